Source: an optimization exercise on an open RTL-to-GDS flow (aim: small area and a short achievable clock period). Production flows keep margins and buffers that such runs may drop.
RTL that was checked went through simulation tests only; none was proved equivalent to the original.
Runs are listed by start time; runs that overlapped did not see each other's results, and the first one shown may already differ from the original design.
Not every run is shown, and edits may drop behaviour that the tests do not exercise.
Function not checked in runs 2 to 6, 8 to 13, 17, 19, 21 and 23: the RTL went through the layout flow alone.

$ cat flow/config.mk
export PLATFORM = sky130hd
export DESIGN_NAME = processor_top
export DESIGN_NICKNAME = processor_top
export VERILOG_FILES = /design/flow/design.v
export SDC_FILE = /design/flow/constraint.sdc
export NUM_CORES = 4
export LEC_CHECK = 0
export CAP_MARGIN = 20
export CORE_MARGIN = 2
export CORE_UTILIZATION = 40
export SLEW_MARGIN = 20
$ cat flow/constraint.sdc
create_clock -name core_clock -period 15.0 [get_ports {clk}]
set_input_delay 3.0000 -clock core_clock [delete_from_list [all_inputs] [get_ports {clk}]]
set_output_delay 3.0000 -clock core_clock [all_outputs]
set_load 0.01 [all_outputs]
$ cat flow/design.v
`timescale 1ns / 1ps
module full_adder (
    input wire A,
    input wire B,
    input wire Cin,
    output wire Sum,
    output wire Cout
);
    assign Sum = A ^ B ^ Cin;
    assign Cout = (A & B) | (B & Cin) | (A & Cin);
endmodule
`timescale 1ns / 1ps
module mux4_to_1 (
    input wire I0,
    input wire I1,
    input wire I2,
    input wire I3,
    input wire [1:0] sel,
    output reg Out
);
    always @(*) begin
        case (sel)
            2'b00: Out = I0;
            2'b01: Out = I1;
            2'b10: Out = I2;
            2'b11: Out = I3;
				default: Out = I0;
        endcase
    end
endmodule
`timescale 1ns / 1ps
module alu (
    input wire [15:0] A,  
    input wire [15:0] B,  
    input wire [3:0] sel,  
    input wire clk,
    input wire resetn,
	 input wire is_compare,
    output wire [15:0] S,  
    output reg NEGATIVE_reg,  
    output reg ZERO_reg,  
    output reg CARRY_reg,  
    output reg OVERFLOW_reg,  
	 output reg LOW_reg  
);
    wire [15:0] B_muxed;
    wire [15:0] Cin_sig;
    wire [15:0] C_out;
	 wire [15:0] S_out;
    reg NEGATIVE;
    reg ZERO;
    reg CARRY;
    reg OVERFLOW;
	 reg LOW;
    assign B_muxed = sel[0] ? ~B : B;
    generate
        genvar i;
        for (i = 0; i < 16; i = i + 1) begin
            if (i == 0) begin
                mux4_to_1 m4_to_1 (
                    .I0(1'b0),
                    .I1(1'b1),
                    .I2(sel[0]),
                    .I3(B[i]),
                    .sel(sel[2:1]),
                    .Out(Cin_sig[i])
                );
                full_adder fa (
                    .A(A[i]),
                    .B(B_muxed[i]),
                    .Cin(Cin_sig[i]),
                    .Sum(S_out[i]),
                    .Cout(C_out[i])
                );
            end else begin
                mux4_to_1 m4_to_1 (
                    .I0(1'b0),
                    .I1(1'b1),
                    .I2(C_out[i-1]),
                    .I3(B[i]),
                    .sel(sel[2:1]),
                    .Out(Cin_sig[i])
                );
                full_adder fa (
                    .A(A[i]),
                    .B(B_muxed[i]),
                    .Cin(Cin_sig[i]),
                    .Sum(S_out[i]),
                    .Cout(C_out[i])
                );
            end
        end
    endgenerate
	 assign S[15:0] = sel[3] ? C_out[15:0] : S_out[15:0];
	always @(*) begin
		case(sel)
			4'b0100 : begin  
							CARRY = C_out[15];
							OVERFLOW = Cin_sig[15] ^ C_out[15];
							NEGATIVE = 0;
							ZERO = 0;
							LOW = 0;
						 end
			4'b0101 : begin 
							if (is_compare == 0) begin  
								CARRY = ~C_out[15];
								OVERFLOW = Cin_sig[15] ^ C_out[15];
								LOW = 0;
								NEGATIVE = S_out[15] ^ C_out[15] ^ Cin_sig[15];
							end else begin  
								LOW = ~C_out[15];
								NEGATIVE = S_out[15] ^ C_out[15] ^ Cin_sig[15];
								CARRY = 0;
								OVERFLOW = 0;
							end
							if (S == 0) begin  
								ZERO = 1;
							end else begin
								ZERO = 0;
							end
						 end
			default: begin
							if (S == 0) begin
								ZERO = 1;
							end else begin
								ZERO = 0;
							end
							CARRY = 0;
							OVERFLOW = 0;
							LOW = 0;
							NEGATIVE = 0;
						end
		endcase
	end
    always @(posedge clk or negedge resetn) begin
        if (!resetn) begin
            NEGATIVE_reg <= 0;
            ZERO_reg <= 0;
            CARRY_reg <= 0;
            OVERFLOW_reg <= 0;
				LOW_reg <= 0;
        end else begin
            NEGATIVE_reg <= NEGATIVE;
            ZERO_reg <= ZERO;
            CARRY_reg <= CARRY;
            OVERFLOW_reg <= OVERFLOW;
				LOW_reg <= LOW;
        end
    end
endmodule
`timescale 1ns / 1ps
`timescale 1ns / 1ps
module condition_logic (
    input wire [3:0] condition_code,  
    input wire negative_flag,
    input wire zero_flag,
    input wire carry_flag,
    input wire overflow_flag,
    output reg condition_met  
);
    always @(*) begin
        case (condition_code)
            4'b0000: condition_met = zero_flag;  
            4'b0001: condition_met = ~zero_flag;  
            4'b0010: condition_met = carry_flag;  
            4'b0011: condition_met = ~carry_flag;  
            4'b0100: condition_met = negative_flag;  
            4'b0101: condition_met = ~negative_flag;  
            4'b0110: condition_met = overflow_flag;  
            4'b0111: condition_met = ~overflow_flag;  
            4'b1000: condition_met = carry_flag & ~zero_flag;  
            4'b1001: condition_met = ~carry_flag | zero_flag;  
            4'b1010: condition_met = negative_flag == overflow_flag;  
            4'b1011: condition_met = negative_flag != overflow_flag;  
            4'b1100: condition_met = ~zero_flag & (negative_flag == overflow_flag);  
            4'b1101: condition_met = zero_flag | (negative_flag != overflow_flag);  
            4'b1110: condition_met = 1'b1;  
            default: condition_met = 1'b0;  
        endcase
    end
endmodule
`timescale 1ns / 1ps
module control_unit (
    input wire clk,
    input wire resetn,
    output reg load_enable,
    output reg pc_enable,
	 output reg wen_rf_wb_state
);
    localparam FETCH = 2'b00;
    localparam EXECUTE = 2'b01;
    localparam WRITE_BACK = 2'b10;
    reg [1:0] current_state, next_state;
    always @(posedge clk or negedge resetn) begin
        if (!resetn)
            current_state <= FETCH;
        else
            current_state <= next_state;
    end
    always @(*) begin
        case (current_state)
            FETCH: next_state = EXECUTE;
            EXECUTE: next_state = WRITE_BACK;
            WRITE_BACK: next_state = FETCH;
            default: next_state = FETCH;
        endcase
    end
    always @(*) begin        
        case (current_state)
            FETCH: begin
                   load_enable = 1;
                   pc_enable = 0;
						 wen_rf_wb_state = 0;
            end
            EXECUTE: begin
                     load_enable = 0;
                     pc_enable = 0;
                     wen_rf_wb_state = 0;
            end
            WRITE_BACK: begin
                        load_enable = 0;
                        pc_enable = 1;
								wen_rf_wb_state = 1;
            end
				default: begin
							load_enable = 0;
							pc_enable = 0;
							wen_rf_wb_state = 0;
				end				
        endcase
    end
endmodule
`timescale 1ns / 1ps
module spblockram (
    input wire clk,
    input wire mem_write,
    input wire [4:0] address,  
    input wire [15:0] write_data,  
    output [15:0] read_data  
);
    reg [15:0] RAM [0:31];
	 reg [4:0] read_addr;
    always @(posedge clk) begin
        if (mem_write) begin
            RAM[address] <= write_data;
        end
		  read_addr <= address;
    end
	 assign read_data = RAM[read_addr];
endmodule
module instruction_decoder (
    input wire [15:0] instruction,  
    output reg [3:0] opcode,        
    output reg [3:0] rdest,         
    output reg [3:0] rsrc,          
    output reg [3:0] imm_high,      
    output reg [3:0] imm_low,       
    output reg [3:0] alu_sel,       
    output reg is_branch,           
    output reg is_jump,             
    output reg is_imm,              
	 output reg is_imm_signext,      
	 output reg is_imm_zeroext,      
	 output reg is_imm_8bit_ls_ext,  
    output reg is_cmp,              
	 output reg wen_rf,              
	 output reg [3:0] cond,          
	 output reg is_shifter,          
	 output reg [4:0] shift_imm,     
	 output reg [2:0] wdata_sel_rf,  
	 output reg wen_mem,
	 output reg [7:0] displacement,
	 output reg is_jal
);
    always @(*) begin
        opcode = instruction[15:12];
        rdest = instruction[11:8];
        rsrc = instruction[3:0];
        imm_high = instruction[7:4];
        imm_low = instruction[3:0];
        alu_sel = 4'b1010;
        is_branch = 0;
        is_jump = 0;
        is_imm = 0; 
        is_cmp = 0; 
		  wen_rf = 0;
		  is_imm_signext = 0;
		  is_imm_zeroext = 0;
		  is_imm_8bit_ls_ext = 0;
		  cond = 0;
		  is_shifter = 0;
		  wdata_sel_rf = 3'b000;
		  wen_mem = 0;
		  displacement = 0;
		  is_jal = 0;
		  shift_imm = instruction[4:0];
        case (opcode)
            4'b0000: begin  
				    rsrc = instruction[3:0];
					 rdest = instruction[11:8];
                case (instruction[7:4])
                    4'b0101: begin alu_sel = 4'b0100;  
						                 wen_rf = 1;
											  wdata_sel_rf = 3'b000;
						           end
                    4'b1001: begin alu_sel = 4'b0101;  
						                 wen_rf = 1;
											  wdata_sel_rf = 3'b000;
						           end
                    4'b1011: begin
                                   alu_sel = 4'b0101;  
                                   is_cmp = 1;
								           wen_rf = 0;
                             end
                    4'b0001: begin alu_sel = 4'b1000;  
						                 wen_rf = 1;
											  wdata_sel_rf = 3'b000;
						           end
                    4'b0010: begin alu_sel = 4'b1010;  
						                 wen_rf = 1;
											  wdata_sel_rf = 3'b000;
						           end
                    4'b0011: begin alu_sel = 4'b0000;  
						                 wen_rf = 1;
											  wdata_sel_rf = 3'b000;
						           end
						  4'b1101: begin                     
									        wen_rf = 1;
											  wdata_sel_rf = 3'b001;
						           end
                    default: begin alu_sel = 4'b1010;  
						                 wen_rf = 1;
											  wdata_sel_rf = 3'b000;
						           end
                endcase
            end
            4'b0101: begin  
                is_imm = 1;  
                imm_high = instruction[7:4];  
                imm_low = instruction[3:0];  
                is_imm_signext = 1;
					 alu_sel = 4'b0100;  
					 wen_rf = 1;
					 wdata_sel_rf = 3'b000;
            end
				4'b0001: begin  
                is_imm = 1;  
                imm_high = instruction[7:4];  
                imm_low = instruction[3:0];  
                is_imm_zeroext = 1;
					 alu_sel = 4'b1000;  
					 wen_rf = 1;
					 wdata_sel_rf = 3'b000;
            end
				4'b1001: begin  
                is_imm = 1;  
                imm_high = instruction[7:4];  
                imm_low = instruction[3:0];  
                is_imm_signext = 1;
					 alu_sel = 4'b0101;  
					 wen_rf = 1;
					 wdata_sel_rf = 3'b000;
            end
				4'b1101: begin  
                is_imm = 1;  
                imm_high = instruction[7:4];  
                imm_low = instruction[3:0];  
                is_imm_zeroext = 1;
					 wen_rf = 1;
					 wdata_sel_rf = 3'b001;
            end
				4'b0010: begin  
                is_imm = 1;  
                imm_high = instruction[7:4];  
                imm_low = instruction[3:0];  
                is_imm_zeroext = 1;
					 alu_sel = 4'b1010;  
					 wen_rf = 1;
					 wdata_sel_rf = 3'b000;
            end
				4'b0011: begin  
                is_imm = 1;  
                imm_high = instruction[7:4];  
                imm_low = instruction[3:0];  
                is_imm_zeroext = 1;
					 alu_sel = 4'b0000;  
					 wen_rf = 1;
					 wdata_sel_rf = 3'b000;
            end
				4'b1011: begin  
                is_imm = 1;  
                imm_high = instruction[7:4];  
                imm_low = instruction[3:0];  
                is_imm_signext = 1;
					 alu_sel = 4'b0101;  
					 is_cmp = 1;
            end
            4'b1111: begin  
                is_imm = 1;  
                imm_high = instruction[7:4];
                imm_low = instruction[3:0];
					 is_imm_8bit_ls_ext = 1;
					 wen_rf = 1;
					 wdata_sel_rf = 3'b010;
            end
            4'b1000: begin  
					 is_shifter = 1;
					 wen_rf = 1;
					 wdata_sel_rf = 3'b011;
                if (instruction[7:4] == 4'b0100) begin  
                    rsrc = instruction[3:0];
						  rdest = instruction[11:8];
                end else if (instruction[7:4] == 4'b0000 || instruction[7:4] == 4'b0001) begin  
                    is_imm = 1;
						  shift_imm = instruction[4:0];
                end
            end
            4'b0100: begin  
                if (instruction[7:4] == 4'b0000) begin  
                    wdata_sel_rf = 3'b101;
						  wen_rf = 1;
                end else if (instruction[7:4] == 4'b0100) begin  
                    rsrc = instruction[3:0];
						  rdest = instruction[11:8];
						  wen_mem = 1;
                end else if (instruction[7:4] == 4'b1000) begin  
						wdata_sel_rf = 3'b100;
						is_jal = 1;
					 end else if (instruction[7:4] == 4'b1100) begin  
						cond = instruction[11:8];
						is_jump = 1;
					 end
            end
            4'b1100: begin  
                is_branch = 1;
					 cond = instruction[11:8];
					 displacement = instruction[7:0];
            end
        endcase
    end
endmodule
`timescale 1ns / 1ps
module instruction_register (
    input wire clk,                 
    input wire resetn,              
    input wire [15:0] instruction_in,  
    input wire load_enable,         
    output reg [15:0] instruction_out  
);
    always @(posedge clk or negedge resetn) begin
        if (!resetn) begin
            instruction_out <= 16'b0;
        end else if (load_enable) begin
            instruction_out <= instruction_in;
        end
    end
endmodule
`timescale 1ns / 1ps
module program_counter(
    input wire clk,
    input wire resetn,
    input wire [3:0] cond,
    input wire is_branch,
    input wire is_jump,
    input wire is_jal,
    input wire [7:0] disp,
    input wire [15:0] jump_target,
    input wire PC_enb,
	 input wire negative_flag,
	 input wire zero_flag,
	 input wire carry_flag,
	 input wire overflow_flag,
    output wire [15:0] PC
    );
	wire condition_met;
	wire jump;
	wire branch;
	wire signed [15:0] disp_ext;
	reg [15:0] PC_reg;
	wire [15:0] next_PC;
	wire [15:0] adder_out;
	wire adder_in;
	condition_logic inst_cl (
		 .condition_code(cond), 
		 .negative_flag(negative_flag), 
		 .zero_flag(zero_flag), 
		 .carry_flag(carry_flag), 
		 .overflow_flag(overflow_flag), 
		 .condition_met(condition_met)
    );
	assign jump = (is_jal) ? 1 :
	              (is_jump) ? condition_met : 0;
	assign branch = (is_branch) ? condition_met : 0;
	assign disp_ext = {{8{disp[7]}}, disp};  
	assign adder_in = (branch) ? disp_ext : 1;
	assign adder_out = adder_in + PC_reg;
	assign next_PC = (jump) ? jump_target : adder_out;
	always@(posedge clk,negedge resetn) begin
		if (~resetn) begin
			PC_reg <= 0;
		end else if(PC_enb == 1) begin
			PC_reg <= next_PC;
		end	
	end
	assign PC = PC_reg;
endmodule
`timescale 1ns / 1ps
module register_file (
    input wire clk,                 
    input wire resetn,              
    input wire [3:0] read_addr1,    
    input wire [3:0] read_addr2,    
    input wire [3:0] write_addr,    
    input wire [15:0] write_data,   
    input wire write_enable,        
    output reg [15:0] read_data1,   
    output reg [15:0] read_data2    
);
    reg [15:0] general_purpose_registers [15:0];
    always @(*) begin
        read_data1 = general_purpose_registers[read_addr1];
        read_data2 = general_purpose_registers[read_addr2];
    end
	 integer i;
    always @(posedge clk or negedge resetn) begin
        if (!resetn) begin
            for (i = 0; i < 16; i = i + 1) begin
                general_purpose_registers[i] <= 16'b0;
            end
        end else if (write_enable) begin
            general_purpose_registers[write_addr] <= write_data;
        end
    end
endmodule
`timescale 1ns / 1ps
module shifter(
    input wire [15:0] data_in,         
    input wire [4:0] shift,            
    output reg [15:0] data_out         
);
    wire [15:0] left_shifted;          
    wire [15:0] right_shifted;         
    wire signed [4:0] signed_shift = shift;  
    assign left_shifted = data_in << signed_shift;
    assign right_shifted = data_in >> -signed_shift;
    always @(*) begin
        if (signed_shift >= 0) begin
            data_out = left_shifted;
        end else begin
            data_out = right_shifted;
        end
    end
endmodule
`timescale 1ns / 1ps
module processor_top (
    input wire clk,
    input wire resetn,
	 input wire [15:0] instruction_input,
	 input wire mem_write,
	 output wire [15:0] PC_out
);
	wire pc_enable;
	wire load_enable;
	wire wen_rf_wb_state;
	wire wen_rf_sync;
	wire wen_rf;
	wire [15:0] instruction;
	wire [15:0] instruction_in;
	wire [3:0] opcode;
	wire [3:0] rdest;
	wire [3:0] rsrc;
	wire [3:0] imm_high;
	wire [3:0] imm_low;
	wire [3:0] alu_sel;
	wire is_branch;
	wire is_jump;
	wire is_jal;
	wire [7:0] disp;
	wire [15:0] read_data1;
	wire [15:0] read_data2;
	wire negative_flag;
	wire zero_flag;
	wire carry_flag;
	wire overflow_flag;
	wire low_flag;
	wire [15:0] PC;
	wire is_imm;
	wire [7:0] imm;
	reg [15:0] imm_ext;
	wire is_cmp;
	wire [3:0] cond;
	wire [4:0] shift_imm;
	wire [4:0] shift;
	wire [15:0] shifter_out;
	wire [2:0] wdata_sel_rf;
	wire [15:0] mem_data;
	wire [15:0] B_operand;
	wire [15:0] alu_result;
	reg [15:0] write_data;
	wire is_imm_signext;
	wire is_imm_zeroext;
	wire is_imm_8bit_ls_ext;
	wire wen_mem;
	assign imm = {imm_high,imm_low};
	assign wen_rf_sync = wen_rf_wb_state && wen_rf;
		control_unit controller (
			 .clk(clk), 
			 .resetn(resetn), 
			 .load_enable(load_enable), 
			 .pc_enable(pc_enable), 
			 .wen_rf_wb_state(wen_rf_wb_state)
			 );
		program_counter pc_inst (
			 .clk(clk), 
			 .resetn(resetn), 
			 .cond(cond), 
			 .is_branch(is_branch), 
			 .is_jump(is_jump), 
			 .is_jal(is_jal), 
			 .disp(disp), 
			 .jump_target(read_data2), 
			 .PC_enb(pc_enable), 
			 .negative_flag(negative_flag), 
			 .zero_flag(zero_flag), 
			 .carry_flag(carry_flag), 
			 .overflow_flag(overflow_flag), 
			 .PC(PC)
			 );
	assign PC_out = PC;
    instruction_register IR_inst (
			.clk(clk), 
			.resetn(resetn), 
			.instruction_in(instruction_in), 
			.load_enable(load_enable), 
			.instruction_out(instruction)
    );
		instruction_decoder instr_decoder (
			 .instruction(instruction), 
			 .opcode(opcode), 
			 .rdest(rdest), 
			 .rsrc(rsrc), 
			 .imm_high(imm_high), 
			 .imm_low(imm_low), 
			 .alu_sel(alu_sel), 
			 .is_branch(is_branch), 
			 .is_jump(is_jump), 
			 .is_imm(is_imm), 
			 .is_imm_signext(is_imm_signext), 
			 .is_imm_zeroext(is_imm_zeroext), 
			 .is_imm_8bit_ls_ext(is_imm_8bit_ls_ext), 
			 .is_cmp(is_cmp), 
			 .wen_rf(wen_rf), 
			 .cond(cond), 
			 .is_shifter(), 
			 .shift_imm(shift_imm), 
			 .wdata_sel_rf(wdata_sel_rf), 
			 .wen_mem(wen_mem), 
			 .displacement(disp), 
			 .is_jal(is_jal)
			 );
	always@(*) begin
		if (is_imm_signext == 1) begin
			imm_ext = {{8{imm[7]}}, imm};
		end else if (is_imm_8bit_ls_ext == 1) begin
			imm_ext = {imm,{8{1'b0}}};
		end else begin
			imm_ext = {{8{1'b0}},imm};
		end
	end
	assign shift = (is_imm) ? shift_imm : read_data2[4:0];
		register_file RF_inst (
			 .clk(clk), 
			 .resetn(resetn), 
			 .read_addr1(rdest), 
			 .read_addr2(rsrc), 
			 .write_addr(rdest), 
			 .write_data(write_data), 
			 .write_enable(wen_rf_sync), 
			 .read_data1(read_data1), 
			 .read_data2(read_data2)
			 );
	always@(*) begin
		case(wdata_sel_rf)
			3'b000: write_data = alu_result;
			3'b001: write_data = B_operand;
			3'b010: write_data = imm_ext;
			3'b011: write_data = shifter_out;
			3'b100: write_data = PC + 1;
			3'b101: write_data = mem_data;
			default: write_data = alu_result;
		endcase
	end
		alu ALU_inst (
			 .A(read_data1), 
			 .B(B_operand), 
			 .sel(alu_sel), 
			 .clk(clk), 
			 .resetn(resetn), 
			 .is_compare(is_cmp), 
			 .S(alu_result), 
			 .NEGATIVE_reg(negative_flag), 
			 .ZERO_reg(zero_flag), 
			 .CARRY_reg(carry_flag), 
			 .OVERFLOW_reg(overflow_flag), 
			 .LOW_reg(low_flag)
			 );
	assign B_operand = (is_imm) ? imm_ext : read_data2;
			shifter brl_shifter (
			 .data_in(read_data1), 
			 .shift(shift), 
			 .data_out(shifter_out)
			 );
		spblockram instr_mem (
			 .clk(clk), 
			 .mem_write(mem_write), 
			 .address(PC[4:0]), 
			 .write_data(instruction_input), 
			 .read_data(instruction_in)
			 );
		spblockram data_mem (
			 .clk(clk), 
			 .mem_write(wen_mem), 
			 .address(read_data2[4:0]), 
			 .write_data(read_data1), 
			 .read_data(mem_data)
			 );
endmodule
$ cat flow/run.sh
#!/bin/bash
# synth_recipe.tcl (not shown) runs the flow's synth.tcl, then flattens the netlist and writes it again
# the make line also repeats each setting of config.mk as NAME=value (left out here)
make -C /OpenROAD-flow-scripts/flow DESIGN_CONFIG=/design/flow/config.mk WORK_HOME=/design/flow/orfs CLKGATE_MAP_FILE= SYNTH_SCRIPT=/design/flow/synth_recipe.tcl finish
==> metrics.cfg, run 1 <==
[outcome]
outcome = finished clean

[final_layout]
nNetsFinal = 4078
drive_gt1_share_pct = 22.75
syn2layout_area_growth_pct = 13.46

[drt]
postRouteAntennaNets = 0
num_vias = 37450
drt_pre_antenna_iters = 6
routed_via_density = 6.156
drt_iter0_drc = 4436
post_drt_wl_per_cell_um = 32.01
drc = 0
drt_wl_total_um = 194700

[grt]
grt_overflow = 0
antenna_found_initial = 12
grt_pass1_vias = 36720
grt_max_degree = 105
grt_pass1_wl_um = 277900
grtUsageTotal_pct = 25.50

[worst_setup_path]
r2r_cells = 43
cp.buffers_inverters = 1
cp.depth = 43
cp.required_ps = 15670
slowest_delay_ps = 580
cp_data_arrival_time_ps = 15080
critPathKind = reg -> reg
crit_top_cell = fa_1
crit_family = adder cells
cp-end-kind = register
start_kind = register
cp_slowest_cell = dfrtp_2
path_max_fanout = 17

[yosys]
yosysTopAreaCell = edfxtp_1
synth_edf_count = 1024
netlist.area_leader.share_pct = 51.52
synthTopCellsByArea = edfxtp_1 (52%), mux4_2 (13%), dfrtp_1 (12%)
ys_seq_area_share_pct = 64.18
syn_nets = 3995
syn-cell-area_mm2 = 0.05968
ys_types = 111
synthArstFlopShare_pct = 22.14
postSynthRegisterBits = 1328
synth_area_per_cell_um2 = 15.10
syn_inst = 3952
synth_top_flop_cell = edfxtp_1
synth.yosys.warnings = 12

[placed_design]
dp_slack_ps = 759.8
place.gp.congestion = 0.9837
port_buffers = 34
dp_hpwl_um = 127800

[clock_network]
cts_buffers = 141
clock-root-buffer = clkbuf_16
clk_path_buf_depth = 3
postCtsSetupRepairBufs = 0
numClockSinks = 1328
cts_htree_levels = 4
clk_pin_slew_ps = 60
clkLatencyLatePin_ps = 820
cts_hold_buf = 0
cts_resized = 0
cts_tree = yes

[die]
num_io_pins = 35
die_x_um = 390.3
start_util_pct = 40.32
core_mm2 = 0.1480
dieHeight_um = 390.3
rows = 141
dieArea_mm2 = 0.1523

[hold_path]
min_path_cells = 1
hp-class = reg -> reg

[sta]
rsz0062_at_grt = false
fmax_mhz = 69.42
post-route-period-util_pct = 96.03
hold_violations = 0
setup_viol = 0
fin_skew_ps = 55.81
relSlewSlack_pct = 22.37
period_needed_ps = 14400
setup_ws_ps = 595.3
slew_viol_final = 0
worstMarginPinSlew_ps = 1164
setup-tns-final_ps = 0

[run]
cap_viol_max_count = 0

## Yosys cell counts (21+ instances only)
cell / count
clkbuf_1: 133
xnor2_1: 21
nand3_1: 92
inv_1: 36
a21oi_1: 141
nor2_1: 255
mux2_2: 43
nor3_1: 46
a22o_1: 21
o21ai_1: 44
nand2_1: 317
mux2i_1: 121
mux4_2: 335
buf_4: 21
nand2b_1: 31
dfrtp_1: 294
buf_1: 34
edfxtp_1: 1024
and3_1: 22
a221oi_1: 35
nor2b_1: 28
a22oi_1: 41
buf_2: 76
o21ai_0: 214
o22ai_1: 28
a31oi_1: 63
## metal layers
metal,wire [um],track usage [%],vias up
met2,91620,40.24,1547
met1,81630,35.27,19670
met4,7586,9.435,16
met5,98,0,-
met3,13780,4.815,387
li1,-,-,15830
## layout make-up
cell class / instances / area [um2]
Tap cell: 1930 / 2415
Timing Repair Buffer: 224 / 1738
Multi-Input combinational cell: 2302 / 20290
Sequential cell: 1328 / 38340
Antenna cell: 4 / 10.01
Clock buffer: 186 / 3829
Inverter: 38 / 147.6
Clock inverter: 72 / 950.9
Fill cell: 12760 / 80300
## placed cells by master (no fill, tap or decap), types with 52 or more instances in the layout
master | synthesis | routed
edfxtp_1 | 1024 | 1024
mux4_2 | 335 | 335
nand2_1 | 317 | 317
dfrtp_1 | 294 | 286
o21ai_0 | 214 | 214
nor2_1 | 255 | 200
buf_4 | 21 | 186
clkbuf_16 | 0 | 142
a21oi_1 | 141 | 138
mux2i_1 | 121 | 121
nand3_1 | 92 | 88
a31oi_1 | 63 | 57
nor2_2 | 1 | 52
## final timing paths
check | from | end | slack (ps)
max in group asynchronous | resetn | RF_inst.general_purpose_registers[5][3]$_DFFE_PN0P_ | 10530
min in group asynchronous | resetn | RF_inst.general_purpose_registers[13][11]$_DFFE_PN0P_ | 2200
hold / removal | controller.current_state[1]$_DFF_PN0_ | controller.current_state[1]$_DFF_PN0_ | 480
hold reg to reg | controller.current_state[1]$_DFF_PN0_ | controller.current_state[1]$_DFF_PN0_ | 480
setup / recovery | IR_inst.instruction_out[0]$_DFFE_PN0N_ | RF_inst.general_purpose_registers[11][15]$_DFFE_PN0P_ | 600
setup reg to reg | IR_inst.instruction_out[0]$_DFFE_PN0N_ | RF_inst.general_purpose_registers[11][15]$_DFFE_PN0P_ | 600
## cells by family (layout without fill, tap and decap cells)
family,Yosys count,after routing,share of synthesized area [%]
compound gates,824,824,9.285
xor+xnor,37,37,0.5430
fa+ha+maj,24,24,0.7170
buf+inv,322,520,2.545
flops,1328,1328,64.18
mux,500,500,15.51
other cells,0,4,0
simple gates,917,917,7.218
## stage by stage
step	area (um2)	utilization, %	std cells	hold slack, ps
2_1_floorplan	59680	-	3952	426.7
3_3_place_gp	62960	42.53	5821	452.1
3_5_place_dp	62980	42.55	5821	461.6
4_1_cts	67760	45.78	6079	467.9
5_1_grt	67700	45.74	6080	501.8
6_report	67710	45.75	6084	476.3
Power of run 1 is not shown: the default activity estimate is doubtful for this run.
==> run 2, diff against run 1 <==
==> flow/design.v (replaced) <==
`timescale 1ns / 1ps
module processor_top (
    input wire clk,
    input wire resetn,
    input wire [15:0] instruction_input,
    input wire mem_write,
    output wire [15:0] PC_out
);
    reg st_e, st_w;                  
    wire st_f = ~st_e & ~st_w;
    always @(posedge clk or negedge resetn) begin
        if (!resetn) begin
            st_e <= 1'b0;
            st_w <= 1'b0;
        end else begin
            st_e <= st_f;
            st_w <= st_e;
        end
    end
    reg  [15:0] pc;
    wire [15:0] pc_next;
    always @(posedge clk or negedge resetn) begin
        if (!resetn)
            pc <= 16'd0;
        else if (st_w)
            pc <= pc_next;
    end
    assign PC_out = pc;
    reg [15:0] imem [0:31];
    reg [4:0]  ra;
    always @(posedge clk) begin
        if (mem_write)
            imem[pc[4:0]] <= instruction_input;
        ra <= pc[4:0];
    end
    reg [15:0] ir;
    always @(posedge clk) begin
        if (st_f)
            ir <= imem[ra];
    end
    wire [3:0] op = ir[15:12];
    wire [3:0] fn = ir[7:4];
    wire [3:0] rd = ir[11:8];
    wire [3:0] rs = ir[3:0];
    reg [15:0] rf [0:15];
    reg [15:0] rv;
    wire       rf_we;
    wire [15:0] wd;
    always @(posedge clk) begin
        if (rf_we)
            rf[rd] <= wd;
    end
    always @(posedge clk or negedge resetn) begin
        if (!resetn)
            rv <= 16'd0;
        else if (rf_we)
            rv[rd] <= 1'b1;
    end
    reg [15:0] A, B;
    always @(posedge clk) begin
        A <= rv[rd] ? rf[rd] : 16'd0;
        B <= rv[rs] ? rf[rs] : 16'd0;
    end
    reg [15:0] dmem [0:31];
    reg        sp;                   
    always @(posedge clk) begin
        sp <= st_e & (op == 4'b0100) & (fn == 4'b0100);
        if (sp)
            dmem[B[4:0]] <= A;
    end
    wire [15:0] mdata = dmem[B[4:0]];
    wire z = ~|(A | B);
    reg  taken;
    always @(*) begin
        case (rd)
            4'd0, 4'd13: taken = z;
            4'd1, 4'd12: taken = ~z;
            4'd3, 4'd5, 4'd7, 4'd9, 4'd10, 4'd14: taken = 1'b1;
            default: taken = 1'b0;
        endcase
    end
    wire is_jal = (op == 4'b0100) & (fn == 4'b1000);
    wire is_jc  = (op == 4'b0100) & (fn == 4'b1100);
    wire is_bc  = (op == 4'b1100);
    wire jump   = is_jal | (is_jc & taken);
    wire inc    = (is_bc & taken) ? ir[0] : 1'b1;
    assign pc_next = jump ? B : pc + {15'd0, inc};
    wire is_imm  = (op != 4'b0000);
    wire sext    = (op == 4'b0101) | (op == 4'b1001);
    wire [15:0] Y = is_imm ? {{8{sext & ir[7]}}, ir[7:0]} : B;
    wire sub     = (op == 4'b1001) | (op == 4'b0000 & fn == 4'b1001);
    wire [15:0] sum = A + (sub ? ~Y : Y) + {15'd0, sub};
    wire [4:0]  sh = (fn[3:1] == 3'b000) ? ir[4:0] : B[4:0];
    wire [4:0]  nsh = -sh;
    wire [15:0] shl = A << sh[3:0];
    wire [15:0] shr = A >> nsh;
    wire [15:0] shout = sh[4] ? shr : shl;
    reg [15:0] res;
    reg        wen;
    always @(*) begin
        res = A | Y;
        wen = 1'b0;
        case (op)
            4'b0000: begin
                wen = (fn != 4'b1011);
                case (fn)
                    4'b0101, 4'b1001: res = sum;
                    4'b0001: res = A & Y;
                    4'b0011: res = A ^ Y;
                    4'b1101: res = Y;
                    default: res = A | Y;
                endcase
            end
            4'b0101, 4'b1001: begin wen = 1'b1; res = sum;   end
            4'b0001:          begin wen = 1'b1; res = A & Y; end
            4'b0010:          begin wen = 1'b1; res = A | Y; end
            4'b0011:          begin wen = 1'b1; res = A ^ Y; end
            4'b1101:          begin wen = 1'b1; res = Y;     end
            4'b1111:          begin wen = 1'b1; res = {ir[7:0], 8'h00}; end
            4'b1000:          begin wen = 1'b1; res = shout; end
            4'b0100:          begin wen = (fn == 4'b0000); res = mdata; end
            default:          begin wen = 1'b0; end
        endcase
    end
    assign wd    = res;
    assign rf_we = st_w & wen;
endmodule
==> run 2 against run 1 <==
Net effect:
- count of clock-buffer cells in the layout decreased by 3
- critical path depth fell by 31
- via count down 14%
- largest cell class unchanged
- cell count decreased by 13%
- area after synthesis down 0.68%
- worst setup slack gained 9100 ps
- register-to-register slack improved by 9100 ps
- still clean on timing, DRC and antenna
- critical endpoint is now rf[9][10]$_DFFE_PP_
- fmax rose to 2.7 times the previous value
==> metrics.cfg, run 2 <==
[outcome]
outcome = finished clean

[placed_design]
dp_cells = 5043
dp_slack_ps = 9503
dp_hpwl_um = 97820
port_buffers = 34
place.gp.congestion = 0.9504

[yosys]
synth.most_common_cell = edfxtp_1
synth_area_per_cell_um2 = 18.84
syn_nets = 3222
ys_types = 94
synthArstFlopShare_pct = 2.485
ys_seq_area_share_pct = 68.37
netlist.area_leader.share_pct = 65.65
synth_common_cells = edfxtp_1 (1296), mux4_2 (461), nor2_1 (143)
synth_edf_count = 1296
syn_inst = 3147
postSynthRegisterBits = 1368
synthTopCellsByArea = edfxtp_1 (66%), mux4_2 (18%), dfrtp_1 (1.4%)
synth.yosys.warnings = 1
syn-cell-area_mm2 = 0.05928
yosysTopAreaCell = edfxtp_1
synth_top_flop_cell = edfxtp_1

[worst_setup_path]
r2r_end = rf[9][10]$_DFFE_PP_
cp.required_ps = 15510
cp_data_arrival_time_ps = 5850
r2r_slack_ps = 9660
critPathKind = reg -> reg
r2r-start = ir[5]$_DFFE_PP_
r2r_cells = 12
path_max_fanout = 47
cp-end-kind = register
start_kind = register

[sta]
rsz0062_at_grt = false
fin_skew_ps = 40.15
hold_violations = 0
period_needed_ps = 5341
setup_viol = 0
setup-tns-final_ps = 0
setup_ws_ps = 9659
fmax_mhz = 187.2
post-route-period-util_pct = 35.61
slew_viol_final = 0
worstMarginPinSlew_ps = 1058
relSlewSlack_pct = 28.85

[drt]
num_vias = 32040
drt_iter0_drc = 3715
postRouteAntennaNets = 0
drc = 0
drt_pre_antenna_iters = 9
routed_via_density = 6.055
post_drt_wl_per_cell_um = 30.04
drt_wl_total_um = 159000

[hold_path]
holdPathEnd = st_w$_DFF_PN0_
hp-class = reg -> reg
min_path_cells = 0
hp-start = st_e$_DFF_PN0_

[grt]
grt_max_degree = 97
grtUsageTotal_pct = 20.92
antenna_found_initial = 3
grt_overflow = 0
grt_pass1_vias = 31830
grt_pass1_wl_um = 228800

[clock_network]
numClockSinks = 1368
cts_htree_levels = 4
cts_hold_buf = 0
clk_pin_slew_ps = 60
clk_path_buf_depth = 3
clkLatencyLatePin_ps = 780
cts_buffers = 142
postCtsSetupRepairBufs = 0
cts_tree = yes
clock-root-buffer = clkbuf_16
cts_resized = 0

[die]
dieHeight_um = 389.0
num_io_pins = 35
die_x_um = 389.0
core_mm2 = 0.1475
start_util_pct = 40.19
dieArea_mm2 = 0.1513
rows = 141

[final_layout]
stdcell_count = 5292
fill_cells = 12480
nNetsFinal = 3332
final_cell_mix = edfxtp_1 (1296), mux4_2 (461), clkbuf_16 (143)
syn2layout_area_growth_pct = 13.00
mostFrequentLayoutCell = edfxtp_1
drive_gt1_share_pct = 27.66
antennaDiodeCount = 0

[run]
cap_viol_max_count = 0

run 2: cell count changes in the layout (fill, tap and decap cells not counted), sizes merged, moves of 28 or more:
cell and change:
ha +48, mux2i -47, a31oi -41, dfxtp +28, o21ai -203, nand3 -45
a21oi -70, mux4 +126, dfrtp -260, nor2 -114, buf -65, nand2 -240
edfxtp +272
run 2: per-stage QoR:
step | area [um2] | util [%] | hold WS [ps]
floorplan | 59280 | - | 375.1
global placement | 62390 | 42.31 | 425.9
detailed placement | 62400 | 42.31 | 435.6
CTS | 66980 | 45.41 | 461.2
global route | 66990 | 45.42 | 485.5
finish | 66990 | 45.42 | 467.9
run 2: cell type report:
cell class | count | area (um2) | share of cell area (%)
sequential | 1368 | 40560 | 60.55
multi-input combinational | 1523 | 17870 | 26.68
clock buffer | 183 | 3789 | 5.656
tap | 1930 | 2415 | 3.605
timing repair buffer | 172 | 1371 | 2.047
clock inverter | 66 | 789.5 | 1.179
inverter | 50 | 190.2 | 0.2839
run 2: how the worst max path moves through the flow:
stage                          from                      to  slack [ps]  depth (start not counted)
floorplan                 mem_write   imem[12][0]$_DFFE_PP_       10280                          3
global placement          mem_write   imem[18][3]$_DFFE_PP_        9530                          3
detailed placement        mem_write  imem[22][14]$_DFFE_PP_        9500                          3
CTS                 ir[5]$_DFFE_PP_    rf[11][10]$_DFFE_PP_        9750                         12
global route        ir[5]$_DFFE_PP_     rf[4][13]$_DFFE_PP_        9290                         11
finish              ir[5]$_DFFE_PP_     rf[9][10]$_DFFE_PP_        9660                         12
run 2: worst max-delay path, stage by stage (launching register included):
cell,delay (ps)
edfxtp_1,360
buf_4,300
or4b_1,670
nand2_2,510
inv_2,330
ha_1,770
inv_2,250
mux4_2,470
mux2i_1,210
nor3_1,70
o41ai_1,620
a32oi_1,240
buf_4,240
run 2: per-layer routing:
| layer | wire (um) | track usage (%) | vias up |
|---|---|---|---|
| met4 | 3877 | 5.765 | 2 |
| met1 | 68620 | 30.34 | 17050 |
| met5 | 8 | 0 | - |
| met3 | 12770 | 4.462 | 233 |
| li1 | - | - | 13360 |
| met2 | 73680 | 32.10 | 1394 |
run 2: kinds of logic after synthesis:
kind of cell | Yosys count | share of synthesized area, %
mux | 562 | 19.30
fa+ha+maj | 56 | 1.195
compound gates | 399 | 4.794
flops | 1368 | 68.37
xor+xnor | 32 | 0.5298
simple gates | 474 | 4.093
buf+inv | 256 | 1.720
Power of run 2 is not shown: the default activity estimate is doubtful for this run.
==> run 3, diff against run 2 <==
==> flow/design.v (replaced) <==
`timescale 1ns / 1ps
module processor_top (
    input wire clk,
    input wire resetn,
    input wire [15:0] instruction_input,
    input wire mem_write,
    output wire [15:0] PC_out
);
    integer i;
    reg st_e, st_w;                  
    wire st_f = ~st_e & ~st_w;
    always @(posedge clk or negedge resetn) begin
        if (!resetn) begin
            st_e <= 1'b0;
            st_w <= 1'b0;
        end else begin
            st_e <= st_f;
            st_w <= st_e;
        end
    end
    reg  [15:0] pc;
    wire [15:0] pc_next;
    always @(posedge clk or negedge resetn) begin
        if (!resetn)
            pc <= 16'd0;
        else if (st_w)
            pc <= pc_next;
    end
    assign PC_out = pc;
    reg [15:0] imem [0:31];
    reg [4:0]  ra;
    always @(posedge clk) begin
        for (i = 0; i < 32; i = i + 1)
            if (mem_write && pc[4:0] == i)
                imem[i] <= instruction_input;
    end
    always @(posedge clk or negedge resetn) begin
        if (!resetn)
            ra <= 5'd0;
        else
            ra <= pc[4:0];
    end
    reg [15:0] imem_q;
    always @(*) begin
        imem_q = 16'd0;
        for (i = 0; i < 32; i = i + 1)
            imem_q = imem_q | ({16{ra == i}} & imem[i]);
    end
    reg [15:0] ir;
    always @(posedge clk) begin
        if (st_f)
            ir <= imem_q;
    end
    wire [3:0] op = ir[15:12];
    wire [3:0] fn = ir[7:4];
    wire [3:0] rd = ir[11:8];
    wire [3:0] rs = ir[3:0];
    wire op_rr   = (op == 4'b0000);
    wire op_mem  = (op == 4'b0100);
    wire is_sub  = (op == 4'b1001) | (op == 4'b1011) | (op_rr & (fn == 4'b1001 | fn == 4'b1011));
    wire is_sext = (op == 4'b0101) | (op == 4'b1001) | (op == 4'b1011);
    wire is_zext = (op == 4'b0001) | (op == 4'b0010) | (op == 4'b0011) | (op == 4'b1101);
    wire is_lui  = (op == 4'b1111);
    wire is_lshi = (op == 4'b1000) & (fn[3:1] == 3'b000);
    wire c_sum   = (op == 4'b0101) | (op == 4'b1001) | (op_rr & (fn == 4'b0101 | fn == 4'b1001));
    wire c_and   = (op == 4'b0001) | (op_rr & fn == 4'b0001);
    wire c_xor   = (op == 4'b0011) | (op_rr & fn == 4'b0011);
    wire c_pass  = (op == 4'b1101) | is_lui | (op_rr & fn == 4'b1101);
    wire c_sh    = (op == 4'b1000);
    wire c_ld    = op_mem & (fn == 4'b0000);
    wire c_or    = (op == 4'b0010) | (op_rr & ~(fn == 4'b0101 | fn == 4'b1001 | fn == 4'b1011 |
                                                fn == 4'b0001 | fn == 4'b0011 | fn == 4'b1101));
    wire wen     = c_sum | c_and | c_xor | c_pass | c_sh | c_ld | c_or;
    reg [15:0] rf [0:15];
    reg [15:0] rv;
    wire [15:0] wd;
    wire        rf_we = st_w & wen;
    always @(posedge clk) begin
        for (i = 0; i < 16; i = i + 1)
            if (rf_we && rd == i)
                rf[i] <= wd;
    end
    always @(posedge clk or negedge resetn) begin
        if (!resetn)
            rv <= 16'd0;
        else
            for (i = 0; i < 16; i = i + 1)
                if (rf_we && rd == i)
                    rv[i] <= 1'b1;
    end
    reg [15:0] rdat_d, rdat_s;
    always @(*) begin
        rdat_d = 16'd0;
        rdat_s = 16'd0;
        for (i = 0; i < 16; i = i + 1) begin
            rdat_d = rdat_d | ({16{rd == i && rv[i]}} & rf[i]);
            rdat_s = rdat_s | ({16{rs == i && rv[i]}} & rf[i]);
        end
    end
    reg [15:0] A, B;
    wire [15:0] yimm = is_lui  ? {ir[7:0], 8'h00} :
                       is_lshi ? {11'd0, ir[4:0]} :
                                 {{8{is_sext & ir[7]}}, ir[7:0]};
    wire        use_imm = is_sext | is_zext | is_lui | is_lshi;
    wire [15:0] y = use_imm ? yimm : rdat_s;
    always @(posedge clk) begin
        A <= rdat_d;
        B <= is_sub ? ~y : y;
    end
    reg [15:0] dmem [0:31];
    reg        sp;                   
    always @(posedge clk) begin
        sp <= st_e & op_mem & (fn == 4'b0100);
        for (i = 0; i < 32; i = i + 1)
            if (sp && B[4:0] == i)
                dmem[i] <= A;
    end
    reg [15:0] mdata;
    always @(*) begin
        mdata = 16'd0;
        for (i = 0; i < 32; i = i + 1)
            mdata = mdata | ({16{B[4:0] == i}} & dmem[i]);
    end
    wire z = ~|(A | B);
    reg  taken;
    always @(*) begin
        case (rd)
            4'd0, 4'd13: taken = z;
            4'd1, 4'd12: taken = ~z;
            4'd3, 4'd5, 4'd7, 4'd9, 4'd10, 4'd14: taken = 1'b1;
            default: taken = 1'b0;
        endcase
    end
    wire is_jal = op_mem & (fn == 4'b1000);
    wire is_jc  = op_mem & (fn == 4'b1100);
    wire is_bc  = (op == 4'b1100);
    wire jump   = is_jal | (is_jc & taken);
    wire inc    = ~(is_bc & taken) | ir[0];
    assign pc_next = jump ? B : pc + {15'd0, inc};
    wire [15:0] sum = A + B + {15'd0, is_sub};
    wire [31:0] shx = {16'd0, A} << {~B[4], B[3:0]};
    assign wd = ({16{c_sum}}  & sum)      |
                ({16{c_and}}  & (A & B))  |
                ({16{c_or}}   & (A | B))  |
                ({16{c_xor}}  & (A ^ B))  |
                ({16{c_pass}} & B)        |
                ({16{c_sh}}   & shx[31:16]) |
                ({16{c_ld}}   & mdata);
endmodule
--- a/flow/config.mk
+++ b/flow/config.mk
@@ -8,4 +8,6 @@
 export CAP_MARGIN = 20
 export CORE_MARGIN = 2
 export CORE_UTILIZATION = 40
+export CTS_BUF_LIST = sky130_fd_sc_hd__clkbuf_4 sky130_fd_sc_hd__clkbuf_8
+export CTS_CLUSTER_SIZE = 30
 export SLEW_MARGIN = 20
==> run 3 against run 2 <==
Net effect:
- still clean
- via count rose by 13%
- count of clock-buffer cells in the layout rose by 116
- critical path depth fell by 11
- fmax fell by 1.4%
- routed wire length rose by 20%
- design area fell by 7.7%
- non-clock buffer count rose by 33
- register-to-register slack improved by 330 ps
- area after synthesis fell by 8.9%
- synthesized cell count rose by 8.9%
- sequential share of layout area rose by 5.1 points
==> metrics.cfg, run 3 <==
[drt]
postRouteAntennaNets = 0
drt_wl_total_um = 190800
num_vias = 36210
post_drt_wl_per_cell_um = 34.00
drt_iter0_drc = 6118
drc = 0
drt_pre_antenna_iters = 7
routed_via_density = 6.455

[outcome]
outcome = finished clean

[sta]
rsz0062_at_grt = false
hold_violations = 0
hold_ws_ps = 448.4
worstMarginPinSlew_ps = 1288
setup-tns-final_ps = 0
post-route-period-util_pct = 36.13
slew_viol_final = 0
fin_skew_ps = 95.42
setup_ws_ps = 9581
relSlewSlack_pct = 14.14
setup_viol = 0
fmax_mhz = 184.5
period_needed_ps = 5419

[worst_setup_path]
cp.buffers_inverters = 1
path_max_fanout = 13
cp-end-kind = output port
cp_slowest_cell = dfrtp_1
slowest_delay_ps = 780
crit_chain = clkdlybuf4s50_1
cp.required_ps = 12000
cp_data_arrival_time_ps = 2420
critPathKind = reg -> out
crit_family = flip-flops
start_kind = register

[yosys]
syn_nets = 3482
synth_edf_count = 1296
ys_types = 84
synthTopCellsByArea = edfxtp_1 (72%), a22oi_1 (7.2%), a221oi_1 (2.2%)
synth.most_common_cell = edfxtp_1
yosysTopAreaCell = edfxtp_1
syn_inst = 3426
synth_area_per_cell_um2 = 15.76
syn-cell-area_mm2 = 0.05400
synth.yosys.warnings = 4
synth_common_cells = edfxtp_1 (1296), a22oi_1 (519), nand2_1 (198)
synthArstFlopShare_pct = 2.851
ys_seq_area_share_pct = 75.10
synth_top_flop_cell = edfxtp_1
postSynthRegisterBits = 1368
netlist.area_leader.share_pct = 72.07

[placed_design]
dp_hpwl_um = 115200
port_buffers = 34
dp_cells = 5199
dp_slack_ps = 9429
place.gp.congestion = 0.9421

[final_layout]
regArea_mm2 = 0.04056
mostFrequentLayoutCell = edfxtp_1
syn2layout_area_growth_pct = 14.44
fill_cells = 11580
stdcell_count = 5610
drive_gt1_share_pct = 17.48
final_cell_mix = edfxtp_1 (1296), a22oi_1 (519), clkbuf_8 (228)
multi_input_area_mm2 = 0.01278
nNetsFinal = 3708

[clock_network]
postCtsSetupRepairBufs = 0
cts_tree = yes
numClockSinks = 1368
cts_htree_levels = 4
clk_pin_slew_ps = 60
cts_resized = 0
clkLatencyLatePin_ps = 970
clk_path_buf_depth = 3
cts_hold_buf = 0
clock-root-buffer = clkbuf_8
cts_buffers = 216

[hold_path]
hp-class = reg -> reg

[die]
num_io_pins = 35
rows = 134
dieArea_mm2 = 0.1380
start_util_pct = 40.36
die_x_um = 371.4
dieHeight_um = 371.4
core_mm2 = 0.1338

[grt]
antenna_found_initial = 10
grt_max_degree = 40
grt_overflow = 0
grt_pass1_vias = 34230
grt_pass1_wl_um = 263600
grtUsageTotal_pct = 27.30

[run]
cap_viol_max_count = 0

## run 3: changes by cell type after synthesis, moves of 34 or more
| cell | delta |
|---|---|
| a221oi_1 | +122 |
| a22o_1 | +125 |
| nand4_1 | +83 |
| a21oi_1 | -34 |
| mux2i_1 | -40 |
| nand2_1 | +120 |
| mux4_2 | -454 |
| a22oi_1 | +479 |
## run 3: through the flow
stage / cell area (um2) / utilization (%)
after floorplan: 54000 / -
after global placement: 57230 / 42.77
after detailed placement: 57250 / 42.79
after CTS: 61720 / 46.13
after global routing: 61800 / 46.19
final: 61800 / 46.19
## run 3: worst paths after layout
check                             startpoint              endpoint  slack, ps  cells past startpoint
setup / recovery           pc[2]$_DFFE_PN0P_             PC_out[2]       9580                      1
hold reg to reg               st_e$_DFF_PN0_        st_w$_DFF_PN0_        450                      0
hold / removal                st_e$_DFF_PN0_        st_w$_DFF_PN0_        450                      0
min in group asynchronous             resetn     pc[7]$_DFFE_PN0P_       2180                      1
setup reg to reg            ir[13]$_DFFE_PP_  rf[13][14]$_DFFE_PP_       9990                     13
max in group asynchronous             resetn     rv[4]$_DFFE_PN0P_      12190                      1
## run 3: layer usage
layer	routed length (um)	global-route usage, %
met5	47	0
met4	9994	13.45
met3	23680	7.706
met2	85190	41.09
met1	71850	36.36
## run 3: layout make-up
type / instances / share of cell area (%)
antenna: 4 / 0.01620
tap: 1768 / 3.579
sequential: 1368 / 65.62
inverter: 49 / 0.2976
clock buffer: 299 / 5.940
timing repair buffer: 205 / 2.571
clock inverter: 105 / 1.302
multi-input combinational: 1812 / 20.67
## run 3: logic make-up after synthesis
kind of cell               after synthesis  share of synthesized area [%]
DFF                                   1368                          75.10
AOI/OAI and AO/OA                      979                          14.08
and+or+nand+nor                        726                          6.703
buffers and inverters                  246                          1.830
muxes                                   43                         0.9662
adders and majority gates               37                         0.8851
xor gates and xnor gates                27                         0.4379
Power of run 3 is not shown: the default activity estimate is doubtful for this run.
==> run 4, diff against run 3 <==
--- a/flow/config.mk
+++ b/flow/config.mk
@@ -8,6 +8,4 @@
 export CAP_MARGIN = 20
 export CORE_MARGIN = 2
 export CORE_UTILIZATION = 40
-export CTS_BUF_LIST = sky130_fd_sc_hd__clkbuf_4 sky130_fd_sc_hd__clkbuf_8
-export CTS_CLUSTER_SIZE = 30
 export SLEW_MARGIN = 20
==> run 4 against run 3 <==
Net effect:
- still clean on timing, DRC and antenna
- routed wire length is 0.57% lower
- area after synthesis stayed put
- synthesized cell count stayed put
- sequential share of layout area is 0.13 points lower
- via count is 1.2% lower
- first-iteration DRC count is 2.2% higher
- die area stayed put
- count of clock-buffer cells in the layout is 119 lower
- non-clock buffer count is 1 lower
- critical endpoint unchanged
==> metrics.cfg, run 4 <==
[yosys]
synthXorXnorAreaFrac_pct = 0.4379
synthTopCellsByArea = edfxtp_1 (72%), a22oi_1 (7.2%), a221oi_1 (2.2%)
synth_top_flop_cell = edfxtp_1
synth-simple-area-share_pct = 6.703
synth.yosys.warnings = 4
synthArstFlopShare_pct = 2.851
syn_inst = 3426
synth_edf_count = 1296
synth_top_family_by_area = compound AO/OA/AOI/OAI gates
synth_adder_area_share_pct = 0.8851
ys_seq_area_share_pct = 75.10
syn-cell-area_mm2 = 0.05400
synth_area_per_cell_um2 = 15.76
synth-compound-area-share_pct = 14.08
synth_common_cells = edfxtp_1 (1296), a22oi_1 (519), nand2_1 (198)
netlist.area_leader.share_pct = 72.07
postSynthRegisterBits = 1368
syn_nets = 3482
synth.most_common_cell = edfxtp_1
synth_mux_area_share_pct = 0.9662
ys_types = 84
yosysTopAreaCell = edfxtp_1

[run]
cap_viol_max_count = 0

[worst_setup_path]
cp.buffers_inverters = 1
r2r_slack_ps = 10040
cp_data_arrival_time_ps = 2230
cp-end-kind = output port
crit_family = flip-flops
slowest_delay_ps = 770
critPathKind = reg -> out
start_kind = register
path_max_fanout = 13
cp.required_ps = 12000
cp_slowest_cell = dfrtp_1
crit_chain = clkdlybuf4s50_1

[sta]
setup_viol = 0
fmax_mhz = 191.3
fin_skew_ps = 26.00
rsz0062_at_grt = false
relSlewSlack_pct = 17.11
setup_ws_ps = 9772
worstMarginPinSlew_ps = 1232
slew_viol_final = 0
setup-tns-final_ps = 0
hold_violations = 0
period_needed_ps = 5228
post-route-period-util_pct = 34.85

[drt]
drt_pre_antenna_iters = 7
post_drt_wl_per_cell_um = 34.71
postRouteAntennaNets = 0
routed_via_density = 6.551
drt_wl_total_um = 189700
num_vias = 35790
drt_iter0_drc = 6250
drc = 0

[die]
num_io_pins = 35
dieArea_mm2 = 0.1380
rows = 134
die_x_um = 371.4
dieHeight_um = 371.4
core_mm2 = 0.1338
start_util_pct = 40.36

[clock_network]
postCtsSetupRepairBufs = 0
cts_buffers = 144
cts_htree_levels = 4
clock-root-buffer = clkbuf_16
clkLatencyLatePin_ps = 790
clk_path_buf_depth = 3
clk_pin_slew_ps = 60
cts_resized = 0
cts_hold_buf = 0
cts_tree = yes
numClockSinks = 1368

[final_layout]
postLayoutCoreUtil_pct = 46.29
nNetsFinal = 3635
syn2layout_area_growth_pct = 14.68
finalInstanceArea_mm2 = 0.06193
mostFrequentLayoutCell = edfxtp_1
fill_cells = 11510
drive_gt1_share_pct = 13.89
final_cell_mix = edfxtp_1 (1296), a22oi_1 (519), nand2_1 (198)

[grt]
grt_pass1_wl_um = 262100
antenna_found_initial = 7
grtUsageTotal_pct = 27.16
grt_overflow = 0
grt_max_degree = 40
grt_pass1_vias = 33530

[placed_design]
port_buffers = 34
dp_slack_ps = 9429
place.gp.congestion = 0.9421
place_area_mm2 = 0.05725
dp_hpwl_um = 115200

[outcome]
outcome = finished clean

[hold_path]
hp-class = reg -> reg

run 4: cell types whose count changed in the layout (fill, tap and decap cells not counted), sizes merged:
cell,previous run,this run
bufinv,5,11
inv,57,53
clkinvlp,4,1
clkbuf,299,180
buf,181,180
clkinv,88,63
run 4: per-layer routing:
metal | share of wire [%] | GRT usage (%) | up-vias | wire, um
met5 | 0.012 | 0.03497 | - | 23
met4 | 5.0 | 12.15 | 4 | 9465
met3 | 13 | 7.107 | 502 | 24540
met2 | 45 | 41.35 | 2904 | 84720
met1 | 37 | 36.64 | 17990 | 70920
li1 | - | - | 14390 | -
run 4: final cells by class:
class | count | area (um2) | share of cell area, %
antenna | 4 | 10.01 | 0.01616
clock buffer | 180 | 3759 | 6.069
clock inverter | 79 | 839.6 | 1.356
inverter | 49 | 183.9 | 0.2970
multi-input combinational | 1812 | 12790 | 20.65
sequential | 1368 | 40550 | 65.49
tap | 1768 | 2212 | 3.572
timing repair buffer | 204 | 1582 | 2.554
run 4: worst paths after layout:
path | start | endpoint | cells after the start
worst max-delay path | pc[2]$_DFFE_PN0P_ | PC_out[2] | 1
worst min-delay path | st_e$_DFF_PN0_ | st_w$_DFF_PN0_ | 0
worst max register to register | ir[13]$_DFFE_PP_ | rf[5][14]$_DFFE_PP_ | 13
worst min register to register | st_e$_DFF_PN0_ | st_w$_DFF_PN0_ | 0
max in group asynchronous | resetn | rv[5]$_DFFE_PN0P_ | 1
min in group asynchronous | resetn | pc[10]$_DFFE_PN0P_ | 1
run 4: cell families (layout without fill, tap and decap cells):
family / count (synthesis) / count (layout)
flip-flops: 1368 / 1368
AO/OA/AOI/OAI: 979 / 979
AND/OR/NAND/NOR: 726 / 726
buffers and inverters: 246 / 512
multiplexers: 43 / 43
adder cells (fa/ha/maj): 37 / 37
XOR/XNOR: 27 / 27
other: 0 / 4
run 4: through the flow:
step                      instances  hold slack (ps)
after CTS                      5458            445.3
after global placement         5199            433.3
after floorplan                3426            367.9
after global routing           5461            459.9
after detailed placement       5199            425.1
final                          5464            447.3
Power of run 4 is not shown: the default activity estimate is doubtful for this run.
==> run 5, diff against run 4 <==
==> flow/flow/run.sh (new file) <==
#!/bin/bash
# The standard layout (standard.sh: ORFS synthesis through finish), with timing repair
# asked to keep more setup slack than the clock period needs, so that it also shortens the paths
# that already meet the clock. The clock, constraints and everything else are the standard flow's.
set -euo pipefail
bash standard.sh SETUP_SLACK_MARGIN=10.8 finish > make_finish.log 2>&1
==> flow/standard.sh (new file) <==
#!/bin/bash
# synth_recipe.tcl (not shown) runs the flow's synth.tcl, then flattens the netlist and writes it again
# the make line also repeats each setting of config.mk as NAME=value (left out here)
make -C /OpenROAD-flow-scripts/flow DESIGN_CONFIG=/design/flow/config.mk WORK_HOME=/design/flow/orfs CLKGATE_MAP_FILE= SYNTH_SCRIPT=/design/flow/synth_recipe.tcl "${@:-finish}"
removed: flow/run.sh
==> run 5 against run 4 <==
Net effect:
- worst hold slack got worse by 10 ps
- area after synthesis unchanged
- first-iteration DRC count fell by 2.1%
- synthesized cell count unchanged
- sequential share of layout area down 1.0 points
- still clean
- global-route usage is essentially flat
- via count up 0.99%
- fmax grew 17%
- non-clock buffer count increased by 58
==> metrics.cfg, run 5 <==
[outcome]
outcome = finished clean

[yosys]
synth_common_cells = edfxtp_1 (1296), a22oi_1 (519), nand2_1 (198)
syn-cell-area_mm2 = 0.05400
ys_seq_area_share_pct = 75.10
ys_types = 84
synthTopCellsByArea = edfxtp_1 (72%), a22oi_1 (7.2%), a221oi_1 (2.2%)
synthArstFlopShare_pct = 2.851
postSynthRegisterBits = 1368
syn_inst = 3426
netlist.area_leader.share_pct = 72.07
synth_area_per_cell_um2 = 15.76
synth_edf_count = 1296
synth.most_common_cell = edfxtp_1
synth_top_flop_cell = edfxtp_1
syn_nets = 3482
synth.yosys.warnings = 4
yosysTopAreaCell = edfxtp_1

[die]
rows = 134
start_util_pct = 40.36
dieHeight_um = 371.4
dieArea_mm2 = 0.1380
die_x_um = 371.4
num_io_pins = 35
core_mm2 = 0.1338

[placed_design]
dp_hpwl_um = 115400
dp_slack_ps = 9466
dp_cells = 5197
port_buffers = 34
place.gp.congestion = 0.9092

[run]
cap_viol_max_count = 0

[sta]
relSlewSlack_pct = 16.88
setup_ws_ps = 10540
fmax_mhz = 224.1
worstMarginPinSlew_ps = 1247
setup-tns-final_ps = 0
slew_viol_final = 0
rsz0062_at_grt = true
period_needed_ps = 4462
fin_skew_ps = 58.04
hold_ws_ps = 436.9
post-route-period-util_pct = 29.75
setup_viol = 0
hold_violations = 0

[drt]
drt_iter0_drc = 6118
num_vias = 36150
postRouteAntennaNets = 0
drt_pre_antenna_iters = 6
post_drt_wl_per_cell_um = 34.42
routed_via_density = 6.550
drt_wl_total_um = 190000
drc = 0

[hold_path]
hp-start = st_e$_DFF_PN0_
hp-class = reg -> reg

[grt]
grt_pass1_wl_um = 262400
grt_pass1_vias = 34030
grtUsageTotal_pct = 27.14
antenna_found_initial = 7
grt_overflow = 0
grt_max_degree = 40

[clock_network]
cts_tree = yes
clkLatencyLatePin_ps = 810
clk_pin_slew_ps = 60
cts_hold_buf = 0
clock-root-buffer = clkbuf_16
cts_htree_levels = 4
numClockSinks = 1368
clk_path_buf_depth = 3
cts_buffers = 144

[worst_setup_path]
cp_data_arrival_time_ps = 1460
r2r-start = ir[12]$_DFFE_PP_
cp-end-kind = output port
crit_start = pc[1]$_DFFE_PN0P_
cp.buffers_inverters = 1
critPathKind = reg -> out
cp_slowest_cell = dfrtp_2
start_kind = register
path_max_fanout = 2
cp.required_ps = 12000
crit_chain = buf_6
slowest_delay_ps = 500
crit_family = flip-flops

[final_layout]
fill_cells = 11460
final_cell_mix = edfxtp_1 (1296), a22oi_1 (519), buf_4 (201)
syn2layout_area_growth_pct = 16.60
mostFrequentLayoutCell = edfxtp_1
nNetsFinal = 3694
stdcell_count = 5519
drive_gt1_share_pct = 16.60

-- run 5: changes by cell type in the layout (fill, tap and decap cells not counted), sizes merged --
cell	change
diode	+1
inv	+2
clkdlybuf4s50	-21
buf	+79
clkinvlp	+4
or4	+1
clkinv	-6
clkbuf	-5
-- run 5: cell type report --
cell class | instances | area, um2 | share of cell area (%)
clock inverter | 79 | 922.1 | 1.465
antenna | 5 | 12.51 | 0.01987
clock buffer | 175 | 3740 | 5.940
sequential | 1368 | 40580 | 64.44
tap | 1768 | 2212 | 3.513
inverter | 49 | 202.7 | 0.3219
multi-input combinational | 1813 | 12990 | 20.64
timing repair buffer | 262 | 2306 | 3.662
-- run 5: layer usage --
metal	share of wire [%]	GRT usage, %	up-vias
met5	0.0068	0	-
met4	4.6	11.34	2
met3	13	7.032	520
met2	45	41.64	2791
met1	38	36.72	18310
li1	-	-	14530
-- run 5: logic make-up after synthesis --
family	share of synthesized area (%)
xor gates and xnor gates	0.4379
DFF	75.10
and+or+nand+nor	6.703
AOI/OAI and AO/OA	14.08
muxes	0.9662
adders and majority gates	0.8851
buffers and inverters	1.830
-- run 5: what timing repair did --
action / 4_1_cts / 5_1_grt
gates resized for setup: 130 / 19
gates cloned: 0 / 1
pin swaps: 19 / 6
setup buffers: 55 / 7
setup endpoints to repair: 502 / 146
-- run 5: stage by stage --
step                      utilization [%]  instance area (um2)
after floorplan                         -                54110
after global placement              42.76                57200
after detailed placement            42.82                57290
after CTS                           46.90                62750
after global routing                47.05                62950
final                               47.06                62960
-- run 5: path summary, 6_finish.rpt --
path | to | slack, ps | cells after the start
hold reg to reg | st_w$_DFF_PN0_ | 440 | 0
setup reg to reg | rf[10][14]$_DFFE_PP_ | 10930 | 13
setup / recovery | PC_out[1] | 10540 | 1
min in group asynchronous | pc[0]$_DFFE_PN0P_ | 2340 | 1
max in group asynchronous | pc[2]$_DFFE_PN0P_ | 11980 | 1
hold / removal | st_w$_DFF_PN0_ | 440 | 0
Power of run 5 is not shown: the default activity estimate is doubtful for this run.
==> run 6, diff against run 5 <==
--- a/flow/design.v
+++ b/flow/design.v
@@ -98,6 +98,7 @@
         end
     end
     reg [15:0] A, B;
+    reg        sub_q;                
     wire [15:0] yimm = is_lui  ? {ir[7:0], 8'h00} :
                        is_lshi ? {11'd0, ir[4:0]} :
                                  {{8{is_sext & ir[7]}}, ir[7:0]};
@@ -106,6 +107,7 @@
     always @(posedge clk) begin
         A <= rdat_d;
         B <= is_sub ? ~y : y;
+        sub_q <= is_sub;
     end
     reg [15:0] dmem [0:31];
     reg        sp;                   
@@ -136,8 +138,10 @@
     wire is_bc  = (op == 4'b1100);
     wire jump   = is_jal | (is_jc & taken);
     wire inc    = ~(is_bc & taken) | ir[0];
-    assign pc_next = jump ? B : pc + {15'd0, inc};
-    wire [15:0] sum = A + B + {15'd0, is_sub};
+    wire [15:0] pc_inc = pc + 16'd1;
+    assign pc_next = jump ? B : (inc ? pc_inc : pc);
+    wire [16:0] sum1 = {A, 1'b1} + {B, sub_q};
+    wire [15:0] sum  = sum1[16:1];
     wire [31:0] shx = {16'd0, A} << {~B[4], B[3:0]};
     assign wd = ({16{c_sum}}  & sum)      |
                 ({16{c_and}}  & (A & B))  |
==> flow/flow/run.sh (replaced) <==
#!/bin/bash
# The standard layout (standard.sh: ORFS synthesis through finish), with timing repair
# asked to keep more setup slack than the clock period needs, so that it also shortens the paths
# that already meet the clock, and clock tree synthesis without dummy loads. The clock,
# constraints and everything else are the standard flow's.
set -euo pipefail
bash standard.sh SETUP_SLACK_MARGIN=11 \
  "CTS_ARGS=-sink_clustering_enable -repair_clock_nets -dont_use_dummy_load -sink_clustering_size 30 -sink_clustering_max_diameter 60" \
  finish > make_finish.log 2>&1
--- a/flow/config.mk
+++ b/flow/config.mk
@@ -7,5 +7,5 @@
 export LEC_CHECK = 0
 export CAP_MARGIN = 20
 export CORE_MARGIN = 2
-export CORE_UTILIZATION = 40
+export CORE_UTILIZATION = 55
 export SLEW_MARGIN = 20
==> run 6 against run 5 <==
Net effect:
- still clean
- worst hold slack better by 11 ps
- core utilization up 14 points
- area after synthesis up 0.12%
- routed wire length up 0.62%
- worst setup slack better by 95 ps
- sequential share of layout area up 3.3 points
- global-route usage up 10 points
- synthesized cell count about the same
- first-iteration DRC count up 1.3%
- critical path depth unchanged
- via count down 1.5%
- cell count down 12%
- highest routed layer unchanged
==> metrics.cfg, run 6 <==
[hold_path]
holdPathEnd = st_w$_DFF_PN0_
min_path_cells = 0
hp-start = st_e$_DFF_PN0_
hp-class = reg -> reg

[placed_design]
dp_hpwl_um = 119100
port_buffers = 34
place.gp.congestion = 0.9570

[sta]
fin_skew_ps = 78.21
setup_viol = 0
setup-tns-final_ps = 0
hold_violations = 0
worstMarginPinSlew_ps = 1267
fmax_mhz = 229.0
relSlewSlack_pct = 15.56
post-route-period-util_pct = 29.12
period_needed_ps = 4368
slew_viol_final = 0
rsz0062_at_grt = true

[drt]
routed_via_density = 7.318
post_drt_wl_per_cell_um = 39.30
postRouteAntennaNets = 0
drc = 0
drt_wl_total_um = 191100
drt_iter0_drc = 6200
num_vias = 35600
drt_pre_antenna_iters = 6

[clock_network]
clk_path_buf_depth = 3
cts_hold_buf = 0
numClockSinks = 1369
cts_htree_levels = 3
clkLatencyLatePin_ps = 720
cts_buffers = 95
clk_pin_slew_ps = 70
clock-root-buffer = clkbuf_16
cts_tree = yes

[yosys]
syn_inst = 3424
synthTopCellsByArea = edfxtp_1 (72%), a22oi_1 (7.1%), a22o_1 (2.2%)
synth_area_per_cell_um2 = 15.79
synth_top_flop_cell = edfxtp_1
synth.most_common_cell = edfxtp_1
ys_seq_area_share_pct = 75.04
synth.yosys.warnings = 4
ys_types = 81
synthArstFlopShare_pct = 2.849
synth_edf_count = 1296
postSynthRegisterBits = 1369
syn_nets = 3483
netlist.area_leader.share_pct = 71.98
synth_common_cells = edfxtp_1 (1296), a22oi_1 (508), clkbuf_1 (175)
syn-cell-area_mm2 = 0.05407
yosysTopAreaCell = edfxtp_1

[worst_setup_path]
cp_data_arrival_time_ps = 1370
cp-end-kind = output port
start_kind = register
critPathKind = reg -> out
crit_family = flip-flops
path_max_fanout = 2
r2r_cells = 8
r2r-start = B[3]$_DFF_P_
cp.required_ps = 12000
cp.buffers_inverters = 1
crit_chain = buf_6
r2r_slack_ps = 11120
r2r_end = rf[4][12]$_DFFE_PP_
cp_slowest_cell = dfrtp_4
slowest_delay_ps = 550

[grt]
antenna_found_initial = 8
grtUsageTotal_pct = 37.58
grt_overflow = 0
grt_pass1_wl_um = 264000
grt_max_degree = 40
grt_pass1_vias = 34000

[die]
rows = 115
die_x_um = 317.5
num_io_pins = 35
dieArea_mm2 = 0.1008
core_mm2 = 0.09784
start_util_pct = 55.26
dieHeight_um = 317.5

[final_layout]
postLayoutCoreUtil_pct = 61.27
multi_input_area_mm2 = 0.01305
mostFrequentLayoutCell = edfxtp_1
syn2layout_area_growth_pct = 10.89
regArea_mm2 = 0.04059
drive_gt1_share_pct = 13.49
fill_cells = 7180
nNetsFinal = 3634
final_cell_mix = edfxtp_1 (1296), a22oi_1 (508), buf_4 (194)

[outcome]
outcome = finished clean

[run]
cap_viol_max_count = 0

run 6: cell count changes after synthesis, sizes merged, moves of 21 or more:
| cell | delta |
|---|---|
| and3 | +46 |
| buf | -24 |
| clkbuf | +22 |
| nand2 | -37 |
| nand3 | +23 |
| nor2 | -31 |
| o21bai | -21 |
run 6: layout make-up:
class / instances / area share (%)
Antenna cell: 4 / 0.01670
Multi-Input combinational cell: 1808 / 21.77
Clock buffer: 95 / 3.965
Tap cell: 1287 / 2.686
Inverter: 52 / 0.3256
Timing Repair Buffer: 249 / 3.539
Sequential cell: 1369 / 67.70
run 6: stage by stage:
stage          hold WS, ps  std cells  worst slack, ps  cell area (um2)
2_1_floorplan        367.9       3424            10850            54250
3_3_place_gp         410.0       4704             9469            56720
3_5_place_dp         413.2       4707             9497            56780
4_1_cts              439.8       4846            10620            59700
5_1_grt              460.9       4860            10640            59940
6_report             448.4       4864            10630            59950
run 6: how the worst max path moves through the flow:
stage / slack (ps) / end / depth (start not counted) / start
finish: 10630 / PC_out[4] / 1 / pc[4]$_DFFE_PN0P_
global route: 10640 / PC_out[4] / 1 / pc[4]$_DFFE_PN0P_
CTS: 10620 / PC_out[4] / 1 / pc[4]$_DFFE_PN0P_
detailed placement: 9500 / imem[23][1]$_DFFE_PP_ / 3 / mem_write
global placement: 9470 / imem[14][0]$_DFFE_PP_ / 3 / mem_write
floorplan: 10850 / imem[28][0]$_DFFE_PP_ / 2 / mem_write
run 6: repair_timing:
item,CTS,global route
resized for setup,116,10
pin swaps,20,8
endpoints found under the setup margin,752,203
buffers inserted,44,12
run 6: kinds of logic after synthesis:
| logic type | Yosys count | synth area share (%) |
|---|---|---|
| AO/OA/AOI/OAI | 959 | 13.74 |
| adder cells (fa/ha/maj) | 40 | 0.9395 |
| multiplexers | 53 | 1.064 |
| flip-flops | 1369 | 75.04 |
| AND/OR/NAND/NOR | 729 | 7.007 |
| buffers and inverters | 247 | 1.766 |
| XOR/XNOR | 27 | 0.4374 |
run 6: routing by layer:
layer	vias to the layer above	routed length (um)	global-route usage (%)
li1	14300	-	-
met1	17950	70210	51.18
met2	2817	86400	58.14
met3	528	24880	8.884
met4	4	9618	16.95
met5	-	27	0
Power of run 6 is not shown: the default activity estimate is doubtful for this run.
==> run 7, diff against run 6 <==
--- a/flow/design.v
+++ b/flow/design.v
@@ -29,10 +29,16 @@
     assign PC_out = pc;
     reg [15:0] imem [0:31];
     reg [4:0]  ra;
+    reg        pw;
+    reg [4:0]  pa;
+    reg [15:0] pd;
     always @(posedge clk) begin
+        pw <= mem_write;
+        pa <= pc[4:0];
+        pd <= instruction_input;
         for (i = 0; i < 32; i = i + 1)
-            if (mem_write && pc[4:0] == i)
-                imem[i] <= instruction_input;
+            if (pw && pa == i)
+                imem[i] <= pd;
     end
     always @(posedge clk or negedge resetn) begin
         if (!resetn)
@@ -49,7 +55,7 @@
     reg [15:0] ir;
     always @(posedge clk) begin
         if (st_f)
-            ir <= imem_q;
+            ir <= (pw && pa == ra) ? pd : imem_q;
     end
     wire [3:0] op = ir[15:12];
     wire [3:0] fn = ir[7:4];
==> run 7 against run 6 <==
Net effect:
- synthesized cell count up 3.0%
- worst hold slack improved by 38 ps
- clock skew fell by 2.5 ps
- sequential cell count grew 22
- fmax grew 2.5%
- cell count is 1.8% higher
- area after synthesis is 1.4% higher
- die area up 1.3%
- count of clock-buffer cells in the layout increased by 11
- critical path depth is the same
- first-iteration DRC count is 23% higher
- largest cell class unchanged
==> metrics.cfg, run 7 <==
[clock_network]
clk_path_buf_depth = 3
cts_buffers = 106
clk_pin_slew_ps = 80
clock-root-buffer = clkbuf_16
cts_hold_buf = 0
clkLatencyLatePin_ps = 730
numClockSinks = 1391
cts_htree_levels = 3
cts_tree = yes

[worst_setup_path]
cp-end-kind = output port
slowest_delay_ps = 430
cp_data_arrival_time_ps = 1260
path_max_fanout = 2
cp.required_ps = 12000
critPathKind = reg -> out
r2r_slack_ps = 11050
crit_chain = buf_6
cp.buffers_inverters = 1
cp_slowest_cell = dfrtp_2
crit_family = flip-flops
start_kind = register

[die]
dieArea_mm2 = 0.1022
rows = 115
core_mm2 = 0.09856
start_util_pct = 55.60
num_io_pins = 35
dieHeight_um = 319.7
die_x_um = 319.7

[sta]
period_needed_ps = 4260
worstMarginPinSlew_ps = 1203
setup_viol = 0
slew_viol_final = 0
relSlewSlack_pct = 19.34
hold_violations = 0
post-route-period-util_pct = 28.40
setup-tns-final_ps = 0
fmax_mhz = 234.8
setup_ws_ps = 10740
rsz0062_at_grt = true
fin_skew_ps = 75.76

[hold_path]
hp-class = reg -> reg

[yosys]
postSynthRegisterBits = 1391
synth.yosys.warnings = 4
syn-cell-area_mm2 = 0.05480
syn_inst = 3528
netlist.area_leader.share_pct = 71.02
synth.most_common_cell = edfxtp_1
yosysTopAreaCell = edfxtp_1
synth_common_cells = edfxtp_1 (1296), a22oi_1 (609), nand2_1 (232)
synth_top_flop_cell = edfxtp_1
ys_seq_area_share_pct = 74.84
synthTopCellsByArea = edfxtp_1 (71%), a22oi_1 (8.3%), dfxtp_1 (2.0%)
ys_types = 78
synth_area_per_cell_um2 = 15.53
synth_edf_count = 1296
synthArstFlopShare_pct = 2.804
syn_nets = 3582

[run]
cap_viol_max_count = 0

[drt]
drt_pre_antenna_iters = 9
routed_via_density = 7.413
drc = 0
num_vias = 36720
drt_iter0_drc = 7642
post_drt_wl_per_cell_um = 39.48
drt_wl_total_um = 195600
postRouteAntennaNets = 0

[placed_design]
dp_hpwl_um = 115800
dp_slack_ps = 10370
port_buffers = 34
place.gp.congestion = 0.9389

[grt]
grtUsageTotal_pct = 38.08
grt_pass1_vias = 35080
antenna_found_initial = 4
grt_max_degree = 40
grt_overflow = 0
grt_pass1_wl_um = 270200

[final_layout]
drive_gt1_share_pct = 13.07
mostFrequentLayoutCell = edfxtp_1
multi_input_area_mm2 = 0.01335
fill_cells = 7121
antennaDiodeCount = 0
postLayoutCoreUtil_pct = 61.62
nNetsFinal = 3722
regArea_mm2 = 0.04102
syn2layout_area_growth_pct = 10.83
final_cell_mix = edfxtp_1 (1296), a22oi_1 (609), nand2_1 (231)

[outcome]
outcome = finished clean

==> run 7: changes by cell type after synthesis, moves of 28 or more <==
cell	delta
a221oi_1	-45
a22o_1	-50
a22oi_1	+101
and3_1	-34
nand2_1	+70
nor2_1	+28
==> run 7: layout make-up <==
type / instances / area share, %
Multi-Input combinational cell: 1896 / 21.99
Tap cell: 1287 / 2.651
Inverter: 45 / 0.2905
Timing Repair Buffer: 228 / 3.160
Clock buffer: 106 / 4.367
Sequential cell: 1391 / 67.54
==> run 7: kinds of logic after synthesis <==
kind of cell / count (synthesis) / share of synthesized area, %
AOI/OAI and AO/OA: 981 / 13.62
xor gates and xnor gates: 31 / 0.5091
adders and majority gates: 35 / 0.8128
buffers and inverters: 241 / 1.703
DFF: 1391 / 74.84
muxes: 68 / 1.482
and+or+nand+nor: 781 / 7.030
==> run 7: what timing repair did <==
item                       4_1_cts  5_1_grt
buffers inserted                27        5
gates resized for setup         92       13
hold endpoints to repair         0        0
setup endpoints to repair      449      162
pin swaps                        8        2
==> run 7: final timing paths <==
kind,start,endpoint,cells past startpoint
min reg2reg,rv[13]$_DFFE_PN0P_,rv[13]$_DFFE_PN0P_,1
max,pc[4]$_DFFE_PN0P_,PC_out[4],1
max in group asynchronous,resetn,pc[0]$_DFFE_PN0P_,2
min in group asynchronous,resetn,pc[7]$_DFFE_PN0P_,2
max reg2reg,B[3]$_DFF_P_,rf[13][8]$_DFFE_PP_,9
min,rv[13]$_DFFE_PN0P_,rv[13]$_DFFE_PN0P_,1
==> run 7: routing by layer <==
| layer | part of all wire [%] | track usage (%) | vias up |
|---|---|---|---|
| met5 | 0.0056 | 0 | - |
| met2 | 43 | 55.28 | 3191 |
| met1 | 38 | 54.91 | 18370 |
| met4 | 4.2 | 13.62 | 2 |
| met3 | 15 | 11.39 | 582 |
| li1 | - | - | 14570 |
==> run 7: stage by stage <==
| stage | instance area, um2 | std cells | hold slack [ps] |
|---|---|---|---|
| after floorplan | 54800 | 3528 | 367.9 |
| after global placement | 57530 | 4812 | 443.1 |
| after detailed placement | 57570 | 4813 | 443.8 |
| after CTS | 60590 | 4946 | 455.7 |
| after global routing | 60740 | 4953 | 463.2 |
| final | 60740 | 4953 | 486.7 |
Power of run 7 is not shown: the default activity estimate is doubtful for this run.
==> run 8, diff against run 7 <==
--- a/flow/design.v
+++ b/flow/design.v
@@ -26,7 +26,14 @@
         else if (st_w)
             pc <= pc_next;
     end
-    assign PC_out = pc;
+    reg  [15:0] pc_o;
+    always @(posedge clk or negedge resetn) begin
+        if (!resetn)
+            pc_o <= 16'd0;
+        else if (st_w & ~st_e)
+            pc_o <= pc_next;
+    end
+    assign PC_out = pc_o;
     reg [15:0] imem [0:31];
     reg [4:0]  ra;
     reg        pw;
==> run 8 against run 7 <==
Net effect:
- routed wire length increased by 0.86%
- sequential cell count increased by 16
- still clean on timing, DRC and antenna
- via count increased by 3.2%
==> metrics.cfg, run 8 <==
[placed_design]
port_buffers = 34
place.gp.congestion = 0.9572
dp_hpwl_um = 120000

[run]
cap_viol_max_count = 0

[yosys]
synth_top_family_by_area = compound AO/OA/AOI/OAI gates
syn-cell-area_mm2 = 0.05618
postSynthRegisterBits = 1407
synthXorXnorAreaFrac_pct = 0.6080
synth_adder_area_share_pct = 0.7929
synth_top_flop_cell = edfxtp_1
synth.most_common_cell = edfxtp_1
ys_seq_area_share_pct = 73.72
synth_area_per_cell_um2 = 15.13
ys_types = 83
synth_common_cells = edfxtp_1 (1296), a22oi_1 (652), nand2_1 (223)
synth_edf_count = 1296
syn_inst = 3714
synth-compound-area-share_pct = 13.45
synth_mux_area_share_pct = 1.347
synth.yosys.warnings = 4
synthArstFlopShare_pct = 3.909
netlist.area_leader.share_pct = 69.27
yosysTopAreaCell = edfxtp_1
syn_nets = 3768
synth-simple-area-share_pct = 8.178
synthTopCellsByArea = edfxtp_1 (69%), a22oi_1 (8.7%), dfrtp_1 (2.4%)

[sta]
slew_viol_final = 0
relSlewSlack_pct = 23.15
period_needed_ps = 4280
fmax_mhz = 233.7
fin_skew_ps = 72.00
worstMarginPinSlew_ps = 1150
setup_viol = 0
setup-tns-final_ps = 0
rsz0062_at_grt = true
hold_violations = 0
post-route-period-util_pct = 28.53

[worst_setup_path]
crit_chain = buf_2
cp-end-kind = output port
cp.required_ps = 12000
start_kind = register
cp.buffers_inverters = 1
crit_start = pc_o[9]$_DFFE_PN0P_
r2r-start = B[3]$_DFF_P_
cp_slowest_cell = dfrtp_1
cp.depth = 1
cp_data_arrival_time_ps = 1280
slowest_delay_ps = 430
crit_family = flip-flops
r2r_cells = 9
critPathKind = reg -> out
path_max_fanout = 2

[clock_network]
numClockSinks = 1407
cts_tree = yes
clk_pin_slew_ps = 60
cts_htree_levels = 3
clock-root-buffer = clkbuf_16
clk_path_buf_depth = 3
cts_hold_buf = 0
cts_buffers = 106
clkLatencyLatePin_ps = 720

[hold_path]
hp-start = rv[4]$_DFFE_PN0P_
hp-class = reg -> reg
min_path_cells = 1

[grt]
antenna_found_initial = 5
grtUsageTotal_pct = 37.48
grt_max_degree = 56
grt_pass1_vias = 36110
grt_pass1_wl_um = 272400
grt_overflow = 0

[drt]
drt_pre_antenna_iters = 8
drc = 0
drt_wl_total_um = 197200
postRouteAntennaNets = 0
post_drt_wl_per_cell_um = 37.86
drt_iter0_drc = 6620
num_vias = 37910
routed_via_density = 7.275

[final_layout]
fill_cells = 7625
nNetsFinal = 3897
final_cell_mix = edfxtp_1 (1296), a22oi_1 (651), nand2_1 (223)
syn2layout_area_growth_pct = 10.39
mostFrequentLayoutCell = edfxtp_1
drive_gt1_share_pct = 13.36

[die]
num_io_pins = 35
core_mm2 = 0.1016
start_util_pct = 55.30
dieArea_mm2 = 0.1047
rows = 117
dieHeight_um = 323.6
die_x_um = 323.6

[outcome]
outcome = finished clean

## run 8: cell count changes after synthesis, sizes merged, moves of 16 or more
| cell | previous run | this run |
|---|---|---|
| and3 | 59 | 140 |
| a22oi | 609 | 652 |
| a221oi | 87 | 48 |
| a22o | 85 | 51 |
| o21ai | 48 | 77 |
| nor2 | 163 | 189 |
| buf | 25 | 49 |
| dfrtp | 39 | 55 |
| nor3 | 43 | 59 |
## run 8: per-stage QoR
stage | worst slack, ps | util (%) | cell area [um2] | hold slack (ps) | instances
floorplan | 11570 | - | 56180 | 362.3 | 3714
global placement | 10590 | 58.13 | 59060 | 462.8 | 5091
detailed placement | 10300 | 58.17 | 59100 | 469.7 | 5093
CTS | 10700 | 60.84 | 61810 | 488.1 | 5203
global route | 10700 | 61.04 | 62020 | 516.8 | 5209
finish | 10720 | 61.05 | 62020 | 497.2 | 5210
## run 8: per-layer routing
| metal | GRT usage [%] | vias up | routed length, um |
|---|---|---|---|
| met3 | 9.328 | 582 | 26600 |
| li1 | - | 15170 | - |
| met1 | 51.72 | 18990 | 72150 |
| met5 | 0.2315 | - | 67 |
| met2 | 56.33 | 3153 | 87920 |
| met4 | 17.72 | 6 | 10500 |
## run 8: area by class of cell
| type | count | area, um2 | share of cell area [%] |
|---|---|---|---|
| sequential | 1407 | 41420 | 66.79 |
| antenna | 1 | 2.502 | 0.004035 |
| timing repair buffer | 241 | 1929 | 3.111 |
| inverter | 43 | 161.4 | 0.2602 |
| multi-input combinational | 2044 | 14140 | 22.79 |
| tap | 1368 | 1712 | 2.760 |
| clock buffer | 106 | 2653 | 4.277 |
## run 8: logic make-up (layout without fill, tap and decap cells)
group	count (synthesis)	count (layout)
flip-flops	1407	1407
buffers and inverters	263	390
multiplexers	59	59
adder cells (fa/ha/maj)	35	35
AND/OR/NAND/NOR	893	893
AO/OA/AOI/OAI	1018	1018
other	0	1
XOR/XNOR	39	39
## run 8: path summary, 6_finish.rpt
kind | to | slack, ps
min | rv[4]$_DFFE_PN0P_ | 500
max | PC_out[9] | 10720
min reg2reg | rv[4]$_DFFE_PN0P_ | 500
max in group asynchronous | pc_o[15]$_DFFE_PN0P_ | 11850
min in group asynchronous | rv[12]$_DFFE_PN0P_ | 2500
max reg2reg | rf[8][7]$_DFFE_PP_ | 11010
## run 8: timing repair
action                                  in CTS  in global routing
pin swaps                                    0                  2
endpoints found under the setup margin     231                235
resized for setup                           98                 20
setup buffers                                4                  6
gates cloned                                 0                  0
Power of run 8 is not shown: the default activity estimate is doubtful for this run.
==> run 9, diff against run 8 <==
==> flow/design.v (replaced) <==
`timescale 1ns / 1ps
module processor_top (
    input wire clk,
    input wire resetn,
    input wire [15:0] instruction_input,
    input wire mem_write,
    output wire [15:0] PC_out
);
    integer i;
    function [14:0] encode(input [15:0] ins);
        reg [2:0] cls;
        reg [3:0] sub;
        begin
            case (ins[15:12])
                4'b0101: cls = 3'b000;
                4'b0001: cls = 3'b001;
                4'b0010: cls = 3'b010;
                4'b0011: cls = 3'b011;
                4'b1001: cls = 3'b100;
                4'b1101: cls = 3'b101;
                4'b1111: cls = 3'b110;
                default: cls = 3'b111;
            endcase
            case (ins[15:12])
                4'b0000:
                    case (ins[7:4])
                        4'b0101: sub = 4'b0000;
                        4'b1001: sub = 4'b0001;
                        4'b0001: sub = 4'b0010;
                        4'b0011: sub = 4'b0100;
                        4'b1101: sub = 4'b0101;
                        4'b1011: sub = 4'b1110;
                        default: sub = 4'b0011;
                    endcase
                4'b1000:
                    case (ins[7:4])
                        4'b0000: sub = 4'b0111;
                        4'b0001: sub = 4'b1000;
                        default: sub = 4'b0110;
                    endcase
                4'b0100:
                    case (ins[7:4])
                        4'b0000: sub = 4'b1001;
                        4'b0100: sub = 4'b1010;
                        4'b1000: sub = 4'b1011;
                        4'b1100: sub = 4'b1100;
                        default: sub = 4'b1110;
                    endcase
                4'b1100: sub = 4'b1101;
                default: sub = 4'b1110;
            endcase
            encode = {cls, ins[11:8], (cls == 3'b111) ? sub : ins[7:4], ins[3:0]};
        end
    endfunction
    reg st_e, st_w;                  
    wire st_f = ~st_e & ~st_w;
    always @(posedge clk or negedge resetn) begin
        if (!resetn) begin
            st_e <= 1'b0;
            st_w <= 1'b0;
        end else begin
            st_e <= st_f;
            st_w <= st_e;
        end
    end
    reg  [15:0] pc;
    wire [15:0] pc_next;
    always @(posedge clk or negedge resetn) begin
        if (!resetn)
            pc <= 16'd0;
        else if (st_w)
            pc <= pc_next;
    end
    assign PC_out = pc;
    reg [14:0] imem [0:31];
    reg [4:0]  ra;
    reg        pw;
    reg [4:0]  pa;
    reg [14:0] pd;
    always @(posedge clk) begin
        pw <= mem_write;
        pa <= pc[4:0];
        pd <= encode(instruction_input);
        for (i = 0; i < 32; i = i + 1)
            if (pw && pa == i)
                imem[i] <= pd;
    end
    always @(posedge clk or negedge resetn) begin
        if (!resetn)
            ra <= 5'd0;
        else
            ra <= pc[4:0];
    end
    reg [14:0] imem_q;
    always @(*) begin
        imem_q = 15'd0;
        for (i = 0; i < 32; i = i + 1)
            imem_q = imem_q | ({15{ra == i}} & imem[i]);
    end
    reg  [14:0] ir;
    wire [14:0] ifetch = (pw && pa == ra) ? pd : imem_q;
    always @(posedge clk) begin
        if (st_f)
            ir <= ifetch;
    end
    wire [2:0] cls = ir[14:12];
    wire [3:0] sop = ir[7:4];
    wire [3:0] rd  = ir[11:8];
    wire [3:0] rs  = ir[3:0];
    wire       oth = (cls == 3'b111);
    wire is_sub  = (cls == 3'b100) | (oth & sop == 4'b0001);
    wire is_sext = (cls == 3'b000) | (cls == 3'b100);
    wire is_lui  = (cls == 3'b110);
    wire is_lshi = oth & (sop == 4'b0111 | sop == 4'b1000);
    wire c_sum   = (cls == 3'b000) | (cls == 3'b100) | (oth & (sop == 4'b0000 | sop == 4'b0001));
    wire c_and   = (cls == 3'b001) | (oth & sop == 4'b0010);
    wire c_or    = (cls == 3'b010) | (oth & sop == 4'b0011);
    wire c_xor   = (cls == 3'b011) | (oth & sop == 4'b0100);
    wire c_pass  = (cls == 3'b101) | is_lui | (oth & sop == 4'b0101);
    wire c_sh    = oth & (sop == 4'b0110 | sop == 4'b0111 | sop == 4'b1000);
    wire c_ld    = oth & (sop == 4'b1001);
    wire wen     = c_sum | c_and | c_xor | c_pass | c_sh | c_ld | c_or;
    reg [15:0] rf [0:15];
    reg [15:0] rv;
    wire [15:0] wd;
    wire        rf_we = st_w & wen;
    always @(posedge clk) begin
        for (i = 0; i < 16; i = i + 1)
            if (rf_we && rd == i)
                rf[i] <= wd;
    end
    always @(posedge clk or negedge resetn) begin
        if (!resetn)
            rv <= 16'd0;
        else
            for (i = 0; i < 16; i = i + 1)
                if (rf_we && rd == i)
                    rv[i] <= 1'b1;
    end
    wire [3:0] raddr = st_f ? ifetch[11:8] : rs;
    reg [15:0] rdat;
    always @(*) begin
        rdat = 16'd0;
        for (i = 0; i < 16; i = i + 1)
            rdat = rdat | ({16{raddr == i && rv[i]}} & rf[i]);
    end
    reg [15:0] A, B;
    reg        sub_q;                
    wire [15:0] yimm = is_lui  ? {ir[7:0], 8'h00} :
                       is_lshi ? {11'd0, sop[3], ir[3:0]} :
                                 {{8{is_sext & ir[7]}}, ir[7:0]};
    wire        use_imm = ~oth | is_lshi;
    wire [15:0] y = use_imm ? yimm : rdat;
    always @(posedge clk) begin
        if (st_f)
            A <= rdat;
        B <= is_sub ? ~y : y;
        sub_q <= is_sub;
    end
    reg [15:0] dmem [0:31];
    reg        sp;                   
    always @(posedge clk) begin
        sp <= st_e & oth & (sop == 4'b1010);
        for (i = 0; i < 32; i = i + 1)
            if (sp && B[4:0] == i)
                dmem[i] <= A;
    end
    reg [15:0] mdata;
    always @(*) begin
        mdata = 16'd0;
        for (i = 0; i < 32; i = i + 1)
            mdata = mdata | ({16{B[4:0] == i}} & dmem[i]);
    end
    wire z = ~|(A | B);
    reg  taken;
    always @(*) begin
        case (rd)
            4'd0, 4'd13: taken = z;
            4'd1, 4'd12: taken = ~z;
            4'd3, 4'd5, 4'd7, 4'd9, 4'd10, 4'd14: taken = 1'b1;
            default: taken = 1'b0;
        endcase
    end
    wire is_jal = oth & (sop == 4'b1011);
    wire is_jc  = oth & (sop == 4'b1100);
    wire is_bc  = oth & (sop == 4'b1101);
    wire jump   = is_jal | (is_jc & taken);
    wire inc    = ~(is_bc & taken) | ir[0];
    wire [15:0] pc_inc = pc + 16'd1;
    assign pc_next = jump ? B : (inc ? pc_inc : pc);
    wire [16:0] sum1 = {A, 1'b1} + {B, sub_q};
    wire [15:0] sum  = sum1[16:1];
    wire [31:0] shx = {16'd0, A} << {~B[4], B[3:0]};
    assign wd = ({16{c_sum}}  & sum)      |
                ({16{c_and}}  & (A & B))  |
                ({16{c_or}}   & (A | B))  |
                ({16{c_xor}}  & (A ^ B))  |
                ({16{c_pass}} & B)        |
                ({16{c_sh}}   & shx[31:16]) |
                ({16{c_ld}}   & mdata);
endmodule
==> run 9 against run 8 <==
Net effect:
- via count down 5.8%
- sequential cell count down 50
- worst setup slack worse by 69 ps
- fmax down 1.6%
- synthesized cell count down 6.0%
- worst hold slack worse by 31 ps
- count of clock-buffer cells in the layout down 9
- sequential share of layout area down 2.4 points
- die area down 4.6%
- critical endpoint is now PC_out[10]
==> metrics.cfg, run 9 <==
[outcome]
outcome = finished clean

[sta]
fmax_mhz = 229.9
relSlewSlack_pct = 20.42
rsz0062_at_grt = true
post-route-period-util_pct = 28.99
worstMarginPinSlew_ps = 1192
slew_viol_final = 0
hold_violations = 0
period_needed_ps = 4349
setup-tns-final_ps = 0
setup_viol = 0
fin_skew_ps = 67.60

[placed_design]
place.gp.congestion = 0.8930
port_buffers = 34
dp_hpwl_um = 105900

[final_layout]
largest_reg_flops = 512
mostFrequentLayoutCell = edfxtp_1
drive_gt1_share_pct = 21.54
final_cell_mix = edfxtp_1 (1279), buf_4 (262), a22oi_1 (228)
fill_cells = 6734
antennaDiodeCount = 0
syn2layout_area_growth_pct = 16.63
nNetsFinal = 3849
largest_register = dmem

[worst_setup_path]
critPathKind = reg -> out
r2r_cells = 15
path_max_fanout = 2
slowest_delay_ps = 490
r2r_end = B[2]$_DFF_P_
cp.buffers_inverters = 1
crit_family = flip-flops
cp-end-kind = output port
crit_chain = buf_6
cp_slowest_cell = dfrtp_2
start_kind = register
cp_data_arrival_time_ps = 1350
r2r-start = ra[2]$_DFF_PN0_
r2r_slack_ps = 10820
cp.required_ps = 12000

[yosys]
synth_common_cells = edfxtp_1 (1279), nor2_1 (281), a22oi_1 (230)
postSynthRegisterBits = 1357
syn_nets = 3544
synth_area_per_cell_um2 = 15.35
netlist.area_leader.share_pct = 71.69
yosysTopAreaCell = edfxtp_1
syn_inst = 3490
synth.yosys.warnings = 4
synth_top_flop_cell = edfxtp_1
syn-cell-area_mm2 = 0.05357
synthTopCellsByArea = edfxtp_1 (72%), a22oi_1 (3.2%), a22o_1 (2.1%)
synthArstFlopShare_pct = 2.874
ys_types = 92
synth.most_common_cell = edfxtp_1
ys_seq_area_share_pct = 74.97
synth_edf_count = 1279

[die]
dieArea_mm2 = 0.09992
core_mm2 = 0.09657
num_io_pins = 35
die_x_um = 316.1
rows = 114
start_util_pct = 55.48
dieHeight_um = 316.1

[clock_network]
clock-root-buffer = clkbuf_16
clk_pin_slew_ps = 80
cts_buffers = 97
cts_hold_buf = 0
cts_htree_levels = 3
cts_tree = yes
numClockSinks = 1357
clk_path_buf_depth = 3
clkLatencyLatePin_ps = 710

[grt]
antenna_found_initial = 2
grt_pass1_vias = 33450
grt_max_degree = 43
grt_overflow = 0
grt_pass1_wl_um = 247000
grtUsageTotal_pct = 35.14

[drt]
post_drt_wl_per_cell_um = 35.51
drt_wl_total_um = 180000
drt_pre_antenna_iters = 8
postRouteAntennaNets = 0
num_vias = 35710
drc = 0
routed_via_density = 7.044
drt_iter0_drc = 6041

[run]
cap_viol_max_count = 0

[hold_path]
hp-start = rv[9]$_DFFE_PN0P_
hp-class = reg -> reg
min_path_cells = 1
holdPathEnd = rv[9]$_DFFE_PN0P_

==> run 9: changes by cell type in the layout (fill, tap and decap cells not counted), sizes merged, moves of 21 or more <==
cell / change
a21oi: +38
and2: +21
a22oi: -422
nor4: -22
a22o: +76
a2111oi: +48
a221oi: +68
nand3: +48
o21ai: -21
buf: +123
nor2: +93
==> run 9: worst max-delay path by stage <==
stage / start / endpoint / slack [ps] / cells after the start
2_1_floorplan: instruction_input[14] / pd[5]$_DFF_P_ / 11010 / 6
3_3_place_gp: ra[0]$_DFF_PN0_ / B[5]$_DFF_P_ / 9210 / 12
3_5_place_dp: ra[0]$_DFF_PN0_ / B[5]$_DFF_P_ / 8980 / 12
4_1_cts: pc[10]$_DFFE_PN0P_ / PC_out[10] / 10640 / 1
5_1_grt: pc[3]$_DFFE_PN0P_ / PC_out[3] / 10630 / 1
6_report: pc[10]$_DFFE_PN0P_ / PC_out[10] / 10650 / 1
==> run 9: metal layers <==
layer	wire length (um)	up-vias	GRT usage, %
met5	0	-	0
met2	79320	2651	52.83
met3	24850	401	8.058
li1	-	14570	-
met1	68940	18080	51.53
met4	6857	0	10.93
==> run 9: cell type report <==
cell class / instances / area (um2) / area share [%]
Clock buffer: 97 / 2427 / 3.885
Sequential cell: 1357 / 40200 / 64.35
Inverter: 51 / 203.9 / 0.3264
Multi-Input combinational cell: 1915 / 14600 / 23.37
Timing Repair Buffer: 373 / 3446 / 5.515
Tap cell: 1276 / 1597 / 2.555
==> run 9: cells by family (layout without fill, tap and decap cells) <==
kind of cell	after synthesis	in the layout	synth area share (%)
and+or+nand+nor	1024	1030	9.543
muxes	24	25	0.6820
xor gates and xnor gates	30	30	0.4905
DFF	1357	1357	74.97
adders and majority gates	35	35	0.8315
AOI/OAI and AO/OA	792	795	11.72
buffers and inverters	228	521	1.759
==> run 9: through the flow <==
step | area, um2 | hold WS, ps | instances | setup WS (ps) | utilization, %
2_1_floorplan | 53590 | 398.1 | 3490 | 11010 | -
3_3_place_gp | 56370 | 451.1 | 4789 | 9206 | 58.37
3_5_place_dp | 56400 | 449.6 | 4790 | 8977 | 58.40
4_1_cts | 60920 | 463.3 | 4988 | 10640 | 63.09
5_1_grt | 62480 | 496.6 | 5069 | 10630 | 64.71
6_report | 62480 | 466.5 | 5069 | 10650 | 64.71
==> run 9: repair_timing <==
action | in CTS | in global routing
gates cloned | 5 | 13
setup buffers | 96 | 68
pin swaps | 66 | 78
setup endpoints to repair | 289 | 505
resized for setup | 327 | 167
Power of run 9 is not shown: the default activity estimate is doubtful for this run.
==> run 10, diff against run 9 <==
==> flow/flow/run.sh (replaced) <==
#!/bin/bash
# The standard layout (standard.sh: ORFS synthesis through finish), with timing repair
# asked to keep more setup slack than the clock period needs, so that it also shortens the paths
# that already meet the clock, and clock tree synthesis with larger sink clusters and without
# dummy loads. The clock, constraints and everything else are the standard flow's.
set -euo pipefail
bash standard.sh SETUP_SLACK_MARGIN=11 \
  "CTS_ARGS=-sink_clustering_enable -repair_clock_nets -dont_use_dummy_load -sink_clustering_size 36 -sink_clustering_max_diameter 60" \
  finish > make_finish.log 2>&1
--- a/flow/config.mk
+++ b/flow/config.mk
@@ -5,7 +5,7 @@
 export SDC_FILE = /design/flow/constraint.sdc
 export NUM_CORES = 4
 export LEC_CHECK = 0
-export CAP_MARGIN = 20
+export CAP_MARGIN = 0
 export CORE_MARGIN = 2
 export CORE_UTILIZATION = 55
-export SLEW_MARGIN = 20
+export SLEW_MARGIN = 0
==> run 10 against run 9 <==
Net effect:
- sequential share of layout area rose by 0.058 points
- critical endpoint is now PC_out[3]
- area after synthesis did not move
- critical path type unchanged
- routed wire length hardly changed
- first-iteration DRC count decreased by 4.0%
- count of clock-buffer cells in the layout decreased by 4
- worst hold slack got worse by 2.1 ps
- via count hardly changed
- die area is the same
==> metrics.cfg, run 10 <==
[worst_setup_path]
start_kind = register
r2r-start = ra[2]$_DFF_PN0_
path_max_fanout = 2
r2r_slack_ps = 10740
r2r_cells = 16
r2r_end = A[13]$_DFFE_PP_
critPathKind = reg -> out
cp_data_arrival_time_ps = 1340
cp.required_ps = 12000
slowest_delay_ps = 490
cp-end-kind = output port
cp_slowest_cell = dfrtp_2
crit_chain = buf_6
cp.buffers_inverters = 1
endpoint = PC_out[3]
cp.depth = 1
crit_start = pc[3]$_DFFE_PN0P_
crit_family = flip-flops

[drt]
drt_pre_antenna_iters = 8
drc = 0
postRouteAntennaNets = 0
drt_iter0_drc = 5797
drt_wl_total_um = 180100
post_drt_wl_per_cell_um = 35.48
num_vias = 35710
routed_via_density = 7.032

[yosys]
synth_area_per_cell_um2 = 15.35
synth_top_flop_cell = edfxtp_1
netlist.area_leader.share_pct = 71.69
syn_inst = 3490
synthArstFlopShare_pct = 2.874
synth_adder_area_share_pct = 0.8314
postSynthRegisterBits = 1357
synth-compound-area-share_pct = 11.72
syn-cell-area_mm2 = 0.05357
synth-simple-area-share_pct = 9.543
synth_top_family_by_area = compound AO/OA/AOI/OAI gates
synth.most_common_cell = edfxtp_1
ys_seq_area_share_pct = 74.97
synth_edf_count = 1279
synthTopCellsByArea = edfxtp_1 (72%), a22oi_1 (3.2%), a22o_1 (2.1%)
syn_nets = 3544
ys_types = 92
synth_common_cells = edfxtp_1 (1279), nor2_1 (281), a22oi_1 (230)
synth.yosys.warnings = 4
synthXorXnorAreaFrac_pct = 0.4905
synth_mux_area_share_pct = 0.6820
yosysTopAreaCell = edfxtp_1

[final_layout]
stdcell_count = 5078
largest_reg_flops = 512
nNetsFinal = 3857
syn2layout_area_growth_pct = 16.50
mostFrequentLayoutCell = edfxtp_1
finalInstanceArea_mm2 = 0.06241
largest_register = dmem
final_cell_mix = edfxtp_1 (1279), buf_4 (272), a22oi_1 (226)
drive_gt1_share_pct = 21.47
fill_cells = 6747

[placed_design]
dp_cells = 4789
dp_slack_ps = 8949
place.gp.congestion = 0.8930
port_buffers = 34
place_area_mm2 = 0.05637
dp_hpwl_um = 105800

[die]
dieArea_mm2 = 0.09992
start_util_pct = 55.48
dieHeight_um = 316.1
die_x_um = 316.1
rows = 114
core_mm2 = 0.09657
num_io_pins = 35

[sta]
fmax_mhz = 230.6
setup_viol = 0
setup-tns-final_ps = 0
rsz0062_at_grt = true
fin_skew_ps = 89.35
post-route-period-util_pct = 28.91
slew_viol_final = 0
worstMarginPinSlew_ps = 1439
period_needed_ps = 4336
setup_ws_ps = 10660
hold_violations = 0
relSlewSlack_pct = 4.041

[clock_network]
numClockSinks = 1357
clock-root-buffer = clkbuf_16
cts_hold_buf = 0
clk_pin_slew_ps = 100
clk_path_buf_depth = 3
cts_tree = yes
clkLatencyLatePin_ps = 730
cts_htree_levels = 3
cts_buffers = 93

[grt]
grt_pass1_vias = 33560
grt_pass1_wl_um = 247900
antenna_found_initial = 3
grt_overflow = 0
grt_max_degree = 43
grtUsageTotal_pct = 35.29

[outcome]
outcome = finished clean

[hold_path]
hp-class = reg -> reg

[run]
cap_viol_max_count = 0

run 10: cell counts after synthesis:
Identical to the previous run, type by type.
run 10: kinds of logic (layout without fill, tap and decap cells):
| group | count (synthesis) | after routing |
|---|---|---|
| other | 0 | 1 |
| buffers and inverters | 228 | 528 |
| flip-flops | 1357 | 1357 |
| adder cells (fa/ha/maj) | 35 | 35 |
| AO/OA/AOI/OAI | 792 | 794 |
| XOR/XNOR | 30 | 30 |
| AND/OR/NAND/NOR | 1024 | 1032 |
| multiplexers | 24 | 25 |
run 10: worst reg2reg max path, stage by stage (launching register included):
cell       delay, ps
dfrtp_4          510
buf_8            150
nor3b_2          160
buf_4            180
buf_4            150
and3_1           250
a221o_1          300
nor4_1           270
and3_4           310
a21o_4           230
buf_4            230
or4b_4           210
buf_12           150
nor2_4            40
a2111oi_4        400
nand4_1          280
buf_4            210
run 10: cell type report:
cell class | instances | area (um2) | area share [%]
Inverter | 51 | 201.4 | 0.3228
Timing Repair Buffer | 384 | 3512 | 5.627
Multi-Input combinational cell | 1916 | 14580 | 23.36
Tap cell | 1276 | 1597 | 2.558
Sequential cell | 1357 | 40200 | 64.40
Clock buffer | 93 | 2327 | 3.729
Antenna cell | 1 | 2.502 | 0.004009
run 10: repair_timing:
action                     in CTS  in global routing
resized for setup             348                148
setup endpoints to repair     290                522
pin swaps                      84                 94
cloned                          8                  7
buffers inserted              112                 68
run 10: worst min-delay path by stage:
stage	startpoint	to	slack, ps	cells after the start
final	rv[9]$_DFFE_PN0P_	rv[9]$_DFFE_PN0P_	460	1
after global routing	rv[9]$_DFFE_PN0P_	rv[9]$_DFFE_PN0P_	500	1
after CTS	rv[9]$_DFFE_PN0P_	rv[9]$_DFFE_PN0P_	460	1
after detailed placement	rv[9]$_DFFE_PN0P_	rv[9]$_DFFE_PN0P_	450	1
after global placement	rv[9]$_DFFE_PN0P_	rv[9]$_DFFE_PN0P_	450	1
after floorplan	st_e$_DFF_PN0_	st_w$_DFF_PN0_	400	0
run 10: through the flow:
step                util [%]  hold WS [ps]
floorplan                  -         398.1
global placement       58.37         451.1
detailed placement     58.37         447.4
CTS                    63.17         462.7
global route           64.63         501.3
finish                 64.63         464.4
run 10: per-layer routing:
metal | up-vias | wire length (um) | share of wire [%] | global-route usage, %
li1 | 14570 | - | - | -
met4 | 2 | 6141 | 3.4 | 10.91
met1 | 18150 | 69820 | 39 | 51.24
met5 | - | 11 | 0.0061 | 0
met2 | 2623 | 81670 | 45 | 53.92
met3 | 364 | 22500 | 12 | 7.737
Power of run 10 is not shown: the default activity estimate is doubtful for this run.
==> run 11, diff against run 10 <==
--- a/flow/design.v
+++ b/flow/design.v
@@ -74,16 +74,11 @@
     assign PC_out = pc;
     reg [14:0] imem [0:31];
     reg [4:0]  ra;
-    reg        pw;
-    reg [4:0]  pa;
-    reg [14:0] pd;
+    wire [14:0] wenc = encode(instruction_input);
     always @(posedge clk) begin
-        pw <= mem_write;
-        pa <= pc[4:0];
-        pd <= encode(instruction_input);
         for (i = 0; i < 32; i = i + 1)
-            if (pw && pa == i)
-                imem[i] <= pd;
+            if (mem_write && pc[4:0] == i)
+                imem[i] <= wenc;
     end
     always @(posedge clk or negedge resetn) begin
         if (!resetn)
@@ -98,10 +93,9 @@
             imem_q = imem_q | ({15{ra == i}} & imem[i]);
     end
     reg  [14:0] ir;
-    wire [14:0] ifetch = (pw && pa == ra) ? pd : imem_q;
     always @(posedge clk) begin
         if (st_f)
-            ir <= ifetch;
+            ir <= imem_q;
     end
     wire [2:0] cls = ir[14:12];
     wire [3:0] sop = ir[7:4];
@@ -137,12 +131,14 @@
                 if (rf_we && rd == i)
                     rv[i] <= 1'b1;
     end
-    wire [3:0] raddr = st_f ? ifetch[11:8] : rs;
-    reg [15:0] rdat;
+    reg [15:0] rdat_d, rdat_s;
     always @(*) begin
-        rdat = 16'd0;
-        for (i = 0; i < 16; i = i + 1)
-            rdat = rdat | ({16{raddr == i && rv[i]}} & rf[i]);
+        rdat_d = 16'd0;
+        rdat_s = 16'd0;
+        for (i = 0; i < 16; i = i + 1) begin
+            rdat_d = rdat_d | ({16{rd == i && rv[i]}} & rf[i]);
+            rdat_s = rdat_s | ({16{rs == i && rv[i]}} & rf[i]);
+        end
     end
     reg [15:0] A, B;
     reg        sub_q;                
@@ -150,10 +146,9 @@
                        is_lshi ? {11'd0, sop[3], ir[3:0]} :
                                  {{8{is_sext & ir[7]}}, ir[7:0]};
     wire        use_imm = ~oth | is_lshi;
-    wire [15:0] y = use_imm ? yimm : rdat;
+    wire [15:0] y = use_imm ? yimm : rdat_s;
     always @(posedge clk) begin
-        if (st_f)
-            A <= rdat;
+        A <= rdat_d;
         B <= is_sub ? ~y : y;
         sub_q <= is_sub;
     end
==> flow/flow/run.sh (replaced) <==
#!/bin/bash
# The standard layout (standard.sh: ORFS synthesis through finish), with timing repair
# asked to keep more setup slack than the clock period needs, so that it also shortens the paths
# that already meet the clock, and clock tree synthesis without dummy loads. The clock,
# constraints and everything else are the standard flow's.
set -euo pipefail
bash standard.sh SETUP_SLACK_MARGIN=11 \
  "CTS_ARGS=-sink_clustering_enable -repair_clock_nets -dont_use_dummy_load -sink_clustering_size 30 -sink_clustering_max_diameter 60" \
  finish > make_finish.log 2>&1
--- a/flow/config.mk
+++ b/flow/config.mk
@@ -5,7 +5,7 @@
 export SDC_FILE = /design/flow/constraint.sdc
 export NUM_CORES = 4
 export LEC_CHECK = 0
-export CAP_MARGIN = 0
+export CAP_MARGIN = 20
 export CORE_MARGIN = 2
 export CORE_UTILIZATION = 55
-export SLEW_MARGIN = 0
+export SLEW_MARGIN = 20
==> run 11 against run 10 <==
Net effect:
- worst hold slack got worse by 61 ps
- routed wire length increased by 7.5%
- synthesized cell count decreased by 1.8%
- core utilization decreased by 2.1 points
- cell count decreased by 3.7%
- sequential cell count decreased by 21
- count of clock-buffer cells in the layout decreased by 1
- area after synthesis decreased by 0.89%
- sequential share of layout area increased by 2.0 points
==> metrics.cfg, run 11 <==
[worst_setup_path]
slowest_delay_ps = 470
crit_start = pc[15]$_DFFE_PN0P_
r2r-start = B[0]$_DFF_P_
critPathKind = reg -> out
crit_chain = buf_6
cp.buffers_inverters = 1
cp_data_arrival_time_ps = 1310
cp_slowest_cell = dfrtp_2
r2r_slack_ps = 11080
cp.required_ps = 12000
cp-end-kind = output port
crit_family = flip-flops
path_max_fanout = 2
start_kind = register
r2r_cells = 9
r2r_end = rf[7][9]$_DFFE_PP_

[die]
die_x_um = 314.7
core_mm2 = 0.09529
num_io_pins = 35
start_util_pct = 55.72
dieArea_mm2 = 0.09904
dieHeight_um = 314.7
rows = 113

[drt]
postRouteAntennaNets = 0
drt_pre_antenna_iters = 8
drt_wl_total_um = 193600
routed_via_density = 7.417
post_drt_wl_per_cell_um = 39.61
drc = 0
num_vias = 36250
drt_iter0_drc = 6768

[grt]
grt_overflow = 0
antenna_found_initial = 5
grt_pass1_wl_um = 267000
grt_max_degree = 40
grt_pass1_vias = 34090
grtUsageTotal_pct = 39.07

[sta]
post-route-period-util_pct = 28.73
fin_skew_ps = 87.65
setup-tns-final_ps = 0
hold_violations = 0
slew_viol_final = 0
relSlewSlack_pct = 17.31
fmax_mhz = 232.1
period_needed_ps = 4309
worstMarginPinSlew_ps = 1240
rsz0062_at_grt = true
setup_viol = 0

[placed_design]
place.gp.congestion = 0.9390
place_area_mm2 = 0.05586
port_buffers = 34
dp_hpwl_um = 119800

[hold_path]
hp-start = st_e$_DFF_PN0_
hp-class = reg -> reg
holdPathEnd = st_w$_DFF_PN0_
min_path_cells = 0

[final_layout]
largest_register = dmem
mostFrequentLayoutCell = edfxtp_1
finalInstanceArea_mm2 = 0.05962
final_cell_mix = edfxtp_1 (1263), a22oi_1 (543), buf_4 (224)
largest_reg_flops = 512
fill_cells = 6997
nNetsFinal = 3681
syn2layout_area_growth_pct = 12.30
drive_gt1_share_pct = 14.97

[clock_network]
cts_hold_buf = 0
clock-root-buffer = clkbuf_16
numClockSinks = 1336
cts_buffers = 92
clkLatencyLatePin_ps = 710
clk_path_buf_depth = 3
cts_tree = yes
clk_pin_slew_ps = 80
cts_htree_levels = 3

[yosys]
syn-cell-area_mm2 = 0.05309
yosysTopAreaCell = edfxtp_1
ys_seq_area_share_pct = 74.55
syn_inst = 3426
postSynthRegisterBits = 1336
synth.most_common_cell = edfxtp_1
ys_types = 78
synth_area_per_cell_um2 = 15.50
synth_edf_count = 1263
synth_common_cells = edfxtp_1 (1263), a22oi_1 (543), nand2_1 (203)
syn_nets = 3485
synthArstFlopShare_pct = 2.919
synthTopCellsByArea = edfxtp_1 (71%), a22oi_1 (7.7%), a22o_1 (1.9%)
synth_top_flop_cell = edfxtp_1
netlist.area_leader.share_pct = 71.43
synth.yosys.warnings = 4

[run]
cap_viol_max_count = 0

[outcome]
outcome = finished clean

==> run 11: cell count changes in the layout (fill, tap and decap cells not counted), sizes merged, moves of 21 or more <==
cell / delta
a22oi: +313
a21oi: -28
nor3: -23
and3: -76
nand3: -44
nor2: -128
a2111oi: -62
mux2i: +21
a221oi: -35
buf: -83
==> run 11: what timing repair did <==
| action | 4_1_cts | 5_1_grt |
|---|---|---|
| pin swaps | 29 | 5 |
| resized for setup | 190 | 33 |
| gates cloned | 10 | 0 |
| setup buffers | 70 | 13 |
| setup endpoints to repair | 944 | 344 |
==> run 11: kinds of logic after synthesis <==
logic type | Yosys count | share of synthesized area, %
AOI/OAI and AO/OA | 975 | 14.04
xor gates and xnor gates | 26 | 0.4289
adders and majority gates | 40 | 0.9568
buffers and inverters | 243 | 1.775
DFF | 1336 | 74.55
muxes | 46 | 1.025
and+or+nand+nor | 760 | 7.218
==> run 11: through the flow <==
step	worst slack [ps]	hold WS [ps]	utilization, %	std cells
after CTS	10690	403.5	62.25	4872
final	10690	403.6	62.57	4888
after global placement	9400	385.0	58.60	4700
after detailed placement	9419	385.1	58.62	4700
after floorplan	10760	366.9	-	3426
after global routing	10700	412.0	62.56	4885
==> run 11: worst max-delay path by stage <==
stage | end | slack [ps] | depth (start not counted)
5_1_grt | PC_out[15] | 10700 | 1
2_1_floorplan | imem[0][7]$_DFFE_PP_ | 10760 | 6
3_5_place_dp | imem[21][1]$_DFFE_PP_ | 9420 | 3
3_3_place_gp | imem[0][7]$_DFFE_PP_ | 9400 | 7
4_1_cts | PC_out[15] | 10690 | 1
6_report | PC_out[15] | 10690 | 1
==> run 11: area by class of cell <==
| class | instances | area (um2) | area share [%] |
|---|---|---|---|
| clock buffer | 92 | 2302 | 3.861 |
| sequential | 1336 | 39600 | 66.41 |
| inverter | 49 | 195.2 | 0.3274 |
| multi-input combinational | 1857 | 13380 | 22.45 |
| antenna | 3 | 7.507 | 0.01259 |
| tap | 1265 | 1583 | 2.655 |
| timing repair buffer | 286 | 2555 | 4.285 |
==> run 11: layer usage <==
| layer | global-route usage, % | vias to the layer above | wire [um] |
|---|---|---|---|
| met5 | 0.9671 | - | 169 |
| met1 | 53.27 | 18160 | 69810 |
| met2 | 58.66 | 3114 | 85870 |
| met3 | 9.709 | 650 | 26000 |
| met4 | 20.15 | 8 | 11750 |
| li1 | - | 14330 | - |
Power of run 11 is not shown: the default activity estimate is doubtful for this run.
==> run 12, diff against run 11 <==
--- a/flow/design.v
+++ b/flow/design.v
@@ -86,12 +86,16 @@
         else
             ra <= pc[4:0];
     end
-    reg [14:0] imem_q;
-    always @(*) begin
-        imem_q = 15'd0;
-        for (i = 0; i < 32; i = i + 1)
-            imem_q = imem_q | ({15{ra == i}} & imem[i]);
-    end
+    reg [31:0]  ra_sel;
+    reg [479:0] imem_flat;
+    always @(*) begin
+        for (i = 0; i < 32; i = i + 1) begin
+            ra_sel[i] = (ra == i);
+            imem_flat[i*15 +: 15] = imem[i];
+        end
+    end
+    wire [14:0] imem_q;
+    sel_or #(.N(32), .W(15)) imem_rd (.sel(ra_sel), .d(imem_flat), .q(imem_q));
     reg  [14:0] ir;
     always @(posedge clk) begin
         if (st_f)
@@ -131,15 +135,18 @@
                 if (rf_we && rd == i)
                     rv[i] <= 1'b1;
     end
-    reg [15:0] rdat_d, rdat_s;
-    always @(*) begin
-        rdat_d = 16'd0;
-        rdat_s = 16'd0;
+    reg [15:0]  dsel, ssel;
+    reg [255:0] rf_flat;
+    always @(*) begin
         for (i = 0; i < 16; i = i + 1) begin
-            rdat_d = rdat_d | ({16{rd == i && rv[i]}} & rf[i]);
-            rdat_s = rdat_s | ({16{rs == i && rv[i]}} & rf[i]);
-        end
-    end
+            dsel[i] = (rd == i) & rv[i];
+            ssel[i] = (rs == i) & rv[i];
+            rf_flat[i*16 +: 16] = rf[i];
+        end
+    end
+    wire [15:0] rdat_d, rdat_s;
+    sel_or #(.N(16), .W(16)) rf_rd_d (.sel(dsel), .d(rf_flat), .q(rdat_d));
+    sel_or #(.N(16), .W(16)) rf_rd_s (.sel(ssel), .d(rf_flat), .q(rdat_s));
     reg [15:0] A, B;
     reg        sub_q;                
     wire [15:0] yimm = is_lui  ? {ir[7:0], 8'h00} :
@@ -160,12 +167,16 @@
             if (sp && B[4:0] == i)
                 dmem[i] <= A;
     end
-    reg [15:0] mdata;
-    always @(*) begin
-        mdata = 16'd0;
-        for (i = 0; i < 32; i = i + 1)
-            mdata = mdata | ({16{B[4:0] == i}} & dmem[i]);
-    end
+    reg [31:0]  msel;
+    reg [511:0] dmem_flat;
+    always @(*) begin
+        for (i = 0; i < 32; i = i + 1) begin
+            msel[i] = (B[4:0] == i);
+            dmem_flat[i*16 +: 16] = dmem[i];
+        end
+    end
+    wire [15:0] mdata;
+    sel_or #(.N(32), .W(16)) dmem_rd (.sel(msel), .d(dmem_flat), .q(mdata));
     wire z = ~|(A | B);
     reg  taken;
     always @(*) begin
@@ -194,3 +205,26 @@
                 ({16{c_sh}}   & shx[31:16]) |
                 ({16{c_ld}}   & mdata);
 endmodule
+module sel_or #(parameter N = 32, parameter W = 16) (
+    input wire [N-1:0]   sel,
+    input wire [N*W-1:0] d,
+    output wire [W-1:0]  q
+);
+    genvar b, i;
+    generate
+        for (b = 0; b < W; b = b + 1) begin : bit_
+            wire [N-1:0] col;
+            for (i = 0; i < N; i = i + 1) begin : word_
+                assign col[i] = d[i*W + b];
+            end
+            sel_or1 #(.N(N)) u (.sel(sel), .d(col), .q(q[b]));
+        end
+    endgenerate
+endmodule
+module sel_or1 #(parameter N = 32) (
+    input wire [N-1:0] sel,
+    input wire [N-1:0] d,
+    output wire        q
+);
+    assign q = |(sel & d);
+endmodule
--- a/flow/config.mk
+++ b/flow/config.mk
@@ -9,3 +9,4 @@
 export CORE_MARGIN = 2
 export CORE_UTILIZATION = 55
 export SLEW_MARGIN = 20
+export SYNTH_HIERARCHICAL = 1
==> run 12 against run 11 <==
Net effect:
- register-to-register slack lost 40 ps
- count of clock-buffer cells in the layout grew 2
- sequential share of layout area shrank 1.4 points
- global-route usage shrank 6.3 points
- first-iteration DRC count shrank 30%
- worst setup slack lost 15 ps
- cell count shrank 1.6%
==> metrics.cfg, run 12 <==
[final_layout]
largest_reg_flops = 512
drive_gt1_share_pct = 21.19
mostFrequentLayoutCell = edfxtp_1
syn2layout_area_growth_pct = 14.01
largest_register = dmem
nNetsFinal = 3591
final_cell_mix = edfxtp_1 (1263), a22oi_1 (473), buf_4 (206)
fill_cells = 6967

[worst_setup_path]
r2r-start = B[1]$_DFF_P_
critPathKind = reg -> out
r2r_end = rf[13][2]$_DFFE_PP_
cp.buffers_inverters = 1
cp.required_ps = 12000
cp-end-kind = output port
crit_family = flip-flops
start_kind = register
slowest_delay_ps = 510
r2r_slack_ps = 11040
r2r_cells = 13
cp_data_arrival_time_ps = 1320
cp_slowest_cell = dfrtp_2
path_max_fanout = 7
crit_chain = buf_6

[sta]
fin_skew_ps = 93.83
hold_violations = 0
slew_viol_final = 0
worstMarginPinSlew_ps = 1224
rsz0062_at_grt = true
setup_viol = 0
relSlewSlack_pct = 18.42
post-route-period-util_pct = 28.82
setup-tns-final_ps = 0
period_needed_ps = 4324
fmax_mhz = 231.3

[placed_design]
place.gp.congestion = 0.9563
dp_hpwl_um = 100900
port_buffers = 34

[clock_network]
clk_pin_slew_ps = 80
cts_buffers = 94
numClockSinks = 1336
clk_path_buf_depth = 3
cts_htree_levels = 3
cts_hold_buf = 0
cts_tree = yes
clock-root-buffer = clkbuf_16
clkLatencyLatePin_ps = 700

[hold_path]
hp-start = st_e$_DFF_PN0_
holdPathEnd = st_w$_DFF_PN0_
min_path_cells = 0
hp-class = reg -> reg

[yosys]
synth_edf_count = 1263
synth_common_cells = edfxtp_1 (1263), a22oi_1 (475), nor2_1 (179)
synthTopCellsByArea = edfxtp_1 (71%), a22oi_1 (6.7%), a221oi_2 (3.6%)
synth.most_common_cell = edfxtp_1
synth.yosys.warnings = 10
ys_types = 83
netlist.area_leader.share_pct = 71.00
syn_inst = 3205
synth_top_flop_cell = edfxtp_1
yosysTopAreaCell = edfxtp_1
ys_seq_area_share_pct = 74.11
synthArstFlopShare_pct = 2.919
postSynthRegisterBits = 1336
synth_area_per_cell_um2 = 16.67
syn_nets = 3264
syn-cell-area_mm2 = 0.05341

[drt]
post_drt_wl_per_cell_um = 34.21
dr_wl_met2_um = 77040
top_layer = met5
wl_met1_um = 64790
routed_via_density = 7.000
wl_met3_um = 15140
drc = 0
drt_pre_antenna_iters = 5
num_vias = 33660
drt_iter0_drc = 4745
drt_wl_total_um = 164500
postRouteAntennaNets = 0

[grt]
antenna_found_initial = 3
grtUsageTotal_pct = 32.74
grt_pass1_wl_um = 232000
grt_overflow = 0
grt_max_degree = 40
grt_pass1_vias = 32420

[die]
rows = 114
die_x_um = 315.6
dieHeight_um = 315.6
num_io_pins = 35
start_util_pct = 55.40
dieArea_mm2 = 0.09963
core_mm2 = 0.09642

[run]
cap_viol_max_count = 0

[outcome]
outcome = finished clean

## run 12: changes by cell type in the layout (fill, tap and decap cells not counted), sizes merged, moves of 10 or more
cell	before	now
nor2	154	179
a22o	113	133
nor4	28	4
nand2	203	109
a221oi	81	129
nor3	37	15
or3	14	4
nand4	85	167
nand3	57	33
or4	11	35
a221o	18	1
and2	41	9
a22oi	543	506
## run 12: cells by family (layout without fill, tap and decap cells)
logic type	after synthesis	count (layout)	synth area share [%]
DFF	1336	1336	74.11
other	0	2	0
adders and majority gates	40	40	0.9510
AOI/OAI and AO/OA	971	979	15.80
xor gates and xnor gates	27	27	0.4427
muxes	47	47	1.209
and+or+nand+nor	670	670	6.587
buffers and inverters	114	431	0.9042
## run 12: timing repair
action	in CTS	in global routing
gates resized for setup	233	41
buffers inserted	56	50
cloned	10	4
pin swaps	35	35
endpoints found under the setup margin	950	550
## run 12: cell type report
cell class	count	area (um2)	share of cell area, %
repair inverters	1	5.005	0.008219
repair buffers	287	2810	4.615
diodes	2	5.005	0.008219
inverters	49	202.7	0.3329
well taps	1276	1597	2.622
multi-input cells	1763	14310	23.49
clock buffers	94	2352	3.863
flip-flops and latches	1336	39620	65.06
## run 12: stage by stage
| stage | std cells | hold WS, ps | util [%] | cell area (um2) | setup WS [ps] |
|---|---|---|---|---|---|
| global route | 4806 | 438.1 | 63.15 | 60890 | 10670 |
| finish | 4808 | 422.9 | 63.16 | 60900 | 10680 |
| CTS | 4752 | 419.6 | 62.25 | 60030 | 10660 |
| global placement | 4592 | 399.6 | 58.56 | 56460 | 9487 |
| detailed placement | 4592 | 402.1 | 58.59 | 56490 | 9395 |
| floorplan | 3205 | 367.6 | - | 53780 | 10490 |
## run 12: metal layers
| layer | track usage [%] | up-vias |
|---|---|---|
| met5 | 0 | - |
| met4 | 12.97 | 2 |
| met3 | 5.149 | 336 |
| met2 | 51.70 | 1860 |
| met1 | 46.15 | 17280 |
| li1 | - | 14180 |
## run 12: worst max-delay path by stage
| stage | to | slack [ps] | from | cells past startpoint |
|---|---|---|---|---|
| finish | PC_out[2] | 10680 | pc[2]$_DFFE_PN0P_ | 1 |
| global route | PC_out[2] | 10670 | pc[2]$_DFFE_PN0P_ | 1 |
| CTS | PC_out[4] | 10660 | pc[4]$_DFFE_PN0P_ | 1 |
| detailed placement | imem[22][6]$_DFFE_PP_ | 9400 | instruction_input[15] | 6 |
| global placement | imem[0][6]$_DFFE_PP_ | 9490 | instruction_input[15] | 6 |
| floorplan | imem[0][4]$_DFFE_PP_ | 10490 | instruction_input[12] | 7 |
Power of run 12 is not shown: the default activity estimate is doubtful for this run.
==> run 13, diff against run 12 <==
==> flow/design.v: back to that of run 11 <==
==> flow/flow/run.sh (replaced) <==
#!/bin/bash
# The standard layout (standard.sh: ORFS synthesis through finish), with timing repair
# asked to keep more setup slack than the clock period needs, so that it also shortens the paths
# that already meet the clock, and clock tree synthesis with larger sink clusters and without
# dummy loads. The clock, constraints and everything else are the standard flow's.
set -euo pipefail
bash standard.sh SETUP_SLACK_MARGIN=10.75 \
  "CTS_ARGS=-sink_clustering_enable -repair_clock_nets -dont_use_dummy_load -sink_clustering_size 30 -sink_clustering_max_diameter 60" \
  finish > make_finish.log 2>&1
--- a/flow/config.mk
+++ b/flow/config.mk
@@ -8,5 +8,5 @@
 export CAP_MARGIN = 20
 export CORE_MARGIN = 2
 export CORE_UTILIZATION = 55
+export GPL_TIMING_DRIVEN = 0
 export SLEW_MARGIN = 20
-export SYNTH_HIERARCHICAL = 1
==> run 13 against run 12 <==
Net effect:
- count of clock-buffer cells in the layout rose by 1
- fmax fell by 1.7%
- via count rose by 8.5%
- design area fell by 0.98%
- non-clock buffer count rose by 68
- highest routed layer unchanged
- worst hold slack improved by 13 ps
- first-iteration DRC count rose by 48%
- cell count rose by 3.2%
- register-to-register slack got worse by 340 ps
- worst setup slack got worse by 73 ps
- global-route usage rose by 6.4 points
- largest cell class unchanged
- area after synthesis fell by 0.60%
==> metrics.cfg, run 13 <==
[worst_setup_path]
crit_chain = buf_4
cp.required_ps = 12000
start_kind = register
cp_slowest_cell = dfrtp_1
cp.buffers_inverters = 1
cp-end-kind = output port
slowest_delay_ps = 460
critPathKind = reg -> out
crit_family = flip-flops
cp_data_arrival_time_ps = 1400
path_max_fanout = 7

[sta]
fmax_mhz = 227.5
worstMarginPinSlew_ps = 1333
hold_violations = 0
slew_viol_final = 0
rsz0062_at_grt = true
period_needed_ps = 4397
post-route-period-util_pct = 29.31
fin_skew_ps = 99.22
setup-tns-final_ps = 0
setup_viol = 0
relSlewSlack_pct = 11.14

[placed_design]
place.gp.congestion = 0.9490
port_buffers = 33
place_area_mm2 = 0.05663
dp_hpwl_um = 124500

[clock_network]
cts_buffers = 95
numClockSinks = 1336
clkLatencyLatePin_ps = 720
cts_htree_levels = 3
clock-root-buffer = clkbuf_16
cts_tree = yes
clk_path_buf_depth = 3
cts_hold_buf = 0
clk_pin_slew_ps = 80

[die]
die_x_um = 314.7
dieArea_mm2 = 0.09904
start_util_pct = 55.72
dieHeight_um = 314.7
num_io_pins = 35
core_mm2 = 0.09529
rows = 113

[yosys]
synth-compound-area-share_pct = 14.04
synth-simple-area-share_pct = 7.218
synthTopCellsByArea = edfxtp_1 (71%), a22oi_1 (7.7%), a22o_1 (1.9%)
yosysTopAreaCell = edfxtp_1
synthXorXnorAreaFrac_pct = 0.4289
synth.yosys.warnings = 4
synthArstFlopShare_pct = 2.919
netlist.area_leader.share_pct = 71.43
synth_area_per_cell_um2 = 15.50
syn-cell-area_mm2 = 0.05309
ys_types = 78
syn_inst = 3426
synth.most_common_cell = edfxtp_1
synth_edf_count = 1263
synth_mux_area_share_pct = 1.025
synth_adder_area_share_pct = 0.9568
synth_common_cells = edfxtp_1 (1263), a22oi_1 (543), nand2_1 (203)
postSynthRegisterBits = 1336
synth_top_flop_cell = edfxtp_1
ys_seq_area_share_pct = 74.55
synth_top_family_by_area = compound AO/OA/AOI/OAI gates
syn_nets = 3485

[drt]
drt_wl_total_um = 195300
postRouteAntennaNets = 0
routed_via_density = 7.360
drt_pre_antenna_iters = 8
drt_iter0_drc = 7040
post_drt_wl_per_cell_um = 39.37
num_vias = 36510
drc = 0

[grt]
grt_max_degree = 38
grtUsageTotal_pct = 39.17
antenna_found_initial = 10
grt_pass1_wl_um = 266600
grt_pass1_vias = 34080
grt_overflow = 0

[final_layout]
syn2layout_area_growth_pct = 13.57
drive_gt1_share_pct = 13.61
final_cell_mix = edfxtp_1 (1263), a22oi_1 (543), nand2_1 (201)
finalInstanceArea_mm2 = 0.06030
mostFrequentLayoutCell = edfxtp_1
largest_register = dmem
fill_cells = 6912
nNetsFinal = 3750
largest_reg_flops = 512

[hold_path]
hp-class = reg -> reg

[run]
cap_viol_max_count = 0

[outcome]
outcome = finished clean

[run 13: cell types whose count changed after synthesis, sizes merged, moves of 24 or more]
cell,change
clkbuf,+138
nand2,+94
nand4,-82
a221oi,-48
a22oi,+37
and2,+32
nor2,-25
nand3,+24
nor4,+24
or4,-24
[run 13: cell families (layout without fill, tap and decap cells)]
kind of cell | after synthesis | in the layout
AOI/OAI and AO/OA | 975 | 982
xor gates and xnor gates | 26 | 26
adders and majority gates | 40 | 40
buffers and inverters | 243 | 499
DFF | 1336 | 1336
muxes | 46 | 46
other | 0 | 6
and+or+nand+nor | 760 | 760
[run 13: final timing paths]
path,slack (ps),cells after the start,startpoint,end
max reg2reg,10700,9,B[4]$_DFF_P_,rf[15][9]$_DFFE_PP_
min,440,0,st_e$_DFF_PN0_,st_w$_DFF_PN0_
min reg2reg,440,0,st_e$_DFF_PN0_,st_w$_DFF_PN0_
min in group asynchronous,2330,1,resetn,pc[12]$_DFFE_PN0P_
max,10600,1,pc[11]$_DFFE_PN0P_,PC_out[11]
max in group asynchronous,12100,2,resetn,rv[12]$_DFFE_PN0P_
[run 13: final cells by class]
cell class	instances	area (um2)	share of cell area (%)
inverters	49	190.2	0.3154
repair buffers	161	2221	3.683
well taps	1265	1583	2.625
clock buffers	95	2377	3.943
diodes	6	15.01	0.02490
flip-flops and latches	1336	39610	65.70
plain buffers	194	874.6	1.450
multi-input cells	1854	13420	22.26
[run 13: metrics by stage]
stage / util (%) / instances / setup WS (ps) / hold WS [ps]
after floorplan: - / 3426 / 10710 / 366.9
after global placement: 57.92 / 4724 / 8812 / 384.2
after detailed placement: 59.42 / 4780 / 9472 / 415.3
after CTS: 63.03 / 4945 / 10440 / 430.3
after global routing: 63.26 / 4954 / 10540 / 442.9
final: 63.28 / 4960 / 10600 / 435.8
[run 13: per-layer routing]
metal | share of wire, % | GRT usage, % | up-vias
met1 | 36 | 54.11 | 18300
met2 | 44 | 57.87 | 3144
met5 | 0.016 | 0 | -
met3 | 14 | 11.03 | 584
li1 | - | - | 14480
met4 | 5.9 | 18.67 | 4
[run 13: timing repair]
item	in CTS	in global routing
endpoints found under the setup margin	857	416
pin swaps	32	5
cloned	6	1
buffers inserted	64	8
resized for setup	142	72
Power of run 13 is not shown: the default activity estimate is doubtful for this run.
==> run 14, diff against run 13 <==
--- a/flow/design.v
+++ b/flow/design.v
@@ -117,7 +117,14 @@
     reg [15:0] rf [0:15];
     reg [15:0] rv;
     wire [15:0] wd;
-    wire        rf_we = st_w & wen;
+    reg         wen_q;
+    always @(posedge clk or negedge resetn) begin
+        if (!resetn)
+            wen_q <= 1'b0;
+        else
+            wen_q <= st_e & wen;
+    end
+    wire        rf_we = wen_q;
     always @(posedge clk) begin
         for (i = 0; i < 16; i = i + 1)
             if (rf_we && rd == i)
--- a/flow/flow/run.sh
+++ b/flow/flow/run.sh
@@ -5,5 +5,5 @@
 # dummy loads. The clock, constraints and everything else are the standard flow's.
 set -euo pipefail
 bash standard.sh SETUP_SLACK_MARGIN=10.75 \
-  "CTS_ARGS=-sink_clustering_enable -repair_clock_nets -dont_use_dummy_load -sink_clustering_size 30 -sink_clustering_max_diameter 60" \
+  "CTS_ARGS=-sink_clustering_enable -repair_clock_nets -dont_use_dummy_load -sink_clustering_size 36 -sink_clustering_max_diameter 65" \
   finish > make_finish.log 2>&1
--- a/flow/config.mk
+++ b/flow/config.mk
@@ -5,8 +5,7 @@
 export SDC_FILE = /design/flow/constraint.sdc
 export NUM_CORES = 4
 export LEC_CHECK = 0
-export CAP_MARGIN = 20
+export CAP_MARGIN = 5
 export CORE_MARGIN = 2
 export CORE_UTILIZATION = 55
-export GPL_TIMING_DRIVEN = 0
-export SLEW_MARGIN = 20
+export SLEW_MARGIN = 5
==> run 14 against run 13 <==
Net effect:
- non-clock buffer count shrank 68
- core utilization shrank 1.9 points
- design area shrank 1.9%
- fmax grew 2.7%
- global-route usage shrank 2.0 points
- sequential cell count grew 1
- via count shrank 2.3%
- critical path depth is the same
- cell count shrank 1.6%
- count of clock-buffer cells in the layout shrank 22
- register-to-register slack gained 220 ps
==> metrics.cfg, run 14 <==
[outcome]
outcome = finished clean

[final_layout]
syn2layout_area_growth_pct = 10.94
mostFrequentLayoutCell = edfxtp_1
nNetsFinal = 3665
largest_reg_flops = 512
drive_gt1_share_pct = 13.98
stdcell_count = 4883
postLayoutCoreUtil_pct = 61.33
largest_register = dmem
final_cell_mix = edfxtp_1 (1263), a22oi_1 (491), buf_4 (219)
fill_cells = 7125
regArea_mm2 = 0.03962
multi_input_area_mm2 = 0.01330

[yosys]
synthArstFlopShare_pct = 2.992
ys_types = 82
postSynthRegisterBits = 1337
synthTopCellsByArea = edfxtp_1 (71%), a22oi_1 (6.9%), a22o_1 (2.1%)
synth.yosys.warnings = 4
netlist.area_leader.share_pct = 71.14
synth_common_cells = edfxtp_1 (1263), a22oi_1 (491), nand2_1 (190)
syn-cell-area_mm2 = 0.05331
synth.most_common_cell = edfxtp_1
synth_edf_count = 1263
synth_top_flop_cell = edfxtp_1
synth_area_per_cell_um2 = 15.48
syn_inst = 3444
ys_seq_area_share_pct = 74.30
yosysTopAreaCell = edfxtp_1
syn_nets = 3503

[placed_design]
port_buffers = 34
dp_hpwl_um = 114700
place.gp.congestion = 0.9171
dp_cells = 4715

[hold_path]
hp-class = reg -> reg
min_path_cells = 0
hp-start = st_e$_DFF_PN0_
holdPathEnd = st_w$_DFF_PN0_

[sta]
fmax_mhz = 233.5
setup-tns-final_ps = 0
rsz0062_at_grt = true
period_needed_ps = 4283
setup_viol = 0
fin_skew_ps = 101.0
slew_viol_final = 0
worstMarginPinSlew_ps = 1450
hold_violations = 0
post-route-period-util_pct = 28.55
relSlewSlack_pct = 3.301

[worst_setup_path]
r2r-start = B[2]$_DFF_P_
cp_data_arrival_time_ps = 1280
slowest_delay_ps = 460
r2r_end = rf[5][10]$_DFFE_PP_
cp_slowest_cell = dfrtp_2
cp-end-kind = output port
crit_chain = clkbuf_2
r2r_slack_ps = 10920
r2r_cells = 8
critPathKind = reg -> out
crit_family = flip-flops
path_max_fanout = 6
cp.buffers_inverters = 1
cp.required_ps = 12000
cp.depth = 1
start_kind = register

[clock_network]
numClockSinks = 1337
clock-root-buffer = clkbuf_16
cts_htree_levels = 3
clkLatencyLatePin_ps = 700
cts_tree = yes
clk_path_buf_depth = 3
cts_buffers = 73
clk_pin_slew_ps = 60

[die]
die_x_um = 315.3
num_io_pins = 35
rows = 114
dieHeight_um = 315.3
dieArea_mm2 = 0.09943
core_mm2 = 0.09642
start_util_pct = 55.29

[grt]
grtUsageTotal_pct = 37.19
grt_overflow = 0
grt_pass1_wl_um = 257200
grt_max_degree = 41
antenna_found_initial = 4
grt_pass1_vias = 33740

[drt]
postRouteAntennaNets = 0
drt_pre_antenna_iters = 9
num_vias = 35680
post_drt_wl_per_cell_um = 38.19
drt_iter0_drc = 6383
routed_via_density = 7.307
drt_wl_total_um = 186500
drc = 0

[run]
cap_viol_max_count = 0

## run 14: cell count changes in the layout (fill, tap and decap cells not counted), moves of 19 or more
cell	change
buf_4	+162
clkbuf_1	-147
a22oi_1	-52
and3_1	+47
a221oi_1	+44
and2_2	-29
clkbuf_16	-24
clkbuf_2	-22
buf_16	-19
## run 14: worst max-delay path by stage
stage | from | endpoint | slack [ps]
2_1_floorplan | mem_write | imem[24][0]$_DFFE_PP_ | 10710
3_3_place_gp | instruction_input[5] | imem[10][7]$_DFFE_PP_ | 9500
3_5_place_dp | mem_write | imem[22][3]$_DFFE_PP_ | 9510
4_1_cts | pc[2]$_DFFE_PN0P_ | PC_out[2] | 10430
5_1_grt | pc[2]$_DFFE_PN0P_ | PC_out[2] | 10650
6_report | pc[2]$_DFFE_PN0P_ | PC_out[2] | 10720
## run 14: through the flow
stage	cell area [um2]	hold slack, ps	setup WS (ps)
5_1_grt	59130	492.3	10650
3_5_place_dp	55950	426.5	9513
6_report	59140	485.9	10720
3_3_place_gp	55950	436.6	9503
4_1_cts	59040	472.4	10430
2_1_floorplan	53500	388.8	10710
## run 14: routing by layer
| layer | vias up | GRT usage (%) | wire, um |
|---|---|---|---|
| met5 | - | 0 | 44 |
| met1 | 17980 | 49.94 | 67890 |
| met2 | 2769 | 59.56 | 87280 |
| li1 | 14350 | - | - |
| met4 | 6 | 15.25 | 9450 |
| met3 | 568 | 7.940 | 21810 |
## run 14: layout make-up
cell class | count | area share, %
well taps | 1276 | 2.700
diodes | 3 | 0.01269
multi-input cells | 1854 | 22.50
repair buffers | 287 | 4.373
clock buffers | 73 | 3.089
inverters | 53 | 0.3427
flip-flops and latches | 1337 | 66.99
## run 14: logic make-up after synthesis
kind of cell / after synthesis / share of synthesized area [%]
adders and majority gates: 40 / 0.9529
buffers and inverters: 259 / 1.953
DFF: 1337 / 74.30
and+or+nand+nor: 782 / 7.562
muxes: 44 / 0.9975
AOI/OAI and AO/OA: 959 / 13.86
xor gates and xnor gates: 23 / 0.3779
## run 14: timing repair
item	in CTS	in global routing
gates cloned	5	1
pin swaps	39	2
buffers inserted	80	5
setup endpoints to repair	712	292
hold buffers	0	0
resized for setup	149	18
Power of run 14 is not shown: the default activity estimate is doubtful for this run.
==> run 15, diff against run 14 <==
--- a/flow/config.mk
+++ b/flow/config.mk
@@ -5,7 +5,7 @@
 export SDC_FILE = /design/flow/constraint.sdc
 export NUM_CORES = 4
 export LEC_CHECK = 0
-export CAP_MARGIN = 5
+export CAP_MARGIN = 10
 export CORE_MARGIN = 2
 export CORE_UTILIZATION = 55
-export SLEW_MARGIN = 5
+export SLEW_MARGIN = 10
==> run 15 against run 14 <==
Net effect:
- worst setup slack is the same
- clock skew is the same
- highest routed layer unchanged
- cell count is the same
- first-iteration DRC count is the same
- routed wire length is the same
- sequential share of layout area is the same
- count of clock-buffer cells in the layout is the same
- non-clock buffer count is the same
- register-to-register slack is essentially flat
- worst hold slack is the same
- area after synthesis is the same
- via count is the same
- still clean
==> metrics.cfg, run 15 <==
[run]
cap_viol_max_count = 0

[final_layout]
nNetsFinal = 3665
syn2layout_area_growth_pct = 10.94
drive_gt1_share_pct = 13.98
finalInstanceArea_mm2 = 0.05914
largest_register = dmem
postLayoutCoreUtil_pct = 61.33
mostFrequentLayoutCell = edfxtp_1
largest_reg_flops = 512
final_cell_mix = edfxtp_1 (1263), a22oi_1 (491), buf_4 (219)
fill_cells = 7125

[yosys]
ys_types = 82
syn-cell-area_mm2 = 0.05331
syn_inst = 3444
netlist.area_leader.share_pct = 71.14
yosysTopAreaCell = edfxtp_1
postSynthRegisterBits = 1337
synth.most_common_cell = edfxtp_1
synth_top_flop_cell = edfxtp_1
synthTopCellsByArea = edfxtp_1 (71%), a22oi_1 (6.9%), a22o_1 (2.1%)
synth.yosys.warnings = 4
synth_area_per_cell_um2 = 15.48
synthArstFlopShare_pct = 2.992
synth_common_cells = edfxtp_1 (1263), a22oi_1 (491), nand2_1 (190)
synth_edf_count = 1263
syn_nets = 3503
ys_seq_area_share_pct = 74.30

[worst_setup_path]
path_max_fanout = 6
cp_data_arrival_time_ps = 1280
r2r-start = B[2]$_DFF_P_
r2r_end = rf[5][10]$_DFFE_PP_
cp_slowest_cell = dfrtp_2
cp.buffers_inverters = 1
start_kind = register
critPathKind = reg -> out
r2r_cells = 8
crit_start = pc[2]$_DFFE_PN0P_
crit_chain = clkbuf_2
cp.depth = 1
crit_family = flip-flops
slowest_delay_ps = 460
r2r_slack_ps = 10920
endpoint = PC_out[2]
cp-end-kind = output port
cp.required_ps = 12000

[die]
core_mm2 = 0.09642
dieHeight_um = 315.3
dieArea_mm2 = 0.09943
num_io_pins = 35
rows = 114
die_x_um = 315.3
start_util_pct = 55.29

[outcome]
outcome = finished clean

[grt]
antenna_found_initial = 4
grt_overflow = 0
grt_pass1_wl_um = 257200
grt_max_degree = 41
grt_pass1_vias = 33740
grtUsageTotal_pct = 37.19

[sta]
fin_skew_ps = 101.0
post-route-period-util_pct = 28.55
hold_violations = 0
setup-tns-final_ps = 0
fmax_mhz = 233.5
relSlewSlack_pct = 3.301
slew_viol_final = 0
rsz0062_at_grt = true
worstMarginPinSlew_ps = 1450
period_needed_ps = 4283
setup_viol = 0

[placed_design]
port_buffers = 34
dp_hpwl_um = 114700
place.gp.congestion = 0.9171
place_area_mm2 = 0.05595

[clock_network]
clock-root-buffer = clkbuf_16
cts_tree = yes
clk_pin_slew_ps = 60
cts_buffers = 73
numClockSinks = 1337
clk_path_buf_depth = 3
cts_htree_levels = 3
clkLatencyLatePin_ps = 700

[drt]
drt_iter0_drc = 6383
drt_pre_antenna_iters = 9
postRouteAntennaNets = 0
drc = 0
drt_wl_total_um = 186500
post_drt_wl_per_cell_um = 38.19
num_vias = 35680
routed_via_density = 7.307

[hold_path]
hp-class = reg -> reg

## run 15: cell counts after synthesis
Identical to the previous run, type by type.
## run 15: cell families (layout without fill, tap and decap cells)
group | after synthesis | count (layout) | share of synthesized area (%)
AOI/OAI and AO/OA | 959 | 965 | 13.86
buffers and inverters | 259 | 413 | 1.953
adders and majority gates | 40 | 40 | 0.9529
muxes | 44 | 44 | 0.9975
xor gates and xnor gates | 23 | 23 | 0.3779
other | 0 | 3 | 0
and+or+nand+nor | 782 | 782 | 7.562
DFF | 1337 | 1337 | 74.30
## run 15: area by class of cell
cell class                 instances  area [um2]  share of cell area [%]
timing repair buffer             287        2586                   4.373
inverter                          53       202.7                  0.3427
antenna                            3       7.507                 0.01269
sequential                      1337       39620                   66.99
tap                             1276        1597                   2.700
multi-input combinational       1854       13300                   22.50
clock buffer                      73        1827                   3.089
## run 15: metrics by stage
stage | cells | setup WS (ps) | hold WS, ps
floorplan | 3444 | 10710 | 388.8
global placement | 4715 | 9503 | 436.6
detailed placement | 4715 | 9513 | 426.5
CTS | 4873 | 10430 | 472.4
global route | 4880 | 10650 | 492.3
finish | 4883 | 10720 | 485.9
## run 15: metal layers
layer	vias to the layer above	global-route usage [%]	routed length [um]	part of all wire, %
li1	14350	-	-	-
met1	17980	49.94	67890	36
met2	2769	59.56	87280	47
met3	568	7.940	21810	12
met4	6	15.25	9450	5.1
met5	-	0	44	0.024
## run 15: timing repair
item,CTS,global route
hold buffers,0,0
setup buffers,80,5
cloned,5,1
resized for setup,149,18
endpoints found under the hold margin,0,0
pin swaps,39,2
setup endpoints to repair,712,292
## run 15: how the worst min path moves through the flow
stage              startpoint             end  slack (ps)  cells after the start
2_1_floorplan  st_e$_DFF_PN0_  st_w$_DFF_PN0_         390                      0
3_3_place_gp   st_e$_DFF_PN0_  st_w$_DFF_PN0_         440                      0
3_5_place_dp   st_e$_DFF_PN0_  st_w$_DFF_PN0_         430                      0
4_1_cts        st_e$_DFF_PN0_  st_w$_DFF_PN0_         470                      0
5_1_grt        st_e$_DFF_PN0_  st_w$_DFF_PN0_         490                      0
6_report       st_e$_DFF_PN0_  st_w$_DFF_PN0_         490                      0
Power of run 15 is not shown: the default activity estimate is doubtful for this run.
==> run 16, diff against run 15 <==
--- a/flow/config.mk
+++ b/flow/config.mk
@@ -7,5 +7,6 @@
 export LEC_CHECK = 0
 export CAP_MARGIN = 10
 export CORE_MARGIN = 2
-export CORE_UTILIZATION = 55
+export CORE_UTILIZATION = 65
+export PLACE_DENSITY = 0.72
 export SLEW_MARGIN = 10
==> run 16 against run 15 <==
Net effect:
- die area shrank 15%
- global-route usage grew 5.5 points
- cell count shrank 4.7%
- count of clock-buffer cells in the layout shrank 12
- via count grew 1.2%
- non-clock buffer count shrank 8
- critical path type unchanged
- largest cell class unchanged
==> metrics.cfg, run 16 <==
[outcome]
outcome = finished clean

[sta]
hold_violations = 0
post-route-period-util_pct = 28.56
worstMarginPinSlew_ps = 1402
setup-tns-final_ps = 0
fin_skew_ps = 98.45
setup_viol = 0
rsz0062_at_grt = true
relSlewSlack_pct = 6.099
fmax_mhz = 233.4
period_needed_ps = 4284
slew_viol_final = 0
hold_ws_ps = 375.8

[worst_setup_path]
slowest_delay_ps = 450
start_kind = register
crit_chain = buf_6
r2r-start = B[0]$_DFF_P_
r2r_cells = 8
cp.buffers_inverters = 1
cp_data_arrival_time_ps = 1280
cp.required_ps = 12000
cp-end-kind = output port
r2r_end = rf[6][10]$_DFFE_PP_
critPathKind = reg -> out
r2r_slack_ps = 10800
crit_family = flip-flops
cp_slowest_cell = dfrtp_2
path_max_fanout = 2

[clock_network]
cts_htree_levels = 2
clk_pin_slew_ps = 110
numClockSinks = 1337
cts_buffers = 61
clock-root-buffer = clkbuf_16
cts_tree = yes
clkLatencyLatePin_ps = 720
cts_hold_buf = 0
clk_path_buf_depth = 3

[yosys]
synthArstFlopShare_pct = 2.992
synth_top_flop_cell = edfxtp_1
syn_nets = 3503
ys_types = 82
synth_common_cells = edfxtp_1 (1263), a22oi_1 (491), nand2_1 (190)
postSynthRegisterBits = 1337
synth.yosys.warnings = 4
syn-cell-area_mm2 = 0.05331
yosysTopAreaCell = edfxtp_1
synth_area_per_cell_um2 = 15.48
syn_inst = 3444
netlist.area_leader.share_pct = 71.14
synth.most_common_cell = edfxtp_1
synthTopCellsByArea = edfxtp_1 (71%), a22oi_1 (6.9%), a22o_1 (2.1%)
synth_edf_count = 1263
ys_seq_area_share_pct = 74.30

[die]
rows = 105
dieHeight_um = 290.4
dieArea_mm2 = 0.08432
core_mm2 = 0.08158
num_io_pins = 35
die_x_um = 290.4
start_util_pct = 65.34

[placed_design]
port_buffers = 34
dp_hpwl_um = 113700
place_area_mm2 = 0.05556
place.gp.congestion = 0.9904

[drt]
drc = 0
drt_wl_total_um = 182400
routed_via_density = 7.755
num_vias = 36100
postRouteAntennaNets = 0
drt_pre_antenna_iters = 7
post_drt_wl_per_cell_um = 39.18
drt_iter0_drc = 6887

[final_layout]
largest_reg_flops = 512
finalInstanceArea_mm2 = 0.05833
drive_gt1_share_pct = 13.40
mostFrequentLayoutCell = edfxtp_1
fill_cells = 5033
final_cell_mix = edfxtp_1 (1263), a22oi_1 (491), buf_4 (220)
nNetsFinal = 3644
largest_register = dmem
syn2layout_area_growth_pct = 9.424

[grt]
grt_pass1_vias = 34540
grtUsageTotal_pct = 42.69
grt_max_degree = 41
grt_pass1_wl_um = 253800
grt_overflow = 0
antenna_found_initial = 10

[hold_path]
hp-class = reg -> reg
holdPathEnd = st_w$_DFF_PN0_
min_path_cells = 0
hp-start = st_e$_DFF_PN0_

[run]
cap_viol_max_count = 0

run 16: metal layers:
| metal | part of all wire [%] | global-route usage [%] | wire [um] | vias to the layer above |
|---|---|---|---|---|
| li1 | - | - | - | 14270 |
| met1 | 33 | 56.28 | 59370 | 17440 |
| met2 | 45 | 65.22 | 81500 | 3569 |
| met3 | 16 | 11.75 | 28400 | 800 |
| met4 | 7.1 | 23.44 | 12980 | 14 |
| met5 | 0.076 | 0 | 138 | - |
run 16: logic make-up (layout without fill, tap and decap cells):
logic type / after synthesis / count (layout) / synth area share [%]
mux: 44 / 44 / 0.9975
xor+xnor: 23 / 23 / 0.3779
other cells: 0 / 2 / 0
compound gates: 959 / 964 / 13.86
simple gates: 782 / 782 / 7.562
flops: 1337 / 1337 / 74.30
buf+inv: 259 / 393 / 1.953
fa+ha+maj: 40 / 40 / 0.9529
run 16: worst max-delay path by stage:
stage | from | to | slack (ps) | cells after the start
finish | pc[4]$_DFFE_PN0P_ | PC_out[4] | 10720 | 1
detailed placement | instruction_input[14] | imem[18][12]$_DFFE_PP_ | 9520 | 5
global route | pc[4]$_DFFE_PN0P_ | PC_out[4] | 10690 | 1
CTS | mem_write | imem[14][6]$_DFFE_PP_ | 10400 | 3
floorplan | mem_write | imem[24][0]$_DFFE_PP_ | 10710 | 2
global placement | instruction_input[6] | imem[11][5]$_DFFE_PP_ | 9500 | 7
run 16: per-stage QoR:
step           utilization, %  setup slack (ps)  cells
3_3_place_gp            68.10              9498   4501
4_1_cts                 71.21             10400   4639
3_5_place_dp            68.10              9517   4501
6_report                71.50             10720   4655
2_1_floorplan               -             10710   3444
5_1_grt                 71.49             10690   4653
run 16: cell type report:
type,count,area [um2],area share (%)
Sequential cell,1337,39620,67.92
Multi-Input combinational cell,1853,13240,22.70
Timing Repair Buffer,279,2401,4.116
Clock buffer,61,1526,2.617
Tap cell,1070,1339,2.295
Inverter,53,202.7,0.3475
Antenna cell,2,5.005,0.008580
run 16: repair_timing:
item	CTS	global route
resized for setup	137	34
setup endpoints to repair	815	337
pin swaps	27	6
setup buffers	73	13
cloned	4	1
Power of run 16 is not shown: the default activity estimate is doubtful for this run.
==> run 17, diff against run 16 <==
--- a/flow/design.v
+++ b/flow/design.v
@@ -65,10 +65,11 @@
     end
     reg  [15:0] pc;
     wire [15:0] pc_next;
+    wire        pc_en;
     always @(posedge clk or negedge resetn) begin
         if (!resetn)
             pc <= 16'd0;
-        else if (st_w)
+        else if (pc_en)
             pc <= pc_next;
     end
     assign PC_out = pc;
@@ -189,15 +190,24 @@
     wire jump   = is_jal | (is_jc & taken);
     wire inc    = ~(is_bc & taken) | ir[0];
     wire [15:0] pc_inc = pc + 16'd1;
-    assign pc_next = jump ? B : (inc ? pc_inc : pc);
+    assign pc_en   = st_w & (jump | inc);
+    assign pc_next = jump ? B : pc_inc;
     wire [16:0] sum1 = {A, 1'b1} + {B, sub_q};
     wire [15:0] sum  = sum1[16:1];
-    wire [31:0] shx = {16'd0, A} << {~B[4], B[3:0]};
+    wire [15:0] rot0 = B[0] ? {A[14:0],    A[15]}    : A;
+    wire [15:0] rot1 = B[1] ? {rot0[13:0], rot0[15:14]} : rot0;
+    wire [15:0] rot2 = B[2] ? {rot1[11:0], rot1[15:12]} : rot1;
+    wire [15:0] rot3 = B[3] ? {rot2[7:0],  rot2[15:8]}  : rot2;
+    reg  [15:0] shv;
+    always @(*) begin
+        for (i = 0; i < 16; i = i + 1)
+            shv[i] = rot3[i] & (B[4] ^ (i >= B[3:0]));
+    end
     assign wd = ({16{c_sum}}  & sum)      |
                 ({16{c_and}}  & (A & B))  |
                 ({16{c_or}}   & (A | B))  |
                 ({16{c_xor}}  & (A ^ B))  |
                 ({16{c_pass}} & B)        |
-                ({16{c_sh}}   & shx[31:16]) |
+                ({16{c_sh}}   & shv)        |
                 ({16{c_ld}}   & mdata);
 endmodule
--- a/flow/flow/run.sh
+++ b/flow/flow/run.sh
@@ -5,5 +5,5 @@
 # dummy loads. The clock, constraints and everything else are the standard flow's.
 set -euo pipefail
 bash standard.sh SETUP_SLACK_MARGIN=10.75 \
-  "CTS_ARGS=-sink_clustering_enable -repair_clock_nets -dont_use_dummy_load -sink_clustering_size 36 -sink_clustering_max_diameter 65" \
+  "CTS_ARGS=-sink_clustering_enable -repair_clock_nets -dont_use_dummy_load -sink_clustering_size 32 -sink_clustering_max_diameter 55" \
   finish > make_finish.log 2>&1
==> run 17 against run 16 <==
Net effect:
- worst hold slack better by 51 ps
- area after synthesis hardly changed
- routed wire length is 3.7% higher
- non-clock buffer count is 4 lower
- worst setup slack worse by 5.4 ps
- highest routed layer unchanged
- via count is 3.1% higher
- critical path depth is 8 higher
- count of clock-buffer cells in the layout is 39 higher
- first-iteration DRC count is 18% higher
- die area hardly changed
- critical endpoint is now rf[10][14]$_DFFE_PP_
==> metrics.cfg, run 17 <==
[outcome]
outcome = finished clean

[sta]
relSlewSlack_pct = 8.153
hold_violations = 0
fmax_mhz = 233.1
post-route-period-util_pct = 28.60
rsz0062_at_grt = true
worstMarginPinSlew_ps = 1378
period_needed_ps = 4290
setup_viol = 0
setup-tns-final_ps = 0
fin_skew_ps = 119.0
slew_viol_final = 0
hold_ws_ps = 426.6

[placed_design]
place_area_mm2 = 0.05553
dp_hpwl_um = 117800
place.gp.congestion = 1.016
port_buffers = 34

[worst_setup_path]
slowest_delay_ps = 900
start_kind = register
critPathKind = reg -> reg
path_max_fanout = 35
crit_chain = buf_4, or3b_2, nor2_1, buf_4, a22oi_1, nand4_1, nor4_1, nor2_1, or4_1
cp.buffers_inverters = 2
cp_data_arrival_time_ps = 4580
cp_slowest_cell = nor4_1
crit_family = simple AND/OR/NAND/NOR gates
cp-end-kind = register
cp.required_ps = 15290

[clock_network]
clk_pin_slew_ps = 70
numClockSinks = 1337
cts_htree_levels = 3
cts_hold_buf = 0
clkLatencyLatePin_ps = 720
cts_buffers = 100
clock-root-buffer = clkbuf_16
clk_path_buf_depth = 3
cts_tree = yes

[final_layout]
drive_gt1_share_pct = 14.53
final_cell_mix = edfxtp_1 (1263), a22oi_1 (623), buf_4 (212)
postLayoutCoreUtil_pct = 72.75
largest_reg_flops = 512
syn2layout_area_growth_pct = 11.37
largest_register = dmem
mostFrequentLayoutCell = edfxtp_1
nNetsFinal = 3696
finalInstanceArea_mm2 = 0.05935

[die]
dieHeight_um = 290.3
start_util_pct = 65.32
dieArea_mm2 = 0.08429
core_mm2 = 0.08158
rows = 105
num_io_pins = 35
die_x_um = 290.3

[drt]
wl_met3_um = 33060
postRouteAntennaNets = 0
top_layer = met5
num_vias = 37230
routed_via_density = 7.905
wl_met1_um = 63070
post_drt_wl_per_cell_um = 40.17
drt_wl_total_um = 189200
drc = 0
drt_iter0_drc = 8140
drt_pre_antenna_iters = 9
dr_wl_met2_um = 79710

[yosys]
synthTopCellsByArea = edfxtp_1 (71%), a22oi_1 (8.8%), dfrtp_1 (1.9%)
postSynthRegisterBits = 1337
syn_inst = 3454
synth_edf_count = 1263
netlist.area_leader.share_pct = 71.17
syn_nets = 3514
synth_top_flop_cell = edfxtp_1
ys_seq_area_share_pct = 74.32
yosysTopAreaCell = edfxtp_1
syn-cell-area_mm2 = 0.05329
synth_common_cells = edfxtp_1 (1263), a22oi_1 (623), nand2_1 (212)
ys_types = 81
synth.yosys.warnings = 4
synth_area_per_cell_um2 = 15.43
synth.most_common_cell = edfxtp_1
synthArstFlopShare_pct = 2.992

[grt]
antenna_found_initial = 13
grt_pass1_wl_um = 262200
grt_pass1_vias = 34880
grtUsageTotal_pct = 44.54
grt_max_degree = 41
grt_overflow = 0

[hold_path]
hp-class = reg -> reg

[run]
cap_viol_max_count = 0

==> run 17: changes by cell type in the layout (fill, tap and decap cells not counted), moves of 9 or more <==
cell	before	now
and3_1	97	70
a22o_1	126	43
mux2i_1	34	21
a222oi_1	12	35
or4_1	11	34
and2_1	16	28
nand3_1	65	56
nand3b_1	16	7
clkbuf_16	61	100
nand4_1	77	99
nand2_1	190	206
a221oi_1	125	48
a22oi_1	491	623
==> run 17: final timing paths <==
kind / slack [ps] / start / end / cells past startpoint
setup / recovery: 10710 / B[0]$_DFF_P_ / rf[10][14]$_DFFE_PP_ / 9
hold / removal: 430 / st_e$_DFF_PN0_ / st_w$_DFF_PN0_ / 0
setup reg to reg: 10710 / B[0]$_DFF_P_ / rf[10][14]$_DFFE_PP_ / 9
hold reg to reg: 430 / st_e$_DFF_PN0_ / st_w$_DFF_PN0_ / 0
max in group asynchronous: 11650 / resetn / pc[4]$_DFFE_PN0P_ / 1
min in group asynchronous: 2530 / resetn / ra[4]$_DFF_PN0_ / 1
==> run 17: worst reg2reg max path: stages (launching register included) <==
cell and delay [ps]:
dfxtp_2 370, buf_4 460, or3b_2 310, nor2_1 260
buf_4 330, a22oi_1 180, nand4_1 190, nor4_1 900
nor2_1 100, or4_1 810
==> run 17: layer usage <==
| metal | up-vias | track usage (%) |
|---|---|---|
| li1 | 14440 | - |
| met1 | 18030 | 60.85 |
| met2 | 3962 | 63.15 |
| met3 | 789 | 16.47 |
| met4 | 12 | 23.29 |
| met5 | - | 0 |
==> run 17: cells by family after synthesis <==
family	count (synthesis)	share of synthesized area (%)
xor+xnor	27	0.4437
buf+inv	249	1.923
compound gates	966	13.66
flops	1337	74.32
mux	37	1.028
fa+ha+maj	41	0.9767
simple gates	797	7.647
==> run 17: cell type report <==
| type | count | area (um2) |
|---|---|---|
| Sequential cell | 1337 | 39620 |
| Fill cell | 4987 | 22240 |
| Multi-Input combinational cell | 1873 | 13300 |
| Clock buffer | 100 | 2502 |
| Timing Repair Buffer | 275 | 2387 |
| Tap cell | 1070 | 1339 |
| Inverter | 49 | 187.7 |
| Antenna cell | 6 | 15.01 |
==> run 17: timing repair <==
| action | in CTS | in global routing |
|---|---|---|
| buffers inserted | 70 | 11 |
| pin swaps | 30 | 6 |
| gates cloned | 5 | 0 |
| resized for setup | 136 | 30 |
| setup endpoints to repair | 737 | 649 |
==> run 17: metrics by stage <==
stage,setup WS (ps),instances
4_1_cts,10520,4691
5_1_grt,10720,4704
3_5_place_dp,9361,4516
6_report,10710,4710
3_3_place_gp,9482,4516
2_1_floorplan,10580,3454
Power of run 17 is not shown: the default activity estimate is doubtful for this run.
==> run 18, diff against run 17 <==
--- a/flow/design.v
+++ b/flow/design.v
@@ -65,11 +65,10 @@
     end
     reg  [15:0] pc;
     wire [15:0] pc_next;
-    wire        pc_en;
     always @(posedge clk or negedge resetn) begin
         if (!resetn)
             pc <= 16'd0;
-        else if (pc_en)
+        else if (st_w)
             pc <= pc_next;
     end
     assign PC_out = pc;
@@ -190,24 +189,15 @@
     wire jump   = is_jal | (is_jc & taken);
     wire inc    = ~(is_bc & taken) | ir[0];
     wire [15:0] pc_inc = pc + 16'd1;
-    assign pc_en   = st_w & (jump | inc);
-    assign pc_next = jump ? B : pc_inc;
+    assign pc_next = jump ? B : (inc ? pc_inc : pc);
     wire [16:0] sum1 = {A, 1'b1} + {B, sub_q};
     wire [15:0] sum  = sum1[16:1];
-    wire [15:0] rot0 = B[0] ? {A[14:0],    A[15]}    : A;
-    wire [15:0] rot1 = B[1] ? {rot0[13:0], rot0[15:14]} : rot0;
-    wire [15:0] rot2 = B[2] ? {rot1[11:0], rot1[15:12]} : rot1;
-    wire [15:0] rot3 = B[3] ? {rot2[7:0],  rot2[15:8]}  : rot2;
-    reg  [15:0] shv;
-    always @(*) begin
-        for (i = 0; i < 16; i = i + 1)
-            shv[i] = rot3[i] & (B[4] ^ (i >= B[3:0]));
-    end
+    wire [31:0] shx = {16'd0, A} << {~B[4], B[3:0]};
     assign wd = ({16{c_sum}}  & sum)      |
                 ({16{c_and}}  & (A & B))  |
                 ({16{c_or}}   & (A | B))  |
                 ({16{c_xor}}  & (A ^ B))  |
                 ({16{c_pass}} & B)        |
-                ({16{c_sh}}   & shv)        |
+                ({16{c_sh}}   & shx[31:16]) |
                 ({16{c_ld}}   & mdata);
 endmodule
==> flow/flow/run.sh (replaced) <==
#!/bin/bash
# The standard layout (standard.sh: ORFS synthesis through finish), with timing repair
# asked to keep more setup slack than the clock period needs, so that it also shortens the paths
# that already meet the clock, repair free to resize cells to any footprint, and clock tree
# synthesis with larger sink clusters and without dummy loads. The clock, constraints and
# everything else are the standard flow's.
set -euo pipefail
bash standard.sh SETUP_SLACK_MARGIN=10.75 MATCH_CELL_FOOTPRINT=0 \
  "CTS_ARGS=-sink_clustering_enable -repair_clock_nets -dont_use_dummy_load -sink_clustering_size 36 -sink_clustering_max_diameter 65" \
  finish > make_finish.log 2>&1
--- a/flow/config.mk
+++ b/flow/config.mk
@@ -7,6 +7,5 @@
 export LEC_CHECK = 0
 export CAP_MARGIN = 10
 export CORE_MARGIN = 2
-export CORE_UTILIZATION = 65
-export PLACE_DENSITY = 0.72
+export CORE_UTILIZATION = 55
 export SLEW_MARGIN = 10
==> run 18 against run 17 <==
Net effect:
- synthesized cell count down 0.29%
- design area fell by 0.37%
- global-route usage shrank 7.4 points
- critical path depth fell by 2
- worst setup slack improved by 1.7 ps
- sequential share of layout area up 0.24 points
- register-to-register slack better by 70 ps
- routed wire length shrank 1.4%
- worst hold slack gained 32 ps
- via count fell by 3.6%
- non-clock buffer count up 6
- critical endpoint is now imem[24][6]$_DFFE_PP_
==> metrics.cfg, run 18 <==
[final_layout]
mostFrequentLayoutCell = edfxtp_1
drive_gt1_share_pct = 13.68
fill_cells = 7148
nNetsFinal = 3666
final_cell_mix = edfxtp_1 (1263), a22oi_1 (491), buf_4 (221)
largest_register = dmem
stdcell_count = 4882
syn2layout_area_growth_pct = 10.92
largest_reg_flops = 512
postLayoutCoreUtil_pct = 61.32

[sta]
period_needed_ps = 4288
setup_viol = 0
setup-tns-final_ps = 0
rsz0062_at_grt = true
slew_viol_final = 0
hold_violations = 0
worstMarginPinSlew_ps = 1400
relSlewSlack_pct = 6.677
fin_skew_ps = 115.3
fmax_mhz = 233.2
post-route-period-util_pct = 28.59

[drt]
routed_via_density = 7.351
drt_iter0_drc = 6198
drc = 0
postRouteAntennaNets = 0
drt_pre_antenna_iters = 8
drt_wl_total_um = 186600
num_vias = 35890
post_drt_wl_per_cell_um = 38.23

[hold_path]
hp-class = reg -> reg
min_path_cells = 0

[yosys]
synth_top_flop_cell = edfxtp_1
synth_edf_count = 1263
syn_inst = 3444
synth.most_common_cell = edfxtp_1
netlist.area_leader.share_pct = 71.14
synth.yosys.warnings = 4
syn_nets = 3503
yosysTopAreaCell = edfxtp_1
postSynthRegisterBits = 1337
syn-cell-area_mm2 = 0.05331
synthTopCellsByArea = edfxtp_1 (71%), a22oi_1 (6.9%), a22o_1 (2.1%)
synth_common_cells = edfxtp_1 (1263), a22oi_1 (491), nand2_1 (190)
synth_area_per_cell_um2 = 15.48
ys_seq_area_share_pct = 74.30
ys_types = 82
synthArstFlopShare_pct = 2.992

[worst_setup_path]
r2r_cells = 9
cp-end-kind = register
crit_chain = dlymetal6s2s_1, nand2_1, and2_4, nor2_4, buf_12, a21oi_4, buf_4
slowest_delay_ps = 480
cp_data_arrival_time_ps = 4720
cp.required_ps = 15430
path_max_fanout = 7
start_kind = primary input
critPathKind = in -> reg
cp_slowest_cell = dlymetal6s2s_1

[grt]
grt_pass1_vias = 34060
antenna_found_initial = 3
grtUsageTotal_pct = 37.13
grt_overflow = 0
grt_max_degree = 41
grt_pass1_wl_um = 257500

[clock_network]
clk_pin_slew_ps = 90
cts_tree = yes
clk_path_buf_depth = 3
numClockSinks = 1337
cts_htree_levels = 3
clock-root-buffer = clkbuf_16
cts_hold_buf = 0
cts_buffers = 80
clkLatencyLatePin_ps = 700

[placed_design]
port_buffers = 34
dp_hpwl_um = 115000
place.gp.congestion = 0.9287
dp_cells = 4714

[die]
num_io_pins = 35
start_util_pct = 55.29
rows = 114
dieHeight_um = 315.3
core_mm2 = 0.09642
die_x_um = 315.3
dieArea_mm2 = 0.09943

[run]
cap_viol_max_count = 0

[outcome]
outcome = finished clean

[run 18: changes by cell type in the layout (fill, tap and decap cells not counted), sizes merged, moves of 14 or more]
cell,change
a22oi,-132
a22o,+83
a221oi,+76
a222oi,-23
and3,+23
or4,-23
nand4,-22
nand2,-21
o21ai,-14
[run 18: what timing repair did]
action,in CTS,in global routing
gates resized for setup,98,22
gates cloned,5,1
setup endpoints to repair,692,236
buffers inserted,67,13
pin swaps,29,7
[run 18: path summary, 6_finish.rpt]
| check | slack, ps | startpoint | to |
|---|---|---|---|
| max | 10710 | instruction_input[12] | imem[24][6]$_DFFE_PP_ |
| min | 460 | st_e$_DFF_PN0_ | st_w$_DFF_PN0_ |
| max reg2reg | 10780 | B[0]$_DFF_P_ | rf[12][9]$_DFFE_PP_ |
| min reg2reg | 460 | st_e$_DFF_PN0_ | st_w$_DFF_PN0_ |
| max in group asynchronous | 11690 | resetn | pc[0]$_DFFE_PN0P_ |
| min in group asynchronous | 2510 | resetn | pc[8]$_DFFE_PN0P_ |
[run 18: area by class of cell]
| type | count | area (um2) | area share [%] |
|---|---|---|---|
| antenna | 1 | 2.502 | 0.004232 |
| sequential | 1337 | 39620 | 67.00 |
| tap | 1276 | 1597 | 2.700 |
| multi-input combinational | 1854 | 13240 | 22.39 |
| timing repair buffer | 281 | 2470 | 4.177 |
| inverter | 53 | 202.7 | 0.3428 |
| clock buffer | 80 | 2002 | 3.386 |
[run 18: per-stage QoR]
| stage | worst slack (ps) | area, um2 | hold slack, ps |
|---|---|---|---|
| 2_1_floorplan | 10710 | 53460 | 388.8 |
| 3_3_place_gp | 9489 | 55920 | 436.5 |
| 3_5_place_dp | 9438 | 55920 | 431.3 |
| 4_1_cts | 10430 | 58900 | 464.1 |
| 5_1_grt | 10700 | 59130 | 467.7 |
| 6_report | 10710 | 59130 | 458.8 |
[run 18: logic make-up (layout without fill, tap and decap cells)]
kind of cell	count (synthesis)	in the layout	synth area share, %
DFF	1337	1337	74.30
muxes	44	44	0.9975
buffers and inverters	259	414	1.953
adders and majority gates	40	40	0.9529
xor gates and xnor gates	23	23	0.3779
AOI/OAI and AO/OA	959	965	13.86
other	0	1	0
and+or+nand+nor	782	782	7.562
[run 18: metal layers]
metal	vias up	track usage, %	share of wire, %
li1	14340	-	-
met1	18130	49.29	36
met2	2826	58.56	47
met3	581	7.933	12
met4	2	18.52	5.7
met5	-	0	0.0059
[run 18: worst max-delay path, delay by kind of cell]
family | cells | cell delay (ps)
buf+inv | 3 | 800
compound gates | 1 | 40
simple gates | 3 | 870
Power of run 18 is not shown: the default activity estimate is doubtful for this run.
==> run 19, diff against run 18 <==
--- a/flow/design.v
+++ b/flow/design.v
@@ -65,10 +65,11 @@
     end
     reg  [15:0] pc;
     wire [15:0] pc_next;
+    wire        pc_en;
     always @(posedge clk or negedge resetn) begin
         if (!resetn)
             pc <= 16'd0;
-        else if (st_w)
+        else if (pc_en)
             pc <= pc_next;
     end
     assign PC_out = pc;
@@ -189,15 +190,24 @@
     wire jump   = is_jal | (is_jc & taken);
     wire inc    = ~(is_bc & taken) | ir[0];
     wire [15:0] pc_inc = pc + 16'd1;
-    assign pc_next = jump ? B : (inc ? pc_inc : pc);
+    assign pc_en   = st_w & (jump | inc);
+    assign pc_next = jump ? B : pc_inc;
     wire [16:0] sum1 = {A, 1'b1} + {B, sub_q};
     wire [15:0] sum  = sum1[16:1];
-    wire [31:0] shx = {16'd0, A} << {~B[4], B[3:0]};
+    wire [15:0] rot0 = B[0] ? {A[14:0],    A[15]}    : A;
+    wire [15:0] rot1 = B[1] ? {rot0[13:0], rot0[15:14]} : rot0;
+    wire [15:0] rot2 = B[2] ? {rot1[11:0], rot1[15:12]} : rot1;
+    wire [15:0] rot3 = B[3] ? {rot2[7:0],  rot2[15:8]}  : rot2;
+    reg  [15:0] shv;
+    always @(*) begin
+        for (i = 0; i < 16; i = i + 1)
+            shv[i] = rot3[i] & (B[4] ^ (i >= B[3:0]));
+    end
     assign wd = ({16{c_sum}}  & sum)      |
                 ({16{c_and}}  & (A & B))  |
                 ({16{c_or}}   & (A | B))  |
                 ({16{c_xor}}  & (A ^ B))  |
                 ({16{c_pass}} & B)        |
-                ({16{c_sh}}   & shx[31:16]) |
+                ({16{c_sh}}   & shv)        |
                 ({16{c_ld}}   & mdata);
 endmodule
==> run 19 against run 18 <==
Net effect:
- worst hold slack gained 29 ps
- design area grew 0.32%
- synthesized cell count rose by 0.29%
- via count increased by 2.1%
- highest routed layer unchanged
- critical endpoint is now PC_out[3]
- critical path type is now reg -> out
==> metrics.cfg, run 19 <==
[outcome]
outcome = finished clean

[hold_path]
min_path_cells = 0
hp-class = reg -> reg

[clock_network]
cts_tree = yes
clock-root-buffer = clkbuf_16
clk_pin_slew_ps = 100
numClockSinks = 1337
clkLatencyLatePin_ps = 710
cts_htree_levels = 3
cts_buffers = 82
clk_path_buf_depth = 3

[sta]
setup_viol = 0
worstMarginPinSlew_ps = 1354
post-route-period-util_pct = 28.67
setup_ws_ps = 10700
period_needed_ps = 4301
relSlewSlack_pct = 8.915
rsz0062_at_grt = true
hold_violations = 0
setup-tns-final_ps = 0
hold_ws_ps = 487.4
slew_viol_final = 0
fmax_mhz = 232.5
fin_skew_ps = 82.38

[die]
dieArea_mm2 = 0.09940
num_io_pins = 35
die_x_um = 315.3
rows = 114
start_util_pct = 55.27
core_mm2 = 0.09642
dieHeight_um = 315.3

[placed_design]
dp_cells = 4743
place.gp.congestion = 0.9669
port_buffers = 34
dp_slack_ps = 9369
dp_hpwl_um = 124800

[yosys]
synth_adder_area_share_pct = 0.9767
postSynthRegisterBits = 1337
syn-cell-area_mm2 = 0.05329
synth.yosys.warnings = 4
synth.most_common_cell = edfxtp_1
synth_area_per_cell_um2 = 15.43
ys_types = 81
ys_seq_area_share_pct = 74.32
synth_common_cells = edfxtp_1 (1263), a22oi_1 (623), nand2_1 (212)
synth_mux_area_share_pct = 1.028
netlist.area_leader.share_pct = 71.17
synth-simple-area-share_pct = 7.647
synthArstFlopShare_pct = 2.992
yosysTopAreaCell = edfxtp_1
synthXorXnorAreaFrac_pct = 0.4437
synth_edf_count = 1263
syn_nets = 3514
synth_top_family_by_area = compound AO/OA/AOI/OAI gates
synth-compound-area-share_pct = 13.66
syn_inst = 3454
synth_top_flop_cell = edfxtp_1
synthTopCellsByArea = edfxtp_1 (71%), a22oi_1 (8.8%), dfrtp_1 (1.9%)

[drt]
post_drt_wl_per_cell_um = 40.72
drc = 0
drt_iter0_drc = 6839
drt_wl_total_um = 199700
drt_pre_antenna_iters = 8
postRouteAntennaNets = 0
routed_via_density = 7.468
num_vias = 36630

[worst_setup_path]
critPathKind = reg -> out
r2r_cells = 10
start_kind = register
cp_data_arrival_time_ps = 1300
crit_chain = buf_6
cp.depth = 1
cp_slowest_cell = dfrtp_4
slowest_delay_ps = 520
cp.buffers_inverters = 1
crit_family = flip-flops
path_max_fanout = 2
cp-end-kind = output port
cp.required_ps = 12000

[final_layout]
final_cell_mix = edfxtp_1 (1263), a22oi_1 (623), buf_4 (220)
largest_reg_flops = 512
stdcell_count = 4905
drive_gt1_share_pct = 14.34
syn2layout_area_growth_pct = 11.30
nNetsFinal = 3688
mostFrequentLayoutCell = edfxtp_1
largest_register = dmem

[grt]
antenna_found_initial = 10
grt_overflow = 0
grt_pass1_wl_um = 272900
grt_max_degree = 41
grt_pass1_vias = 34230
grtUsageTotal_pct = 40.08

[run]
cap_viol_max_count = 0

[run 19: changes by cell type in the layout (fill, tap and decap cells not counted), moves of 16 or more]
cell / change
nand4_1: +22
a221oi_1: -77
a22o_1: -83
nand2_1: +16
and3_1: -23
a222oi_1: +23
or4_1: +22
a22oi_1: +132
[run 19: worst paths after layout]
check | startpoint | end | slack [ps]
setup reg to reg | B[1]$_DFF_P_ | rf[1][15]$_DFFE_PP_ | 10710
min in group asynchronous | resetn | rv[15]$_DFFE_PN0P_ | 2500
hold reg to reg | st_e$_DFF_PN0_ | st_w$_DFF_PN0_ | 490
hold / removal | st_e$_DFF_PN0_ | st_w$_DFF_PN0_ | 490
max in group asynchronous | resetn | pc[3]$_DFFE_PN0P_ | 11650
setup / recovery | pc[3]$_DFFE_PN0P_ | PC_out[3] | 10700
[run 19: stage by stage]
step	util [%]	area, um2
2_1_floorplan	-	53430
3_3_place_gp	58.04	55960
3_5_place_dp	58.06	55980
4_1_cts	61.35	59150
5_1_grt	61.51	59310
6_report	61.52	59320
[run 19: layer usage]
metal	part of all wire [%]	up-vias	global-route usage, %
li1	-	14410	-
met1	36	18300	55.98
met2	43	3336	58.25
met3	15	574	11.95
met4	5.8	8	18.58
met5	0.023	-	0
[run 19: timing repair]
action / 4_1_cts / 5_1_grt
gates resized for setup: 137 / 22
pin swaps: 27 / 6
gates cloned: 4 / 0
setup buffers: 68 / 5
endpoints found under the hold margin: 0 / 0
hold buffers: 0 / 0
endpoints found under the setup margin: 783 / 589
[run 19: kinds of logic (layout without fill, tap and decap cells)]
logic type	count (synthesis)	count (layout)
buf+inv	249	417
simple gates	797	797
other cells	0	3
mux	37	37
flops	1337	1337
compound gates	966	970
xor+xnor	27	27
fa+ha+maj	41	41
[run 19: layout make-up]
class                      instances  area (um2)
sequential                      1337       39620
fill                            7102       37110
multi-input combinational       1872       13280
timing repair buffer             286        2575
clock buffer                      82        2052
tap                             1276        1597
inverter                          49       187.7
antenna                            3       7.507
Power of run 19 is not shown: the default activity estimate is doubtful for this run.
==> run 20, diff against run 19 <==
--- a/flow/design.v
+++ b/flow/design.v
@@ -65,11 +65,10 @@
     end
     reg  [15:0] pc;
     wire [15:0] pc_next;
-    wire        pc_en;
     always @(posedge clk or negedge resetn) begin
         if (!resetn)
             pc <= 16'd0;
-        else if (pc_en)
+        else if (st_w)
             pc <= pc_next;
     end
     assign PC_out = pc;
@@ -190,24 +189,15 @@
     wire jump   = is_jal | (is_jc & taken);
     wire inc    = ~(is_bc & taken) | ir[0];
     wire [15:0] pc_inc = pc + 16'd1;
-    assign pc_en   = st_w & (jump | inc);
-    assign pc_next = jump ? B : pc_inc;
+    assign pc_next = jump ? B : (inc ? pc_inc : pc);
     wire [16:0] sum1 = {A, 1'b1} + {B, sub_q};
     wire [15:0] sum  = sum1[16:1];
-    wire [15:0] rot0 = B[0] ? {A[14:0],    A[15]}    : A;
-    wire [15:0] rot1 = B[1] ? {rot0[13:0], rot0[15:14]} : rot0;
-    wire [15:0] rot2 = B[2] ? {rot1[11:0], rot1[15:12]} : rot1;
-    wire [15:0] rot3 = B[3] ? {rot2[7:0],  rot2[15:8]}  : rot2;
-    reg  [15:0] shv;
-    always @(*) begin
-        for (i = 0; i < 16; i = i + 1)
-            shv[i] = rot3[i] & (B[4] ^ (i >= B[3:0]));
-    end
+    wire [31:0] shx = {16'd0, A} << {~B[4], B[3:0]};
     assign wd = ({16{c_sum}}  & sum)      |
                 ({16{c_and}}  & (A & B))  |
                 ({16{c_or}}   & (A | B))  |
                 ({16{c_xor}}  & (A ^ B))  |
                 ({16{c_pass}} & B)        |
-                ({16{c_sh}}   & shv)        |
+                ({16{c_sh}}   & shx[31:16]) |
                 ({16{c_ld}}   & mdata);
 endmodule
==> flow/flow/run.sh (replaced) <==
#!/bin/bash
# The standard layout (standard.sh: ORFS synthesis through finish), with timing repair
# asked to keep more setup slack than the clock period needs, so that it also shortens the paths
# that already meet the clock, and clock tree synthesis with larger sink clusters and without
# dummy loads. The clock, constraints and everything else are the standard flow's.
set -euo pipefail
bash standard.sh SETUP_SLACK_MARGIN=10.75 \
  "CTS_ARGS=-sink_clustering_enable -repair_clock_nets -dont_use_dummy_load -sink_clustering_size 36 -sink_clustering_max_diameter 65" \
  finish > make_finish.log 2>&1
--- a/flow/config.mk
+++ b/flow/config.mk
@@ -5,7 +5,8 @@
 export SDC_FILE = /design/flow/constraint.sdc
 export NUM_CORES = 4
 export LEC_CHECK = 0
-export CAP_MARGIN = 10
+export CAP_MARGIN = 20
 export CORE_MARGIN = 2
-export CORE_UTILIZATION = 55
-export SLEW_MARGIN = 10
+export CORE_UTILIZATION = 60
+export PLACE_DENSITY = 0.66
+export SLEW_MARGIN = 20
==> run 20 against run 19 <==
Net effect:
- global-route usage decreased by 1.1 points
- design area is 1.0% lower
- core utilization rose by 5.0 points
- fmax barely moved
- synthesized cell count down 0.29%
- first-iteration DRC count fell by 3.3%
- register-to-register slack improved by 120 ps
- routed wire length down 10%
- clock skew increased by 18 ps
- area after synthesis barely moved
- via count fell by 2.2%
- critical path type is now in -> reg
- critical endpoint is now imem[22][5]$_DFFE_PP_
==> metrics.cfg, run 20 <==
[final_layout]
postLayoutCoreUtil_pct = 66.55
syn2layout_area_growth_pct = 10.16
fill_cells = 6078
final_cell_mix = edfxtp_1 (1263), a22oi_1 (491), buf_4 (216)
nNetsFinal = 3653
largest_register = dmem
drive_gt1_share_pct = 13.67
largest_reg_flops = 512
mostFrequentLayoutCell = edfxtp_1

[drt]
num_vias = 35810
drt_pre_antenna_iters = 7
routed_via_density = 7.524
drt_iter0_drc = 6615
drt_wl_total_um = 179600
drc = 0
postRouteAntennaNets = 0
post_drt_wl_per_cell_um = 37.75

[sta]
relSlewSlack_pct = 10.37
period_needed_ps = 4300
rsz0062_at_grt = true
fmax_mhz = 232.6
setup-tns-final_ps = 0
slew_viol_final = 0
hold_violations = 0
setup_ws_ps = 10700
worstMarginPinSlew_ps = 1344
post-route-period-util_pct = 28.66
fin_skew_ps = 100.4
hold_ws_ps = 483.7
setup_viol = 0

[yosys]
synth_top_flop_cell = edfxtp_1
postSynthRegisterBits = 1337
yosysTopAreaCell = edfxtp_1
synth.most_common_cell = edfxtp_1
ys_types = 82
synthArstFlopShare_pct = 2.992
synth.yosys.warnings = 4
synth_area_per_cell_um2 = 15.48
syn-cell-area_mm2 = 0.05331
synth_edf_count = 1263
ys_seq_area_share_pct = 74.30
synthTopCellsByArea = edfxtp_1 (71%), a22oi_1 (6.9%), a22o_1 (2.1%)
syn_nets = 3503
syn_inst = 3444
netlist.area_leader.share_pct = 71.14
synth_common_cells = edfxtp_1 (1263), a22oi_1 (491), nand2_1 (190)

[clock_network]
clkLatencyLatePin_ps = 680
clk_pin_slew_ps = 80
numClockSinks = 1337
cts_htree_levels = 3
cts_buffers = 67
cts_tree = yes
cts_hold_buf = 0
clock-root-buffer = clkbuf_16
clk_path_buf_depth = 3

[placed_design]
dp_hpwl_um = 110500
place.gp.congestion = 0.9623
dp_slack_ps = 9452
port_buffers = 34

[die]
dieArea_mm2 = 0.09125
rows = 109
core_mm2 = 0.08824
dieHeight_um = 302.1
start_util_pct = 60.41
die_x_um = 302.1
num_io_pins = 35

[worst_setup_path]
r2r_end = rf[6][2]$_DFFE_PP_
crit_start = instruction_input[6]
start_kind = primary input
r2r_slack_ps = 10830
cp.required_ps = 15440
cp-end-kind = register
path_max_fanout = 11
r2r-start = B[2]$_DFF_P_
endpoint = imem[22][5]$_DFFE_PP_
critPathKind = in -> reg
cp_data_arrival_time_ps = 4740
r2r_cells = 9

[grt]
grt_overflow = 0
antenna_found_initial = 7
grtUsageTotal_pct = 38.97
grt_max_degree = 41
grt_pass1_vias = 34180
grt_pass1_wl_um = 249400

[hold_path]
hp-class = reg -> reg

[run]
cap_viol_max_count = 0

[outcome]
outcome = finished clean

==> run 20: cell count changes after synthesis, moves of 8 or more <==
| cell | previous run | this run |
|---|---|---|
| a221oi_1 | 48 | 125 |
| nand3_1 | 58 | 66 |
| a22oi_1 | 623 | 491 |
| a22o_1 | 43 | 126 |
| nand4_1 | 99 | 77 |
| o21ai_0 | 47 | 37 |
| and3_1 | 75 | 98 |
| clkbuf_1 | 157 | 166 |
| nand2_1 | 212 | 190 |
| mux2i_1 | 21 | 34 |
| nand3b_1 | 7 | 16 |
| or4_1 | 34 | 11 |
| a222oi_1 | 35 | 12 |
| and2_1 | 30 | 21 |
==> run 20: how the worst min path moves through the flow <==
stage,depth (start not counted),endpoint,slack [ps],start
5_1_grt,1,rv[1]$_DFFE_PN0P_,490,rv[1]$_DFFE_PN0P_
4_1_cts,1,rv[1]$_DFFE_PN0P_,480,rv[1]$_DFFE_PN0P_
6_report,1,rv[1]$_DFFE_PN0P_,480,rv[1]$_DFFE_PN0P_
3_3_place_gp,0,st_w$_DFF_PN0_,430,st_e$_DFF_PN0_
3_5_place_dp,0,st_w$_DFF_PN0_,430,st_e$_DFF_PN0_
2_1_floorplan,0,st_w$_DFF_PN0_,390,st_e$_DFF_PN0_
==> run 20: critical path, cell delays in order <==
cell	delay (ps)
clkdlybuf4s15_2	360
nor2_2	110
and3_1	190
a21oi_1	160
a21oi_2	100
a311oi_4	310
buf_12	170
o22a_2	330
==> run 20: cell type report <==
| cell class | instances | area (um2) | area share [%] |
|---|---|---|---|
| Antenna cell | 2 | 5.005 | 0.008522 |
| Clock buffer | 67 | 1677 | 2.855 |
| Inverter | 53 | 202.7 | 0.3452 |
| Multi-Input combinational cell | 1856 | 13310 | 22.67 |
| Sequential cell | 1337 | 39620 | 67.46 |
| Tap cell | 1165 | 1458 | 2.482 |
| Timing Repair Buffer | 279 | 2452 | 4.176 |
==> run 20: routing by layer <==
metal | share of wire (%) | GRT usage, % | vias to the layer above
met5 | 0.015 | 0 | -
met4 | 5.8 | 18.89 | 4
met3 | 13 | 8.245 | 613
met2 | 46 | 61.49 | 3038
met1 | 35 | 52.21 | 17830
li1 | - | - | 14320
==> run 20: per-stage QoR <==
step	instance area, um2	cells
2_1_floorplan	53500	3444
3_3_place_gp	55690	4590
3_5_place_dp	55710	4591
4_1_cts	58500	4741
5_1_grt	58720	4757
6_report	58730	4759
==> run 20: cells by family after synthesis <==
| group | after synthesis | share of synthesized area [%] |
|---|---|---|
| compound gates | 959 | 13.86 |
| buf+inv | 259 | 1.953 |
| flops | 1337 | 74.30 |
| simple gates | 782 | 7.562 |
| xor+xnor | 23 | 0.3779 |
| mux | 44 | 0.9975 |
| fa+ha+maj | 40 | 0.9529 |
==> run 20: repair_timing <==
action                                  4_1_cts  5_1_grt
pin swaps                                    39        3
gates cloned                                  4        4
gates resized for setup                     133       32
setup buffers                                79        8
endpoints found under the setup margin      737      311
Power of run 20 is not shown: the default activity estimate is doubtful for this run.
==> run 21, diff against run 20 <==
--- a/flow/design.v
+++ b/flow/design.v
@@ -65,10 +65,11 @@
     end
     reg  [15:0] pc;
     wire [15:0] pc_next;
+    wire        pc_en;
     always @(posedge clk or negedge resetn) begin
         if (!resetn)
             pc <= 16'd0;
-        else if (st_w)
+        else if (pc_en)
             pc <= pc_next;
     end
     assign PC_out = pc;
@@ -189,15 +190,24 @@
     wire jump   = is_jal | (is_jc & taken);
     wire inc    = ~(is_bc & taken) | ir[0];
     wire [15:0] pc_inc = pc + 16'd1;
-    assign pc_next = jump ? B : (inc ? pc_inc : pc);
+    assign pc_en   = st_w & (jump | inc);
+    assign pc_next = jump ? B : pc_inc;
     wire [16:0] sum1 = {A, 1'b1} + {B, sub_q};
     wire [15:0] sum  = sum1[16:1];
-    wire [31:0] shx = {16'd0, A} << {~B[4], B[3:0]};
+    wire [15:0] rot0 = B[0] ? {A[14:0],    A[15]}    : A;
+    wire [15:0] rot1 = B[1] ? {rot0[13:0], rot0[15:14]} : rot0;
+    wire [15:0] rot2 = B[2] ? {rot1[11:0], rot1[15:12]} : rot1;
+    wire [15:0] rot3 = B[3] ? {rot2[7:0],  rot2[15:8]}  : rot2;
+    reg  [15:0] shv;
+    always @(*) begin
+        for (i = 0; i < 16; i = i + 1)
+            shv[i] = rot3[i] & (B[4] ^ (i >= B[3:0]));
+    end
     assign wd = ({16{c_sum}}  & sum)      |
                 ({16{c_and}}  & (A & B))  |
                 ({16{c_or}}   & (A | B))  |
                 ({16{c_xor}}  & (A ^ B))  |
                 ({16{c_pass}} & B)        |
-                ({16{c_sh}}   & shx[31:16]) |
+                ({16{c_sh}}   & shv)        |
                 ({16{c_ld}}   & mdata);
 endmodule
==> run 21 against run 20 <==
Net effect:
- largest cell class unchanged
- core utilization is 0.15 points lower
- sequential share of layout area is 0.17 points higher
- still clean
- highest routed layer unchanged
- clock skew is 22 ps higher
- routed wire length is 4.7% higher
- synthesized cell count is 0.29% higher
==> metrics.cfg, run 21 <==
[outcome]
outcome = finished clean

[clock_network]
clock-root-buffer = clkbuf_16
numClockSinks = 1337
cts_hold_buf = 0
clk_pin_slew_ps = 80
cts_buffers = 67
cts_tree = yes
clkLatencyLatePin_ps = 700
cts_htree_levels = 3
clk_path_buf_depth = 3

[worst_setup_path]
crit_family = flip-flops
critPathKind = reg -> out
slowest_delay_ps = 530
path_max_fanout = 3
crit_chain = buf_6
start_kind = register
cp-end-kind = output port
cp_slowest_cell = dfrtp_4
cp.required_ps = 12000
cp.buffers_inverters = 1
cp_data_arrival_time_ps = 1270

[die]
num_io_pins = 35
start_util_pct = 60.40
core_mm2 = 0.08824
dieHeight_um = 302.0
rows = 109
die_x_um = 302.0
dieArea_mm2 = 0.09122

[sta]
hold_violations = 0
fin_skew_ps = 122.0
rsz0062_at_grt = true
slew_viol_final = 0
relSlewSlack_pct = 15.96
post-route-period-util_pct = 28.45
worstMarginPinSlew_ps = 1249
period_needed_ps = 4267
setup_viol = 0
fmax_mhz = 234.3
setup-tns-final_ps = 0

[drt]
drt_iter0_drc = 7473
drt_pre_antenna_iters = 9
drt_wl_total_um = 188100
postRouteAntennaNets = 0
post_drt_wl_per_cell_um = 39.51
routed_via_density = 7.621
drc = 0
num_vias = 36290

[yosys]
synthTopCellsByArea = edfxtp_1 (71%), a22oi_1 (8.8%), dfrtp_1 (1.9%)
ys_types = 81
postSynthRegisterBits = 1337
syn_inst = 3454
synth.yosys.warnings = 4
synth_common_cells = edfxtp_1 (1263), a22oi_1 (623), nand2_1 (212)
ys_seq_area_share_pct = 74.32
synth_edf_count = 1263
syn-cell-area_mm2 = 0.05329
synth.most_common_cell = edfxtp_1
syn_nets = 3514
yosysTopAreaCell = edfxtp_1
synthArstFlopShare_pct = 2.992
synth_top_flop_cell = edfxtp_1
netlist.area_leader.share_pct = 71.17
synth_area_per_cell_um2 = 15.43

[grt]
antenna_found_initial = 13
grt_overflow = 0
grt_pass1_wl_um = 258900
grt_max_degree = 41
grtUsageTotal_pct = 41.17
grt_pass1_vias = 33800

[placed_design]
place.gp.congestion = 0.9622
port_buffers = 34
dp_hpwl_um = 118700

[final_layout]
largest_reg_flops = 512
largest_register = dmem
syn2layout_area_growth_pct = 9.952
final_cell_mix = edfxtp_1 (1263), a22oi_1 (623), nand2_1 (207)
multi_input_area_mm2 = 0.01327
nNetsFinal = 3654
regArea_mm2 = 0.03963
fill_cells = 6033
mostFrequentLayoutCell = edfxtp_1
drive_gt1_share_pct = 13.95

[run]
cap_viol_max_count = 0

[hold_path]
hp-class = reg -> reg

run 21: path summary, 6_finish.rpt:
check,from,endpoint,slack [ps],cells past startpoint
setup / recovery,pc[4]$_DFFE_PN0P_,PC_out[4],10730,1
hold / removal,st_e$_DFF_PN0_,st_w$_DFF_PN0_,460,0
setup reg to reg,B[0]$_DFF_P_,rf[3][10]$_DFFE_PP_,10820,9
hold reg to reg,st_e$_DFF_PN0_,st_w$_DFF_PN0_,460,0
max in group asynchronous,resetn,pc[4]$_DFFE_PN0P_,11690,1
min in group asynchronous,resetn,rv[10]$_DFFE_PN0P_,2550,1
run 21: kinds of logic (layout without fill, tap and decap cells):
group                      count (synthesis)  in the layout  share of synthesized area [%]
AOI/OAI and AO/OA                        966            970                          13.66
muxes                                     37             37                          1.028
and+or+nand+nor                          797            797                          7.647
buffers and inverters                    249            383                          1.923
other                                      0              5                              0
adders and majority gates                 41             41                         0.9767
xor gates and xnor gates                  27             27                         0.4437
DFF                                     1337           1337                          74.32
run 21: cell type report:
type,instances,share of cell area (%)
antenna,5,0.02135
clock buffer,67,2.861
inverter,49,0.3139
multi-input combinational,1872,22.64
sequential,1337,67.63
tap,1165,2.488
timing repair buffer,267,4.046
run 21: layer usage:
layer / GRT usage, % / wire (um) / up-vias
met5: 0 / 102 / -
met4: 19.71 / 11360 / 16
met3: 12.27 / 30490 / 598
met2: 59.86 / 80810 / 3509
met1: 57.60 / 65370 / 17840
li1: - / - / 14330
run 21: stage by stage:
| step | instance area, um2 | hold WS, ps | instances | utilization [%] | worst slack [ps] |
|---|---|---|---|---|---|
| finish | 58600 | 459.8 | 4762 | 66.41 | 10730 |
| global route | 58580 | 489.8 | 4757 | 66.39 | 10710 |
| CTS | 58470 | 458.9 | 4752 | 66.26 | 10500 |
| detailed placement | 55690 | 440.3 | 4611 | 63.11 | 9357 |
| global placement | 55650 | 430.7 | 4610 | 63.07 | 9372 |
| floorplan | 53450 | 389.0 | 3454 | - | 10580 |
run 21: repair_timing:
action | CTS | global route
endpoints found under the hold margin | 0 | 0
pin swaps | 32 | 0
gates cloned | 4 | 0
setup endpoints to repair | 722 | 389
gates resized for setup | 128 | 33
setup buffers | 70 | 4
run 21: worst reg2reg max path, stage by stage, from the launching register on:
cell,delay (ps)
dfxtp_2,460
buf_4,430
or3b_2,560
nor2_1,770
buf_4,410
a22oi_1,120
nand4_1,160
nor4_2,100
o221ai_1,200
a221o_1,690
Power of run 21 is not shown: the default activity estimate is doubtful for this run.
==> run 22, diff against run 21 <==
--- a/flow/design.v
+++ b/flow/design.v
@@ -118,18 +118,25 @@
     reg [15:0] rf [0:15];
     reg [15:0] rv;
     wire [15:0] wd;
-    reg         wen_q;
-    always @(posedge clk or negedge resetn) begin
-        if (!resetn)
+    reg         wen_q, wr_q;
+    reg  [15:0] res_q;
+    always @(posedge clk or negedge resetn) begin
+        if (!resetn) begin
             wen_q <= 1'b0;
-        else
+            wr_q  <= 1'b0;
+        end else begin
             wen_q <= st_e & wen;
-    end
-    wire        rf_we = wen_q;
+            wr_q  <= wen_q;
+        end
+    end
+    always @(posedge clk) begin
+        res_q <= wd;
+    end
+    wire        rf_we = wr_q;
     always @(posedge clk) begin
         for (i = 0; i < 16; i = i + 1)
             if (rf_we && rd == i)
-                rf[i] <= wd;
+                rf[i] <= res_q;
     end
     always @(posedge clk or negedge resetn) begin
         if (!resetn)
==> run 22 against run 21 <==
Net effect:
- critical path depth unchanged
- non-clock buffer count down 7
- largest cell class unchanged
- routed wire length shrank 0.97%
- worst hold slack worse by 91 ps
- still clean
- critical path type unchanged
- register-to-register slack better by 140 ps
==> metrics.cfg, run 22 <==
[outcome]
outcome = finished clean

[sta]
period_needed_ps = 4250
setup-tns-final_ps = 0
relSlewSlack_pct = 14.50
slew_viol_final = 0
worstMarginPinSlew_ps = 1283
rsz0062_at_grt = true
fin_skew_ps = 83.00
setup_viol = 0
hold_violations = 0
fmax_mhz = 235.3
post-route-period-util_pct = 28.33

[drt]
drt_pre_antenna_iters = 7
routed_via_density = 7.662
drt_wl_total_um = 186300
num_vias = 36000
drc = 0
drt_iter0_drc = 6758
postRouteAntennaNets = 0
post_drt_wl_per_cell_um = 39.64

[final_layout]
mostFrequentLayoutCell = edfxtp_1
drive_gt1_share_pct = 13.68
nNetsFinal = 3592
syn2layout_area_growth_pct = 9.983
largest_reg_flops = 512
final_cell_mix = edfxtp_1 (1263), a22oi_1 (488), buf_4 (199)
largest_register = dmem

[yosys]
synth.yosys.warnings = 4
synth_top_flop_cell = edfxtp_1
ys_types = 79
ys_seq_area_share_pct = 74.78
syn_nets = 3447
synth_edf_count = 1263
synthTopCellsByArea = edfxtp_1 (71%), a22oi_1 (6.9%), a221oi_1 (2.0%)
syn-cell-area_mm2 = 0.05343
synth.most_common_cell = edfxtp_1
synth_area_per_cell_um2 = 15.77
synthArstFlopShare_pct = 3.028
syn_inst = 3387
synth_common_cells = edfxtp_1 (1263), a22oi_1 (488), clkbuf_1 (157)
netlist.area_leader.share_pct = 70.98
yosysTopAreaCell = edfxtp_1
postSynthRegisterBits = 1354

[grt]
antenna_found_initial = 11
grtUsageTotal_pct = 40.55
grt_pass1_vias = 33720
grt_max_degree = 42
grt_pass1_wl_um = 256900
grt_overflow = 0

[clock_network]
clk_path_buf_depth = 3
cts_htree_levels = 3
clock-root-buffer = clkbuf_16
numClockSinks = 1354
clkLatencyLatePin_ps = 690
cts_tree = yes
clk_pin_slew_ps = 100
cts_hold_buf = 0
cts_buffers = 67

[placed_design]
place.gp.congestion = 0.9691
dp_hpwl_um = 115100
port_buffers = 34

[die]
dieArea_mm2 = 0.09145
start_util_pct = 60.46
dieHeight_um = 302.4
num_io_pins = 35
core_mm2 = 0.08837
die_x_um = 302.4
rows = 109

[worst_setup_path]
path_max_fanout = 2
cp_data_arrival_time_ps = 1250
cp.required_ps = 12000
start_kind = register
cp.buffers_inverters = 1
slowest_delay_ps = 460
cp_slowest_cell = dfrtp_2
critPathKind = reg -> out
crit_family = flip-flops
cp-end-kind = output port
crit_chain = buf_6

[run]
cap_viol_max_count = 0

[hold_path]
hp-class = reg -> reg

==> run 22: path summary, 6_finish.rpt <==
path	end	slack, ps	start	cells past startpoint
max in group asynchronous	st_w$_DFF_PN0_	12150	resetn	1
setup / recovery	PC_out[1]	10750	pc[1]$_DFFE_PN0P_	1
min in group asynchronous	pc[3]$_DFFE_PN0P_	2350	resetn	1
setup reg to reg	res_q[8]$_DFF_P_	10960	B[4]$_DFF_P_	8
hold / removal	wr_q$_DFF_PN0_	370	wen_q$_DFF_PN0_	0
hold reg to reg	wr_q$_DFF_PN0_	370	wen_q$_DFF_PN0_	0
==> run 22: cells by family (layout without fill, tap and decap cells) <==
logic type                 after synthesis  count (layout)  synth area share, %
DFF                                   1354            1354                74.78
AOI/OAI and AO/OA                      961             967                13.86
and+or+nand+nor                        709             710                6.922
buffers and inverters                  247             383                1.873
muxes                                   47              47                1.133
adders and majority gates               41              41               0.9742
xor gates and xnor gates                28              28               0.4590
other                                    0               4                    0
==> run 22: through the flow <==
| stage | std cells | utilization (%) | hold WS (ps) | setup slack [ps] | instance area (um2) |
|---|---|---|---|---|---|
| global placement | 4556 | 63.32 | 342.1 | 9394 | 55960 |
| global route | 4695 | 66.48 | 369.9 | 10720 | 58750 |
| detailed placement | 4556 | 63.33 | 342.8 | 9416 | 55960 |
| floorplan | 3387 | - | 331.2 | 10470 | 53700 |
| CTS | 4685 | 66.32 | 361.9 | 10580 | 58610 |
| finish | 4699 | 66.49 | 369.2 | 10750 | 58760 |
==> run 22: area by class of cell <==
cell class                 count  area [um2]
timing repair buffer         260        2332
fill                        5973       29610
multi-input combinational   1793       13110
clock buffer                  67        1677
antenna                        4       10.01
tap                         1165        1458
sequential                  1354       39960
inverter                      56       214.0
==> run 22: layer usage <==
| layer | up-vias | global-route usage (%) | wire (um) |
|---|---|---|---|
| met4 | 12 | 21.77 | 12420 |
| met2 | 3354 | 61.76 | 83800 |
| met5 | - | 0 | 79 |
| met1 | 17780 | 53.51 | 63340 |
| li1 | 14160 | - | - |
| met3 | 700 | 11.54 | 26660 |
==> run 22: repair_timing <==
action                     in CTS  in global routing
setup endpoints to repair     637                171
gates resized for setup       124                 23
pin swaps                      27                  6
gates cloned                    6                  1
buffers inserted               56                  9
Power of run 22 is not shown: the default activity estimate is doubtful for this run.
==> run 23, diff against run 22 <==
--- a/flow/design.v
+++ b/flow/design.v
@@ -72,7 +72,14 @@
         else if (pc_en)
             pc <= pc_next;
     end
-    assign PC_out = pc;
+    reg  [15:0] pc_o;
+    always @(posedge clk or negedge resetn) begin
+        if (!resetn)
+            pc_o <= 16'd0;
+        else
+            pc_o <= (pc_en & ~st_e) ? pc_next : pc;
+    end
+    assign PC_out = pc_o;
     reg [14:0] imem [0:31];
     reg [4:0]  ra;
     wire [14:0] wenc = encode(instruction_input);
==> run 23 against run 22 <==
Net effect:
- still clean
- sequential cell count is 16 higher
- register-to-register slack worse by 110 ps
- synthesized cell count is 3.2% higher
- core utilization is 0.079 points lower
- routed wire length is 0.89% higher
- first-iteration DRC count is 19% higher
- critical path depth is 3 higher
- cell count is 2.0% higher
- fmax is 5.8% lower
- worst hold slack worse by 20 ps
- design area is 1.6% higher
- critical path type is now in -> reg
==> metrics.cfg, run 23 <==
[clock_network]
numClockSinks = 1370
cts_buffers = 78
clock-root-buffer = clkbuf_16
clk_pin_slew_ps = 80
cts_tree = yes
clk_path_buf_depth = 3
clkLatencyLatePin_ps = 710
cts_htree_levels = 3

[placed_design]
place.gp.congestion = 0.9620
port_buffers = 34
dp_hpwl_um = 115700

[sta]
relSlewSlack_pct = 12.59
hold_ws_ps = 349.4
rsz0062_at_grt = true
worstMarginPinSlew_ps = 1311
hold_violations = 0
setup-tns-final_ps = 0
period_needed_ps = 4512
post-route-period-util_pct = 30.08
setup_viol = 0
fmax_mhz = 221.7
fin_skew_ps = 103.9
slew_viol_final = 0

[yosys]
synth_edf_count = 1263
ys_seq_area_share_pct = 74.34
synthTopCellsByArea = edfxtp_1 (70%), a22oi_1 (7.7%), dfrtp_1 (2.6%)
synth.most_common_cell = edfxtp_1
netlist.area_leader.share_pct = 69.87
syn-cell-area_mm2 = 0.05428
syn_inst = 3494
postSynthRegisterBits = 1370
synth.yosys.warnings = 4
synth_top_flop_cell = edfxtp_1
ys_types = 85
synthArstFlopShare_pct = 4.161
syn_nets = 3554
yosysTopAreaCell = edfxtp_1
synth_area_per_cell_um2 = 15.54
synth_common_cells = edfxtp_1 (1263), a22oi_1 (555), nand2_1 (166)

[hold_path]
min_path_cells = 0
hp-class = reg -> reg

[grt]
grt_overflow = 0
grtUsageTotal_pct = 40.25
antenna_found_initial = 10
grt_max_degree = 58
grt_pass1_vias = 34370
grt_pass1_wl_um = 262100

[final_layout]
regArea_mm2 = 0.04036
fill_cells = 6113
syn2layout_area_growth_pct = 9.957
final_cell_mix = edfxtp_1 (1263), a22oi_1 (555), buf_4 (187)
postLayoutCoreUtil_pct = 66.41
multi_input_area_mm2 = 0.01353
nNetsFinal = 3679
drive_gt1_share_pct = 12.94
largest_reg_flops = 512
mostFrequentLayoutCell = edfxtp_1
largest_register = dmem

[drt]
drt_wl_total_um = 187900
post_drt_wl_per_cell_um = 39.20
drt_pre_antenna_iters = 7
postRouteAntennaNets = 0
num_vias = 36900
routed_via_density = 7.695
drc = 0
drt_iter0_drc = 8015

[worst_setup_path]
cp-end-kind = register
path_max_fanout = 13
cp.required_ps = 15360
cp_data_arrival_time_ps = 4880
start_kind = primary input
critPathKind = in -> reg
r2r_cells = 10

[run]
cap_viol_max_count = 0

[die]
dieArea_mm2 = 0.09289
rows = 110
dieHeight_um = 304.8
core_mm2 = 0.08987
die_x_um = 304.8
start_util_pct = 60.40
num_io_pins = 35

[outcome]
outcome = finished clean

==> run 23: cell count changes after synthesis, sizes merged, moves of 9 or more <==
cell | previous run | this run
o21a | 14 | 5
clkbuf | 157 | 166
dfrtp | 41 | 57
and3 | 37 | 53
inv | 54 | 41
nand2 | 154 | 166
a22oi | 488 | 555
a22o | 115 | 83
a221oi | 121 | 84
o21ai | 47 | 65
nand4 | 120 | 107
nand3 | 44 | 56
a21oi | 47 | 59
==> run 23: cell families after synthesis <==
logic type	count (synthesis)	share of synthesized area (%)
flip-flops	1370	74.34
AO/OA/AOI/OAI	998	13.89
AND/OR/NAND/NOR	751	7.141
buffers and inverters	252	1.952
multiplexers	54	1.270
adder cells (fa/ha/maj)	41	0.9589
XOR/XNOR	28	0.4518
==> run 23: worst paths after layout <==
path	start	endpoint	slack (ps)
setup / recovery	mem_write	imem[6][7]$_DFFE_PP_	10490
hold / removal	wen_q$_DFF_PN0_	wr_q$_DFF_PN0_	350
setup reg to reg	B[2]$_DFF_P_	pc_o[6]$_DFF_PN0_	10850
hold reg to reg	wen_q$_DFF_PN0_	wr_q$_DFF_PN0_	350
max in group asynchronous	resetn	pc_o[6]$_DFF_PN0_	11830
min in group asynchronous	resetn	rv[0]$_DFFE_PN0P_	2470
==> run 23: what timing repair did <==
item | in CTS | in global routing
endpoints found under the setup margin | 662 | 444
resized for setup | 133 | 8
gates cloned | 4 | 1
setup buffers | 58 | 0
pin swaps | 33 | 1
hold buffers | 0 | 0
==> run 23: per-layer routing <==
layer  share of wire [%]  track usage (%)
met1                  37            59.03
met2                  43            57.40
met4                 4.8            15.77
met3                  16            11.63
met5               0.048                0
==> run 23: layout make-up <==
class / count / area share (%)
repair buffers: 248 / 3.696
multi-input cells: 1877 / 22.66
well taps: 1176 / 2.465
clock buffers: 78 / 3.270
flip-flops and latches: 1370 / 67.61
inverters: 44 / 0.2830
diodes: 2 / 0.008385
==> run 23: through the flow <==
| step | std cells | area, um2 | setup WS (ps) |
|---|---|---|---|
| final | 4795 | 59690 | 10490 |
| after global routing | 4793 | 59680 | 10460 |
| after CTS | 4792 | 59630 | 10650 |
| after detailed placement | 4652 | 56660 | 9430 |
| after global placement | 4651 | 56630 | 9494 |
| after floorplan | 3494 | 54500 | 10500 |
==> run 23: critical path, cell delays in order <==
cell and delay, ps:
clkdlybuf4s50_1 620, nand3_1 680, nor2_4 370, buf_12 190
Power of run 23 is not shown: the default activity estimate is doubtful for this run.
==> run 24, diff against run 23 <==
--- a/flow/design.v
+++ b/flow/design.v
@@ -72,14 +72,7 @@
         else if (pc_en)
             pc <= pc_next;
     end
-    reg  [15:0] pc_o;
-    always @(posedge clk or negedge resetn) begin
-        if (!resetn)
-            pc_o <= 16'd0;
-        else
-            pc_o <= (pc_en & ~st_e) ? pc_next : pc;
-    end
-    assign PC_out = pc_o;
+    assign PC_out = pc;
     reg [14:0] imem [0:31];
     reg [4:0]  ra;
     wire [14:0] wenc = encode(instruction_input);
--- a/flow/flow/run.sh
+++ b/flow/flow/run.sh
@@ -5,5 +5,5 @@
 # dummy loads. The clock, constraints and everything else are the standard flow's.
 set -euo pipefail
 bash standard.sh SETUP_SLACK_MARGIN=10.75 \
-  "CTS_ARGS=-sink_clustering_enable -repair_clock_nets -dont_use_dummy_load -sink_clustering_size 36 -sink_clustering_max_diameter 65" \
+  "CTS_ARGS=-sink_clustering_enable -repair_clock_nets -dont_use_dummy_load -sink_clustering_size 32 -sink_clustering_max_diameter 60" \
   finish > make_finish.log 2>&1
--- a/flow/config.mk
+++ b/flow/config.mk
@@ -7,6 +7,6 @@
 export LEC_CHECK = 0
 export CAP_MARGIN = 20
 export CORE_MARGIN = 2
-export CORE_UTILIZATION = 60
-export PLACE_DENSITY = 0.66
+export CORE_UTILIZATION = 65
+export PLACE_DENSITY = 0.72
 export SLEW_MARGIN = 20
==> run 24 against run 23 <==
Net effect:
- via count decreased by 2.2%
- count of clock-buffer cells in the layout decreased by 4
- first-iteration DRC count decreased by 10%
- routed wire length decreased by 2.9%
- cell count decreased by 4.0%
- sequential cell count decreased by 16
- critical path depth unchanged
- register-to-register slack improved by 40 ps
- fmax increased by 4.4%
- sequential share of layout area increased by 0.50 points
- global-route usage increased by 2.5 points
- largest cell class unchanged
==> metrics.cfg, run 24 <==
[sta]
post-route-period-util_pct = 28.80
setup_ws_ps = 10680
period_needed_ps = 4320
rsz0062_at_grt = true
setup_viol = 0
worstMarginPinSlew_ps = 1271
slew_viol_final = 0
setup-tns-final_ps = 0
fin_skew_ps = 97.84
hold_violations = 0
relSlewSlack_pct = 15.27
fmax_mhz = 231.5

[placed_design]
place.gp.congestion = 0.9647
port_buffers = 34
place_area_mm2 = 0.05577
dp_hpwl_um = 113100
dp_slack_ps = 9468

[drt]
drt_pre_antenna_iters = 8
drt_iter0_drc = 7194
drc = 0
num_vias = 36090
drt_wl_total_um = 182400
post_drt_wl_per_cell_um = 39.63
postRouteAntennaNets = 0
routed_via_density = 7.841

[yosys]
ys_seq_area_share_pct = 74.78
syn_inst = 3387
syn-cell-area_mm2 = 0.05343
synthTopCellsByArea = edfxtp_1 (71%), a22oi_1 (6.9%), a221oi_1 (2.0%)
synth.most_common_cell = edfxtp_1
synth.yosys.warnings = 4
netlist.area_leader.share_pct = 70.98
synth_area_per_cell_um2 = 15.77
syn_nets = 3447
synth_top_flop_cell = edfxtp_1
synth_common_cells = edfxtp_1 (1263), a22oi_1 (488), clkbuf_1 (157)
yosysTopAreaCell = edfxtp_1
ys_types = 79
postSynthRegisterBits = 1354
synth_edf_count = 1263
synthArstFlopShare_pct = 3.028

[grt]
grt_pass1_wl_um = 253000
antenna_found_initial = 13
grt_max_degree = 42
grt_pass1_vias = 33690
grtUsageTotal_pct = 42.78
grt_overflow = 0

[final_layout]
largest_register = dmem
syn2layout_area_growth_pct = 9.814
largest_reg_flops = 512
drive_gt1_share_pct = 13.93
finalInstanceArea_mm2 = 0.05867
fill_cells = 5094
antennaDiodeCount = 0
final_cell_mix = edfxtp_1 (1263), a22oi_1 (487), buf_4 (198)
nNetsFinal = 3595
mostFrequentLayoutCell = edfxtp_1

[die]
dieArea_mm2 = 0.08451
core_mm2 = 0.08172
dieHeight_um = 290.7
start_util_pct = 65.38
rows = 105
num_io_pins = 35
die_x_um = 290.7

[hold_path]
hp-class = reg -> reg

[worst_setup_path]
cp.required_ps = 15320
cp-end-kind = register
critPathKind = in -> reg
cp_data_arrival_time_ps = 4640
path_max_fanout = 7
start_kind = primary input

[outcome]
outcome = finished clean

[clock_network]
numClockSinks = 1354
clkLatencyLatePin_ps = 690
cts_buffers = 74
cts_tree = yes
clk_pin_slew_ps = 90
cts_hold_buf = 0
clk_path_buf_depth = 3
clock-root-buffer = clkbuf_16
cts_htree_levels = 3

[run]
cap_viol_max_count = 0

-- run 24: final timing paths --
| kind | to | slack, ps | depth (start not counted) | startpoint |
|---|---|---|---|---|
| setup / recovery | imem[14][0]$_DFFE_PP_ | 10680 | 4 | mem_write |
| hold / removal | wr_q$_DFF_PN0_ | 360 | 0 | wen_q$_DFF_PN0_ |
| setup reg to reg | pc[4]$_DFFE_PN0P_ | 10890 | 11 | B[0]$_DFF_P_ |
| hold reg to reg | wr_q$_DFF_PN0_ | 360 | 0 | wen_q$_DFF_PN0_ |
| max in group asynchronous | st_w$_DFF_PN0_ | 12090 | 2 | resetn |
| min in group asynchronous | pc[10]$_DFFE_PN0P_ | 2410 | 2 | resetn |
-- run 24: metal layers --
layer	wire length [um]	track usage, %	part of all wire [%]
met4	13680	25.34	7.5
met2	80340	63.64	44
met3	27640	12.68	15
met5	96	0	0.053
met1	60670	56.58	33
-- run 24: worst max-delay path: stages --
cell and delay, ps:
clkdlybuf4s50_1 610, nand3_1 500, nor2_4 250, buf_4 270
-- run 24: repair_timing --
| item | 4_1_cts | 5_1_grt |
|---|---|---|
| buffers inserted | 49 | 21 |
| setup endpoints to repair | 689 | 216 |
| gates cloned | 6 | 1 |
| pin swaps | 16 | 10 |
| gates resized for setup | 129 | 16 |
-- run 24: stage by stage --
step	hold slack (ps)	utilization, %	std cells
after detailed placement	345.6	68.25	4451
final	358.9	71.80	4603
after CTS	353.1	71.40	4580
after global placement	346.7	68.21	4451
after floorplan	331.2	-	3387
after global routing	359.6	71.80	4603
-- run 24: kinds of logic (layout without fill, tap and decap cells) --
group                    count (synthesis)  count (layout)  synth area share (%)
multiplexers                            47              47                 1.133
adder cells (fa/ha/maj)                 41              41                0.9742
flip-flops                            1354            1354                 74.78
AO/OA/AOI/OAI                          961             967                 13.86
buffers and inverters                  247             386                 1.873
AND/OR/NAND/NOR                        709             710                 6.922
XOR/XNOR                                28              28                0.4590
-- run 24: final cells by class --
class	count	area [um2]	share of cell area, %
flip-flops and latches	1354	39960	68.11
multi-input cells	1793	13090	22.31
repair buffers	256	2216	3.777
clock buffers	74	1852	3.156
well taps	1070	1339	2.282
inverters	56	211.5	0.3604
Power of run 24 is not shown: the default activity estimate is doubtful for this run.
==> run 25, diff against run 24 <==
--- a/flow/flow/run.sh
+++ b/flow/flow/run.sh
@@ -5,5 +5,5 @@
 # dummy loads. The clock, constraints and everything else are the standard flow's.
 set -euo pipefail
 bash standard.sh SETUP_SLACK_MARGIN=10.75 \
-  "CTS_ARGS=-sink_clustering_enable -repair_clock_nets -dont_use_dummy_load -sink_clustering_size 32 -sink_clustering_max_diameter 60" \
+  "CTS_ARGS=-sink_clustering_enable -repair_clock_nets -dont_use_dummy_load -sink_clustering_size 36 -sink_clustering_max_diameter 65" \
   finish > make_finish.log 2>&1
==> flow/config.mk (replaced) <==
export PLATFORM = sky130hd
export DESIGN_NAME = processor_top
export DESIGN_NICKNAME = processor_top
export VERILOG_FILES = /design/flow/design.v
export SDC_FILE = /design/flow/constraint.sdc
export NUM_CORES = 4
export LEC_CHECK = 0
export CAP_MARGIN = 10
export CORE_MARGIN = 2
export CORE_UTILIZATION = 60
export PLACE_DENSITY = 0.66
export SLEW_MARGIN = 10
==> run 25 against run 24 <==
Net effect:
- critical path type is now reg -> out
- still clean on timing, DRC and antenna
- non-clock buffer count up 9
- routed wire length up 1.2%
- cell count up 2.2%
- highest routed layer unchanged
==> metrics.cfg, run 25 <==
[die]
dieHeight_um = 302.4
start_util_pct = 60.46
rows = 109
dieArea_mm2 = 0.09145
core_mm2 = 0.08837
num_io_pins = 35
die_x_um = 302.4

[worst_setup_path]
cp.buffers_inverters = 1
crit_chain = buf_6
cp_slowest_cell = dfrtp_2
start_kind = register
slowest_delay_ps = 460
path_max_fanout = 2
critPathKind = reg -> out
cp-end-kind = output port
crit_family = flip-flops
cp.required_ps = 12000
cp_data_arrival_time_ps = 1250

[final_layout]
final_cell_mix = edfxtp_1 (1263), a22oi_1 (488), buf_4 (204)
mostFrequentLayoutCell = edfxtp_1
nNetsFinal = 3596
largest_reg_flops = 512
syn2layout_area_growth_pct = 9.950
largest_register = dmem
drive_gt1_share_pct = 13.50

[yosys]
ys_seq_area_share_pct = 74.78
synth_top_family_by_area = compound AO/OA/AOI/OAI gates
yosysTopAreaCell = edfxtp_1
synth_edf_count = 1263
synth_mux_area_share_pct = 1.133
ys_types = 79
syn-cell-area_mm2 = 0.05343
postSynthRegisterBits = 1354
synth-simple-area-share_pct = 6.922
synth_area_per_cell_um2 = 15.77
synthXorXnorAreaFrac_pct = 0.4590
synth-compound-area-share_pct = 13.86
synth.most_common_cell = edfxtp_1
synth_top_flop_cell = edfxtp_1
syn_nets = 3447
netlist.area_leader.share_pct = 70.98
synth_common_cells = edfxtp_1 (1263), a22oi_1 (488), clkbuf_1 (157)
synthTopCellsByArea = edfxtp_1 (71%), a22oi_1 (6.9%), a221oi_1 (2.0%)
synth_adder_area_share_pct = 0.9742
synth.yosys.warnings = 4
synthArstFlopShare_pct = 3.028
syn_inst = 3387

[drt]
drt_pre_antenna_iters = 9
drc = 0
postRouteAntennaNets = 0
drt_wl_total_um = 184600
routed_via_density = 7.588
post_drt_wl_per_cell_um = 39.25
drt_iter0_drc = 6773
num_vias = 35680

[clock_network]
cts_hold_buf = 0
clock-root-buffer = clkbuf_16
cts_buffers = 68
numClockSinks = 1354
clk_pin_slew_ps = 100
cts_htree_levels = 3
clk_path_buf_depth = 3
cts_tree = yes
clkLatencyLatePin_ps = 690

[placed_design]
place.gp.congestion = 0.9691
port_buffers = 34
dp_hpwl_um = 114900
dp_slack_ps = 9408

[sta]
setup_viol = 0
relSlewSlack_pct = 7.718
setup_ws_ps = 10750
fmax_mhz = 235.5
hold_violations = 0
worstMarginPinSlew_ps = 1379
fin_skew_ps = 92.53
hold_ws_ps = 380.5
setup-tns-final_ps = 0
slew_viol_final = 0
post-route-period-util_pct = 28.31
period_needed_ps = 4247
rsz0062_at_grt = true

[grt]
grt_pass1_wl_um = 256100
antenna_found_initial = 5
grt_pass1_vias = 33670
grt_overflow = 0
grt_max_degree = 42
grtUsageTotal_pct = 40.37

[hold_path]
hp-class = reg -> reg

[outcome]
outcome = finished clean

[run]
cap_viol_max_count = 0

==> run 25: cell counts after synthesis <==
No cell type changed its count.
==> run 25: kinds of logic (layout without fill, tap and decap cells) <==
group	after synthesis	count (layout)
AOI/OAI and AO/OA	961	966
xor gates and xnor gates	28	28
adders and majority gates	41	41
buffers and inverters	247	389
DFF	1354	1354
muxes	47	47
other	0	3
and+or+nand+nor	709	709
==> run 25: layout make-up <==
| class | count | area, um2 |
|---|---|---|
| antenna | 3 | 7.507 |
| clock buffer | 68 | 1702 |
| fill | 5985 | 29630 |
| inverter | 56 | 214.0 |
| multi-input combinational | 1791 | 13060 |
| sequential | 1354 | 39960 |
| tap | 1165 | 1458 |
| timing repair buffer | 265 | 2345 |
==> run 25: path summary, 6_finish.rpt <==
kind                            slack [ps]  cells past startpoint         startpoint                 end
min in group asynchronous             2530                      1             resetn  pc[13]$_DFFE_PN0P_
worst max register to register       10980                      8       B[4]$_DFF_P_    res_q[8]$_DFF_P_
worst max-delay path                 10750                      1  pc[4]$_DFFE_PN0P_           PC_out[4]
worst min register to register         380                      0    wen_q$_DFF_PN0_      wr_q$_DFF_PN0_
worst min-delay path                   380                      0    wen_q$_DFF_PN0_      wr_q$_DFF_PN0_
max in group asynchronous            11710                      1             resetn      st_e$_DFF_PN0_
==> run 25: layer usage <==
metal	wire, um	track usage [%]	share of wire [%]	vias to the layer above
met3	25660	10.43	14	679
met2	83380	61.92	45	3278
met5	41	0	0.022	-
met4	11980	20.76	6.5	6
li1	-	-	-	14160
met1	63500	54.00	34	17560
==> run 25: what timing repair did <==
action | CTS | global route
pin swaps | 28 | 9
resized for setup | 126 | 17
setup endpoints to repair | 646 | 161
setup buffers | 62 | 8
cloned | 5 | 0
==> run 25: per-stage QoR <==
stage                     instance area, um2  utilization (%)  cells
final                                  58750            66.47   4702
after global routing                   58740            66.46   4699
after CTS                              58620            66.33   4691
after detailed placement               55960            63.32   4556
after global placement                 55960            63.32   4556
after floorplan                        53700                -   3387
Power of run 25 is not shown: the default activity estimate is doubtful for this run.
==> run 26, diff against run 25 <==
--- a/flow/flow/run.sh
+++ b/flow/flow/run.sh
@@ -4,6 +4,6 @@
 # that already meet the clock, and clock tree synthesis with larger sink clusters and without
 # dummy loads. The clock, constraints and everything else are the standard flow's.
 set -euo pipefail
-bash standard.sh SETUP_SLACK_MARGIN=10.75 \
+bash standard.sh SETUP_SLACK_MARGIN=11 \
   "CTS_ARGS=-sink_clustering_enable -repair_clock_nets -dont_use_dummy_load -sink_clustering_size 36 -sink_clustering_max_diameter 65" \
   finish > make_finish.log 2>&1
--- a/flow/config.mk
+++ b/flow/config.mk
@@ -5,8 +5,8 @@
 export SDC_FILE = /design/flow/constraint.sdc
 export NUM_CORES = 4
 export LEC_CHECK = 0
-export CAP_MARGIN = 10
+export CAP_MARGIN = 20
 export CORE_MARGIN = 2
 export CORE_UTILIZATION = 60
 export PLACE_DENSITY = 0.66
-export SLEW_MARGIN = 10
+export SLEW_MARGIN = 20
==> run 26 against run 25 <==
Net effect:
- die area is the same
- area after synthesis stayed put
- worst hold slack about the same
- design area grew 0.72%
- count of clock-buffer cells in the layout is 4 higher
- first-iteration DRC count is essentially flat
- register-to-register slack better by 90 ps
==> metrics.cfg, run 26 <==
[clock_network]
cts_htree_levels = 3
clock-root-buffer = clkbuf_16
cts_tree = yes
clk_pin_slew_ps = 100
numClockSinks = 1354
clk_path_buf_depth = 3
cts_buffers = 72
clkLatencyLatePin_ps = 690

[run]
cap_viol_max_count = 0

[sta]
fmax_mhz = 236.3
setup-tns-final_ps = 0
slew_viol_final = 0
setup_viol = 0
worstMarginPinSlew_ps = 1329
rsz0062_at_grt = true
period_needed_ps = 4232
setup_ws_ps = 10770
fin_skew_ps = 113.9
hold_violations = 0
relSlewSlack_pct = 10.61
post-route-period-util_pct = 28.21

[placed_design]
dp_cells = 4563
place.gp.congestion = 0.9830
dp_slack_ps = 9265
port_buffers = 34
dp_hpwl_um = 117300

[die]
start_util_pct = 60.46
core_mm2 = 0.08837
dieArea_mm2 = 0.09145
die_x_um = 302.4
dieHeight_um = 302.4
num_io_pins = 35
rows = 109

[yosys]
netlist.area_leader.share_pct = 70.98
ys_types = 79
synthTopCellsByArea = edfxtp_1 (71%), a22oi_1 (6.9%), a221oi_1 (2.0%)
postSynthRegisterBits = 1354
yosysTopAreaCell = edfxtp_1
syn_nets = 3447
synth_top_flop_cell = edfxtp_1
synth_edf_count = 1263
synthArstFlopShare_pct = 3.028
synth.most_common_cell = edfxtp_1
syn-cell-area_mm2 = 0.05343
syn_inst = 3387
synth_area_per_cell_um2 = 15.77
synth.yosys.warnings = 4
synth_common_cells = edfxtp_1 (1263), a22oi_1 (488), clkbuf_1 (157)
ys_seq_area_share_pct = 74.78

[worst_setup_path]
cp.required_ps = 12000
cp_slowest_cell = dfrtp_2
r2r_slack_ps = 11070
critPathKind = reg -> out
start_kind = register
r2r-start = B[4]$_DFF_P_
path_max_fanout = 2
cp_data_arrival_time_ps = 1230
cp.buffers_inverters = 1
crit_start = pc[11]$_DFFE_PN0P_
slowest_delay_ps = 440
crit_chain = buf_6
cp-end-kind = output port
crit_family = flip-flops

[grt]
grt_max_degree = 42
grt_pass1_wl_um = 260700
grtUsageTotal_pct = 41.35
grt_pass1_vias = 34280
antenna_found_initial = 14
grt_overflow = 0

[hold_path]
hp-class = reg -> reg
hp-start = wen_q$_DFF_PN0_

[drt]
postRouteAntennaNets = 0
drt_iter0_drc = 6776
num_vias = 36320
drt_pre_antenna_iters = 7
routed_via_density = 7.662
post_drt_wl_per_cell_um = 39.87
drc = 0
drt_wl_total_um = 189000

[final_layout]
mostFrequentLayoutCell = edfxtp_1
largest_reg_flops = 512
nNetsFinal = 3630
largest_register = dmem
stdcell_count = 4740
syn2layout_area_growth_pct = 10.75
final_cell_mix = edfxtp_1 (1263), a22oi_1 (488), buf_4 (232)
postLayoutCoreUtil_pct = 66.95
drive_gt1_share_pct = 14.69

[outcome]
outcome = finished clean

[run 26: routing by layer]
metal / vias to the layer above / wire length (um) / GRT usage, %
met5: - / 40 / 0.1553
met4: 6 / 14630 / 24.97
met3: 759 / 26120 / 10.68
met2: 3439 / 85910 / 63.71
met1: 17870 / 62260 / 53.42
li1: 14240 / - / -
[run 26: repair_timing]
action	4_1_cts	5_1_grt
hold buffers	0	0
resized for setup	160	14
setup buffers	90	1
endpoints found under the setup margin	676	90
gates cloned	7	0
pin swaps	44	6
[run 26: cell families after synthesis]
kind of cell / count (synthesis) / synth area share (%)
XOR/XNOR: 28 / 0.4590
multiplexers: 47 / 1.133
adder cells (fa/ha/maj): 41 / 0.9742
flip-flops: 1354 / 74.78
AND/OR/NAND/NOR: 709 / 6.922
buffers and inverters: 247 / 1.873
AO/OA/AOI/OAI: 961 / 13.86
[run 26: area by class of cell]
type | instances | area [um2]
antenna | 7 | 17.52
clock buffer | 72 | 1802
fill | 5984 | 29200
inverter | 56 | 215.2
multi-input combinational | 1792 | 13110
sequential | 1354 | 39970
tap | 1165 | 1458
timing repair buffer | 294 | 2608
[run 26: path summary, 6_finish.rpt]
check | endpoint | cells past startpoint
min in group asynchronous | pc[12]$_DFFE_PN0P_ | 2
max reg2reg | res_q[14]$_DFF_P_ | 8
min reg2reg | wr_q$_DFF_PN0_ | 0
min | wr_q$_DFF_PN0_ | 0
max | PC_out[11] | 1
max in group asynchronous | wr_q$_DFF_PN0_ | 2
[run 26: per-stage QoR]
step	instance area [um2]	hold WS, ps
floorplan	53800	331.2
detailed placement	56080	343.6
global route	59150	380.8
CTS	59100	374.5
global placement	56070	350.6
finish	59170	380.2
Power of run 26 is not shown: the default activity estimate is doubtful for this run.
==> run 27, diff against run 26 <==
--- a/flow/flow/run.sh
+++ b/flow/flow/run.sh
@@ -4,6 +4,6 @@
 # that already meet the clock, and clock tree synthesis with larger sink clusters and without
 # dummy loads. The clock, constraints and everything else are the standard flow's.
 set -euo pipefail
-bash standard.sh SETUP_SLACK_MARGIN=11 \
+bash standard.sh SETUP_SLACK_MARGIN=10.75 \
   "CTS_ARGS=-sink_clustering_enable -repair_clock_nets -dont_use_dummy_load -sink_clustering_size 36 -sink_clustering_max_diameter 65" \
   finish > make_finish.log 2>&1
--- a/flow/config.mk
+++ b/flow/config.mk
@@ -7,6 +7,6 @@
 export LEC_CHECK = 0
 export CAP_MARGIN = 20
 export CORE_MARGIN = 2
-export CORE_UTILIZATION = 60
-export PLACE_DENSITY = 0.66
+export CORE_UTILIZATION = 58
+export PLACE_DENSITY = 0.64
 export SLEW_MARGIN = 20
==> run 27 against run 26 <==
Net effect:
- routed wire length is 2.0% higher
- fmax is 3.1% lower
- design area is 0.39% lower
- sequential cell count stayed put
- non-clock buffer count is 33 lower
- worst hold slack worse by 27 ps
- synthesized cell count stayed put
- clock skew is 15 ps lower
- via count is 0.98% lower
- cell count is 0.27% lower
- first-iteration DRC count is 2.8% higher
- critical path type unchanged
- highest routed layer unchanged
==> metrics.cfg, run 27 <==
[outcome]
outcome = finished clean

[drt]
drc = 0
routed_via_density = 7.608
drt_wl_total_um = 192700
post_drt_wl_per_cell_um = 40.76
postRouteAntennaNets = 0
drt_pre_antenna_iters = 6
num_vias = 35960
drt_iter0_drc = 6964

[yosys]
syn_nets = 3447
synth_area_per_cell_um2 = 15.77
synth.most_common_cell = edfxtp_1
netlist.area_leader.share_pct = 70.98
ys_types = 79
syn_inst = 3387
ys_seq_area_share_pct = 74.78
synth_edf_count = 1263
synthTopCellsByArea = edfxtp_1 (71%), a22oi_1 (6.9%), a221oi_1 (2.0%)
synthArstFlopShare_pct = 3.028
synth_top_flop_cell = edfxtp_1
synth_common_cells = edfxtp_1 (1263), a22oi_1 (488), clkbuf_1 (157)
postSynthRegisterBits = 1354
yosysTopAreaCell = edfxtp_1
syn-cell-area_mm2 = 0.05343
synth.yosys.warnings = 4

[die]
dieHeight_um = 307.5
dieArea_mm2 = 0.09456
num_io_pins = 35
rows = 111
start_util_pct = 58.38
core_mm2 = 0.09152
die_x_um = 307.5

[worst_setup_path]
crit_family = flip-flops
cp.buffers_inverters = 1
cp-end-kind = output port
start_kind = register
critPathKind = reg -> out
cp.required_ps = 12000
slowest_delay_ps = 520
r2r_cells = 10
r2r_end = pc[10]$_DFFE_PN0P_
r2r_slack_ps = 10930
path_max_fanout = 2
r2r-start = B[0]$_DFF_P_
crit_chain = buf_6
cp_slowest_cell = dfrtp_2
cp_data_arrival_time_ps = 1370

[final_layout]
syn2layout_area_growth_pct = 10.31
final_cell_mix = edfxtp_1 (1263), a22oi_1 (488), buf_4 (199)
largest_reg_flops = 512
finalInstanceArea_mm2 = 0.05894
nNetsFinal = 3599
largest_register = dmem
stdcell_count = 4727
drive_gt1_share_pct = 14.16
mostFrequentLayoutCell = edfxtp_1

[clock_network]
clk_pin_slew_ps = 100
numClockSinks = 1354
clock-root-buffer = clkbuf_16
cts_buffers = 74
clkLatencyLatePin_ps = 690
cts_htree_levels = 3
cts_tree = yes
cts_hold_buf = 0
clk_path_buf_depth = 3

[sta]
fin_skew_ps = 99.16
rsz0062_at_grt = true
worstMarginPinSlew_ps = 1327
setup_viol = 0
post-route-period-util_pct = 29.12
fmax_mhz = 228.9
hold_violations = 0
period_needed_ps = 4368
relSlewSlack_pct = 11.54
slew_viol_final = 0
setup-tns-final_ps = 0

[placed_design]
port_buffers = 34
place.gp.congestion = 0.9509
dp_hpwl_um = 118700
dp_cells = 4567
place_area_mm2 = 0.05590

[hold_path]
holdPathEnd = wr_q$_DFF_PN0_
hp-class = reg -> reg
min_path_cells = 0
hp-start = wen_q$_DFF_PN0_

[grt]
grt_overflow = 0
grt_pass1_wl_um = 264000
grt_max_degree = 42
grt_pass1_vias = 33920
antenna_found_initial = 7
grtUsageTotal_pct = 40.56

[run]
cap_viol_max_count = 0

==> run 27: cell counts after synthesis <==
No cell type changed its count.
==> run 27: cell type report <==
cell class | instances | area (um2)
flip-flops and latches | 1354 | 39960
inverters | 56 | 215.2
repair buffers | 261 | 2298
fillers | 6424 | 32590
multi-input cells | 1792 | 13120
well taps | 1186 | 1484
clock buffers | 74 | 1852
diodes | 4 | 10.01
==> run 27: per-stage QoR <==
step	hold WS, ps	util [%]	setup slack, ps
after floorplan	331.2	-	10470
after global placement	337.9	61.06	9265
after detailed placement	356.8	61.08	9237
after CTS	360.5	64.32	10520
after global routing	358.0	64.39	10640
final	353.2	64.40	10630
==> run 27: per-layer routing <==
layer	vias to the layer above	global-route usage, %	routed length (um)
met5	-	0	38
met1	18000	53.44	66660
met4	6	23.98	14040
met3	651	9.084	24800
li1	14170	-	-
met2	3135	62.46	87120
==> run 27: cell families (layout without fill, tap and decap cells) <==
kind of cell	Yosys count	after routing	share of synthesized area (%)
compound gates	961	966	13.86
flops	1354	1354	74.78
simple gates	709	710	6.922
other cells	0	4	0
buf+inv	247	391	1.873
xor+xnor	28	28	0.4590
fa+ha+maj	41	41	0.9742
mux	47	47	1.133
==> run 27: how the worst max path moves through the flow <==
stage	start	endpoint	slack, ps	depth (start not counted)
5_1_grt	pc[4]$_DFFE_PN0P_	PC_out[4]	10640	1
3_3_place_gp	instruction_input[13]	imem[14][12]$_DFFE_PP_	9270	4
6_report	pc[4]$_DFFE_PN0P_	PC_out[4]	10630	1
2_1_floorplan	instruction_input[6]	imem[0][7]$_DFFE_PP_	10470	5
3_5_place_dp	instruction_input[13]	imem[14][12]$_DFFE_PP_	9240	4
4_1_cts	pc[2]$_DFFE_PN0P_	PC_out[2]	10520	1
==> run 27: what timing repair did <==
item	4_1_cts	5_1_grt
setup buffers	74	2
gates resized for setup	142	9
setup endpoints to repair	642	150
pin swaps	34	2
cloned	6	0
Power of run 27 is not shown: the default activity estimate is doubtful for this run.

-- afterwards: timing with drivers on the ports --
Ports are ideal in the flow. The routed layouts listed here were re-timed in OpenROAD.
Step 1 (the two cells are an assumption about what drives the block):
set clk [get_ports {clk}]
set_driving_cell -lib_cell sky130_fd_sc_hd__clkbuf_16 $clk
set_driving_cell -lib_cell sky130_fd_sc_hd__buf_2 [delete_from_list [all_inputs] $clk]
Step 2 moves the port delays by t, midway between the first and last clock arrival at a register: inputs arrive t later, outputs are due t later. That takes back most of the time a late clock gives input paths.
a / b / c = ideal / step 1 / step 2; a / b = the first two.
| run | shift t [ns] | setup slack, ns | worst setup path after step 2 | worst slew at a driven data input, ns |
|---|---|---|---|---|
| run 1 | 0.873 | 0.595 / 0.595 / 0.595 | register to register | 0.10 |
| run 2 | 0.843 | 9.659 / 9.659 / 9.408 | input to register | 0.07 |
| run 3 | 1.010 | 9.581 / 9.503 / 9.432 | input to register | 0.17 |
| run 4 | 0.855 | 9.772 / 9.696 / 9.393 | input to register | 0.17 |
| run 5 | 0.853 | 10.538 / 10.461 / 9.877 | input to register | 0.17 |
| run 6 | 0.748 | 10.632 / 10.558 / 10.188 | input to register | 0.13 |
| run 7 | 0.763 | 10.740 / 10.669 / 11.049 | register to register | 0.05 |
| run 8 | 0.768 | 10.720 / 10.649 / 11.005 | register to register | 0.05 |
| run 9 | 0.748 | 10.651 / 10.583 / 10.365 | input to register | 0.04 |
| run 10 | 0.756 | 10.664 / 10.592 / 10.313 | input to register | 0.04 |
| run 11 | 0.744 | 10.691 / 10.621 / 10.223 | input to register | 0.13 |
| run 12 | 0.720 | 10.676 / 10.607 / 10.255 | input to register | 0.06 |
| run 13 | 0.748 | 10.603 / 10.529 / 10.119 | input to register | 0.17 |
| run 14 | 0.721 | 10.717 / 10.644 / 10.163 | input to register | 0.17 |
| run 15 | 0.721 | 10.717 / 10.644 / 10.163 | input to register | 0.17 |
| run 16 | 0.739 | 10.716 / 10.647 / 10.104 | input to register | 0.16 |
| run 17 | 0.734 | 10.710 / 10.649 / 9.930 | input to register | 0.17 |
| run 18 | 0.722 | 10.712 / 10.616 / 9.894 | input to register | 0.18 |
| run 19 | 0.735 | 10.699 / 10.635 / 10.117 | input to register | 0.21 |
| run 20 | 0.691 | 10.700 / 10.666 / 10.007 | input to register | 0.14 |
| run 21 | 0.702 | 10.733 / 10.662 / 9.970 | input to register | 0.16 |
| run 22 | 0.707 | 10.750 / 10.682 / 10.107 | input to register | 0.07 |
| run 23 | 0.739 | 10.488 / 10.481 / 9.742 | input to register | 0.08 |
| run 24 | 0.711 | 10.680 / 10.660 / 10.018 | input to register | 0.13 |
| run 25 | 0.707 | 10.753 / 10.685 / 10.108 | input to register | 0.07 |
| run 26 | 0.695 | 10.768 / 10.702 / 10.325 | input to register | 0.08 |
| run 27 | 0.710 | 10.632 / 10.565 / 10.141 | input to register | 0.14 |
After both steps every run listed still meets setup and hold. The setup slack of run 18, which loses most, moves by -0.096 ns with the drivers and by -0.818 ns with both steps.
